Source: an optimization exercise on an open RTL-to-GDS flow (aim: small area). Production flows keep margins and buffers that such runs may drop.
Where RTL was checked, it was by simulation tests only, not by an equivalence proof against the original.
Order is by start time. A run may have started before the one above it ended, and the first run may already hold edits.
Some runs may be left out. An edit can pass the tests and still lose a function that they never use.
No functional check of the RTL was part of runs 14 and 15.
No activity file was given, so power comes from the tool's default toggle rates.

### config.mk
export PLATFORM = sky130hd
export DESIGN_NAME = top_mem_ctrl
export DESIGN_NICKNAME = top_mem_ctrl
export VERILOG_FILES = /design/flow/design.v
export SDC_FILE = /design/flow/constraint.sdc
export NUM_CORES = 4
export LEC_CHECK = 0
export CAP_MARGIN = 20
export CORE_MARGIN = 2
export CORE_UTILIZATION = 40
export SLEW_MARGIN = 20
### constraint.sdc
create_clock -name core_clock -period 10.0 [get_ports {HCLK}]
set_input_delay 2.0000 -clock core_clock [delete_from_list [all_inputs] [get_ports {HCLK}]]
set_output_delay 2.0000 -clock core_clock [all_outputs]
set_load 0.01 [all_outputs]
### design.v
module ahb (
  input wire HCLK,            
  input wire HRESETn,          
  input wire HREADYIN,         
  input wire HSEL,             
  input wire [31:0] HADDR,     
  input wire BUSYn,            
  input wire [31:0] HRDATA_R,  
  input wire [31:0] HWDATA,    
  input wire HWRITE,           
  output wire ENABLE,          
  output wire [1:0] MEM_BA,          
  output wire [11:0] MEM_ADDR, 
  output wire HREADYOUT,       
  output wire HRESP,           
  output wire [31:0] HRDATA,   
  output wire [31:0] MEM_WDATA, 
  output wire W_EN,            
  output wire R_EN             
);
wire i_enable;
assign ENABLE = i_enable;
assign i_enable = HREADYIN & HSEL;
assign MEM_BA = HADDR[13:12];
assign MEM_ADDR[11:0] = HADDR[11:0];
assign HREADYOUT = BUSYn;
assign HRESP = 1'b0;
assign W_EN = HWRITE & i_enable;
assign R_EN = (~HWRITE) & i_enable;
assign HRDATA = HRDATA_R;
assign MEM_WDATA = HWDATA;
endmodule
module cache(
  input wire clk,
  input wire n_rst,
  input wire addr_enable,
  input wire [11:0]addr_in,
  input wire [31:0]data_in,
  input wire write_enable,
  input wire [2:0]write_pointer,
  input wire read_enable,
  input wire [2:0]read_pointer,
  output wire [11:0]addr_out,
  output wire [31:0]data_out
  );
  reg [11:0]address;  
  wire [11:0]nextaddr;  
  reg [31:0]cache0;   
  reg [31:0]cache1;   
  reg [31:0]cache2;   
  reg [31:0]cache3;   
  reg [31:0]cache4;   
  reg [31:0]cache5;   
  reg [31:0]cache6;   
  reg [31:0]cache7;   
  wire [31:0]nextcache0;   
  wire [31:0]nextcache1;   
  wire [31:0]nextcache2;   
  wire [31:0]nextcache3;   
  wire [31:0]nextcache4;   
  wire [31:0]nextcache5;   
  wire [31:0]nextcache6;   
  wire [31:0]nextcache7;   
  always_ff @ (posedge clk,negedge n_rst)
  begin
    if(n_rst == 0)
    begin
      address <= 0;
    end
    else
    begin
      address <= nextaddr;    
    end
  end
  assign nextaddr = (addr_enable == 1'b1) ? addr_in : address;
  assign addr_out = address;    
  always_ff @ (posedge clk,negedge n_rst)
  begin
    if(n_rst == 0)
    begin
      cache0 <= 0;
      cache1 <= 0;
      cache2 <= 0;
      cache3 <= 0;
      cache4 <= 0;
      cache5 <= 0;
      cache6 <= 0;
      cache7 <= 0;
    end
    else
    begin
      cache0 <= nextcache0;
      cache1 <= nextcache1;
      cache2 <= nextcache2;
      cache3 <= nextcache3;
      cache4 <= nextcache4;
      cache5 <= nextcache5;
      cache6 <= nextcache6;
      cache7 <= nextcache7;    
    end
  end
  assign nextcache0 = (write_enable == 1'b0) ? cache0 : (write_pointer == 3'b000) ? data_in : cache0;
  assign nextcache1 = (write_enable == 1'b0) ? cache1 : (write_pointer == 3'b001) ? data_in : cache1;
  assign nextcache2 = (write_enable == 1'b0) ? cache2 : (write_pointer == 3'b010) ? data_in : cache2;
  assign nextcache3 = (write_enable == 1'b0) ? cache3 : (write_pointer == 3'b011) ? data_in : cache3;
  assign nextcache4 = (write_enable == 1'b0) ? cache4 : (write_pointer == 3'b100) ? data_in : cache4;
  assign nextcache5 = (write_enable == 1'b0) ? cache5 : (write_pointer == 3'b101) ? data_in : cache5;
  assign nextcache6 = (write_enable == 1'b0) ? cache6 : (write_pointer == 3'b110) ? data_in : cache6;
  assign nextcache7 = (write_enable == 1'b0) ? cache7 : (write_pointer == 3'b111) ? data_in : cache7;
  assign data_out = (read_enable == 1'b0)? 0 : 
                    (read_pointer == 3'b000) ? cache0 : 
                    (read_pointer == 3'b001) ? cache1 : 
                    (read_pointer == 3'b010) ? cache2 : 
                    (read_pointer == 3'b011) ? cache3 :
                    (read_pointer == 3'b100) ? cache4 :
                    (read_pointer == 3'b101) ? cache5 :
                    (read_pointer == 3'b110) ? cache6 :
                    (read_pointer == 3'b111) ? cache7 : 0;
endmodule
module flex_counter
#( parameter NUM_CNT_BITS = 12
)
(
  input wire clk, n_rst, clear, count_enable,
  input wire [NUM_CNT_BITS-1:0] rollover_val,
  output reg [NUM_CNT_BITS-1:0] count_out,
  output reg rollover_flag
);
  reg [NUM_CNT_BITS-1:0] next_count;
  reg next_flag;
  always_ff @ (posedge clk, negedge n_rst) begin
    if (n_rst == 1'b0) begin
      count_out <= '0;
      rollover_flag <= 1'b0;
    end
    else if (clear == 1'b1) begin
      count_out <= '0;
      rollover_flag <= 1'b0;
    end
    else if (count_enable == 1'b1) begin
      count_out <= next_count;
      rollover_flag <= next_flag;
    end
    else begin
      count_out <= count_out;
    end
  end  
  always_comb begin
    next_count =((count_out == rollover_val) ? 1'b1 : (count_out + 1));
    next_flag = (((count_out + 1) == rollover_val) ? 1'b1 : 1'b0);
  end  
endmodule
module memcontrol
(
  input wire hclk,                     
  input wire nrst,                     
  input wire [1:0] target_ba,          
  input wire [11:0] target_addr,       
  input wire enable,                   
  input wire w_en,                     
  input wire r_en,                     
  input wire [11:0] c_addr_o,          
  input wire rollover_flag,            
  output reg c_addr_en,                
  output reg [11:0] c_addr_i,          
  output reg c_w_en,                   
  output reg [2:0] c_w_addr,           
  output reg c_r_en,                   
  output reg [2:0] c_r_addr,           
  output reg BUSYn,                    
  output reg [1:0] mem_ba,              
  output reg [11:0] mem_addr,          
  output reg mem_cke,                  
  output reg mem_CSn,                  
  output reg mem_RASn,                 
  output reg mem_CASn,                 
  output reg mem_WEn,                  
  output reg [3:0] mem_DQM,                  
  output reg tim_clear,                
  output reg tim_EN,                   
  output reg [11:0] tim_ro_value       
);
  typedef enum logic [5:0] {
    INIT_WAIT0,          
    INIT_WAIT1,          
    INIT_PRE_C,          
    INIT_WAIT2,          
    INIT_AUTO_R1,        
    INIT_WAIT3,          
    INIT_AUTO_R2,        
    INIT_WAIT4,          
    INIT_SET_MODE,       
    INIT_WAIT5,          
    INIT_WAIT6,          
    INIT_WAIT7,          
    ACTIVE_IDLE,         
    RF_PRE_C,            
    RF_AUTO_R,           
    RF_WAIT1,            
    RF_WAIT2,            
    RF_WAIT3,            
    R_CHECK_HIT,         
    R_RELAY_DATA,        
    R_SET_PREP,          
    R_SET_CMD,           
    R_WAIT1,             
    R_WAIT2,             
    R_WAIT3,             
    R_WAIT4,             
    R_WAIT5,             
    R_WAIT6,             
    R_WAIT7,             
    R_WAIT8,             
    R_PRE_C,             
    W_SET_PREP,          
    W_SET_CMD,           
    W_WAIT,              
    W_PRE_C              
  } state_type;
  state_type state;
  state_type nextState;
  reg [2:0] offset;
  reg [2:0] offset_q;             
  reg next_BUSYn;
  always_ff @ (posedge hclk, negedge nrst) begin
    if (nrst == 1'b0) begin
      state <= INIT_WAIT0;
      BUSYn <= 1'b0;
    end
    else begin
    state <= nextState;
    BUSYn <= next_BUSYn;
    end
  end
  always_ff @ (posedge hclk, negedge nrst) begin
    if (nrst == 1'b0)
      offset_q <= 3'b000;
    else if (state == R_CHECK_HIT)
      offset_q <= offset;
  end
  always_comb begin
    nextState = state;
    case (state)
      INIT_WAIT0:
      begin
        nextState = ((rollover_flag == 1'b1)? INIT_WAIT1 : INIT_WAIT0);
      end
      INIT_WAIT1:
      begin
        nextState = INIT_WAIT2;
      end
      INIT_WAIT2:
      begin
        nextState = ((rollover_flag == 1'b1)? INIT_PRE_C: INIT_WAIT2);
      end
      INIT_PRE_C:
      begin
        nextState = INIT_WAIT3;
      end
      INIT_WAIT3:
      begin
        nextState = INIT_AUTO_R1;
      end
      INIT_AUTO_R1:
      begin
        nextState = INIT_WAIT4;
      end
      INIT_WAIT4:
      begin
        nextState = ((rollover_flag == 1'b1)? INIT_AUTO_R2: INIT_WAIT4); 
      end
      INIT_AUTO_R2:
      begin
        nextState = INIT_WAIT5;
      end
      INIT_WAIT5:
      begin
        nextState = ((rollover_flag == 1'b1)? INIT_SET_MODE: INIT_WAIT5);
      end
      INIT_SET_MODE:
      begin
        nextState = INIT_WAIT6;
      end
      INIT_WAIT6:
      begin
        nextState = INIT_WAIT7;
      end
      INIT_WAIT7:
      begin
        nextState = ACTIVE_IDLE;
      end
      ACTIVE_IDLE:
      begin
        if (rollover_flag == 1'b1)
          nextState = RF_PRE_C;
        else if ((w_en == 1'b1) & (r_en == 1'b0) & (enable == 1'b1))
          nextState = W_SET_PREP;
        else if ((w_en == 1'b0) & (r_en == 1'b1) & (enable == 1'b1))
          nextState = R_CHECK_HIT;
        else
          nextState = ACTIVE_IDLE;
      end
      RF_PRE_C:
      begin
        nextState = RF_AUTO_R;
      end
      RF_AUTO_R:
      begin
        nextState = RF_WAIT1;
      end
      RF_WAIT1:
      begin
        nextState = RF_WAIT2;
      end
      RF_WAIT2:
      begin
        nextState = RF_WAIT3;
      end
      RF_WAIT3:
      begin
        nextState = ACTIVE_IDLE;
      end
      R_CHECK_HIT:
      begin
        if (target_addr == c_addr_o)
          nextState = R_RELAY_DATA;
        else if (target_addr == (c_addr_o + 1))
          nextState = R_RELAY_DATA;
        else if (target_addr == (c_addr_o + 2))
          nextState = R_RELAY_DATA;
        else if (target_addr == (c_addr_o + 3))
          nextState = R_RELAY_DATA;
        else if (target_addr == (c_addr_o + 4))
          nextState = R_RELAY_DATA;
        else if (target_addr == (c_addr_o + 5))
          nextState = R_RELAY_DATA;
        else if (target_addr == (c_addr_o + 6))
          nextState = R_RELAY_DATA;
        else if (target_addr == (c_addr_o + 7))
          nextState = R_RELAY_DATA;
        else
          nextState = R_SET_PREP;
      end
      R_RELAY_DATA:
      begin
        nextState = ACTIVE_IDLE;
      end
      R_SET_PREP:
      begin
        nextState = R_SET_CMD;
      end
      R_SET_CMD:
      begin
        nextState = R_WAIT1;
      end
      R_WAIT1:
      begin
        nextState = R_WAIT2;
      end
      R_WAIT2:
      begin
        nextState = R_WAIT3;
      end
      R_WAIT3:
      begin
        nextState = R_WAIT4;
      end
      R_WAIT4:
      begin
        nextState = R_WAIT5;
      end
      R_WAIT5:
      begin
        nextState = R_WAIT6;
      end
      R_WAIT6:
      begin
        nextState = R_WAIT7;
      end
      R_WAIT7:
      begin
        nextState = R_WAIT8;
      end
      R_WAIT8:
      begin
        nextState = R_PRE_C;
      end
      R_PRE_C:
      begin
        nextState = R_RELAY_DATA;
      end
      W_SET_PREP:
      begin
        nextState = W_SET_CMD;
      end
      W_SET_CMD:
      begin
        nextState = W_WAIT;
      end
      W_WAIT:
      begin
        nextState = W_PRE_C;
      end
      W_PRE_C:
      begin
        nextState = ACTIVE_IDLE;
      end
      default:
      begin
        nextState = state;
      end
    endcase 
  end  
  always_comb begin
    mem_ba = target_ba;            
    mem_cke = 1'b1;                
    next_BUSYn = 1'b0;
    c_addr_en = 1'b0;              
    c_addr_i = 12'b000000000000;   
    c_w_en = 1'b0;                
    c_w_addr = 3'b000;
    c_r_en = 1'b0;
    c_r_addr = 3'b000;
    mem_addr = 12'b000000000000;
    mem_CSn = 1'b0;                
    mem_RASn = 1'b1;
    mem_CASn = 1'b1;
    mem_WEn = 1'b1;
    mem_DQM = 4'b1111;
    offset = 0;
    tim_EN = 1'b0;
    tim_clear = 1'b1;
    tim_ro_value = '0;
    case (state)
      INIT_WAIT0:
      begin
        mem_addr = 12'b000000000000;
        mem_cke = 1'b0;
        mem_CSn = 1'b0;
        mem_RASn = 1'b1;
        mem_CASn = 1'b1;
        mem_WEn = 1'b1;
        tim_clear = 1'b0;
        tim_EN = 1'b1;
        tim_ro_value = 2500;
      end
      INIT_WAIT1:
      begin
        mem_addr = 12'b000000000000;
        mem_cke = 1'b1;
        mem_CSn = 1'b0;
        mem_RASn = 1'b1;
        mem_CASn = 1'b1;
        mem_WEn = 1'b1;
        tim_clear = 1'b1;
        tim_EN = 1'b0;
        tim_ro_value = 2500;  
      end
      INIT_WAIT2:
      begin
        mem_addr = 12'b000000000000;
        mem_CSn = 1'b0;
        mem_RASn = 1'b1;
        mem_CASn = 1'b1;
        mem_WEn = 1'b1;
        tim_EN = 1'b1;
        tim_clear = 1'b0;
        tim_ro_value = 2500;    
      end
      INIT_PRE_C:
      begin
        mem_CSn = 1'b0;
        mem_RASn = 1'b0;
        mem_CASn = 1'b1;
        mem_WEn = 1'b0;
        tim_EN = 1'b0;
        tim_clear = 1'b1;    
      end
      INIT_WAIT3:
      begin
        mem_CSn = 1'b0;
        mem_RASn = 1'b1;
        mem_CASn = 1'b1;
        mem_WEn = 1'b1;
      end
      INIT_AUTO_R1:
      begin
        mem_CSn = 1'b0;
        mem_RASn = 1'b0;
        mem_CASn = 1'b0;
        mem_WEn = 1'b1;
        tim_clear = 1'b1;
        tim_EN = 1'b0;
      end
      INIT_WAIT4:
      begin
        mem_CSn = 1'b0;
        mem_RASn = 1'b1;
        mem_CASn = 1'b1;
        mem_WEn = 1'b1;
        tim_clear = 1'b0;
        tim_EN = 1'b1;
        tim_ro_value = 3;
      end
      INIT_AUTO_R2:
      begin
        mem_CSn = 1'b0;
        mem_RASn = 1'b0;
        mem_CASn = 1'b0;
        mem_WEn = 1'b1;
        tim_clear = 1'b1;
        tim_EN = 1'b0;
      end
      INIT_WAIT5:
      begin
        mem_CSn = 1'b0;
        mem_RASn = 1'b1;
        mem_CASn = 1'b1;
        mem_WEn = 1'b1;
        tim_clear = 1'b0;
        tim_EN = 1'b1;
        tim_ro_value = 3;
      end
      INIT_SET_MODE:
      begin
        mem_addr = 12'b001000010011;  
        mem_CSn = 1'b0;
        mem_RASn = 1'b0;
        mem_CASn = 1'b0;
        mem_WEn = 1'b0;
        tim_clear = 1'b1;
        tim_EN = 1'b0;
      end
      INIT_WAIT6:
      begin
        mem_CSn = 1'b0;
        mem_RASn = 1'b1;
        mem_CASn = 1'b1;
        mem_WEn = 1'b1;
        tim_clear = 1'b1;
        tim_EN = 1'b0;
      end
      INIT_WAIT7:
      begin
        mem_CSn = 1'b0;
        mem_RASn = 1'b1;
        mem_CASn = 1'b1;
        mem_WEn = 1'b1;
        tim_clear = 1'b1;
        tim_EN = 1'b0;
        tim_ro_value = 750;
      end
      ACTIVE_IDLE:
      begin
        next_BUSYn = 1'b1;
        tim_clear = 1'b0;
        tim_EN = 1'b1;
        tim_ro_value = 750;
        if (rollover_flag == 1'b1) begin
          next_BUSYn = 1'b0;
          mem_CSn = 1'b0;
          mem_RASn = 1'b0;
          mem_CASn = 1'b0;
          mem_WEn = 1'b1;
          end
        else if (((w_en == 1'b1) | (r_en == 1'b1)) & (enable == 1'b1)) begin
          next_BUSYn = 1'b0;
          mem_CSn = 1'b0;
          mem_RASn = 1'b1;
          mem_CASn = 1'b1;
          mem_WEn = 1'b1;
        end
        else begin
          next_BUSYn = 1'b1;
          mem_CSn = 1'b0;
          mem_RASn = 1'b1;
          mem_CASn = 1'b1;
          mem_WEn = 1'b1;
          end
      end
      RF_PRE_C:
      begin
        mem_CSn = 1'b0;
        mem_RASn = 1'b0;
        mem_CASn = 1'b1;
        mem_WEn = 1'b0;
        tim_clear = 1'b1;
        tim_EN = 1'b0;
      end
      RF_AUTO_R:
      begin
        mem_CSn = 1'b0;
        mem_RASn = 1'b0;
        mem_CASn = 1'b0;
        mem_WEn = 1'b1;
        tim_clear = 1'b1;
        tim_EN = 1'b0;
      end
      RF_WAIT1:
      begin
        mem_CSn = 1'b0;
        mem_RASn = 1'b1;
        mem_CASn = 1'b1;
        mem_WEn = 1'b1;
        tim_clear = 1'b1;
        tim_EN = 1'b0;
      end
      RF_WAIT2:
      begin
        mem_CSn = 1'b0;
        mem_RASn = 1'b1;
        mem_CASn = 1'b1;
        mem_WEn = 1'b1;
        tim_clear = 1'b1;
        tim_EN = 1'b0;
      end
      RF_WAIT3:
      begin
        mem_CSn = 1'b0;
        mem_RASn = 1'b1;
        mem_CASn = 1'b1;
        mem_WEn = 1'b1;
        tim_clear = 1'b1;
        tim_EN = 1'b0;
        tim_ro_value = 750;
      end
      R_CHECK_HIT:
      begin
        offset = 0;
        mem_addr = 12'b000000000000;
        mem_CSn = 1'b0;
        mem_RASn = 1'b1;
        mem_CASn = 1'b1;
        mem_WEn = 1'b1;
        if (target_addr == c_addr_o) begin
          offset = 0;
        end else if (target_addr == (c_addr_o + 1)) begin
          offset = 1;
        end else if (target_addr == (c_addr_o + 2)) begin
          offset = 2;
        end else if (target_addr == (c_addr_o + 3)) begin
          offset = 3;
        end else if (target_addr == (c_addr_o + 4)) begin
          offset = 4;
        end else if (target_addr == (c_addr_o + 5)) begin
          offset = 5;
        end else if (target_addr == (c_addr_o + 6)) begin
          offset = 6;
        end else if (target_addr == (c_addr_o + 7)) begin
          offset = 7;
        end
        if(nextState == R_RELAY_DATA) begin
          next_BUSYn = 1'b1;
        end
      end
      R_RELAY_DATA:
      begin
        next_BUSYn = 1'b1;
        c_r_en = 1'b1;
        c_r_addr = offset_q;
      end
      R_SET_PREP:
      begin
        mem_addr = target_addr;
        mem_CSn = 1'b0;
        mem_RASn = 1'b0;
        mem_CASn = 1'b1;
        mem_WEn = 1'b1;
      end
      R_SET_CMD:
      begin
        mem_addr = target_addr;
        mem_CSn = 1'b0;
        mem_RASn = 1'b1;
        mem_CASn = 1'b0;
        mem_WEn = 1'b1;
      end
      R_WAIT1:
      begin
        mem_addr = target_addr;
        c_w_en = 1'b1;
        c_w_addr = 3'b000;
        c_addr_i = target_addr;
        c_addr_en = 1'b1;
        mem_CSn = 1'b0;
        mem_RASn = 1'b1;
        mem_CASn = 1'b1;
        mem_WEn = 1'b1;
      end
      R_WAIT2:
      begin
        c_w_en = 1'b1;
        c_w_addr = 3'b001;
        c_addr_i = 12'b000000000000;
        c_addr_en = 1'b0;
        mem_CSn = 1'b0;
        mem_RASn = 1'b1;
        mem_CASn = 1'b1;
        mem_WEn = 1'b1;
      end
      R_WAIT3:
      begin
        c_w_en = 1'b1;
        c_w_addr = 3'b010;
        mem_CSn = 1'b0;
        mem_RASn = 1'b1;
        mem_CASn = 1'b1;
        mem_WEn = 1'b1;
      end
      R_WAIT4:
      begin
        c_w_en = 1'b1;
        c_w_addr = 3'b011;
        mem_CSn = 1'b0;
        mem_RASn = 1'b1;
        mem_CASn = 1'b1;
        mem_WEn = 1'b1;
      end
      R_WAIT5:
      begin
        c_w_en = 1'b1;
        c_w_addr = 3'b100;
        mem_CSn = 1'b0;
        mem_RASn = 1'b1;
        mem_CASn = 1'b1;
        mem_WEn = 1'b1;
      end
      R_WAIT6:
      begin
        c_w_en = 1'b1;
        c_w_addr = 3'b101;
        mem_CSn = 1'b0;
        mem_RASn = 1'b1;
        mem_CASn = 1'b1;
        mem_WEn = 1'b1;
      end
      R_WAIT7:
      begin
        c_w_en = 1'b1;
        c_w_addr = 3'b110;
        mem_CSn = 1'b0;
        mem_RASn = 1'b1;
        mem_CASn = 1'b1;
        mem_WEn = 1'b1;
      end
      R_WAIT8:
      begin
        c_w_en = 1'b1;
        c_w_addr = 3'b111;
        mem_CSn = 1'b0;
        mem_RASn = 1'b1;
        mem_CASn = 1'b1;
        mem_WEn = 1'b0;
      end
      R_PRE_C:
      begin
        next_BUSYn = 1'b1;
        mem_CSn = 1'b0;
        mem_RASn = 1'b0;
        mem_CASn = 1'b1;
        mem_WEn = 1'b0;
      end
      W_SET_PREP:
      begin
        mem_addr = target_addr;
        mem_CSn = 1'b0;
        mem_RASn = 1'b0;
        mem_CASn = 1'b1;
        mem_WEn = 1'b1;
      end
      W_SET_CMD:
      begin
        mem_addr = target_addr;
        mem_CSn = 1'b0;
        mem_RASn = 1'b1;
        mem_CASn = 1'b0;
        mem_WEn = 1'b0;
      end
      W_WAIT:
      begin
        next_BUSYn = 1'b1;
        mem_CSn = 1'b0;
        mem_RASn = 1'b1;
        mem_CASn = 1'b1;
        mem_WEn = 1'b0;
      end
      W_PRE_C:
      begin
        next_BUSYn = 1'b1;
        mem_CSn = 1'b0;
        mem_RASn = 1'b0;
        mem_CASn = 1'b1;
        mem_WEn = 1'b0;
      end
    endcase
  end  
endmodule     
module top_mem_ctrl
  (
    input wire HCLK,
    input wire HRESETn,
    input wire [31:0] HADDR,
    input wire [2:0] HBURST,
    input wire [3:0] HPROT,
    input wire [2:0] HSIZE,
    input wire [1:0] HTRANS,
    input wire [31:0] HWDATA,
    input wire HWRITE,
    input wire HREADYIN,
    input wire HSEL,
    output wire [31:0] HRDATA,
    output wire HRESP,
    output wire HREADYOUT,
    input wire [31:0] MEM_RDATA,
    output wire [31:0] MEM_WDATA,
    output wire [11:0] MEM_ADDR,
    output wire [1:0] MEM_BA,
    output wire MEM_CKE,
    output wire MEM_CSn,
    output wire MEM_RASn,
    output wire MEM_CASn,
    output wire MEM_WEn,
    output wire[3:0] MEM_DQM
  );
  wire MEM_CTRL_ENABLE;
  wire MEM_CTRL_W_EN;
  wire MEM_CTRL_R_EN;
  wire MEM_CTRL_BUSYn;
  wire [11:0] MEM_CTRL_ADDR;
  wire MEM_CTRL_REFRESH;
  wire [1:0] MEM_CTRL_BA;
  wire c_addr_en;
  wire [11:0] c_addr_in;
  wire [31:0] c_data_in;
  wire c_w_en;
  wire [2:0] c_w_ptr;
  wire c_r_en;
  wire [2:0] c_r_ptr;
  wire [11:0] c_addr_out;
  wire [31:0] c_data_out;
  wire tim_clear;
  wire tim_EN;
  wire [11:0] tim_ro_value;
  wire [11:0] tim_out;
  wire rollover_flag;
  ahb AHB_SLAVE
  (
    .HCLK(HCLK),
    .HRESETn(HRESETn),
    .HREADYIN(HREADYIN),
    .HSEL(HSEL),
    .HADDR(HADDR),
    .BUSYn(MEM_CTRL_BUSYn),
    .HRDATA_R(c_data_out),
    .HWDATA(HWDATA),
    .HWRITE(HWRITE),
    .ENABLE(MEM_CTRL_ENABLE),
    .MEM_BA(MEM_CTRL_BA),
    .MEM_ADDR(MEM_CTRL_ADDR),
    .HREADYOUT(HREADYOUT),
    .HRESP(HRESP),
    .HRDATA(HRDATA),
    .MEM_WDATA(MEM_WDATA),
    .W_EN(MEM_CTRL_W_EN),
    .R_EN(MEM_CTRL_R_EN)
  );
  cache CACHE
  (
    .clk(HCLK),
    .n_rst(HRESETn),
    .addr_enable(c_addr_en),
    .addr_in(c_addr_in),
    .data_in(MEM_RDATA),
    .write_enable(c_w_en),
    .write_pointer(c_w_ptr),
    .read_enable(c_r_en),
    .read_pointer(c_r_ptr),
    .addr_out(c_addr_out),
    .data_out(c_data_out) 
  );
  flex_counter #(12) INIT_REFRESH_TIMER
  (
    .clk(HCLK),
    .n_rst(HRESETn),
    .clear(tim_clear),
    .count_enable(tim_EN),
    .rollover_val(tim_ro_value),
    .count_out(tim_out),
    .rollover_flag(rollover_flag)
  ); 
  memcontrol MEM_CONTROLLER
  (
    .hclk(HCLK),
    .nrst(HRESETn),
    .target_ba(MEM_CTRL_BA),
    .target_addr(MEM_CTRL_ADDR),
    .enable(MEM_CTRL_ENABLE),
    .w_en(MEM_CTRL_W_EN),
    .r_en(MEM_CTRL_R_EN),
    .c_addr_o(c_addr_out),
    .rollover_flag(rollover_flag),
    .c_addr_en(c_addr_en),
    .c_addr_i(c_addr_in),
    .c_w_en(c_w_en),
    .c_w_addr(c_w_ptr),
    .c_r_en(c_r_en),
    .c_r_addr(c_r_ptr),
    .BUSYn(MEM_CTRL_BUSYn),
    .mem_ba(MEM_BA),
    .mem_addr(MEM_ADDR),
    .mem_cke(MEM_CKE),
    .mem_CSn(MEM_CSn),
    .mem_RASn(MEM_RASn),
    .mem_CASn(MEM_CASn),
    .mem_WEn(MEM_WEn),
    .mem_DQM(MEM_DQM),
    .tim_clear(tim_clear),
    .tim_EN(tim_EN),
    .tim_ro_value(tim_ro_value)
  );
endmodule
### run.sh
#!/bin/bash
# synth_recipe.tcl (not shown) runs the flow's synth.tcl, then flattens the netlist and writes it again
# the make line also repeats each setting of config.mk as NAME=value (left out here)
make -C /OpenROAD-flow-scripts/flow DESIGN_CONFIG=/design/flow/config.mk WORK_HOME=/design/flow/orfs CLKGATE_MAP_FILE= SYNTH_SCRIPT=/design/flow/synth_recipe.tcl finish
==> results of run 1 <==
## synthesized netlist by cell type (6+ instances only)
master,number,share of area (%)
dfrtp_1,291,47
nor3b_1,8,0.38
o21ai_0,33,1.1
buf_4,41,2.0
clkbuf_1,70,1.7
buf_2,16,0.51
nor3_1,55,1.8
nand2_1,65,1.6
nand2b_1,13,0.52
or3_1,6,0.24
xnor2_1,31,1.7
a21oi_1,45,1.4
a22o_1,56,3.1
a22oi_1,57,2.7
xor2_1,27,1.5
and3_1,10,0.40
mux2i_1,7,0.45
inv_1,12,0.29
buf_1,18,0.43
nor4_1,14,0.56
and2_1,13,0.52
nor2b_1,12,0.48
ha_1,9,0.72
mux2_2,271,19
nor2_1,50,1.2
nand4_1,7,0.28
nand3_1,29,0.93
a31oi_1,38,1.5
a222oi_1,6,0.38
o211ai_1,8,0.38
o22ai_1,8,0.32
mux4_2,8,1.2
## path summary, 6_finish.rpt
| check | end | slack, ns | cells past startpoint |
|---|---|---|---|
| max in group asynchronous | CACHE.cache5[18] | 7.02 | 2 |
| max | HRDATA[24] | 3.08 | 10 |
| max reg2reg | MEM_CONTROLLER.BUSYn | 6.35 | 9 |
| min | CACHE.cache6[26] | 0.50 | 1 |
| min in group asynchronous | CACHE.address[0] | 1.51 | 1 |
| min reg2reg | CACHE.cache6[26] | 0.50 | 1 |
## layout make-up
cell class	instances	area (µm²)
diodes	1	2.50
clock buffers	50	972
clock inverters	10	100
fillers	3563	20800
inverters	14	52.6
multi-input cells	957	7650
flip-flops and latches	291	7280
well taps	518	648
repair buffers	118	1150
## flip-flops by register name, indices dropped and copies added (netlist names)
signal / flops
CACHE.address: 12
CACHE.cache0: 32
CACHE.cache1: 32
CACHE.cache2: 32
CACHE.cache3: 32
CACHE.cache4: 32
CACHE.cache5: 32
CACHE.cache6: 32
CACHE.cache7: 32
INIT_REFRESH_TIMER.count_out: 12
INIT_REFRESH_TIMER.rollover_flag: 1
MEM_CONTROLLER.BUSYn: 1
MEM_CONTROLLER.offset_q: 3
MEM_CONTROLLER.state: 6
## worst register-to-register path, stage by stage, from the launching register on
cell and delay (ns):
dfrtp_1 0.75, ha_1 0.72, nand3_1 0.34, xnor2_1 0.22
o221ai_1 0.20, nor3_1 0.07, and4b_1 0.24, or4_1 0.50
o21ai_1 0.30, o211ai_1 0.15
## layer usage
metal / share of wire, % / routed length (µm) / up-vias
met3: 5.5 / 2240 / 64
met2: 46 / 18800 / 292
li1: - / - / 5197
met4: 2.2 / 908 / 2
met1: 47 / 19100 / 5854
met5: 0.027 / 11 / -
## where the power goes
part	leakage, nW	switching, mW	internal, mW
clock	0.526	0.495	0.706
combinational	3.18	0.928	0.933
sequential	3.53	0.381	1.73
## logic make-up (layout without fill, tap and decap cells)
logic type,after synthesis,in the layout,synth area share [%]
and+or+nand+nor,308,308,10.3
muxes,286,286,21.1
buffers and inverters,159,192,4.92
AOI/OAI and AO/OA,289,289,13.0
other,2,7,0.0480
xor gates and xnor gates,59,59,3.35
DFF,291,291,46.5
adders and majority gates,9,9,0.719
## metrics by stage
stage / total power, mW / hold slack (ns) / std cells
floorplan: 3.39 / 0.474 / 1407
global placement: 3.90 / 0.483 / 1898
detailed placement: 3.97 / 0.491 / 1898
CTS: 5.20 / 0.504 / 1958
global route: 5.50 / 0.510 / 1958
finish: 5.17 / 0.503 / 1959
==> flow_summary.yaml, run 1 <==
status:
  status: "complete, no violations"
synthesis:
  yosysSeqAreaShare_pct: 46.5
  syn_inst: 1403
  ys.flop_type: "dfrtp_1"
  ys_seq_elements: 291
  ys_async_sr_fraction_pct: 100
  syn_avg_cell_area_um2: 11.2
  yosys_warnings: 3
  syn-cell-area_um2: 15700
  ys_types: 69
  synth_edf_count: 0
worst_setup_path:
  cpLargestDelayFamily: "simple AND/OR/NAND/NOR gates"
  critPathKind: "flip-flop to output pin"
  r2r-start: "CACHE.address[3]"
  cp-end-kind: "output pin"
  path_cells: "buf_4, nor2b_1, nand2_1, nor2_1, and3_2, buf_4, nor2b_1, a222oi_1, a21oi_1, clkdlybuf4s50_1"
  cp_num_buf_inv: 3
  worst_path_max_delay_cell: "buf_4"
  critPathArrivalTime_ns: 4.92
  worstPathMaxFanout: 57
  startpoint_type: "flip-flop"
  cp-startpoint: "MEM_CONTROLLER.state[4]"
  cp_slowest_stage_delay_ns: 0.67
  critPathRequiredTime_ns: 8.00
cts:
  cts_tree: "done"
  cts_resized: 0
  postCtsHoldBufs: 0
  post_cts_buffers: 0
  clock_path_buffers: 3
  clkTransAtPathRegs_ns: 0.06
  cts_sinks: 291
  cts_made_buffers: 34
  cts_root_buf: "clkbuf_16"
  clk_latency_ns: 0.52
  cts_max_level: 2
global_route:
  overflow: 0
  grt_antenna_before_repair: 2
  grt_pass1_vias: 11450
  grt_usage_pct: 20.0
  grt_max_degree: 174
  busiest_layer: "met2"
  grt_pass1_wl_um: 65300
  grt_util_met2_pct: 31.1
  grt_use_met3_pct: 4.06
  grt.met1_usage_pct: 28.4
cells_and_area:
  fin_util_pct: 46.2
  drive_gt1_share_pct: 25.5
  layout_common_cells: "dfrtp_1 (290), mux2_2 (271), clkdlybuf4s50_1 (96)"
  layout_commonest_cell: "dfrtp_1"
  area_growth_pct: 14.1
  nets: 1538
  fin_area_um2: 17900
floorplanning:
  coreArea_um2: 38600
  pin_count: 202
  rows: 72
  fp.dieW_um: 202
  die_h_um: 202
  design.die.area_um2: 40700
  initial_core_util_pct: 40.5
sta:
  slew_headroom_pct: 24.7
  finalSetupViolCount: 0
  final_hold_viol_count: 0
  fin_crit_sh_pct: 69.2
  rsz0062_at_grt: "false"
  clock_skew_ns: 0.0183
  fin_crit_ns: 6.92
  setup-tns-final_ns: 0
  fmax_ghz: 0.145
  slew_viol_final: 0
  tightest_slew_ns: 1.13
  setup_ws_ns: 3.08
route:
  routed_wl_um: 41100
  avgRoutedWirePerCell_um: 21.0
  drtAntennaViolNets: 0
  via_count: 11409
  drt_first_iter_violations: 664
  drc: 0
  first_pass_iters: 5
  vias_per_cell: 5.82
run:
  max_cap_violations: 0
placed_design:
  dpl_cell_area_um2: 16800
  pre_cts_slack_ns: 3.73
  gp_congestion: 0.903
  port_buffers: 97
  dpl.hpwl_um: 24200
pwr:
  power.leakage_nw: 7.23
  peakVddDrop_v: 0.000178
  cellPowerDensity_nw_per_um2: 290
hold_path:
  hold_path_class: "flip-flop to flip-flop"
  hold_path_startpoint: "CACHE.cache6[26]"
==> run 2, diff against run 1 <==
==> design.v (replaced) <==
module top_mem_ctrl
  (
    input wire HCLK,
    input wire HRESETn,
    input wire [31:0] HADDR,
    input wire [2:0] HBURST,
    input wire [3:0] HPROT,
    input wire [2:0] HSIZE,
    input wire [1:0] HTRANS,
    input wire [31:0] HWDATA,
    input wire HWRITE,
    input wire HREADYIN,
    input wire HSEL,
    output wire [31:0] HRDATA,
    output wire HRESP,
    output wire HREADYOUT,
    input wire [31:0] MEM_RDATA,
    output wire [31:0] MEM_WDATA,
    output wire [11:0] MEM_ADDR,
    output wire [1:0] MEM_BA,
    output wire MEM_CKE,
    output wire MEM_CSn,
    output wire MEM_RASn,
    output wire MEM_CASn,
    output wire MEM_WEn,
    output wire [3:0] MEM_DQM
  );
  localparam [5:0]
    INIT_WAIT0    = 6'd0,
    INIT_WAIT1    = 6'd1,
    INIT_PRE_C    = 6'd2,
    INIT_WAIT2    = 6'd3,
    INIT_AUTO_R1  = 6'd4,
    INIT_WAIT3    = 6'd5,
    INIT_AUTO_R2  = 6'd6,
    INIT_WAIT4    = 6'd7,
    INIT_SET_MODE = 6'd8,
    INIT_WAIT5    = 6'd9,
    INIT_WAIT6    = 6'd10,
    INIT_WAIT7    = 6'd11,
    ACTIVE_IDLE   = 6'd12,
    RF_PRE_C      = 6'd13,
    RF_AUTO_R     = 6'd14,
    RF_WAIT1      = 6'd15,
    RF_WAIT2      = 6'd16,
    RF_WAIT3      = 6'd17,
    R_CHECK_HIT   = 6'd18,
    R_RELAY_DATA  = 6'd19,
    R_SET_PREP    = 6'd20,
    R_SET_CMD     = 6'd21,
    R_WAIT1       = 6'd22,
    R_WAIT2       = 6'd23,
    R_WAIT3       = 6'd24,
    R_WAIT4       = 6'd25,
    R_WAIT5       = 6'd26,
    R_WAIT6       = 6'd27,
    R_WAIT7       = 6'd28,
    R_WAIT8       = 6'd29,
    R_PRE_C       = 6'd30,
    W_SET_PREP    = 6'd31,
    W_SET_CMD     = 6'd32,
    W_WAIT        = 6'd33,
    W_PRE_C       = 6'd34;
  reg [5:0]   state;
  reg [5:0]   next_state;
  reg [11:0]  cnt;           
  reg         busyn;         
  reg         next_busyn;
  reg         valid;         
  reg [11:0]  line_a;        
  reg [255:0] line_d;        
  reg [2:0]   offset_q;      
  wire enable = HSEL & HREADYIN;
  wire [12:0] diff = {1'b0, HADDR[11:0]} - {1'b0, line_a};
  wire hit = (diff[12:3] == 10'd0);
  wire ro_init = cnt[11] & cnt[8] & cnt[7] & cnt[6] & cnt[2];            
  wire ro_3    = cnt[1] & cnt[0];                                        
  wire ro_750  = cnt[9] & cnt[7] & cnt[6] & cnt[5] & cnt[3] & cnt[2] & cnt[1];  
  reg counting;
  reg rollover;
  reg ras, cas, we, cke, addr_sel, mode;
  always @* begin
    next_state = state;
    next_busyn = 1'b0;
    counting = 1'b0;
    rollover = 1'b0;
    ras = 1'b1; cas = 1'b1; we = 1'b1; cke = 1'b1;
    addr_sel = 1'b0; mode = 1'b0;
    case (state)
      INIT_WAIT0:    begin cke = 1'b0; counting = 1'b1; rollover = ro_init;
                           if (ro_init) next_state = INIT_WAIT1; end
      INIT_WAIT1:    next_state = INIT_WAIT2;
      INIT_WAIT2:    begin counting = 1'b1; rollover = ro_init;
                           if (ro_init) next_state = INIT_PRE_C; end
      INIT_PRE_C:    begin ras = 1'b0; we = 1'b0; next_state = INIT_WAIT3; end
      INIT_WAIT3:    next_state = INIT_AUTO_R1;
      INIT_AUTO_R1:  begin ras = 1'b0; cas = 1'b0; next_state = INIT_WAIT4; end
      INIT_WAIT4:    begin counting = 1'b1;
                           if (ro_3) next_state = INIT_AUTO_R2; end
      INIT_AUTO_R2:  begin ras = 1'b0; cas = 1'b0; next_state = INIT_WAIT5; end
      INIT_WAIT5:    begin counting = 1'b1;
                           if (ro_3) next_state = INIT_SET_MODE; end
      INIT_SET_MODE: begin ras = 1'b0; cas = 1'b0; we = 1'b0; mode = 1'b1;
                           next_state = INIT_WAIT6; end
      INIT_WAIT6:    next_state = INIT_WAIT7;
      INIT_WAIT7:    next_state = ACTIVE_IDLE;
      ACTIVE_IDLE: begin
        counting = 1'b1;
        if (ro_750) begin
          ras = 1'b0; cas = 1'b0;
          next_state = RF_PRE_C;
        end else if (enable) begin
          next_state = HWRITE ? W_SET_PREP : R_CHECK_HIT;
        end else
          next_busyn = 1'b1;
      end
      RF_PRE_C:      begin ras = 1'b0; we = 1'b0; next_state = RF_AUTO_R; end
      RF_AUTO_R:     begin ras = 1'b0; cas = 1'b0; next_state = RF_WAIT1; end
      RF_WAIT1:      next_state = RF_WAIT2;
      RF_WAIT2:      next_state = RF_WAIT3;
      RF_WAIT3:      next_state = ACTIVE_IDLE;
      R_CHECK_HIT:   begin next_busyn = hit;
                           next_state = hit ? R_RELAY_DATA : R_SET_PREP; end
      R_RELAY_DATA:  begin next_busyn = 1'b1; next_state = ACTIVE_IDLE; end
      R_SET_PREP:    begin ras = 1'b0; addr_sel = 1'b1; next_state = R_SET_CMD; end
      R_SET_CMD:     begin cas = 1'b0; addr_sel = 1'b1; next_state = R_WAIT1; end
      R_WAIT1:       begin addr_sel = 1'b1; next_state = R_WAIT2; end
      R_WAIT2:       next_state = R_WAIT3;
      R_WAIT3:       next_state = R_WAIT4;
      R_WAIT4:       next_state = R_WAIT5;
      R_WAIT5:       next_state = R_WAIT6;
      R_WAIT6:       next_state = R_WAIT7;
      R_WAIT7:       next_state = R_WAIT8;
      R_WAIT8:       begin we = 1'b0; next_state = R_PRE_C; end
      R_PRE_C:       begin ras = 1'b0; we = 1'b0; next_busyn = 1'b1;
                           next_state = R_RELAY_DATA; end
      W_SET_PREP:    begin ras = 1'b0; addr_sel = 1'b1; next_state = W_SET_CMD; end
      W_SET_CMD:     begin cas = 1'b0; we = 1'b0; addr_sel = 1'b1; next_state = W_WAIT; end
      W_WAIT:        begin we = 1'b0; next_busyn = 1'b1; next_state = W_PRE_C; end
      W_PRE_C:       begin ras = 1'b0; we = 1'b0; next_busyn = 1'b1;
                           next_state = ACTIVE_IDLE; end
      default:       ;
    endcase
  end
  always @(posedge HCLK or negedge HRESETn) begin
    if (!HRESETn) begin
      state <= INIT_WAIT0;
      busyn <= 1'b0;
      cnt   <= 12'd0;
      valid <= 1'b0;
      line_a <= 12'd0;
    end else begin
      state <= next_state;
      busyn <= next_busyn;
      cnt   <= counting ? cnt + 12'd1 : 12'd0;
      if (state == R_WAIT1) begin
        valid  <= 1'b1;
        line_a <= HADDR[11:0];
      end
    end
  end
  always @(posedge HCLK) begin
    if (state == R_WAIT1) line_d[ 31:  0] <= MEM_RDATA;
    if (state == R_WAIT2) line_d[ 63: 32] <= MEM_RDATA;
    if (state == R_WAIT3) line_d[ 95: 64] <= MEM_RDATA;
    if (state == R_WAIT4) line_d[127: 96] <= MEM_RDATA;
    if (state == R_WAIT5) line_d[159:128] <= MEM_RDATA;
    if (state == R_WAIT6) line_d[191:160] <= MEM_RDATA;
    if (state == R_WAIT7) line_d[223:192] <= MEM_RDATA;
    if (state == R_WAIT8) line_d[255:224] <= MEM_RDATA;
    offset_q <= (state == R_CHECK_HIT) ? diff[2:0] : 3'd0;
  end
  wire relay = (state == R_RELAY_DATA) & valid;
  assign HRDATA    = relay ? line_d[offset_q*32 +: 32] : 32'd0;
  assign HRESP     = 1'b0;
  assign HREADYOUT = busyn;
  assign MEM_WDATA = HWDATA;
  assign MEM_BA    = HADDR[13:12];
  assign MEM_ADDR  = mode ? 12'h213 : (addr_sel ? HADDR[11:0] : 12'd0);
  assign MEM_CKE   = cke;
  assign MEM_CSn   = 1'b0;
  assign MEM_RASn  = ras;
  assign MEM_CASn  = cas;
  assign MEM_WEn   = we;
  assign MEM_DQM   = 4'b1111;
endmodule
==> run 2 against run 1 <==
  * Still clean
  * Via count is 38% lower
  * Power decreased by 38%
  * Critical endpoint is now HRDATA[0]
  * Critical path type unchanged
  * Routed wire length down 35%
==> flow_summary.yaml, run 2 <==
status:
  status: "complete, no violations"
worst_setup_path:
  crit_top_cell: "nor2_1"
  cp-end-kind: "output pin"
  rr_endpoint: "line_d[95]"
  worstPathMaxFanout: 23
  worst_path_max_delay_cell: "dfrtp_1"
  critPathKind: "flip-flop to output pin"
  critPathArrivalTime_ns: 4.28
  r2r_slack_ns: 7.05
  path_cells: "inv_1, nor2_1, nand4_1, buf_4, nor2_1, clkdlybuf4s50_1"
  r2r-start: "state[4]"
  rr_worst_depth: 5
  cp_slowest_stage_delay_ns: 0.81
  startpoint_type: "flip-flop"
  critPathRequiredTime_ns: 8.00
synthesis:
  syn-cell-area_um2: 12800
  synth_area_leader_cell: "edfxtp_1"
  synthAdderAreaFrac_pct: 1.42
  syn_inst: 837
  synth-simple-area-share_pct: 7.31
  synth_edf_count: 256
  yosys_warnings: 1
  synthMuxAreaShare_pct: 13.9
  ys.flop_type: "edfxtp_1"
  synth_xor_area_share_pct: 1.02
  synth_top_family_by_area: "multiplexers"
  yosysSeqAreaShare_pct: 66.5
  yosysTopAreaCellShare_pct: 59.8
  synthTopCellsByCount: "edfxtp_1 (256), nor2_1 (80), mux4_2 (64), nand2_1 (53), buf_4 (40)"
  synth_compound_area_share_pct: 5.33
  ys_types: 60
  ys_seq_elements: 291
  ys_async_sr_fraction_pct: 11.0
  syn_avg_cell_area_um2: 15.4
  synth_area_leaders: "edfxtp_1 (60%), mux4_2 (11%), dfrtp_1 (6.2%)"
  yosysMostFrequentCell: "edfxtp_1"
cts:
  clk_latency_ns: 0.56
  cts_max_level: 1
  postCtsHoldBufs: 0
  cts_made_buffers: 31
  post_cts_buffers: 0
  cts_tree: "done"
  cts_root_buf: "clkbuf_16"
  cts_resized: 0
  clock_path_buffers: 3
  clkTransAtPathRegs_ns: 0.06
  cts_sinks: 291
floorplanning:
  design.die.area_um2: 33600
  rows: 65
  coreArea_um2: 31600
  fp.dieW_um: 183
  initial_core_util_pct: 40.7
  pin_count: 202
  die_h_um: 183
route:
  drt_first_iter_violations: 541
  via_count: 7102
  vias_per_cell: 5.34
  first_pass_iters: 4
  avgRoutedWirePerCell_um: 19.9
  drtAntennaViolNets: 0
  drc: 0
  routed_wl_um: 26500
global_route:
  grt_pass1_wl_um: 41500
  grt_max_degree: 65
  grt_antenna_before_repair: 2
  overflow: 0
  grt_usage_pct: 16.1
  grt_pass1_vias: 7219
hold_path:
  hold_path_startpoint: "valid"
  min_to: "valid"
  min_path_cells: 1
  hold_path_class: "flip-flop to flip-flop"
placed_design:
  pre_cts_slack_ns: 4.27
  gp_congestion: 0.873
  dpl_cell_area_um2: 14000
  port_buffers: 97
  dpl.hpwl_um: 15000
sta:
  tightest_slew_ns: 1.03
  clock_skew_ns: 0.0137
  setup_ws_ns: 3.72
  slew_headroom_pct: 31.3
  final_hold_viol_count: 0
  fin_crit_ns: 6.28
  fin_crit_sh_pct: 62.8
  slew_viol_final: 0
  finalSetupViolCount: 0
  setup-tns-final_ns: 0
  fmax_ghz: 0.159
  rsz0062_at_grt: "false"
pwr:
  peakVddDrop_v: 0.000160
  power.leakage_nw: 4.85
  cellPowerDensity_nw_per_um2: 213
cells_and_area:
  regMostFlops: "line_d"
  layout_common_cells: "edfxtp_1 (256), clkdlybuf4s50_1 (97), nor2_1 (76)"
  fin_area_um2: 14900
  fin_util_pct: 47.4
  drive_gt1_share_pct: 15.6
  area_growth_pct: 16.3
  largest_reg_flops: 256
  layout_commonest_cell: "edfxtp_1"
  reg.largest.list: "line_d: 256 flops, cnt: 12 flops, line_a: 12 flops"
  nets: 1029
run:
  max_cap_violations: 0
==> run 2: changes by cell type after synthesis, moves of 45 or more <==
cell	before	now
clkbuf_1	70	23
edfxtp_1	0	256
mux4_2	8	64
nor3_1	55	10
mux2_2	271	0
dfrtp_1	291	32
a22o_1	56	0
a22oi_1	57	3
==> run 2: how the worst max path moves through the flow <==
| stage | start | to | slack (ns) | depth (start not counted) |
|---|---|---|---|---|
| final | state[4] | HRDATA[0] | 3.72 | 6 |
| after global routing | state[4] | HRDATA[0] | 3.37 | 6 |
| after CTS | state[4] | HRDATA[0] | 3.68 | 6 |
| after detailed placement | state[4] | HRDATA[0] | 4.27 | 6 |
| after global placement | state[4] | HRDATA[0] | 4.27 | 6 |
| after floorplan | HADDR[10] | MEM_ADDR[10] | 5.85 | 1 |
==> run 2: area by class of cell <==
class	count	area (µm²)
sequential	291	8550
fill	2765	16600
tap	402	503
clock buffer	36	795
timing repair buffer	111	1080
multi-input combinational	444	3790
clock inverter	22	135
inverter	23	86.3
antenna	2	5.00
==> run 2: worst max-delay path: cells and delay by family, from the launching register on <==
kind | cells | cell delay [ns]
simple gates | 3 | 1.50
buf+inv | 3 | 1.40
flops | 1 | 0.81
==> run 2: kinds of logic (layout without fill, tap and decap cells) <==
| kind of cell | count (synthesis) | count (layout) |
|---|---|---|
| xor+xnor | 15 | 15 |
| compound gates | 105 | 105 |
| simple gates | 205 | 205 |
| other cells | 2 | 8 |
| flops | 291 | 291 |
| fa+ha+maj | 14 | 14 |
| mux | 99 | 99 |
| buf+inv | 106 | 192 |
==> run 2: routing by layer <==
layer	vias to the layer above	GRT usage [%]	share of wire, %
met5	-	0	0
met4	0	4.13	1.9
met3	43	2.78	5.0
met2	197	26.2	48
met1	3550	22.5	45
li1	3312	-	-
==> run 2: power breakdown <==
part           switching (mW)  internal [mW]  total, mW
sequential             0.0624           1.38       1.44
clock                   0.463          0.572       1.04
combinational           0.431          0.281      0.712
total                   0.957           2.23       3.19
==> run 2: stage by stage <==
step	total power [mW]	hold slack, ns	instances
6_report	3.19	0.479	1331
5_1_grt	3.35	0.494	1330
4_1_cts	3.21	0.480	1329
3_5_place_dp	2.17	0.460	1271
3_3_place_gp	2.17	0.454	1271
2_1_floorplan	1.98	0.434	841
==> run 3, diff against run 2 <==
--- a/design.v
+++ b/design.v
@@ -69,7 +69,6 @@
   reg         valid;         
   reg [11:0]  line_a;        
   reg [255:0] line_d;        
-  reg [2:0]   offset_q;      
   wire enable = HSEL & HREADYIN;
   wire [12:0] diff = {1'b0, HADDR[11:0]} - {1'b0, line_a};
   wire hit = (diff[12:3] == 10'd0);
@@ -159,19 +158,35 @@
       end
     end
   end
+  reg shift_q, hold_q;
+  wire shift_next = (next_state >= R_WAIT1) && (next_state <= R_WAIT8);
   always @(posedge HCLK) begin
-    if (state == R_WAIT1) line_d[ 31:  0] <= MEM_RDATA;
-    if (state == R_WAIT2) line_d[ 63: 32] <= MEM_RDATA;
-    if (state == R_WAIT3) line_d[ 95: 64] <= MEM_RDATA;
-    if (state == R_WAIT4) line_d[127: 96] <= MEM_RDATA;
-    if (state == R_WAIT5) line_d[159:128] <= MEM_RDATA;
-    if (state == R_WAIT6) line_d[191:160] <= MEM_RDATA;
-    if (state == R_WAIT7) line_d[223:192] <= MEM_RDATA;
-    if (state == R_WAIT8) line_d[255:224] <= MEM_RDATA;
-    offset_q <= (state == R_CHECK_HIT) ? diff[2:0] : 3'd0;
-  end
-  wire relay = (state == R_RELAY_DATA) & valid;
-  assign HRDATA    = relay ? line_d[offset_q*32 +: 32] : 32'd0;
+    shift_q <= shift_next;
+    hold_q  <= ~shift_next;
+  end
+  wire [255:0] line_in = {MEM_RDATA, line_d[255:32]};
+  always @(posedge HCLK)
+    line_d <= ({256{shift_q}} & line_in) | ({256{hold_q}} & line_d);
+  reg [7:0] sel_q;
+  wire [7:0] hit_sel = (8'd1 << diff[2:0]);
+  always @(posedge HCLK or negedge HRESETn) begin
+    if (!HRESETn)
+      sel_q <= 8'd0;
+    else if (state == R_CHECK_HIT)
+      sel_q <= (hit & valid) ? hit_sel : 8'd0;
+    else if (state == R_PRE_C)
+      sel_q <= 8'd1;
+    else
+      sel_q <= 8'd0;
+  end
+  reg [31:0] rdata;
+  integer k;
+  always @* begin
+    rdata = 32'd0;
+    for (k = 0; k < 8; k = k + 1)
+      rdata = rdata | ({32{sel_q[k]}} & line_d[k*32 +: 32]);
+  end
+  assign HRDATA    = rdata;
   assign HRESP     = 1'b0;
   assign HREADYOUT = busyn;
   assign MEM_WDATA = HWDATA;
==> run 3 against run 2 <==
  * Still clean on timing, DRC and antenna
  * Maximum frequency rose by 14%
  * Clock-buffer cell count grew 16
  * Utilization fell by 0.096 points
  * Sequential power rose by about 50%
  * Clock skew up 0.0052 ns
  * Non-clock buffer count is 1 higher
  * Combinational power is 110% higher
  * First-iteration DRC count increased by 17%
  * Synthesized cell count is 43% higher
  * Via count increased by 36%
  * Cell count rose by 22%
==> flow_summary.yaml, run 3 <==
route:
  routed_wl_um: 30200
  vias_per_cell: 5.91
  drt_first_iter_violations: 631
  via_count: 9626
  drc: 0
  first_pass_iters: 5
  avgRoutedWirePerCell_um: 18.5
  drtAntennaViolNets: 0
synthesis:
  ys_seq_elements: 298
  ys.flop_type: "dfxtp_1"
  syn_avg_cell_area_um2: 10.4
  synth_area_leaders: "dfxtp_1 (41%), a22o_1 (18%), dfrtp_1 (8.0%)"
  ys_types: 73
  yosys_warnings: 1
  yosysTopAreaCellShare_pct: 41.4
  synth_edf_count: 0
  yosysMostFrequentCell: "dfxtp_1"
  syn_inst: 1201
  yosysSeqAreaShare_pct: 49.4
  ys_async_sr_fraction_pct: 13.4
  synthTopCellsByCount: "dfxtp_1 (258), a22o_1 (256), a22oi_1 (130), clkbuf_1 (87)"
  syn-cell-area_um2: 12500
  synth_area_leader_cell: "dfxtp_1"
cells_and_area:
  drive_gt1_share_pct: 8.19
  regMostFlops: "line_d"
  nets: 1335
  largest_reg_flops: 256
  fill_cells: 2884
  reg.largest.list: "line_d: 256 flops, cnt: 12 flops, line_a: 12 flops"
  area_growth_pct: 16.3
  layout_common_cells: "a22o_1 (256), dfxtp_1 (256), a22oi_1 (130)"
worst_setup_path:
  critPathRequiredTime_ns: 8.00
  path_cells: "and2_1, nand3_1, o22ai_1, and2_1, clkdlybuf4s50_1"
  cp-end-kind: "output pin"
  startpoint_type: "flip-flop"
  r2r-start: "state[1]"
  critPathArrivalTime_ns: 3.50
  worstPathMaxFanout: 30
  crit_top_cell: "and2_1"
  worst_path_max_delay_cell: "dfrtp_1"
  critPathKind: "flip-flop to output pin"
  cp-startpoint: "state[1]"
  cp_slowest_stage_delay_ns: 0.93
global_route:
  overflow: 0
  grt_pass1_vias: 9020
  grt_max_degree: 113
  grt_usage_pct: 17.7
  grt_pass1_wl_um: 48300
  grt_antenna_before_repair: 2
cts:
  cts_resized: 0
  clkTransAtPathRegs_ns: 0.06
  cts_root_buf: "clkbuf_16"
  cts_sinks: 298
  postCtsHoldBufs: 0
  cts_tree: "done"
  post_cts_buffers: 0
  clock_path_buffers: 3
  cts_made_buffers: 34
  clk_latency_ns: 0.52
  cts_max_level: 2
sta:
  fmax_ghz: 0.182
  tightest_slew_ns: 1.06
  slew_headroom_pct: 29.3
  clock_skew_ns: 0.0189
  rsz0062_at_grt: "false"
  final_hold_viol_count: 0
  fin_crit_ns: 5.50
  setup-tns-final_ns: 0
  fin_crit_sh_pct: 55.0
  finalSetupViolCount: 0
  slew_viol_final: 0
placed_design:
  port_buffers: 97
  gp_congestion: 0.853
  dpl.hpwl_um: 16500
floorplanning:
  rows: 64
  initial_core_util_pct: 40.7
  coreArea_um2: 30700
  pin_count: 202
  design.die.area_um2: 32600
  die_h_um: 181
  fp.dieW_um: 181
pwr:
  power.leakage_nw: 5.79
  finalPower_mw: 4.90
  cellPowerDensity_nw_per_um2: 338
  peakVddDrop_v: 0.000159
run:
  max_cap_violations: 0
hold_path:
  hold_path_startpoint: "line_d[3]"
  hold_path_class: "flip-flop to flip-flop"
status:
  status: "complete, no violations"
-- run 3: cell count changes after synthesis, moves of 20 or more --
cell,previous run,this run
clkbuf_1,23,87
mux4_2,64,0
nor2_1,80,38
nand2_1,53,33
a22oi_1,3,130
mux2i_1,35,2
edfxtp_1,256,0
a22o_1,0,256
nand4_1,4,36
dfxtp_1,3,258
-- run 3: cell families after synthesis --
group	count (synthesis)	synth area share, %
fa+ha+maj	14	1.46
other cells	2	0.0602
simple gates	189	8.25
buf+inv	175	6.78
compound gates	494	31.7
xor+xnor	16	1.12
flops	298	49.4
mux	13	1.15
-- run 3: cell type report --
| cell class | instances | area (µm²) | area share [%] |
|---|---|---|---|
| Sequential cell | 298 | 6170 | 42.6 |
| Multi-Input combinational cell | 732 | 5480 | 37.8 |
| Timing Repair Buffer | 112 | 1080 | 7.46 |
| Clock buffer | 52 | 1040 | 7.18 |
| Tap cell | 396 | 495 | 3.42 |
| Clock inverter | 9 | 116 | 0.803 |
| Inverter | 30 | 113 | 0.777 |
| Antenna cell | 1 | 2.50 | 0.0173 |
-- run 3: critical path: cells and delay by family (launching register included) --
| kind | cells | cell delay (ns) |
|---|---|---|
| compound gates | 1 | 0.73 |
| buf+inv | 1 | 0.54 |
| flops | 1 | 0.93 |
| simple gates | 3 | 0.78 |
-- run 3: power by group --
group,switching (mW),internal (mW)
registers,0.457,1.70
logic,0.713,0.761
clock network,0.489,0.774
-- run 3: final timing paths --
check / end / slack [ns] / cells past startpoint
min reg2reg: line_d[3] / 0.48 / 1
min: line_d[3] / 0.48 / 1
min in group asynchronous: line_a[9] / 1.62 / 1
max: MEM_ADDR[10] / 4.50 / 5
max reg2reg: sel_q[1] / 7.03 / 5
max in group asynchronous: cnt[10] / 7.80 / 1
-- run 3: per-stage QoR --
step | cells | instance area, µm² | util [%] | hold WS (ns) | setup WS (ns)
2_1_floorplan | 1205 | 12500 | - | 0.440 | 5.85
3_3_place_gp | 1568 | 13300 | 43.5 | 0.458 | 4.78
3_5_place_dp | 1568 | 13300 | 43.5 | 0.457 | 4.78
4_1_cts | 1629 | 14500 | 47.3 | 0.477 | 4.47
5_1_grt | 1629 | 14500 | 47.3 | 0.489 | 4.16
6_report | 1630 | 14500 | 47.3 | 0.476 | 4.50
-- run 3: routing by layer --
metal,track usage (%),wire length (µm),vias up
li1,-,-,4619
met1,25.9,14700,4723
met2,26.2,13300,228
met3,3.70,1630,54
met4,4.74,543,2
met5,0,16,-
==> run 4, diff against run 3 <==
--- a/config.mk
+++ b/config.mk
@@ -7,5 +7,6 @@
 export LEC_CHECK = 0
 export CAP_MARGIN = 20
 export CORE_MARGIN = 2
-export CORE_UTILIZATION = 40
+export CORE_UTILIZATION = 60
+export CTS_BUF_LIST = sky130_fd_sc_hd__clkbuf_4 sky130_fd_sc_hd__clkbuf_8
 export SLEW_MARGIN = 20
==> run 4 against run 3 <==
  * Sequential cell count unchanged
  * Critical path depth unchanged
  * Synthesized cell count is the same
  * Cell count fell by 7.1%
  * Utilization rose by 22 points
  * Combinational power about the same
  * Sequential share of layout area rose by 1.3 points
  * Register-to-register slack got worse by 0.09 ns
  * Area after synthesis stayed put
  * Clock-buffer cell count rose by 18
  * Critical path type unchanged
  * Highest routed layer is now met4
==> flow_summary.yaml, run 4 <==
sta:
  slew_headroom_pct: 28.2
  setup-tns-final_ns: 0
  tightest_slew_ns: 1.08
  fin_crit_sh_pct: 54.6
  rsz0062_at_grt: "false"
  fin_crit_ns: 5.46
  slew_viol_final: 0
  finalSetupViolCount: 0
  fmax_ghz: 0.183
  clock_skew_ns: 0.0235
  final_hold_viol_count: 0
worst_setup_path:
  critPathArrivalTime_ns: 3.46
  critPathKind: "flip-flop to output pin"
  worstPathMaxFanout: 25
  cpLargestDelayFamily: "flip-flops"
  r2r_slack_ns: 6.94
  crit_top_cell: "and2_1"
  cp-end-kind: "output pin"
  worst_path_max_delay_cell: "dfrtp_1"
  cp_slowest_stage_delay_ns: 0.85
  cp_num_buf_inv: 1
  critPathRequiredTime_ns: 8.00
  path_cells: "and2_1, nand3_1, o22ai_1, and2_1, clkdlybuf4s50_1"
  startpoint_type: "flip-flop"
floorplanning:
  fp.dieW_um: 148
  pin_count: 202
  die_h_um: 148
  initial_core_util_pct: 61.4
  rows: 52
  coreArea_um2: 20300
  design.die.area_um2: 22000
route:
  vias_per_cell: 6.43
  routed_wl_um: 28400
  first_pass_iters: 5
  drc: 0
  drtAntennaViolNets: 0
  avgRoutedWirePerCell_um: 18.8
  drt_first_iter_violations: 863
  via_count: 9731
global_route:
  grt_usage_pct: 25.1
  grt_max_degree: 114
  grt_antenna_before_repair: 0
  grt_pass1_wl_um: 46100
  grt_pass1_vias: 9135
  overflow: 0
run:
  max_cap_violations: 0
cells_and_area:
  fill_cells: 1619
  area_growth_pct: 13.0
  regMostFlops: "line_d"
  drive_gt1_share_pct: 10.3
  diodes: 0
  reg.largest.list: "line_d: 256 flops, cnt: 12 flops, line_a: 12 flops"
  largest_reg_flops: 256
  layout_common_cells: "a22o_1 (256), dfxtp_1 (256), a22oi_1 (130)"
  nets: 1342
synthesis:
  ys_seq_elements: 298
  syn_avg_cell_area_um2: 10.4
  syn-cell-area_um2: 12500
  yosysMostFrequentCell: "dfxtp_1"
  yosysTopAreaCellShare_pct: 41.4
  yosysSeqAreaShare_pct: 49.4
  ys.flop_type: "dfxtp_1"
  synth_area_leaders: "dfxtp_1 (41%), a22o_1 (18%), dfrtp_1 (8.0%)"
  yosys_warnings: 1
  ys_types: 73
  ys_async_sr_fraction_pct: 13.4
  synthTopCellsByCount: "dfxtp_1 (258), a22o_1 (256), a22oi_1 (130), clkbuf_1 (87)"
  synth_edf_count: 0
  syn_inst: 1201
  synth_area_leader_cell: "dfxtp_1"
cts:
  cts_max_level: 2
  cts_sinks: 298
  cts_made_buffers: 47
  clk_latency_ns: 0.56
  clkTransAtPathRegs_ns: 0.06
  cts_resized: 0
  post_cts_buffers: 0
  clock_path_buffers: 3
  cts_root_buf: "clkbuf_8"
  postCtsHoldBufs: 0
  cts_tree: "done"
status:
  status: "complete, no violations"
placed_design:
  port_buffers: 97
  dpl.hpwl_um: 15400
  gp_congestion: 0.889
pwr:
  power_frac_clock_pct: 22.0
  swShare_pct: 34.9
  power.internal_mw: 3.03
  finalPower_mw: 4.65
  seqPwrFrac_pct: 46.3
  power.leakage_nw: 5.68
  peakVddDrop_v: 0.000215
  p_switching_mw: 1.62
  combPwrFrac_pct: 31.6
  cellPowerDensity_nw_per_um2: 330
hold_path:
  hold_path_class: "flip-flop to flip-flop"
## run 4: cell counts after synthesis
Identical to the previous run, type by type.
## run 4: layer usage
layer	share of wire (%)	track usage [%]
met1	45	35.6
met2	46	38.9
met3	6.9	5.67
met4	1.4	7.10
met5	0	0
## run 4: path summary, 6_finish.rpt
path                       startpoint           end  cells after the start
setup / recovery             state[0]  MEM_ADDR[11]                      5
hold / removal             line_d[11]    line_d[11]                      1
setup reg to reg            line_a[0]      state[1]                      9
hold reg to reg            line_d[11]    line_d[11]                      1
max in group asynchronous     HRESETn      sel_q[3]                      2
min in group asynchronous     HRESETn      state[5]                      2
## run 4: kinds of logic after synthesis
kind of cell | count (synthesis) | share of synthesized area [%]
fa+ha+maj | 14 | 1.46
buf+inv | 175 | 6.78
simple gates | 189 | 8.25
compound gates | 494 | 31.7
flops | 298 | 49.4
mux | 13 | 1.15
xor+xnor | 16 | 1.12
other cells | 2 | 0.0602
## run 4: cell type report
cell class	count	area, µm²	area share [%]
clock buffers	70	876	6.22
clock inverters	8	56.3	0.400
inverters	30	113	0.799
multi-input cells	732	5480	38.9
flip-flops and latches	298	6180	43.9
well taps	270	338	2.40
repair buffers	106	1050	7.43
## run 4: power by group through the flow
stage / Sequential (mW) / Combinational [mW] / Clock [mW]
2_1_floorplan: 1.98 / 1.29 / 0
3_3_place_gp: 2.16 / 1.42 / 0
3_5_place_dp: 2.15 / 1.46 / 0
4_1_cts: 2.14 / 1.46 / 1.05
5_1_grt: 2.22 / 1.63 / 1.10
6_report: 2.15 / 1.47 / 1.02
## run 4: stage by stage
stage	std cells	hold WS, ns	utilization, %	area (µm²)	setup slack, ns
after detailed placement	1435	0.456	64.7	13100	4.77
after CTS	1513	0.477	69.3	14100	4.45
after global routing	1514	0.490	69.4	14100	4.15
final	1514	0.476	69.4	14100	4.54
after global placement	1435	0.457	64.7	13100	4.79
after floorplan	1205	0.440	-	12500	5.85
==> run 5, diff against run 4 <==
--- a/config.mk
+++ b/config.mk
@@ -8,5 +8,7 @@
 export CAP_MARGIN = 20
 export CORE_MARGIN = 2
 export CORE_UTILIZATION = 60
-export CTS_BUF_LIST = sky130_fd_sc_hd__clkbuf_4 sky130_fd_sc_hd__clkbuf_8
+export CTS_BUF_LIST = sky130_fd_sc_hd__clkbuf_16
+export CTS_CLUSTER_DIAMETER = 80
+export CTS_CLUSTER_SIZE = 35
 export SLEW_MARGIN = 20
==> run 5 against run 4 <==
  * Sequential power barely moved
  * Area after synthesis did not move
  * First-iteration DRC count fell by 9.7%
  * Critical path type unchanged
==> flow_summary.yaml, run 5 <==
synthesis:
  yosysSeqAreaShare_pct: 49.4
  ys_types: 73
  ys.flop_type: "dfxtp_1"
  synthTopCellsByCount: "dfxtp_1 (258), a22o_1 (256), a22oi_1 (130), clkbuf_1 (87)"
  syn_avg_cell_area_um2: 10.4
  synth_edf_count: 0
  syn-cell-area_um2: 12500
  yosysTopAreaCellShare_pct: 41.4
  synth_area_leader_cell: "dfxtp_1"
  ys_async_sr_fraction_pct: 13.4
  yosysMostFrequentCell: "dfxtp_1"
  synth_area_leaders: "dfxtp_1 (41%), a22o_1 (18%), dfrtp_1 (8.0%)"
  syn_inst: 1201
  yosys_warnings: 1
  ys_seq_elements: 298
route:
  avgRoutedWirePerCell_um: 18.8
  routed_wl_um: 27400
  drc: 0
  drtAntennaViolNets: 0
  via_count: 9545
  first_pass_iters: 5
  drt_first_iter_violations: 779
  vias_per_cell: 6.54
cts:
  cts_max_level: 1
  cts_resized: 0
  clk_latency_ns: 0.50
  cts_sinks: 298
  postCtsHoldBufs: 0
  cts_root_buf: "clkbuf_16"
  cts_made_buffers: 14
  clkTransAtPathRegs_ns: 0.12
  cts_tree: "done"
  post_cts_buffers: 0
  clock_path_buffers: 3
sta:
  fmax_ghz: 0.186
  fin_crit_sh_pct: 53.9
  clock_skew_ns: 0.0231
  slew_viol_final: 0
  tightest_slew_ns: 1.08
  rsz0062_at_grt: "false"
  final_hold_viol_count: 0
  timing.hold.ws_ns: 0.489
  finalSetupViolCount: 0
  slew_headroom_pct: 28.2
  setup-tns-final_ns: 0
  fin_crit_ns: 5.39
cells_and_area:
  regMostFlops: "line_d"
  diodes: 0
  reg.largest.list: "line_d: 256 flops, cnt: 12 flops, line_a: 12 flops"
  fin_util_pct: 67.2
  largest_reg_flops: 256
  nets: 1309
  area_growth_pct: 9.37
  final-instance-count-excl-fill: 1459
  layout_common_cells: "a22o_1 (256), dfxtp_1 (256), a22oi_1 (130)"
  drive_gt1_share_pct: 6.14
  fill_cells: 1640
floorplanning:
  fp.dieW_um: 148
  die_h_um: 148
  initial_core_util_pct: 61.4
  rows: 52
  coreArea_um2: 20300
  design.die.area_um2: 22000
  pin_count: 202
hold_path:
  min_path_cells: 1
  hold_path_class: "flip-flop to flip-flop"
pwr:
  peakVddDrop_v: 0.000194
  power_frac_clock_pct: 16.2
  combPwrFrac_pct: 34.0
  cellPowerDensity_nw_per_um2: 316
  finalPower_mw: 4.31
  seqPwrFrac_pct: 49.7
  p_switching_mw: 1.55
  swShare_pct: 36.0
  power.internal_mw: 2.76
  power.leakage_nw: 5.41
global_route:
  grt_antenna_before_repair: 0
  grt_max_degree: 114
  grt_pass1_vias: 8775
  grt_pass1_wl_um: 44900
  grt_usage_pct: 24.3
  overflow: 0
placed_design:
  dpl.hpwl_um: 15400
  gp_congestion: 0.889
  dp_cells: 1435
  port_buffers: 97
worst_setup_path:
  worstPathMaxFanout: 25
  cpLargestDelayFamily: "flip-flops"
  critPathKind: "flip-flop to output pin"
  critPathArrivalTime_ns: 3.39
  path_cells: "and2_1, nand3_1, o22ai_1, and2_1, clkdlybuf4s50_1"
  crit_top_cell: "and2_1"
  critPathRequiredTime_ns: 8.00
  cp_num_buf_inv: 1
  path_depth: 5
  worst_path_max_delay_cell: "dfrtp_1"
  cp_slowest_stage_delay_ns: 0.86
  rr_worst_depth: 9
  cp-end-kind: "output pin"
  startpoint_type: "flip-flop"
run:
  max_cap_violations: 0
status:
  status: "complete, no violations"
## run 5: cell count changes in the layout (fill, tap and decap cells not counted), sizes merged
cell	before	now
clkinv	6	5
clkbuf	70	15
clkinvlp	1	2
## run 5: path summary, 6_finish.rpt
| check | startpoint | endpoint | slack (ns) |
|---|---|---|---|
| worst max-delay path | state[0] | MEM_ADDR[11] | 4.61 |
| worst min-delay path | line_d[28] | line_d[28] | 0.49 |
| worst max register to register | line_a[0] | sel_q[1] | 7.00 |
| worst min register to register | line_d[28] | line_d[28] | 0.49 |
| max in group asynchronous | HRESETn | sel_q[7] | 8.06 |
| min in group asynchronous | HRESETn | line_a[6] | 1.55 |
## run 5: metrics by stage
stage               worst slack [ns]  instance area [µm²]
finish                          4.61                13600
global placement                4.79                13100
global route                    4.22                13600
CTS                             4.53                13600
floorplan                       5.85                12500
detailed placement              4.77                13100
## run 5: cell type report
| class | instances | area [µm²] | area share [%] |
|---|---|---|---|
| clock buffer | 15 | 375 | 2.75 |
| clock inverter | 8 | 110 | 0.807 |
| inverter | 30 | 113 | 0.826 |
| multi-input combinational | 732 | 5480 | 40.1 |
| sequential | 298 | 6180 | 45.3 |
| tap | 270 | 338 | 2.48 |
| timing repair buffer | 106 | 1050 | 7.67 |
## run 5: power groups by stage
stage | combinational (mW) | clock, mW | sequential [mW]
6_report | 1.47 | 0.700 | 2.14
5_1_grt | 1.63 | 0.760 | 2.21
4_1_cts | 1.46 | 0.719 | 2.14
3_5_place_dp | 1.46 | 0 | 2.15
3_3_place_gp | 1.42 | 0 | 2.16
2_1_floorplan | 1.29 | 0 | 1.98
## run 5: routing by layer
| layer | GRT usage (%) | vias up | wire [µm] |
|---|---|---|---|
| li1 | - | 4552 | - |
| met1 | 35.7 | 4643 | 12600 |
| met2 | 38.0 | 307 | 12700 |
| met3 | 4.02 | 43 | 1650 |
| met4 | 5.05 | 0 | 519 |
| met5 | 0 | - | 0 |
## run 5: cells by family (layout without fill, tap and decap cells)
group / count (synthesis) / count (layout) / synth area share, %
xor gates and xnor gates: 16 / 16 / 1.12
DFF: 298 / 298 / 49.4
buffers and inverters: 175 / 159 / 6.78
adders and majority gates: 14 / 14 / 1.46
other: 2 / 6 / 0.0602
and+or+nand+nor: 189 / 189 / 8.25
AOI/OAI and AO/OA: 494 / 494 / 31.7
muxes: 13 / 13 / 1.15
==> run 6, diff against run 5 <==
--- a/config.mk
+++ b/config.mk
@@ -8,7 +8,7 @@
 export CAP_MARGIN = 20
 export CORE_MARGIN = 2
 export CORE_UTILIZATION = 60
-export CTS_BUF_LIST = sky130_fd_sc_hd__clkbuf_16
-export CTS_CLUSTER_DIAMETER = 80
-export CTS_CLUSTER_SIZE = 35
+export CTS_BUF_LIST = sky130_fd_sc_hd__clkbuf_8
+export CTS_CLUSTER_DIAMETER = 60
+export CTS_CLUSTER_SIZE = 20
 export SLEW_MARGIN = 20
==> run 6 against run 5 <==
  * Still clean on timing, DRC and antenna
  * Global-route usage increased by 0.27 points
  * Critical path depth unchanged
  * Worst hold slack barely moved
  * Sequential power about the same
  * Combinational power about the same
  * Clock-buffer cell count is 9 higher
  * Sequential cell count unchanged
  * Cell count up 0.82%
  * Critical endpoint unchanged
  * Largest power group unchanged
==> flow_summary.yaml, run 6 <==
status:
  status: "complete, no violations"
cells_and_area:
  drive_gt1_share_pct: 6.91
  area_growth_pct: 9.22
  fin_util_pct: 67.1
  largest_reg_flops: 256
  regMostFlops: "line_d"
  layout_common_cells: "a22o_1 (256), dfxtp_1 (256), a22oi_1 (130)"
  diodes: 0
  nets: 1317
  final-instance-count-excl-fill: 1471
  reg.largest.list: "line_d: 256 flops, cnt: 12 flops, line_a: 12 flops"
  fin_area_um2: 13600
synthesis:
  syn-cell-area_um2: 12500
  ys_async_sr_fraction_pct: 13.4
  synth_edf_count: 0
  yosysTopAreaCellShare_pct: 41.4
  ys_types: 73
  synth_top_family_by_area: "compound AO/OA/AOI/OAI gates"
  syn_inst: 1201
  synthAdderAreaFrac_pct: 1.46
  yosys_warnings: 1
  synth_area_leaders: "dfxtp_1 (41%), a22o_1 (18%), dfrtp_1 (8.0%)"
  synthTopCellsByCount: "dfxtp_1 (258), a22o_1 (256), a22oi_1 (130), clkbuf_1 (87)"
  syn_avg_cell_area_um2: 10.4
  synth_compound_area_share_pct: 31.7
  synthMuxAreaShare_pct: 1.15
  synth-simple-area-share_pct: 8.25
  synth_area_leader_cell: "dfxtp_1"
  synth_xor_area_share_pct: 1.12
  yosysMostFrequentCell: "dfxtp_1"
  ys.flop_type: "dfxtp_1"
  ys_seq_elements: 298
  yosysSeqAreaShare_pct: 49.4
sta:
  clock_skew_ns: 0.0255
  slew_viol_final: 0
  rsz0062_at_grt: "false"
  tightest_slew_ns: 1.09
  fin_crit_ns: 5.49
  setup-tns-final_ns: 0
  fmax_ghz: 0.182
  final_hold_viol_count: 0
  slew_headroom_pct: 27.6
  fin_crit_sh_pct: 54.9
  finalSetupViolCount: 0
worst_setup_path:
  cp-end-kind: "output pin"
  worstPathMaxFanout: 25
  path_cells: "and2_1, nand3_1, o22ai_1, and2_1, clkdlybuf4s50_1"
  cpLargestDelayFamily: "flip-flops"
  critPathRequiredTime_ns: 8.00
  r2r_slack_ns: 7.01
  worst_path_max_delay_cell: "dfrtp_1"
  startpoint_type: "flip-flop"
  crit_top_cell: "and2_1"
  critPathArrivalTime_ns: 3.49
  critPathKind: "flip-flop to output pin"
  cp_num_buf_inv: 1
  cp_slowest_stage_delay_ns: 0.88
placed_design:
  port_buffers: 97
  dpl_cell_area_um2: 13100
  gp_congestion: 0.889
  dp_cells: 1435
  dpl.hpwl_um: 15400
cts:
  cts_made_buffers: 22
  clkTransAtPathRegs_ns: 0.11
  cts_max_level: 1
  cts_root_buf: "clkbuf_8"
  clock_path_buffers: 3
  postCtsHoldBufs: 0
  cts_tree: "done"
  post_cts_buffers: 0
  clk_latency_ns: 0.57
  cts_resized: 0
  cts_sinks: 298
global_route:
  grt_antenna_before_repair: 0
  grt_pass1_wl_um: 45200
  overflow: 0
  grt_max_degree: 114
  grt_usage_pct: 24.5
  grt_pass1_vias: 8851
route:
  drc: 0
  routed_wl_um: 27700
  drtAntennaViolNets: 0
  drt_first_iter_violations: 751
  vias_per_cell: 6.51
  avgRoutedWirePerCell_um: 18.8
  first_pass_iters: 5
  via_count: 9572
pwr:
  peakVddDrop_v: 0.000207
  seqPwrFrac_pct: 50.0
  power.internal_mw: 2.73
  p_switching_mw: 1.56
  power.leakage_nw: 5.42
  swShare_pct: 36.4
  combPwrFrac_pct: 34.2
  power_frac_clock_pct: 15.8
  cellPowerDensity_nw_per_um2: 315
floorplanning:
  coreArea_um2: 20300
  design.die.area_um2: 22000
  pin_count: 202
  fp.dieW_um: 148
  rows: 52
  initial_core_util_pct: 61.4
  die_h_um: 148
run:
  max_cap_violations: 0
hold_path:
  hold_path_class: "flip-flop to flip-flop"
==> run 6: cell counts after synthesis <==
Identical to the previous run, type by type.
==> run 6: area by class of cell <==
cell class / count / area, µm²
fillers: 1668 / 6680
flip-flops and latches: 298 / 6180
multi-input cells: 732 / 5480
repair buffers: 106 / 1050
well taps: 270 / 338
clock buffers: 24 / 330
clock inverters: 11 / 136
inverters: 30 / 113
==> run 6: routing by layer <==
| metal | vias up | global-route usage (%) | routed length [µm] |
|---|---|---|---|
| li1 | 4569 | - | - |
| met1 | 4644 | 35.6 | 12700 |
| met2 | 313 | 38.4 | 12800 |
| met3 | 46 | 4.63 | 1750 |
| met4 | 0 | 5.24 | 480 |
| met5 | - | 0 | 0 |
==> run 6: cells by family (layout without fill, tap and decap cells) <==
family	Yosys count	after routing
adders and majority gates	14	14
and+or+nand+nor	189	189
AOI/OAI and AO/OA	494	494
other	2	6
muxes	13	13
buffers and inverters	175	171
xor gates and xnor gates	16	16
DFF	298	298
==> run 6: power groups by stage <==
stage	Clock, mW	Sequential, mW	Combinational [mW]
2_1_floorplan	0	1.98	1.29
3_3_place_gp	0	2.16	1.42
3_5_place_dp	0	2.15	1.46
4_1_cts	0.699	2.14	1.46
5_1_grt	0.742	2.22	1.63
6_report	0.676	2.15	1.47
==> run 6: stage by stage <==
step | total power [mW] | worst slack (ns) | hold WS [ns]
after floorplan | 3.27 | 5.85 | 0.440
after global placement | 3.58 | 4.79 | 0.457
after detailed placement | 3.61 | 4.77 | 0.456
after CTS | 4.30 | 4.42 | 0.490
after global routing | 4.59 | 4.12 | 0.506
final | 4.29 | 4.51 | 0.490
==> run 6: path summary, 6_finish.rpt <==
| check | from | end | depth (start not counted) |
|---|---|---|---|
| setup / recovery | state[0] | MEM_ADDR[11] | 5 |
| hold / removal | line_d[16] | line_d[16] | 1 |
| setup reg to reg | line_a[0] | sel_q[1] | 9 |
| hold reg to reg | line_d[16] | line_d[16] | 1 |
| max in group asynchronous | HRESETn | cnt[4] | 2 |
| min in group asynchronous | HRESETn | valid | 2 |
==> run 7, diff against run 6 <==
--- a/design.v
+++ b/design.v
@@ -158,24 +158,27 @@
       end
     end
   end
-  reg shift_q, hold_q;
-  wire shift_next = (next_state >= R_WAIT1) && (next_state <= R_WAIT8);
+  reg fill_q, keep_q;
+  wire fill_next = (next_state >= R_WAIT1) && (next_state <= R_WAIT8);
   always @(posedge HCLK) begin
-    shift_q <= shift_next;
-    hold_q  <= ~shift_next;
-  end
-  wire [255:0] line_in = {MEM_RDATA, line_d[255:32]};
+    fill_q <= fill_next;
+    keep_q <= ~fill_next;
+  end
+  wire [31:0] word7_in = ({32{fill_q}} & MEM_RDATA) | ({32{keep_q}} & line_d[31:0]);
   always @(posedge HCLK)
-    line_d <= ({256{shift_q}} & line_in) | ({256{hold_q}} & line_d);
+    line_d <= {word7_in, line_d[255:32]};
+  reg [2:0] ptr;
+  always @(posedge HCLK)
+    ptr <= (state == R_WAIT8) ? 3'd0 : ptr - 3'd1;
   reg [7:0] sel_q;
-  wire [7:0] hit_sel = (8'd1 << diff[2:0]);
+  wire [2:0] rel_off = (state == R_CHECK_HIT) ? diff[2:0] : 3'd0;
+  wire [2:0] rel_pos = ptr - 3'd1 + rel_off;
+  wire [7:0] rel_sel = (8'd1 << rel_pos);
   always @(posedge HCLK or negedge HRESETn) begin
     if (!HRESETn)
       sel_q <= 8'd0;
-    else if (state == R_CHECK_HIT)
-      sel_q <= (hit & valid) ? hit_sel : 8'd0;
-    else if (state == R_PRE_C)
-      sel_q <= 8'd1;
+    else if (((state == R_CHECK_HIT) && hit && valid) || (state == R_PRE_C))
+      sel_q <= rel_sel;
     else
       sel_q <= 8'd0;
   end
--- a/config.mk
+++ b/config.mk
@@ -7,8 +7,5 @@
 export LEC_CHECK = 0
 export CAP_MARGIN = 20
 export CORE_MARGIN = 2
-export CORE_UTILIZATION = 60
-export CTS_BUF_LIST = sky130_fd_sc_hd__clkbuf_8
-export CTS_CLUSTER_DIAMETER = 60
-export CTS_CLUSTER_SIZE = 20
+export CORE_UTILIZATION = 40
 export SLEW_MARGIN = 20
==> run 7 against run 6 <==
  * Still clean on timing, DRC and antenna
  * Synthesized cell count shrank 23%
  * Utilization shrank 19 points
  * Global-route usage shrank 7.5 points
  * Clock-buffer cell count grew 16
==> flow_summary.yaml, run 7 <==
route:
  routed_wl_um: 22800
  vias_per_cell: 5.33
  drt_first_iter_violations: 541
  first_pass_iters: 5
  avgRoutedWirePerCell_um: 17.3
  drc: 0
  drtAntennaViolNets: 0
  via_count: 7015
global_route:
  grt_pass1_vias: 6895
  grt_usage_pct: 17.1
  overflow: 0
  grt_max_degree: 41
  grt_pass1_wl_um: 36900
  grt_antenna_before_repair: 0
cells_and_area:
  drive_gt1_share_pct: 7.11
  layout_commonest_cell: "dfxtp_1"
  layout_common_cells: "dfxtp_1 (261), a22oi_1 (129), clkdlybuf4s50_1 (96)"
  fin_area_um2: 12000
  fill_cells: 2356
  reg.largest.list: "line_d: 256 flops, cnt: 12 flops, line_a: 12 flops"
  nets: 1100
  largest_reg_flops: 256
  final-instance-count-excl-fill: 1315
  multi_input_area_um2: 3430
  diodes: 0
  area_growth_pct: 17.6
  seq_area_um2: 6230
  fin_util_pct: 47.9
  regMostFlops: "line_d"
sta:
  fin_crit_ns: 5.25
  rsz0062_at_grt: "false"
  setup-tns-final_ns: 0
  slew_headroom_pct: 39.8
  fmax_ghz: 0.190
  fin_crit_sh_pct: 52.5
  clock_skew_ns: 0.0255
  tightest_slew_ns: 0.902
  final_hold_viol_count: 0
  setup_ws_ns: 4.75
  timing.hold.ws_ns: 0.329
  slew_viol_final: 0
  finalSetupViolCount: 0
hold_path:
  min_to: "line_d[6]"
  min_path_cells: 0
  hold_path_startpoint: "line_d[38]"
  hold_path_class: "flip-flop to flip-flop"
synthesis:
  synthMuxAreaShare_pct: 1.52
  synthAdderAreaFrac_pct: 2.23
  synth_area_leaders: "dfxtp_1 (51%), dfrtp_1 (9.8%), a22oi_1 (9.5%)"
  yosysMostFrequentCell: "dfxtp_1"
  yosysTopAreaCellShare_pct: 51.1
  synth_compound_area_share_pct: 17.4
  synth-simple-area-share_pct: 10.6
  ys_async_sr_fraction_pct: 13.3
  yosys_warnings: 1
  synthTopCellsByCount: "dfxtp_1 (261), a22oi_1 (129), nand2_1 (55), clkbuf_1 (47), nor2_1 (47)"
  ys_seq_elements: 301
  syn-cell-area_um2: 10200
  syn_avg_cell_area_um2: 11.1
  synth_top_family_by_area: "compound AO/OA/AOI/OAI gates"
  ys_types: 58
  synth_xor_area_share_pct: 1.63
  syn_inst: 924
  synth_area_leader_cell: "dfxtp_1"
  yosysSeqAreaShare_pct: 60.9
  synth_edf_count: 0
  ys.flop_type: "dfxtp_1"
worst_setup_path:
  cp-end-kind: "output pin"
  critPathKind: "primary input to output pin"
  worst_path_max_delay_cell: "clkdlybuf4s50_1"
  critPathArrivalTime_ns: 3.25
  cp_slowest_stage_delay_ns: 0.56
  rr_endpoint: "sel_q[3]"
  rr_worst_depth: 10
  r2r_slack_ns: 6.54
  startpoint_type: "primary input"
  path_cells: "clkdlybuf4s50_1, nand2_1, nand2_1, clkdlybuf4s50_1"
  worstPathMaxFanout: 3
  r2r-start: "state[4]"
  critPathRequiredTime_ns: 8.00
placed_design:
  pre_cts_slack_ns: 4.68
  dpl_cell_area_um2: 11200
  port_buffers: 97
  dp_cells: 1270
  dpl.hpwl_um: 13600
  gp_congestion: 0.837
cts:
  cts_root_buf: "clkbuf_16"
  clkTransAtPathRegs_ns: 0.06
  clk_latency_ns: 0.55
  clock_path_buffers: 3
  cts_tree: "done"
  cts_made_buffers: 28
  postCtsHoldBufs: 0
  post_cts_buffers: 0
  cts_sinks: 301
  cts_resized: 0
  cts_max_level: 1
floorplanning:
  coreArea_um2: 25100
  design.die.area_um2: 26800
  initial_core_util_pct: 40.7
  fp.dieW_um: 164
  die_h_um: 164
  pin_count: 202
  rows: 58
run:
  max_cap_violations: 0
pwr:
  peakVddDrop_v: 0.000131
  power.leakage_nw: 4.69
  cellPowerDensity_nw_per_um2: 290
  finalPower_mw: 3.49
status:
  status: "complete, no violations"
run 7: cell count changes after synthesis, moves of 12 or more:
cell	previous run	this run
nand2_1	33	55
nand3_1	21	9
a22o_1	256	34
clkbuf_1	87	47
run 7: layer usage:
layer / global-route usage (%) / wire [µm] / vias up
li1: - / - / 3400
met1: 24.7 / 11000 / 3352
met2: 26.7 / 10100 / 223
met3: 2.95 / 1360 / 40
met4: 3.91 / 378 / 0
met5: 0 / 0 / -
run 7: worst max-delay path, delay by kind of cell:
kind | cells | cell delay (ns)
buf+inv | 2 | 1.09
simple gates | 2 | 0.16
run 7: where the power goes:
| group | leakage [nW] | internal [mW] | switching (mW) |
|---|---|---|---|
| clock network | 0.416 | 0.563 | 0.430 |
| registers | 2.68 | 1.65 | 0.267 |
| logic | 1.59 | 0.273 | 0.310 |
run 7: cell type report:
| class | instances | area share (%) |
|---|---|---|
| clock buffers | 40 | 6.45 |
| clock inverters | 5 | 0.645 |
| inverters | 25 | 0.781 |
| multi-input cells | 513 | 28.5 |
| flip-flops and latches | 301 | 51.9 |
| well taps | 330 | 3.44 |
| repair buffers | 101 | 8.29 |
run 7: how the worst max path moves through the flow:
stage,endpoint,cells after the start,from,slack (ns)
4_1_cts,MEM_ADDR[6],7,state[0],4.47
2_1_floorplan,fill_q,12,HADDR[0],5.47
5_1_grt,MEM_ADDR[0],8,state[0],4.40
6_report,MEM_ADDR[1],4,HADDR[1],4.75
3_5_place_dp,fill_q,13,HADDR[0],4.68
3_3_place_gp,fill_q,13,HADDR[0],4.67
run 7: logic make-up after synthesis:
family                   after synthesis
buffers and inverters                114
AO/OA/AOI/OAI                        241
other                                  2
flip-flops                           301
XOR/XNOR                              19
AND/OR/NAND/NOR                      216
adder cells (fa/ha/maj)               17
multiplexers                          14
==> run 8, diff against run 7 <==
--- a/config.mk
+++ b/config.mk
@@ -7,5 +7,8 @@
 export LEC_CHECK = 0
 export CAP_MARGIN = 20
 export CORE_MARGIN = 2
-export CORE_UTILIZATION = 40
+export CORE_UTILIZATION = 65
+export CTS_BUF_LIST = sky130_fd_sc_hd__clkbuf_16
+export CTS_CLUSTER_DIAMETER = 80
+export CTS_CLUSTER_SIZE = 35
 export SLEW_MARGIN = 20
==> run 8 against run 7 <==
  * Still clean on timing, DRC and antenna
  * Global-route usage up 10 points
  * Area after synthesis unchanged
  * Clock power down 37%
  * Clock skew shrank 0.0098 ns
  * Utilization rose by 27 points
  * Power decreased by 9.8%
  * Non-clock buffer count increased by 6
  * Register-to-register slack improved by 0.16 ns
  * Final area is 4.8% lower
  * First-iteration DRC count shrank 12%
  * Critical endpoint is now MEM_ADDR[6]
  * Largest power group unchanged
==> flow_summary.yaml, run 8 <==
status:
  status: "complete, no violations"
synthesis:
  synthTopCellsByCount: "dfxtp_1 (261), a22oi_1 (129), nand2_1 (55), clkbuf_1 (47), nor2_1 (47)"
  yosysMostFrequentCell: "dfxtp_1"
  ys_async_sr_fraction_pct: 13.3
  synth_area_leader_cell: "dfxtp_1"
  syn-cell-area_um2: 10200
  syn_inst: 924
  synth_edf_count: 0
  synth_area_leaders: "dfxtp_1 (51%), dfrtp_1 (9.8%), a22oi_1 (9.5%)"
  ys_types: 58
  yosysTopAreaCellShare_pct: 51.1
  yosys_warnings: 1
  syn_avg_cell_area_um2: 11.1
  ys_seq_elements: 301
  ys.flop_type: "dfxtp_1"
  yosysSeqAreaShare_pct: 60.9
cells_and_area:
  largest_reg_flops: 256
  diodes: 0
  reg.largest.list: "line_d: 256 flops, cnt: 12 flops, line_a: 12 flops"
  area_growth_pct: 12.0
  nets: 1091
  layout_commonest_cell: "dfxtp_1"
  layout_common_cells: "dfxtp_1 (260), a22oi_1 (129), clkdlybuf4s50_1 (96)"
  regMostFlops: "line_d"
  fin_util_pct: 75.0
  drive_gt1_share_pct: 5.19
sta:
  fin_crit_ns: 5.23
  slew_viol_final: 0
  fmax_ghz: 0.191
  fin_crit_sh_pct: 52.3
  slew_headroom_pct: 39.7
  rsz0062_at_grt: "false"
  final_hold_viol_count: 0
  setup-tns-final_ns: 0
  tightest_slew_ns: 0.905
  clock_skew_ns: 0.0157
  finalSetupViolCount: 0
worst_setup_path:
  cp_slowest_stage_delay_ns: 0.65
  critPathKind: "flip-flop to output pin"
  critPathRequiredTime_ns: 8.00
  worst_path_max_delay_cell: "dfrtp_1"
  cp-end-kind: "output pin"
  cpLargestDelayFamily: "simple AND/OR/NAND/NOR gates"
  critPathArrivalTime_ns: 3.23
  startpoint_type: "flip-flop"
  path_depth: 7
  cp_num_buf_inv: 1
  rr_worst_depth: 11
  path_cells: "nor2_1, nand2_1, nor3_1, a31oi_1, o21ai_1, and2_1, clkdlybuf4s50_1"
  worstPathMaxFanout: 21
cts:
  cts_sinks: 301
  post_cts_buffers: 0
  cts_max_level: 1
  cts_made_buffers: 13
  postCtsHoldBufs: 0
  cts_resized: 0
  cts_tree: "done"
  clock_path_buffers: 3
  clk_latency_ns: 0.49
  clkTransAtPathRegs_ns: 0.12
  cts_root_buf: "clkbuf_16"
global_route:
  grt_util_met2_pct: 48.0
  overflow: 0
  grt_pass1_vias: 7266
  grt_use_met3_pct: 4.25
  grt_pass1_wl_um: 36400
  busiest_layer: "met2"
  grt.met1_usage_pct: 34.7
  grt_usage_pct: 27.1
  grt_max_degree: 41
  grt_antenna_before_repair: 0
pwr:
  peakVddDrop_v: 0.000141
  finalPower_mw: 3.15
  power.leakage_nw: 4.51
  cellPowerDensity_nw_per_um2: 275
floorplanning:
  initial_core_util_pct: 67.0
  coreArea_um2: 15300
  pin_count: 202
  fp.dieW_um: 129
  design.die.area_um2: 16700
  die_h_um: 129
  rows: 45
route:
  via_count: 7139
  drc: 0
  routed_wl_um: 23000
  avgRoutedWirePerCell_um: 19.5
  vias_per_cell: 6.08
  drtAntennaViolNets: 0
  drt_first_iter_violations: 475
  first_pass_iters: 5
placed_design:
  gp_congestion: 0.865
  dpl.hpwl_um: 14600
  port_buffers: 97
hold_path:
  hold_path_class: "flip-flop to flip-flop"
  min_path_cells: 0
run:
  max_cap_violations: 0
[run 8: cell counts after synthesis]
Identical to the previous run, type by type.
[run 8: cell type report]
| type | count | area, µm² |
|---|---|---|
| Clock buffer | 13 | 325 |
| Clock inverter | 5 | 63.8 |
| Fill cell | 1047 | 3810 |
| Inverter | 25 | 93.8 |
| Multi-Input combinational cell | 513 | 3430 |
| Sequential cell | 301 | 6230 |
| Tap cell | 211 | 264 |
| Timing Repair Buffer | 107 | 1040 |
[run 8: final timing paths]
path	start	endpoint	slack (ns)
setup / recovery	state[0]	MEM_ADDR[6]	4.77
hold / removal	line_d[223]	line_d[191]	0.35
setup reg to reg	state[0]	sel_q[3]	6.70
hold reg to reg	line_d[223]	line_d[191]	0.35
max in group asynchronous	HRESETn	cnt[2]	7.79
min in group asynchronous	HRESETn	sel_q[7]	1.64
[run 8: cells by family (layout without fill, tap and decap cells)]
group	count (synthesis)	in the layout	synth area share [%]
AO/OA/AOI/OAI	241	241	17.4
XOR/XNOR	19	19	1.63
adder cells (fa/ha/maj)	17	17	2.23
buffers and inverters	114	150	5.66
flip-flops	301	301	60.9
multiplexers	14	14	1.52
other	2	6	0.0735
AND/OR/NAND/NOR	216	216	10.6
[run 8: routing by layer]
metal,vias up,routed length [µm]
met1,3465,9580
li1,3367,-
met3,47,1500
met5,-,0
met2,260,11400
met4,0,445
[run 8: metrics by stage]
stage	setup slack, ns	cell area, µm²	std cells	hold WS (ns)
2_1_floorplan	5.47	10200	928	0.331
3_3_place_gp	4.74	11100	1157	0.333
3_5_place_dp	4.71	11100	1157	0.337
4_1_cts	4.38	11400	1175	0.351
5_1_grt	4.47	11400	1175	0.354
6_report	4.77	11400	1175	0.345
[run 8: power by group]
group	leakage [nW]	internal (mW)	switching [mW]	total [mW]
clock	0.198	0.254	0.372	0.627
sequential	2.69	1.64	0.283	1.93
combinational	1.63	0.274	0.320	0.594
total	4.51	2.17	0.976	3.15
==> run 9, diff against run 8 <==
==> flow/run.sh (new file) <==
#!/bin/bash
# Standard ORFS layout, with two changes to the steps' arguments:
#  - ports are buffered with the smallest buffer (buf_1) instead of the
#    one buffer_ports picks by itself; every port still gets its buffer
#  - clock tree synthesis inserts no dummy loads
# Each tool's output stays in orfs/logs; make's own output goes to
# standard_flow.log in the work folder.
set -euo pipefail
export BUFFER_PORTS_ARGS="-buffer_cell sky130_fd_sc_hd__buf_1"
export CTS_ARGS="-sink_clustering_enable -repair_clock_nets -dont_use_dummy_load -sink_clustering_size ${CTS_CLUSTER_SIZE:-35} -sink_clustering_max_diameter ${CTS_CLUSTER_DIAMETER:-80} -buf_list sky130_fd_sc_hd__clkbuf_16"
bash standard.sh finish > standard_flow.log 2>&1
==> standard.sh (new file) <==
#!/bin/bash
# synth_recipe.tcl (not shown) runs the flow's synth.tcl, then flattens the netlist and writes it again
# the make line also repeats each setting of config.mk as NAME=value (left out here)
make -C /OpenROAD-flow-scripts/flow DESIGN_CONFIG=/design/flow/config.mk WORK_HOME=/design/flow/orfs CLKGATE_MAP_FILE= SYNTH_SCRIPT=/design/flow/synth_recipe.tcl "${@:-finish}"
removed: run.sh
==> run 9 against run 8 <==
  * Register-to-register slack worse by 0.05 ns
  * Highest routed layer unchanged
  * Maximum frequency up 8.1%
  * Via count up 0.36%
  * Synthesized cell count unchanged
  * Still clean
  * First-iteration DRC count up 14%
  * Routed wire length down 1.6%
  * Critical path depth unchanged
==> flow_summary.yaml, run 9 <==
cells_and_area:
  regMostFlops: "line_d"
  layout_commonest_cell: "dfxtp_1"
  largest_reg_flops: 256
  fin_util_pct: 70.7
  reg.largest.list: "line_d: 256 flops, cnt: 12 flops, line_a: 12 flops"
  nets: 1092
  final-instance-count-excl-fill: 1171
  layout_common_cells: "dfxtp_1 (261), a22oi_1 (129), buf_1 (96)"
  area_growth_pct: 5.56
  drive_gt1_share_pct: 4.90
  diodes: 0
sta:
  slew_headroom_pct: 40.8
  slew_viol_final: 0
  final_hold_viol_count: 0
  rsz0062_at_grt: "false"
  setup-tns-final_ns: 0
  timing.hold.ws_ns: 0.327
  tightest_slew_ns: 0.888
  fin_crit_sh_pct: 48.4
  fmax_ghz: 0.207
  clock_skew_ns: 0.0490
  fin_crit_ns: 4.84
  finalSetupViolCount: 0
hold_path:
  hold_path_class: "flip-flop to flip-flop"
  min_path_cells: 0
  min_to: "line_d[96]"
  hold_path_startpoint: "line_d[128]"
cts:
  cts_tree: "done"
  cts_made_buffers: 13
  postCtsHoldBufs: 0
  cts_sinks: 301
  clkTransAtPathRegs_ns: 0.12
  cts_max_level: 1
  cts_resized: 0
  cts_root_buf: "clkbuf_16"
  clk_latency_ns: 0.51
  post_cts_buffers: 0
  clock_path_buffers: 3
route:
  wl_met1_um: 9490
  drc: 0
  wl_met3_um: 1580
  first_pass_iters: 5
  via_count: 7165
  drt_first_iter_violations: 543
  avgRoutedWirePerCell_um: 19.3
  vias_per_cell: 6.12
  drtAntennaViolNets: 0
  top_layer: "met4"
  wl_met2_um: 11000
  routed_wl_um: 22600
worst_setup_path:
  r2r_slack_ns: 6.65
  path_cells: "nor2_1, nand2_1, nor3_1, a31oi_1, o21ai_1, and2_1, buf_1"
  critPathRequiredTime_ns: 8.00
  cpLargestDelayFamily: "simple AND/OR/NAND/NOR gates"
  cp_num_buf_inv: 1
  cp-end-kind: "output pin"
  worstPathMaxFanout: 21
  cp_slowest_stage_delay_ns: 0.65
  critPathArrivalTime_ns: 2.84
  worst_path_max_delay_cell: "o21ai_1"
  r2r-start: "state[0]"
  rr_endpoint: "sel_q[1]"
  critPathKind: "flip-flop to output pin"
  startpoint_type: "flip-flop"
  rr_worst_depth: 12
global_route:
  grt_antenna_before_repair: 0
  grt_usage_pct: 26.5
  overflow: 0
  grt_pass1_vias: 7000
  grt_max_degree: 41
  grt_pass1_wl_um: 35500
synthesis:
  synth_top_family_by_area: "compound AO/OA/AOI/OAI gates"
  synth_edf_count: 0
  synth_area_leader_cell: "dfxtp_1"
  syn-cell-area_um2: 10200
  synth_area_leaders: "dfxtp_1 (51%), dfrtp_1 (9.8%), a22oi_1 (9.5%)"
  yosysTopAreaCellShare_pct: 51.1
  ys_async_sr_fraction_pct: 13.3
  syn_avg_cell_area_um2: 11.1
  ys.flop_type: "dfxtp_1"
  yosys_warnings: 1
  synthAdderAreaFrac_pct: 2.23
  yosysMostFrequentCell: "dfxtp_1"
  ys_types: 58
  syn_inst: 924
  yosysSeqAreaShare_pct: 60.9
  synthMuxAreaShare_pct: 1.52
  synth-simple-area-share_pct: 10.6
  ys_seq_elements: 301
  synth_compound_area_share_pct: 17.4
  synthTopCellsByCount: "dfxtp_1 (261), a22oi_1 (129), nand2_1 (55), clkbuf_1 (47), nor2_1 (47)"
  synth_xor_area_share_pct: 1.63
floorplanning:
  initial_core_util_pct: 67.0
  fp.dieW_um: 129
  die_h_um: 129
  coreArea_um2: 15300
  rows: 45
  design.die.area_um2: 16700
  pin_count: 202
placed_design:
  gp_congestion: 0.879
  dpl.hpwl_um: 13900
  port_buffers: 97
  dp_cells: 1158
pwr:
  finalPower_mw: 3.08
  power.leakage_nw: 4.24
  peakVddDrop_v: 0.000123
  cellPowerDensity_nw_per_um2: 286
run:
  max_cap_violations: 0
status:
  status: "complete, no violations"
[run 9: how the worst max path moves through the flow]
stage / to / slack [ns] / start / depth (start not counted)
2_1_floorplan: fill_q / 5.47 / HADDR[0] / 12
3_3_place_gp: fill_q / 5.11 / HADDR[0] / 13
3_5_place_dp: fill_q / 5.07 / HADDR[0] / 13
4_1_cts: MEM_ADDR[6] / 4.83 / state[0] / 7
5_1_grt: MEM_ADDR[1] / 4.77 / state[0] / 8
6_report: MEM_ADDR[6] / 5.16 / state[0] / 7
[run 9: cell type report]
type                            count  area [µm²]
Clock buffer                       13         325
Fill cell                        1097        4470
Inverter                           25        93.8
Multi-Input combinational cell    513        3430
Sequential cell                   301        6230
Tap cell                          211         264
Timing Repair Buffer              108         448
[run 9: cell families after synthesis]
family,Yosys count
fa+ha+maj,17
simple gates,216
flops,301
other cells,2
buf+inv,114
xor+xnor,19
compound gates,241
mux,14
[run 9: report_power, final]
| group | internal (mW) | total [mW] | switching [mW] |
|---|---|---|---|
| logic | 0.257 | 0.578 | 0.321 |
| registers | 1.64 | 1.92 | 0.278 |
| clock network | 0.236 | 0.579 | 0.343 |
[run 9: worst reg2reg max path: cells and delay by family (launching register included)]
family	cells	cell delay, ns
flip-flops	1	0.64
AND/OR/NAND/NOR	6	1.10
XOR/XNOR	2	0.58
buffers and inverters	2	0.39
adder cells (fa/ha/maj)	2	0.59
[run 9: metrics by stage]
step                setup WS (ns)  cell area (µm²)
global route                 4.77            10800
finish                       5.16            10800
CTS                          4.83            10800
floorplan                    5.47            10200
global placement             5.11            10500
detailed placement           5.07            10500
[run 9: per-layer routing]
metal  track usage, %  vias up
li1                 -     3374
met1             35.8     3450
met2             44.1      292
met3             3.84       49
met4             9.27        0
met5                0        -
==> run 10, diff against run 9 <==
--- a/design.v
+++ b/design.v
@@ -70,8 +70,13 @@
   reg [11:0]  line_a;        
   reg [255:0] line_d;        
   wire enable = HSEL & HREADYIN;
-  wire [12:0] diff = {1'b0, HADDR[11:0]} - {1'b0, line_a};
-  wire hit = (diff[12:3] == 10'd0);
+  wire [3:0] diff_b = {1'b0, HADDR[2:0]} - {1'b0, line_a[2:0]};
+  wire [2:0] diff = diff_b[2:0];
+  wire       b = diff_b[3];
+  wire [8:0] hx = HADDR[11:3];
+  wire [8:0] hy = ~line_a[11:3];
+  wire [9:0] hc = {hx | hy, ~b};
+  wire hit = (&((hx ^ hy) ~^ hc[8:0])) & hc[9];
   wire ro_init = cnt[11] & cnt[8] & cnt[7] & cnt[6] & cnt[2];            
   wire ro_3    = cnt[1] & cnt[0];                                        
   wire ro_750  = cnt[9] & cnt[7] & cnt[6] & cnt[5] & cnt[3] & cnt[2] & cnt[1];  
@@ -170,18 +175,18 @@
   reg [2:0] ptr;
   always @(posedge HCLK)
     ptr <= (state == R_WAIT8) ? 3'd0 : ptr - 3'd1;
-  reg [7:0] sel_q;
+  reg [2:0] pos_q;
+  reg       relay_q;
   wire [2:0] rel_off = (state == R_CHECK_HIT) ? diff[2:0] : 3'd0;
-  wire [2:0] rel_pos = ptr - 3'd1 + rel_off;
-  wire [7:0] rel_sel = (8'd1 << rel_pos);
+  always @(posedge HCLK)
+    pos_q <= ptr - 3'd1 + rel_off;
   always @(posedge HCLK or negedge HRESETn) begin
     if (!HRESETn)
-      sel_q <= 8'd0;
-    else if (((state == R_CHECK_HIT) && hit && valid) || (state == R_PRE_C))
-      sel_q <= rel_sel;
+      relay_q <= 1'b0;
     else
-      sel_q <= 8'd0;
-  end
+      relay_q <= ((state == R_CHECK_HIT) && hit && valid) || (state == R_PRE_C);
+  end
+  wire [7:0] sel_q = {8{relay_q}} & (8'd1 << pos_q);
   reg [31:0] rdata;
   integer k;
   always @* begin
==> flow/run.sh (replaced) <==
#!/bin/bash
# Standard ORFS layout (standard.sh) with three changes:
#  - synthesis maps logic with an area-oriented ABC script (flow/abc_area.script)
#    instead of ORFS's speed script; everything else in synthesis, including
#    flip-flop mapping, is the standard synthesis script, run unchanged
#  - ports are buffered with the smallest buffer (buf_1); every port still
#    gets its buffer
#  - clock tree synthesis inserts no dummy loads
# Each tool's log stays in orfs/logs; make's own output goes to
# standard_flow.log in the work folder.
set -euo pipefail
W=$(pwd)
orig=$(grep -o 'SYNTH_SCRIPT=[^ ]*' standard.sh | head -1 | cut -d= -f2)
cat > "$W/my_synth.tcl" <<EOT
proc abc {args} {
  set i [lsearch -exact \$args -script]
  if {\$i >= 0} { set args [lreplace \$args \$i [expr {\$i+1}] -script $W/flow/abc_area.script] }
  yosys abc {*}\$args
}
source $orig
EOT
sed "s#SYNTH_SCRIPT=[^ ]*#SYNTH_SCRIPT=$W/my_synth.tcl#" standard.sh > my_standard.sh
export BUFFER_PORTS_ARGS="-buffer_cell sky130_fd_sc_hd__buf_1"
export CTS_ARGS="-sink_clustering_enable -repair_clock_nets -dont_use_dummy_load -sink_clustering_size ${CTS_CLUSTER_SIZE:-35} -sink_clustering_max_diameter ${CTS_CLUSTER_DIAMETER:-80} -buf_list ${CTS_BUF_LIST:-sky130_fd_sc_hd__clkbuf_16}"
bash my_standard.sh finish > standard_flow.log 2>&1
==> flow/abc_area.script (new file) <==
strash
dch -f
amap
&get -n
&st
&dch -f
&nf -R 1000
&put
&get -n
&st
&dch -f
&nf -R 1000
&put
topo
stime -c
==> run 10 against run 9 <==
  * Routed wire length shrank 7.8%
  * Global-route usage grew 0.26 points
  * Combinational power shrank 8.0%
  * Die area shrank 8.8%
  * Largest power group unchanged
  * Register-to-register slack gained 0.43 ns
  * Synthesized cell count shrank 16%
  * Sequential power grew 7%
  * Cell count shrank 12%
  * Clock power shrank 3%
  * Critical path depth shrank 1
  * Sequential share of layout area grew 3.3 points
==> flow_summary.yaml, run 10 <==
cells_and_area:
  fill_cells: 992
  regMostFlops: "line_d"
  layout_common_cells: "dfxtp_1 (264), buf_1 (97), a222oi_1 (62)"
  reg.largest.list: "line_d: 256 flops, cnt: 12 flops, line_a: 12 flops"
  diodes: 0
  area_growth_pct: 7.83
  largest_reg_flops: 256
  layout_commonest_cell: "dfxtp_1"
  drive_gt1_share_pct: 3.17
  nets: 984
synthesis:
  yosysTopAreaCellShare_pct: 56.9
  syn-cell-area_um2: 9290
  ys_types: 42
  syn_avg_cell_area_um2: 12.0
  synth_area_leader_cell: "dfxtp_1"
  yosysSeqAreaShare_pct: 65.8
  ys_seq_elements: 297
  synth_area_leaders: "dfxtp_1 (57%), dfrtp_1 (8.9%), a222oi_1 (6.7%)"
  synth_edf_count: 0
  syn_inst: 773
  ys_async_sr_fraction_pct: 11.1
  ys.flop_type: "dfxtp_1"
  yosysMostFrequentCell: "dfxtp_1"
  yosys_warnings: 1
  synthTopCellsByCount: "dfxtp_1 (264), a222oi_1 (62), nand2_1 (45), nor2_1 (44), buf_4 (40)"
cts:
  cts_max_level: 1
  postCtsHoldBufs: 0
  cts_root_buf: "clkbuf_16"
  cts_resized: 0
  cts_sinks: 297
  post_cts_buffers: 0
  cts_made_buffers: 13
  clock_path_buffers: 3
  clkTransAtPathRegs_ns: 0.12
  cts_tree: "done"
  clk_latency_ns: 0.49
worst_setup_path:
  cp-end-kind: "output pin"
  startpoint_type: "flip-flop"
  critPathArrivalTime_ns: 2.92
  critPathRequiredTime_ns: 8.00
  cp_slowest_stage_delay_ns: 0.73
  cpLargestDelayFamily: "compound AO/OA/AOI/OAI gates"
  worstPathMaxFanout: 14
  worst_path_max_delay_cell: "a21oi_1"
  cp_num_buf_inv: 1
  critPathKind: "flip-flop to output pin"
  path_cells: "nor2_1, and3_1, o21bai_1, a21oi_1, o21ai_0, buf_1"
sta:
  finalSetupViolCount: 0
  slew_headroom_pct: 31.4
  clock_skew_ns: 0.0907
  rsz0062_at_grt: "false"
  slew_viol_final: 0
  fin_crit_ns: 4.92
  fin_crit_sh_pct: 49.2
  setup_ws_ns: 5.08
  final_hold_viol_count: 0
  fmax_ghz: 0.203
  tightest_slew_ns: 1.03
  setup-tns-final_ns: 0
pwr:
  peakVddDrop_v: 0.000158
  cellPowerDensity_nw_per_um2: 314
  swShare_pct: 30.2
  seqPwrFrac_pct: 65.3
  power_frac_clock_pct: 17.8
  p_switching_mw: 0.948
  power.leakage_nw: 3.96
  power.internal_mw: 2.20
  combPwrFrac_pct: 16.9
route:
  drc: 0
  via_count: 6600
  drtAntennaViolNets: 0
  avgRoutedWirePerCell_um: 20.2
  first_pass_iters: 6
  drt_first_iter_violations: 675
  routed_wl_um: 20800
  vias_per_cell: 6.40
placed_design:
  gp_congestion: 0.904
  dpl.hpwl_um: 12900
  port_buffers: 97
  pre_cts_slack_ns: 5.33
floorplanning:
  coreArea_um2: 13900
  die_h_um: 124
  pin_count: 202
  rows: 43
  fp.dieW_um: 124
  initial_core_util_pct: 66.6
  design.die.area_um2: 15300
global_route:
  grt_antenna_before_repair: 0
  grt_max_degree: 36
  grt_pass1_vias: 6567
  grt_usage_pct: 26.8
  overflow: 0
  grt_pass1_wl_um: 32600
run:
  max_cap_violations: 0
hold_path:
  hold_path_class: "flip-flop to flip-flop"
status:
  status: "complete, no violations"
## run 10: cell count changes after synthesis, sizes merged, moves of 12 or more
cell    change
clkinv     +21
a222oi     +62
nand4      -31
inv        -24
nand3      +28
clkbuf     -47
mux2       -12
a22oi      -96
## run 10: power groups by stage
stage          combinational (mW)  clock [mW]  sequential (mW)
2_1_floorplan               0.386           0             1.97
3_3_place_gp                0.513           0             2.02
3_5_place_dp                0.518           0             2.06
4_1_cts                     0.524       0.571             2.05
5_1_grt                     0.594       0.608             2.11
6_report                    0.532       0.559             2.05
## run 10: routing by layer
layer	vias up	track usage, %	part of all wire, %
li1	3024	-	-
met1	3192	34.1	40
met2	330	46.7	49
met3	54	4.84	8.0
met4	0	7.88	2.5
met5	-	0	0
## run 10: area by class of cell
type,instances,area [µm²],share of cell area [%]
clock buffers,13,325,3.25
multi-input cells,418,2870,28.6
well taps,180,225,2.25
inverters,22,82.6,0.825
flip-flops and latches,297,6110,61.0
repair buffers,102,402,4.01
## run 10: path summary, 6_finish.rpt
| path | start | end | slack [ns] | depth (start not counted) |
|---|---|---|---|---|
| worst min-delay path | line_d[168] | line_d[136] | 0.25 | 0 |
| worst max-delay path | state[0] | MEM_ADDR[1] | 5.08 | 6 |
| worst min register to register | line_d[168] | line_d[136] | 0.25 | 0 |
| max in group asynchronous | HRESETn | state[4] | 8.13 | 2 |
| min in group asynchronous | HRESETn | cnt[1] | 1.53 | 2 |
| worst max register to register | line_a[2] | fill_q | 7.08 | 14 |
## run 10: worst register-to-register path: stages, from the launching register on
cell       delay, ns
dfrtp_1         0.34
clkinv_1        0.07
ha_1            0.33
nand2_1         0.06
o21ai_0         0.23
xnor2_1         0.15
o2111ai_1       0.14
a211o_1         0.29
nor4_1          0.41
nand3_1         0.27
nand3_1         0.20
nand2_1         0.08
xnor2_1         0.12
nand2_1         0.09
clkinv_1        0.06
## run 10: kinds of logic (layout without fill, tap and decap cells)
kind of cell / after synthesis / in the layout / share of synthesized area [%]
and+or+nand+nor: 190 / 190 / 9.73
other: 2 / 6 / 0.0809
DFF: 297 / 297 / 65.8
buffers and inverters: 62 / 137 / 4.12
AOI/OAI and AO/OA: 193 / 193 / 16.7
adders and majority gates: 17 / 17 / 2.45
xor gates and xnor gates: 12 / 12 / 1.13
## run 10: through the flow
step | cells | power (mW) | hold slack, ns | instance area (µm²) | util [%]
after floorplan | 777 | 2.36 | 0.330 | 9300 | -
after global placement | 1019 | 2.54 | 0.332 | 9680 | 69.5
after detailed placement | 1019 | 2.58 | 0.337 | 9680 | 69.5
after CTS | 1032 | 3.14 | 0.239 | 10000 | 71.8
after global routing | 1032 | 3.31 | 0.247 | 10000 | 71.9
final | 1032 | 3.14 | 0.247 | 10000 | 71.9
==> run 11, diff against run 10 <==
--- a/flow/run.sh
+++ b/flow/run.sh
@@ -21,5 +21,5 @@
 EOT
 sed "s#SYNTH_SCRIPT=[^ ]*#SYNTH_SCRIPT=$W/my_synth.tcl#" standard.sh > my_standard.sh
 export BUFFER_PORTS_ARGS="-buffer_cell sky130_fd_sc_hd__buf_1"
-export CTS_ARGS="-sink_clustering_enable -repair_clock_nets -dont_use_dummy_load -sink_clustering_size ${CTS_CLUSTER_SIZE:-35} -sink_clustering_max_diameter ${CTS_CLUSTER_DIAMETER:-80} -buf_list ${CTS_BUF_LIST:-sky130_fd_sc_hd__clkbuf_16}"
+export CTS_ARGS="-sink_clustering_enable -repair_clock_nets -dont_use_dummy_load -sink_clustering_size ${CTS_CLUSTER_SIZE:-20} -sink_clustering_max_diameter ${CTS_CLUSTER_DIAMETER:-100} -buf_list ${CTS_BUF_LIST:-sky130_fd_sc_hd__clkbuf_8}"
 bash my_standard.sh finish > standard_flow.log 2>&1
--- a/config.mk
+++ b/config.mk
@@ -8,7 +8,7 @@
 export CAP_MARGIN = 20
 export CORE_MARGIN = 2
 export CORE_UTILIZATION = 65
-export CTS_BUF_LIST = sky130_fd_sc_hd__clkbuf_16
-export CTS_CLUSTER_DIAMETER = 80
-export CTS_CLUSTER_SIZE = 35
+export CTS_BUF_LIST = sky130_fd_sc_hd__clkbuf_8
+export CTS_CLUSTER_DIAMETER = 100
+export CTS_CLUSTER_SIZE = 20
 export SLEW_MARGIN = 20
==> run 11 against run 10 <==
  * Maximum frequency is 0.38% lower
  * Power is 2.3% lower
  * Combinational power hardly changed
  * Global-route usage is 0.19 points higher
  * Sequential share of layout area is 0.48 points higher
  * Cell count is 0.48% higher
  * Utilization is 0.56 points lower
  * Largest power group unchanged
==> flow_summary.yaml, run 11 <==
placed_design:
  dp_cells: 1019
  dpl_cell_area_um2: 9680
  port_buffers: 97
  gp_congestion: 0.904
  dpl.hpwl_um: 12900
cells_and_area:
  largest_reg_flops: 256
  layout_common_cells: "dfxtp_1 (264), buf_1 (97), a222oi_1 (62)"
  layout_commonest_cell: "dfxtp_1"
  fill_cells: 1010
  drive_gt1_share_pct: 3.73
  area_growth_pct: 6.99
  nets: 989
  diodes: 0
  regMostFlops: "line_d"
  reg.largest.list: "line_d: 256 flops, cnt: 12 flops, line_a: 12 flops"
  fin_area_um2: 9930
  final-instance-count-excl-fill: 1037
floorplanning:
  pin_count: 202
  design.die.area_um2: 15300
  initial_core_util_pct: 66.6
  die_h_um: 124
  rows: 43
  fp.dieW_um: 124
  coreArea_um2: 13900
worst_setup_path:
  rr_endpoint: "fill_q"
  worst_path_max_delay_cell: "a21oi_1"
  worstPathMaxFanout: 14
  critPathRequiredTime_ns: 8.00
  cp-end-kind: "output pin"
  cp_slowest_stage_delay_ns: 0.74
  critPathKind: "flip-flop to output pin"
  critPathArrivalTime_ns: 2.94
  path_cells: "nor2_1, and3_1, o21bai_1, a21oi_1, o21ai_0, buf_1"
  r2r-start: "line_a[1]"
  startpoint_type: "flip-flop"
  r2r_slack_ns: 7.02
  rr_worst_depth: 14
synthesis:
  yosysMostFrequentCell: "dfxtp_1"
  synth_area_leader_cell: "dfxtp_1"
  yosysSeqAreaShare_pct: 65.8
  ys.flop_type: "dfxtp_1"
  syn_inst: 773
  ys_types: 42
  syn-cell-area_um2: 9290
  synthTopCellsByCount: "dfxtp_1 (264), a222oi_1 (62), nand2_1 (45), nor2_1 (44), buf_4 (40)"
  syn_avg_cell_area_um2: 12.0
  ys_seq_elements: 297
  synth_area_leaders: "dfxtp_1 (57%), dfrtp_1 (8.9%), a222oi_1 (6.7%)"
  yosysTopAreaCellShare_pct: 56.9
  yosys_warnings: 1
  ys_async_sr_fraction_pct: 11.1
  synth_edf_count: 0
cts:
  cts_resized: 0
  cts_made_buffers: 18
  clkTransAtPathRegs_ns: 0.11
  clk_latency_ns: 0.52
  cts_sinks: 297
  clock_path_buffers: 3
  cts_root_buf: "clkbuf_8"
  post_cts_buffers: 0
  postCtsHoldBufs: 0
  cts_max_level: 1
  cts_tree: "done"
route:
  avgRoutedWirePerCell_um: 20.1
  routed_wl_um: 20900
  first_pass_iters: 6
  drt_first_iter_violations: 660
  via_count: 6603
  drtAntennaViolNets: 0
  vias_per_cell: 6.37
  drc: 0
sta:
  fin_crit_sh_pct: 49.4
  finalSetupViolCount: 0
  fmax_ghz: 0.202
  final_hold_viol_count: 0
  fin_crit_ns: 4.94
  slew_headroom_pct: 31.5
  clock_skew_ns: 0.0415
  tightest_slew_ns: 1.02
  slew_viol_final: 0
  rsz0062_at_grt: "false"
  setup-tns-final_ns: 0
pwr:
  power.leakage_nw: 3.93
  cellPowerDensity_nw_per_um2: 309
  peakVddDrop_v: 0.000130
hold_path:
  min_path_cells: 0
  min_to: "line_d[66]"
  hold_path_startpoint: "line_d[98]"
  hold_path_class: "flip-flop to flip-flop"
run:
  max_cap_violations: 0
global_route:
  overflow: 0
  grt_antenna_before_repair: 0
  grt_max_degree: 34
  grt_pass1_wl_um: 32700
  grt_pass1_vias: 6564
  grt_usage_pct: 27.0
status:
  status: "complete, no violations"
==> run 11: cell counts after synthesis <==
No cell type changed its count.
==> run 11: power breakdown <==
group          switching [mW]  internal [mW]  leakage [nW]  total (mW)
clock                   0.326          0.164         0.129       0.490
sequential              0.315           1.74          2.61        2.05
combinational           0.308          0.224          1.20       0.532
==> run 11: per-stage QoR <==
| stage | hold slack, ns | utilization, % | power [mW] | setup WS [ns] |
|---|---|---|---|---|
| 6_report | 0.316 | 71.3 | 3.07 | 5.06 |
| 2_1_floorplan | 0.330 | - | 2.36 | 5.36 |
| 3_3_place_gp | 0.332 | 69.5 | 2.54 | 5.32 |
| 5_1_grt | 0.331 | 71.3 | 3.24 | 4.92 |
| 4_1_cts | 0.322 | 71.3 | 3.07 | 5.10 |
| 3_5_place_dp | 0.337 | 69.5 | 2.58 | 5.33 |
==> run 11: cell families (layout without fill, tap and decap cells) <==
| group | count (synthesis) | count (layout) | synth area share [%] |
|---|---|---|---|
| and+or+nand+nor | 190 | 190 | 9.73 |
| buffers and inverters | 62 | 142 | 4.12 |
| other | 2 | 6 | 0.0809 |
| DFF | 297 | 297 | 65.8 |
| xor gates and xnor gates | 12 | 12 | 1.13 |
| AOI/OAI and AO/OA | 193 | 193 | 16.7 |
| adders and majority gates | 17 | 17 | 2.45 |
==> run 11: metal layers <==
layer	up-vias	track usage, %	share of wire [%]
met5	-	0	0
met4	0	8.03	2.6
met3	60	5.03	8.2
met2	317	46.3	48
met1	3197	34.9	41
li1	3029	-	-
==> run 11: area by class of cell <==
cell class / count / area, µm² / area share [%]
Sequential cell: 297 / 6110 / 61.5
Multi-Input combinational cell: 418 / 2870 / 28.9
Timing Repair Buffer: 102 / 402 / 4.04
Clock buffer: 18 / 248 / 2.49
Tap cell: 180 / 225 / 2.27
Inverter: 22 / 82.6 / 0.831
==> run 11: worst max-delay path: cells and delay by family, from the launching register on <==
kind	cells	cell delay, ns
buffers and inverters	1	0.18
AND/OR/NAND/NOR	2	0.47
AO/OA/AOI/OAI	3	1.16
flip-flops	1	0.63
==> run 11: worst max-delay path by stage <==
| stage | from | to | slack, ns | cells past startpoint |
|---|---|---|---|---|
| final | state[0] | MEM_ADDR[1] | 5.06 | 6 |
| after global routing | state[0] | MEM_ADDR[1] | 4.92 | 6 |
| after CTS | state[0] | MEM_ADDR[1] | 5.10 | 6 |
| after detailed placement | HADDR[1] | MEM_ADDR[1] | 5.33 | 4 |
| after global placement | HADDR[1] | MEM_ADDR[1] | 5.32 | 4 |
| after floorplan | pos_q[2] | HRDATA[12] | 5.36 | 4 |
==> run 12, diff against run 11 <==
--- a/design.v
+++ b/design.v
@@ -25,50 +25,44 @@
     output wire MEM_WEn,
     output wire [3:0] MEM_DQM
   );
-  localparam [5:0]
-    INIT_WAIT0    = 6'd0,
-    INIT_WAIT1    = 6'd1,
-    INIT_PRE_C    = 6'd2,
-    INIT_WAIT2    = 6'd3,
-    INIT_AUTO_R1  = 6'd4,
-    INIT_WAIT3    = 6'd5,
-    INIT_AUTO_R2  = 6'd6,
-    INIT_WAIT4    = 6'd7,
-    INIT_SET_MODE = 6'd8,
-    INIT_WAIT5    = 6'd9,
-    INIT_WAIT6    = 6'd10,
-    INIT_WAIT7    = 6'd11,
-    ACTIVE_IDLE   = 6'd12,
-    RF_PRE_C      = 6'd13,
-    RF_AUTO_R     = 6'd14,
-    RF_WAIT1      = 6'd15,
-    RF_WAIT2      = 6'd16,
-    RF_WAIT3      = 6'd17,
-    R_CHECK_HIT   = 6'd18,
-    R_RELAY_DATA  = 6'd19,
-    R_SET_PREP    = 6'd20,
-    R_SET_CMD     = 6'd21,
-    R_WAIT1       = 6'd22,
-    R_WAIT2       = 6'd23,
-    R_WAIT3       = 6'd24,
-    R_WAIT4       = 6'd25,
-    R_WAIT5       = 6'd26,
-    R_WAIT6       = 6'd27,
-    R_WAIT7       = 6'd28,
-    R_WAIT8       = 6'd29,
-    R_PRE_C       = 6'd30,
-    W_SET_PREP    = 6'd31,
-    W_SET_CMD     = 6'd32,
-    W_WAIT        = 6'd33,
-    W_PRE_C       = 6'd34;
-  reg [5:0]   state;
-  reg [5:0]   next_state;
+  localparam [4:0]
+    INIT_WAIT0    = 5'd0,
+    INIT_WAIT1    = 5'd1,
+    INIT_PRE_C    = 5'd2,
+    INIT_WAIT2    = 5'd3,
+    INIT_AUTO_R1  = 5'd4,
+    INIT_WAIT3    = 5'd5,
+    INIT_AUTO_R2  = 5'd6,
+    INIT_WAIT4    = 5'd7,
+    INIT_SET_MODE = 5'd8,
+    INIT_WAIT5    = 5'd9,
+    INIT_WAIT6    = 5'd10,
+    INIT_WAIT7    = 5'd11,
+    ACTIVE_IDLE   = 5'd12,
+    RF_PRE_C      = 5'd13,
+    RF_AUTO_R     = 5'd14,
+    RF_WAIT1      = 5'd15,
+    RF_WAIT2      = 5'd16,
+    RF_WAIT3      = 5'd17,
+    R_CHECK_HIT   = 5'd18,
+    R_RELAY_DATA  = 5'd19,
+    R_SET_PREP    = 5'd20,
+    R_SET_CMD     = 5'd21,
+    R_BURST       = 5'd22,
+    R_PRE_C       = 5'd23,
+    W_SET_PREP    = 5'd24,
+    W_SET_CMD     = 5'd25,
+    W_WAIT        = 5'd26,
+    W_PRE_C       = 5'd27;
+  reg [4:0]   state;
+  reg [4:0]   next_state;
   reg [11:0]  cnt;           
   reg         busyn;         
   reg         next_busyn;
   reg         valid;         
   reg [11:0]  line_a;        
-  reg [255:0] line_d;        
+  reg [255:0] line_d;
+  reg [2:0]   ptr;           
   wire enable = HSEL & HREADYIN;
   wire [3:0] diff_b = {1'b0, HADDR[2:0]} - {1'b0, line_a[2:0]};
   wire [2:0] diff = diff_b[2:0];
@@ -77,9 +71,12 @@
   wire [8:0] hy = ~line_a[11:3];
   wire [9:0] hc = {hx | hy, ~b};
   wire hit = (&((hx ^ hy) ~^ hc[8:0])) & hc[9];
-  wire ro_init = cnt[11] & cnt[8] & cnt[7] & cnt[6] & cnt[2];            
-  wire ro_3    = cnt[1] & cnt[0];                                        
-  wire ro_750  = cnt[9] & cnt[7] & cnt[6] & cnt[5] & cnt[3] & cnt[2] & cnt[1];  
+  wire lfsr_fb = ~(cnt[11] ^ cnt[10] ^ cnt[7] ^ cnt[5]);
+  wire ro_3    = cnt[2];                                                    
+  wire ro_750  = cnt[0] & ~cnt[1] & ~cnt[3] & cnt[5] & ~cnt[8] & cnt[9] & ~cnt[10];   
+  wire ro_init = ~cnt[0] & ~cnt[2] & ~cnt[4] & ~cnt[5] & cnt[6] & ~cnt[7] & ~cnt[8]
+               & cnt[9] & cnt[10];                                        
+  wire first_beat = (state == R_BURST) && (ptr == 3'd0);    
   reg counting;
   reg rollover;
   reg ras, cas, we, cke, addr_sel, mode;
@@ -127,15 +124,9 @@
                            next_state = hit ? R_RELAY_DATA : R_SET_PREP; end
       R_RELAY_DATA:  begin next_busyn = 1'b1; next_state = ACTIVE_IDLE; end
       R_SET_PREP:    begin ras = 1'b0; addr_sel = 1'b1; next_state = R_SET_CMD; end
-      R_SET_CMD:     begin cas = 1'b0; addr_sel = 1'b1; next_state = R_WAIT1; end
-      R_WAIT1:       begin addr_sel = 1'b1; next_state = R_WAIT2; end
-      R_WAIT2:       next_state = R_WAIT3;
-      R_WAIT3:       next_state = R_WAIT4;
-      R_WAIT4:       next_state = R_WAIT5;
-      R_WAIT5:       next_state = R_WAIT6;
-      R_WAIT6:       next_state = R_WAIT7;
-      R_WAIT7:       next_state = R_WAIT8;
-      R_WAIT8:       begin we = 1'b0; next_state = R_PRE_C; end
+      R_SET_CMD:     begin cas = 1'b0; addr_sel = 1'b1; next_state = R_BURST; end
+      R_BURST:       begin addr_sel = (ptr == 3'd0); we = (ptr != 3'd1);
+                           if (ptr == 3'd1) next_state = R_PRE_C; end
       R_PRE_C:       begin ras = 1'b0; we = 1'b0; next_busyn = 1'b1;
                            next_state = R_RELAY_DATA; end
       W_SET_PREP:    begin ras = 1'b0; addr_sel = 1'b1; next_state = W_SET_CMD; end
@@ -156,15 +147,15 @@
     end else begin
       state <= next_state;
       busyn <= next_busyn;
-      cnt   <= counting ? cnt + 12'd1 : 12'd0;
-      if (state == R_WAIT1) begin
+      cnt   <= counting ? {cnt[10:0], lfsr_fb} : 12'd0;
+      if (first_beat) begin
         valid  <= 1'b1;
         line_a <= HADDR[11:0];
       end
     end
   end
   reg fill_q, keep_q;
-  wire fill_next = (next_state >= R_WAIT1) && (next_state <= R_WAIT8);
+  wire fill_next = (next_state == R_BURST);
   always @(posedge HCLK) begin
     fill_q <= fill_next;
     keep_q <= ~fill_next;
@@ -172,9 +163,8 @@
   wire [31:0] word7_in = ({32{fill_q}} & MEM_RDATA) | ({32{keep_q}} & line_d[31:0]);
   always @(posedge HCLK)
     line_d <= {word7_in, line_d[255:32]};
-  reg [2:0] ptr;
   always @(posedge HCLK)
-    ptr <= (state == R_WAIT8) ? 3'd0 : ptr - 3'd1;
+    ptr <= (state == R_SET_CMD) ? 3'd0 : ptr - 3'd1;
   reg [2:0] pos_q;
   reg       relay_q;
   wire [2:0] rel_off = (state == R_CHECK_HIT) ? diff[2:0] : 3'd0;
==> run 12 against run 11 <==
  * Still clean on timing, DRC and antenna
  * Clock-buffer cell count did not move
  * Clock skew decreased by 0.016 ns
  * First-iteration DRC count up 0.45%
  * Critical path type unchanged
  * Largest cell class unchanged
  * Highest routed layer unchanged
==> flow_summary.yaml, run 12 <==
status:
  status: "complete, no violations"
global_route:
  grt_pass1_vias: 6382
  grt_antenna_before_repair: 0
  grt_usage_pct: 27.3
  grt_pass1_wl_um: 32500
  overflow: 0
  grt_max_degree: 33
cells_and_area:
  reg.largest.list: "line_d: 256 flops, cnt: 12 flops, line_a: 12 flops"
  largest_reg_flops: 256
  nets: 965
  fill_cells: 1011
  drive_gt1_share_pct: 3.73
  seq_area_um2: 6090
  diodes: 0
  area_growth_pct: 7.06
  layout_common_cells: "dfxtp_1 (263), buf_1 (97), a222oi_1 (57)"
  multi_input_area_um2: 2740
  layout_commonest_cell: "dfxtp_1"
  regMostFlops: "line_d"
sta:
  fin_crit_ns: 5.36
  finalSetupViolCount: 0
  tightest_slew_ns: 1.02
  slew_headroom_pct: 31.8
  slew_viol_final: 0
  fin_crit_sh_pct: 53.6
  setup-tns-final_ns: 0
  rsz0062_at_grt: "false"
  final_hold_viol_count: 0
  clock_skew_ns: 0.0252
  fmax_ghz: 0.186
hold_path:
  min_to: "line_d[147]"
  hold_path_startpoint: "line_d[179]"
  min_path_cells: 0
  hold_path_class: "flip-flop to flip-flop"
cts:
  clk_latency_ns: 0.52
  post_cts_buffers: 0
  postCtsHoldBufs: 0
  cts_root_buf: "clkbuf_8"
  cts_sinks: 296
  cts_resized: 0
  clock_path_buffers: 3
  cts_max_level: 1
  cts_tree: "done"
  cts_made_buffers: 18
  clkTransAtPathRegs_ns: 0.12
floorplanning:
  pin_count: 202
  fp.dieW_um: 123
  die_h_um: 123
  initial_core_util_pct: 66.3
  coreArea_um2: 13800
  design.die.area_um2: 15000
  rows: 43
worst_setup_path:
  cp-end-kind: "output pin"
  worstPathMaxFanout: 27
  path_cells: "nor2b_1, nand2_1, nor3_1, nand2_1, o21a_1, o21ai_0, buf_1"
  rr_endpoint: "keep_q"
  cp-startpoint: "state[2]"
  critPathKind: "flip-flop to output pin"
  cp_slowest_stage_delay_ns: 0.55
  cp_num_buf_inv: 1
  rr_worst_depth: 13
  cpLargestDelayFamily: "simple AND/OR/NAND/NOR gates"
  crit_top_cell: "nand2_1"
  critPathRequiredTime_ns: 8.00
  r2r-start: "state[1]"
  r2r_slack_ns: 7.40
  startpoint_type: "flip-flop"
  critPathArrivalTime_ns: 3.36
  worst_path_max_delay_cell: "dfrtp_1"
placed_design:
  gp_congestion: 0.882
  dpl.hpwl_um: 12300
  port_buffers: 97
synthesis:
  yosys_warnings: 1
  yosysMostFrequentCell: "dfxtp_1"
  syn-cell-area_um2: 9130
  synth_area_leaders: "dfxtp_1 (58%), dfrtp_1 (8.8%), a222oi_1 (6.3%)"
  ys.flop_type: "dfxtp_1"
  syn_inst: 749
  synth_area_leader_cell: "dfxtp_1"
  synth_edf_count: 0
  ys_seq_elements: 296
  yosysSeqAreaShare_pct: 66.7
  synthTopCellsByCount: "dfxtp_1 (264), a222oi_1 (57), nand2_1 (50), nand3_1 (41), buf_4 (40)"
  yosysTopAreaCellShare_pct: 57.9
  syn_avg_cell_area_um2: 12.2
  ys_async_sr_fraction_pct: 10.8
  ys_types: 39
route:
  via_count: 6327
  routed_wl_um: 20500
  drc: 0
  vias_per_cell: 6.25
  drt_first_iter_violations: 663
  avgRoutedWirePerCell_um: 20.3
  drtAntennaViolNets: 0
  first_pass_iters: 12
run:
  max_cap_violations: 0
## run 12: changes by cell type after synthesis, moves of 5 or more
cell      before  now
nor2_1        44   36
a221oi_1       1    7
nand2_1       45   50
nor3_1        16   11
nor2b_1        8   15
nor4_1         7    2
a222oi_1      62   57
and3_1         8    1
o21ai_0       23   28
a21oi_1       19   11
## run 12: kinds of logic after synthesis
group                      share of synthesized area, %
AOI/OAI and AO/OA                                  16.0
xor gates and xnor gates                           1.06
adders and majority gates                          2.63
buffers and inverters                              4.11
DFF                                                66.7
other                                            0.0823
and+or+nand+nor                                    9.46
## run 12: layer usage
metal / GRT usage [%] / vias to the layer above / share of wire (%)
met5: 0 / - / 0
li1: - / 2924 / -
met2: 44.9 / 300 / 48
met1: 36.5 / 3064 / 41
met3: 5.25 / 39 / 8.6
met4: 8.91 / 0 / 2.0
## run 12: final cells by class
class / instances / area share, %
inverters: 20 / 0.768
multi-input cells: 397 / 28.1
clock buffers: 18 / 2.54
well taps: 180 / 2.30
flip-flops and latches: 296 / 62.3
repair buffers: 101 / 4.03
## run 12: per-stage QoR
step | setup WS, ns | util, % | hold slack (ns) | cells | cell area (µm²)
3_5_place_dp | 5.24 | 69.1 | 0.336 | 994 | 9520
2_1_floorplan | 5.32 | - | 0.330 | 753 | 9140
4_1_cts | 4.67 | 70.9 | 0.344 | 1012 | 9770
6_report | 4.64 | 70.9 | 0.335 | 1012 | 9770
3_3_place_gp | 5.21 | 69.1 | 0.332 | 994 | 9520
5_1_grt | 4.32 | 70.9 | 0.344 | 1012 | 9770
## run 12: worst max path at each step
stage / slack [ns] / endpoint / cells after the start
2_1_floorplan: 5.32 / HRDATA[25] / 4
3_3_place_gp: 5.21 / MEM_ADDR[9] / 7
3_5_place_dp: 5.24 / MEM_ADDR[0] / 7
4_1_cts: 4.67 / MEM_ADDR[0] / 7
5_1_grt: 4.32 / MEM_ADDR[0] / 7
6_report: 4.64 / MEM_ADDR[0] / 7
## run 12: worst register-to-register path, stage by stage, from the launching register on
cell,delay [ns]
dfrtp_1,0.56
nand2_1,0.26
nor2_1,0.13
a21oi_1,0.17
o21ai_0,0.14
nand2b_1,0.19
nor4b_1,0.29
nand4_1,0.20
clkinv_1,0.11
a21oi_1,0.07
nand3_1,0.12
nand2_1,0.06
nor2_1,0.12
clkinv_1,0.07
Power of run 12 is not shown: the default activity estimate is doubtful for this run.
==> run 13, diff against run 12 <==
--- a/flow/run.sh
+++ b/flow/run.sh
@@ -21,5 +21,5 @@
 EOT
 sed "s#SYNTH_SCRIPT=[^ ]*#SYNTH_SCRIPT=$W/my_synth.tcl#" standard.sh > my_standard.sh
 export BUFFER_PORTS_ARGS="-buffer_cell sky130_fd_sc_hd__buf_1"
-export CTS_ARGS="-sink_clustering_enable -repair_clock_nets -dont_use_dummy_load -sink_clustering_size ${CTS_CLUSTER_SIZE:-20} -sink_clustering_max_diameter ${CTS_CLUSTER_DIAMETER:-100} -buf_list ${CTS_BUF_LIST:-sky130_fd_sc_hd__clkbuf_8}"
+export CTS_ARGS="-sink_clustering_enable -repair_clock_nets -dont_use_dummy_load -sink_clustering_size ${CTS_CLUSTER_SIZE:-16} -sink_clustering_max_diameter ${CTS_CLUSTER_DIAMETER:-60} -buf_list ${CTS_BUF_LIST:-sky130_fd_sc_hd__clkbuf_8}"
 bash my_standard.sh finish > standard_flow.log 2>&1
--- a/config.mk
+++ b/config.mk
@@ -9,6 +9,6 @@
 export CORE_MARGIN = 2
 export CORE_UTILIZATION = 65
 export CTS_BUF_LIST = sky130_fd_sc_hd__clkbuf_8
-export CTS_CLUSTER_DIAMETER = 100
-export CTS_CLUSTER_SIZE = 20
+export CTS_CLUSTER_DIAMETER = 60
+export CTS_CLUSTER_SIZE = 16
 export SLEW_MARGIN = 20
==> run 13 against run 12 <==
  * Setup slack improved by 0.0067 ns
  * First-iteration DRC count grew 4.7%
  * Non-clock buffer count did not move
  * Area after synthesis unchanged
==> flow_summary.yaml, run 13 <==
sta:
  finalSetupViolCount: 0
  fin_crit_sh_pct: 53.6
  clock_skew_ns: 0.0457
  slew_viol_final: 0
  fin_crit_ns: 5.36
  tightest_slew_ns: 1.02
  setup-tns-final_ns: 0
  fmax_ghz: 0.187
  rsz0062_at_grt: "false"
  timing.hold.ws_ns: 0.315
  slew_headroom_pct: 32.2
  final_hold_viol_count: 0
route:
  first_pass_iters: 9
  drc: 0
  avgRoutedWirePerCell_um: 20.0
  vias_per_cell: 6.26
  via_count: 6363
  drtAntennaViolNets: 0
  drt_first_iter_violations: 694
  routed_wl_um: 20300
cts:
  cts_tree: "done"
  clock_path_buffers: 3
  post_cts_buffers: 0
  cts_sinks: 296
  cts_made_buffers: 22
  clkTransAtPathRegs_ns: 0.10
  cts_resized: 0
  postCtsHoldBufs: 0
  cts_root_buf: "clkbuf_8"
  cts_max_level: 1
  clk_latency_ns: 0.54
synthesis:
  yosysMostFrequentCell: "dfxtp_1"
  syn-cell-area_um2: 9130
  syn_avg_cell_area_um2: 12.2
  yosysTopAreaCellShare_pct: 57.9
  synthTopCellsByCount: "dfxtp_1 (264), a222oi_1 (57), nand2_1 (50), nand3_1 (41), buf_4 (40)"
  ys_seq_elements: 296
  yosys_warnings: 1
  ys.flop_type: "dfxtp_1"
  yosysSeqAreaShare_pct: 66.7
  syn_inst: 749
  ys_async_sr_fraction_pct: 10.8
  synth_area_leaders: "dfxtp_1 (58%), dfrtp_1 (8.8%), a222oi_1 (6.3%)"
  synth_edf_count: 0
  ys_types: 39
  synth_area_leader_cell: "dfxtp_1"
floorplanning:
  initial_core_util_pct: 66.3
  die_h_um: 123
  rows: 43
  pin_count: 202
  coreArea_um2: 13800
  fp.dieW_um: 123
  design.die.area_um2: 15000
hold_path:
  hold_path_class: "flip-flop to flip-flop"
  hold_path_startpoint: "line_d[115]"
worst_setup_path:
  crit_top_cell: "nand2_1"
  critPathArrivalTime_ns: 3.36
  worst_path_max_delay_cell: "dfrtp_1"
  cp-end-kind: "output pin"
  path_cells: "nor2b_1, nand2_1, nor3_1, nand2_1, o21a_1, o21ai_0, buf_1"
  cp_slowest_stage_delay_ns: 0.54
  startpoint_type: "flip-flop"
  cp_num_buf_inv: 1
  cpLargestDelayFamily: "simple AND/OR/NAND/NOR gates"
  worstPathMaxFanout: 27
  r2r-start: "state[1]"
  critPathKind: "flip-flop to output pin"
  critPathRequiredTime_ns: 8.00
  cp-startpoint: "state[2]"
cells_and_area:
  nets: 969
  largest_reg_flops: 256
  drive_gt1_share_pct: 4.19
  fill_cells: 1012
  layout_commonest_cell: "dfxtp_1"
  area_growth_pct: 7.66
  reg.largest.list: "line_d: 256 flops, cnt: 12 flops, line_a: 12 flops"
  regMostFlops: "line_d"
  layout_common_cells: "dfxtp_1 (263), buf_1 (97), a222oi_1 (57)"
  final-instance-count-excl-fill: 1016
  diodes: 0
global_route:
  grt_pass1_wl_um: 32400
  grt_pass1_vias: 6359
  grt_usage_pct: 27.1
  overflow: 0
  grt_max_degree: 33
  grt_antenna_before_repair: 0
placed_design:
  gp_congestion: 0.882
  port_buffers: 97
  dp_cells: 994
  dpl.hpwl_um: 12300
status:
  status: "complete, no violations"
run:
  max_cap_violations: 0
==> run 13: changes by cell type in the layout (fill, tap and decap cells not counted) <==
cell      change
clkbuf_8      +4
==> run 13: area by class of cell <==
class                   instances  area, µm²  area share, %
clock buffers                  22        303           3.08
inverters                      20       75.1          0.764
repair buffers                101        394           4.01
well taps                     180        225           2.29
multi-input cells             397       2740           27.9
flip-flops and latches        296       6090           61.9
==> run 13: per-layer routing <==
| metal | GRT usage (%) | routed length, µm | up-vias |
|---|---|---|---|
| met5 | 0 | 0 | - |
| met4 | 8.41 | 413 | 0 |
| met3 | 5.67 | 1710 | 44 |
| met2 | 44.3 | 9650 | 307 |
| li1 | - | - | 2921 |
| met1 | 36.6 | 8510 | 3091 |
==> run 13: stage by stage <==
stage                     instance area [µm²]  setup slack [ns]  util, %
final                                    9830              4.64     71.3
after floorplan                          9140              5.32        -
after global routing                     9830              4.32     71.3
after CTS                                9830              4.66     71.3
after global placement                   9520              5.21     69.1
after detailed placement                 9520              5.24     69.1
==> run 13: cell families (layout without fill, tap and decap cells) <==
logic type / after synthesis / after routing / share of synthesized area [%]
flops: 296 / 296 / 66.7
compound gates: 181 / 181 / 16.0
simple gates: 181 / 181 / 9.46
buf+inv: 60 / 143 / 4.11
fa+ha+maj: 18 / 18 / 2.63
xor+xnor: 11 / 11 / 1.06
other cells: 2 / 6 / 0.0823
==> run 13: path summary, 6_finish.rpt <==
check / slack, ns / depth (start not counted) / end
min reg2reg: 0.31 / 0 / line_d[83]
min: 0.31 / 0 / line_d[83]
max in group asynchronous: 8.19 / 2 / line_a[5]
max: 4.64 / 7 / MEM_ADDR[0]
max reg2reg: 7.38 / 13 / keep_q
min in group asynchronous: 1.50 / 2 / state[1]
Power of run 13 is not shown: the default activity estimate is doubtful for this run.
==> run 14, diff against run 13 <==
==> design.v (replaced) <==
module top_mem_ctrl
  (
    input wire HCLK,
    input wire HRESETn,
    input wire [31:0] HADDR,
    input wire [2:0] HBURST,
    input wire [3:0] HPROT,
    input wire [2:0] HSIZE,
    input wire [1:0] HTRANS,
    input wire [31:0] HWDATA,
    input wire HWRITE,
    input wire HREADYIN,
    input wire HSEL,
    output wire [31:0] HRDATA,
    output wire HRESP,
    output wire HREADYOUT,
    input wire [31:0] MEM_RDATA,
    output wire [31:0] MEM_WDATA,
    output wire [11:0] MEM_ADDR,
    output wire [1:0] MEM_BA,
    output wire MEM_CKE,
    output wire MEM_CSn,
    output wire MEM_RASn,
    output wire MEM_CASn,
    output wire MEM_WEn,
    output wire [3:0] MEM_DQM
  );
  localparam [3:0]
    S_IW0   = 4'd0,    
    S_IW1   = 4'd1,    
    S_IW2   = 4'd2,    
    S_PCR   = 4'd3,    
    S_IW4   = 4'd4,    
    S_IAR2  = 4'd5,    
    S_IW5   = 4'd6,    
    S_MODE  = 4'd7,    
    S_IDLE  = 4'd8,    
    S_RF    = 4'd9,    
    S_CHECK = 4'd10,   
    S_RELAY = 4'd11,   
    S_PREP  = 4'd12,   
    S_BURST = 4'd13,   
    S_RPRE  = 4'd14,   
    S_W     = 4'd15;   
  reg [3:0]   state;
  reg [3:0]   next_state;
  reg [11:0]  cnt;           
  reg         busyn;         
  reg         next_busyn;
  reg         valid;         
  reg [11:0]  line_a;        
  reg [255:0] line_d;        
  reg [2:0]   ptr;           
  wire enable = HSEL & HREADYIN;
  wire [3:0] diff_b = {1'b0, HADDR[2:0]} - {1'b0, line_a[2:0]};
  wire [2:0] diff = diff_b[2:0];
  wire       b = diff_b[3];
  wire [8:0] hx = HADDR[11:3];
  wire [8:0] hy = ~line_a[11:3];
  wire [9:0] hc = {hx | hy, ~b};
  wire hit = (&((hx ^ hy) ~^ hc[8:0])) & hc[9];
  wire lfsr_fb = ~(cnt[11] ^ cnt[10] ^ cnt[7] ^ cnt[5]);
  wire ro_3    = cnt[2];                                                    
  wire ro_750  = cnt[0] & ~cnt[1] & ~cnt[3] & cnt[5] & ~cnt[8] & cnt[9] & ~cnt[10];   
  wire ro_init = ~cnt[0] & ~cnt[2] & ~cnt[4] & ~cnt[5] & cnt[6] & ~cnt[7] & ~cnt[8]
               & cnt[9] & cnt[10];                                        
  wire step0   = ~cnt[0];                  
  wire step1   = cnt[0] & ~cnt[1];         
  wire first_beat = (state == S_BURST) && (ptr == 3'd0);    
  reg step;
  reg ras, cas, we, cke, addr_sel, mode;
  always @* begin
    next_state = state;
    next_busyn = 1'b0;
    step = 1'b0;
    ras = 1'b1; cas = 1'b1; we = 1'b1; cke = 1'b1;
    addr_sel = 1'b0; mode = 1'b0;
    case (state)
      S_IW0:   begin cke = 1'b0; step = 1'b1;
                     if (ro_init) next_state = S_IW1; end
      S_IW1:   next_state = S_IW2;
      S_IW2:   begin step = ~ro_init;
                     if (ro_init) next_state = S_PCR; end
      S_PCR:   begin
                 step = ~cnt[1];
                 if (step0) begin ras = 1'b0; we = 1'b0; end             
                 if (cnt[1]) begin ras = 1'b0; cas = 1'b0;               
                                   next_state = S_IW4; end
               end
      S_IW4:   begin step = 1'b1;
                     if (ro_3) next_state = S_IAR2; end
      S_IAR2:  begin ras = 1'b0; cas = 1'b0; next_state = S_IW5; end
      S_IW5:   begin step = ~ro_3;
                     if (ro_3) next_state = S_MODE; end
      S_MODE:  begin
                 step = ~cnt[1];
                 if (step0) begin ras = 1'b0; cas = 1'b0; we = 1'b0;     
                                  mode = 1'b1; end
                 if (cnt[1]) next_state = S_IDLE;                        
               end
      S_IDLE: begin
        if (ro_750) begin
          ras = 1'b0; cas = 1'b0;
          next_state = S_RF;
        end else if (enable) begin
          next_state = HWRITE ? S_W : S_CHECK;
        end else begin
          next_busyn = 1'b1;
          step = 1'b1;
        end
      end
      S_RF:    begin
                 step = ~cnt[3];
                 if (step0) begin ras = 1'b0; we = 1'b0; end             
                 if (step1) begin ras = 1'b0; cas = 1'b0; end            
                 if (cnt[3]) next_state = S_IDLE;                        
               end
      S_CHECK: begin next_busyn = hit;
                     next_state = hit ? S_RELAY : S_PREP; end
      S_RELAY: begin next_busyn = 1'b1; next_state = S_IDLE; end
      S_PREP:  begin
                 step = step0; addr_sel = 1'b1;
                 if (step0) ras = 1'b0;                                  
                 else begin cas = 1'b0; next_state = S_BURST; end       
               end
      S_BURST: begin addr_sel = (ptr == 3'd0); we = (ptr != 3'd1);
                     if (ptr == 3'd1) next_state = S_RPRE; end
      S_RPRE:  begin ras = 1'b0; we = 1'b0; next_busyn = 1'b1;
                     next_state = S_RELAY; end
      S_W:     begin
                 step = ~cnt[2];
                 addr_sel = ~cnt[1];                                     
                 we = step0;                                             
                 cas = ~step1;                                           
                 ras = ~(step0 | cnt[2]);                                
                 next_busyn = cnt[1];                                    
                 if (cnt[2]) next_state = S_IDLE;                        
               end
      default: ;
    endcase
  end
  always @(posedge HCLK or negedge HRESETn) begin
    if (!HRESETn) begin
      state <= S_IW0;
      busyn <= 1'b0;
      cnt   <= 12'd0;
      valid <= 1'b0;
      line_a <= 12'd0;
    end else begin
      state <= next_state;
      busyn <= next_busyn;
      cnt   <= step ? {cnt[10:0], lfsr_fb} : 12'd0;
      if (first_beat) begin
        valid  <= 1'b1;
        line_a <= HADDR[11:0];
      end
    end
  end
  reg fill_q, keep_q;
  wire fill_next = (next_state == S_BURST);
  always @(posedge HCLK) begin
    fill_q <= fill_next;
    keep_q <= ~fill_next;
  end
  wire [31:0] word7_in = ({32{fill_q}} & MEM_RDATA) | ({32{keep_q}} & line_d[31:0]);
  always @(posedge HCLK)
    line_d <= {word7_in, line_d[255:32]};
  always @(posedge HCLK)
    ptr <= (state == S_PREP && !step0) ? 3'd0 : ptr - 3'd1;
  reg [2:0] pos_q;
  wire [2:0] rel_off = (state == S_CHECK) ? diff[2:0] : 3'd0;
  always @(posedge HCLK)
    pos_q <= ptr - 3'd1 + rel_off;
  wire relay_q = (state == S_RELAY) & valid;
  wire [7:0] sel_q = {8{relay_q}} & (8'd1 << pos_q);
  reg [31:0] rdata;
  integer k;
  always @* begin
    rdata = 32'd0;
    for (k = 0; k < 8; k = k + 1)
      rdata = rdata | ({32{sel_q[k]}} & line_d[k*32 +: 32]);
  end
  assign HRDATA    = rdata;
  assign HRESP     = 1'b0;
  assign HREADYOUT = busyn;
  assign MEM_WDATA = HWDATA;
  assign MEM_BA    = HADDR[13:12];
  assign MEM_ADDR  = mode ? 12'h213 : (addr_sel ? HADDR[11:0] : 12'd0);
  assign MEM_CKE   = cke;
  assign MEM_CSn   = 1'b0;
  assign MEM_RASn  = ras;
  assign MEM_CASn  = cas;
  assign MEM_WEn   = we;
  assign MEM_DQM   = 4'b1111;
endmodule
==> flow/run.sh (replaced) <==
#!/bin/bash
# Standard ORFS layout (standard.sh) with these changes:
#  - synthesis maps logic with an area-oriented ABC script (flow/abc_area.script)
#    instead of ORFS's speed script, and leaves adders to ABC instead of
#    mapping them to half/full adder cells first (ADDER_MAP_FILE empty);
#    everything else in synthesis, including flip-flop mapping, is the
#    standard synthesis script, run unchanged
#  - ports are buffered with the smallest buffer (buf_1); every port still
#    gets its buffer
#  - clock tree synthesis uses clkbuf_8 and inserts no dummy loads
# Each tool's log stays in orfs/logs; make's own output goes to
# standard_flow.log in the work folder.
set -euo pipefail
W=$(pwd)
orig=$(grep -o 'SYNTH_SCRIPT=[^ ]*' standard.sh | head -1 | cut -d= -f2)
cat > "$W/my_synth.tcl" <<EOT
proc abc {args} {
  set i [lsearch -exact \$args -script]
  if {\$i >= 0} { set args [lreplace \$args \$i [expr {\$i+1}] -script $W/flow/abc_area.script] }
  yosys abc {*}\$args
}
source $orig
EOT
sed "s#SYNTH_SCRIPT=[^ ]*#SYNTH_SCRIPT=$W/my_synth.tcl ADDER_MAP_FILE=#" standard.sh > my_standard.sh
export BUFFER_PORTS_ARGS="-buffer_cell sky130_fd_sc_hd__buf_1"
export CTS_ARGS="-sink_clustering_enable -repair_clock_nets -dont_use_dummy_load -sink_clustering_size 20 -sink_clustering_max_diameter 60 -buf_list sky130_fd_sc_hd__clkbuf_8"
bash my_standard.sh finish > standard_flow.log 2>&1
--- a/config.mk
+++ b/config.mk
@@ -10,5 +10,5 @@
 export CORE_UTILIZATION = 65
 export CTS_BUF_LIST = sky130_fd_sc_hd__clkbuf_8
 export CTS_CLUSTER_DIAMETER = 60
-export CTS_CLUSTER_SIZE = 16
+export CTS_CLUSTER_SIZE = 20
 export SLEW_MARGIN = 20
==> run 14 against run 13 <==
  * Clock-buffer cell count decreased by 3
  * Worst hold slack improved by 0.0017 ns
  * Final area decreased by 2.2%
  * Cell count down 2.6%
  * Synthesized cell count fell by 2.8%
  * Area after synthesis decreased by 1.8%
  * Critical path depth rose by 1
  * Register-to-register slack lost 0.16 ns
  * Critical endpoint is now HRDATA[2]
  * Sequential cell count fell by 2
  * Highest routed layer unchanged
  * Global-route usage shrank 0.73 points
  * Largest cell class unchanged
  * Non-clock buffer count grew 1
==> flow_summary.yaml, run 14 <==
synthesis:
  synth_edf_count: 0
  synth_compound_area_share_pct: 15.4
  synth_top_family_by_area: "compound AO/OA/AOI/OAI gates"
  synth_xor_area_share_pct: 1.76
  ys.flop_type: "dfxtp_1"
  synth_area_leader_cell: "dfxtp_1"
  synth-simple-area-share_pct: 10.5
  yosysTopAreaCellShare_pct: 59.0
  syn_inst: 728
  yosys_warnings: 1
  syn-cell-area_um2: 8960
  ys_types: 43
  yosysSeqAreaShare_pct: 67.4
  synth_area_leaders: "dfxtp_1 (59%), dfrtp_1 (8.4%), a222oi_1 (6.0%)"
  synthAdderAreaFrac_pct: 0.223
  ys_async_sr_fraction_pct: 10.2
  synthTopCellsByCount: "dfxtp_1 (264), a222oi_1 (54), nand2_1 (45), buf_4 (40), nor2_1 (34)"
  syn_avg_cell_area_um2: 12.3
  synthMuxAreaShare_pct: 1.01
  ys_seq_elements: 294
  yosysMostFrequentCell: "dfxtp_1"
cts:
  cts_max_level: 1
  cts_sinks: 294
  clk_latency_ns: 0.52
  post_cts_buffers: 0
  clkTransAtPathRegs_ns: 0.11
  cts_made_buffers: 19
  cts_resized: 0
  postCtsHoldBufs: 0
  cts_tree: "done"
  cts_root_buf: "clkbuf_8"
  clock_path_buffers: 3
sta:
  setup_ws_ns: 4.53
  slew_viol_final: 0
  rsz0062_at_grt: "false"
  setup-tns-final_ns: 0
  fin_crit_sh_pct: 54.7
  finalSetupViolCount: 0
  slew_headroom_pct: 32.4
  fin_crit_ns: 5.47
  tightest_slew_ns: 1.01
  clock_skew_ns: 0.0439
  timing.hold.ws_ns: 0.316
  final_hold_viol_count: 0
  fmax_ghz: 0.183
route:
  via_count: 6187
  avgRoutedWirePerCell_um: 20.0
  first_pass_iters: 5
  routed_wl_um: 19800
  drt_first_iter_violations: 619
  drc: 0
  vias_per_cell: 6.25
  drtAntennaViolNets: 0
hold_path:
  min_to: "line_d[151]"
  hold_path_startpoint: "line_d[183]"
  min_path_cells: 0
  hold_path_class: "flip-flop to flip-flop"
pwr:
  finalPower_mw: 3.05
  power.leakage_nw: 3.73
  cellPowerDensity_nw_per_um2: 317
  peakVddDrop_v: 0.000146
global_route:
  grt_use_met3_pct: 5.73
  busiest_layer: "met2"
  grt_pass1_wl_um: 31000
  grt.met1_usage_pct: 33.7
  overflow: 0
  grt_pass1_vias: 6210
  grt_usage_pct: 26.4
  grt_max_degree: 33
  grt_util_met2_pct: 45.3
  grt_antenna_before_repair: 1
worst_setup_path:
  critPathKind: "flip-flop to output pin"
  startpoint_type: "flip-flop"
  worstPathMaxFanout: 32
  cp-end-kind: "output pin"
  critPathRequiredTime_ns: 8.00
  r2r_slack_ns: 7.22
  r2r-start: "state[3]"
  rr_endpoint: "cnt[0]"
  critPathArrivalTime_ns: 3.47
  rr_worst_depth: 8
run:
  max_cap_violations: 0
cells_and_area:
  fin_util_pct: 72.0
  fin_area_um2: 9620
  drive_gt1_share_pct: 3.94
  fill_cells: 995
  layout_commonest_cell: "dfxtp_1"
  largest_reg_flops: 256
  nets: 928
  final-instance-count-excl-fill: 990
  regMostFlops: "line_d"
  layout_common_cells: "dfxtp_1 (264), buf_1 (97), a222oi_1 (54)"
  reg.largest.list: "line_d: 256 flops, cnt: 12 flops, line_a: 12 flops"
  area_growth_pct: 7.32
floorplanning:
  coreArea_um2: 13300
  rows: 42
  pin_count: 202
  fp.dieW_um: 121
  initial_core_util_pct: 67.1
  design.die.area_um2: 14700
  die_h_um: 121
placed_design:
  pre_cts_slack_ns: 5.08
  gp_congestion: 0.840
  dp_cells: 970
  dpl.hpwl_um: 12100
  dpl_cell_area_um2: 9350
  port_buffers: 97
status:
  status: "complete, no violations"
## run 14: logic make-up after synthesis
logic type,after synthesis
AND/OR/NAND/NOR,189
other,2
AO/OA/AOI/OAI,168
adder cells (fa/ha/maj),2
buffers and inverters,47
XOR/XNOR,18
flip-flops,294
multiplexers,8
## run 14: layer usage
layer	vias up	part of all wire [%]
li1	2855	-
met2	289	49
met4	0	2.0
met5	-	0
met3	41	8.0
met1	3002	41
## run 14: report_power, final
group | internal [mW] | switching (mW) | total, mW
Sequential | 1.71 | 0.328 | 2.04
Combinational | 0.222 | 0.280 | 0.503
Clock | 0.173 | 0.330 | 0.503
## run 14: worst max path at each step
stage | start | to | slack, ns | cells after the start
finish | state[2] | HRDATA[2] | 4.53 | 8
global route | state[2] | HRDATA[2] | 4.33 | 8
CTS | state[2] | HRDATA[2] | 4.49 | 8
detailed placement | state[3] | HRDATA[2] | 5.08 | 8
global placement | state[3] | HRDATA[2] | 5.12 | 8
floorplan | state[2] | HRDATA[30] | 4.79 | 6
## run 14: cell type report
class / count / area (µm²) / area share (%)
flip-flops and latches: 294 / 6040 / 62.8
diodes: 1 / 2.50 / 0.0260
well taps: 176 / 220 / 2.29
multi-input cells: 391 / 2670 / 27.7
repair buffers: 102 / 402 / 4.18
inverters: 7 / 26.3 / 0.273
clock buffers: 19 / 262 / 2.72
## run 14: worst max-delay path, cell delays in order (launching register included)
cell      delay, ns
dfrtp_1        0.54
nand2b_1       0.24
nor2_1         0.26
nand3b_1       0.33
nor2_4         0.86
a22o_1         0.27
a221oi_1       0.06
nand3_1        0.18
buf_1          0.19
==> run 15, diff against run 14 <==
--- a/flow/run.sh
+++ b/flow/run.sh
@@ -23,5 +23,5 @@
 EOT
 sed "s#SYNTH_SCRIPT=[^ ]*#SYNTH_SCRIPT=$W/my_synth.tcl ADDER_MAP_FILE=#" standard.sh > my_standard.sh
 export BUFFER_PORTS_ARGS="-buffer_cell sky130_fd_sc_hd__buf_1"
-export CTS_ARGS="-sink_clustering_enable -repair_clock_nets -dont_use_dummy_load -sink_clustering_size 20 -sink_clustering_max_diameter 60 -buf_list sky130_fd_sc_hd__clkbuf_8"
+export CTS_ARGS="-sink_clustering_enable -repair_clock_nets -dont_use_dummy_load -sink_clustering_size 18 -sink_clustering_max_diameter 80 -buf_list sky130_fd_sc_hd__clkbuf_8"
 bash my_standard.sh finish > standard_flow.log 2>&1
--- a/config.mk
+++ b/config.mk
@@ -9,6 +9,6 @@
 export CORE_MARGIN = 2
 export CORE_UTILIZATION = 65
 export CTS_BUF_LIST = sky130_fd_sc_hd__clkbuf_8
-export CTS_CLUSTER_DIAMETER = 60
-export CTS_CLUSTER_SIZE = 20
+export CTS_CLUSTER_DIAMETER = 80
+export CTS_CLUSTER_SIZE = 18
 export SLEW_MARGIN = 20
==> run 15 against run 14 <==
  * Global-route usage is 0.11 points higher
  * Clock skew fell by 0.0011 ns
  * Worst hold slack better by 0.0035 ns
  * Area after synthesis stayed put
  * Clock-buffer cell count rose by 1
  * Sequential share of layout area fell by 0.090 points
  * Setup slack worse by 0.014 ns
  * Register-to-register slack lost 0.03 ns
  * Maximum frequency decreased by 0.25%
  * Via count grew 0.23%
  * Critical path type unchanged
  * Critical endpoint unchanged
  * Largest cell class unchanged
  * Largest power group unchanged
==> flow_summary.yaml, run 15 <==
status:
  status: "complete, no violations"
cells_and_area:
  fin_util_pct: 72.1
  layout_commonest_cell: "dfxtp_1"
  multi_input_area_um2: 2670
  regMostFlops: "line_d"
  nets: 929
  largest_reg_flops: 256
  layout_common_cells: "dfxtp_1 (264), buf_1 (97), a222oi_1 (54)"
  fin_area_um2: 9630
  area_growth_pct: 7.47
  fill_cells: 969
  reg.largest.list: "line_d: 256 flops, cnt: 12 flops, line_a: 12 flops"
  drive_gt1_share_pct: 4.05
  seq_area_um2: 6040
  final-instance-count-excl-fill: 991
floorplanning:
  fp.dieW_um: 121
  coreArea_um2: 13300
  design.die.area_um2: 14700
  pin_count: 202
  rows: 42
  die_h_um: 121
  initial_core_util_pct: 67.1
synthesis:
  ys_async_sr_fraction_pct: 10.2
  ys_types: 43
  ys_seq_elements: 294
  synth_area_leader_cell: "dfxtp_1"
  syn_avg_cell_area_um2: 12.3
  yosys_warnings: 1
  ys.flop_type: "dfxtp_1"
  synth_area_leaders: "dfxtp_1 (59%), dfrtp_1 (8.4%), a222oi_1 (6.0%)"
  synth_edf_count: 0
  yosysSeqAreaShare_pct: 67.4
  yosysMostFrequentCell: "dfxtp_1"
  syn_inst: 728
  yosysTopAreaCellShare_pct: 59.0
  synthTopCellsByCount: "dfxtp_1 (264), a222oi_1 (54), nand2_1 (45), buf_4 (40), nor2_1 (34)"
  syn-cell-area_um2: 8960
route:
  top_layer: "met4"
  vias_per_cell: 6.26
  routed_wl_um: 19800
  drt_first_iter_violations: 639
  drtAntennaViolNets: 0
  avgRoutedWirePerCell_um: 20.0
  wl_met2_um: 9860
  wl_met3_um: 1730
  wl_met1_um: 7970
  via_count: 6201
  drc: 0
  first_pass_iters: 8
cts:
  post_cts_buffers: 0
  clk_latency_ns: 0.51
  cts_resized: 0
  postCtsHoldBufs: 0
  cts_root_buf: "clkbuf_8"
  cts_tree: "done"
  cts_made_buffers: 20
  clkTransAtPathRegs_ns: 0.11
  cts_sinks: 294
  clock_path_buffers: 3
  cts_max_level: 1
sta:
  final_hold_viol_count: 0
  fmax_ghz: 0.182
  slew_headroom_pct: 31.8
  tightest_slew_ns: 1.02
  fin_crit_sh_pct: 54.8
  rsz0062_at_grt: "false"
  slew_viol_final: 0
  finalSetupViolCount: 0
  setup-tns-final_ns: 0
  fin_crit_ns: 5.48
  clock_skew_ns: 0.0428
placed_design:
  port_buffers: 97
  gp_congestion: 0.840
  dpl.hpwl_um: 12100
  dp_cells: 970
  dpl_cell_area_um2: 9350
worst_setup_path:
  critPathRequiredTime_ns: 8.00
  rr_worst_depth: 8
  path_depth: 8
  critPathKind: "flip-flop to output pin"
  worstPathMaxFanout: 32
  cp_slowest_stage_delay_ns: 0.88
  cp_num_buf_inv: 1
  worst_path_max_delay_cell: "nor2_4"
  cp-end-kind: "output pin"
  path_cells: "nand2b_1, nor2_1, nand3b_1, nor2_4, a22o_1, a221oi_1, nand3_1, buf_1"
  startpoint_type: "flip-flop"
  cpLargestDelayFamily: "simple AND/OR/NAND/NOR gates"
  critPathArrivalTime_ns: 3.48
global_route:
  grt_usage_pct: 26.5
  grt_pass1_wl_um: 31200
  overflow: 0
  grt_antenna_before_repair: 1
  grt_pass1_vias: 6258
  grt_max_degree: 33
pwr:
  peakVddDrop_v: 0.000151
  power.leakage_nw: 3.73
  cellPowerDensity_nw_per_um2: 317
run:
  max_cap_violations: 0
hold_path:
  hold_path_class: "flip-flop to flip-flop"
  min_path_cells: 0
## run 15: changes by cell type in the layout (fill, tap and decap cells not counted), sizes merged
cell | previous run | this run
clkbuf | 19 | 20
## run 15: path summary, 6_finish.rpt
path	startpoint	endpoint	slack [ns]
worst max-delay path	state[3]	HRDATA[2]	4.52
worst min-delay path	line_d[149]	line_d[117]	0.32
worst max register to register	state[3]	cnt[0]	7.19
worst min register to register	line_d[149]	line_d[117]	0.32
max in group asynchronous	HRESETn	cnt[4]	8.18
min in group asynchronous	HRESETn	line_a[9]	1.48
## run 15: area by class of cell
class,count,area share [%]
flip-flops and latches,294,62.7
multi-input cells,391,27.7
repair buffers,102,4.17
clock buffers,20,2.86
well taps,176,2.29
inverters,7,0.273
diodes,1,0.0260
## run 15: cell families after synthesis
logic type	after synthesis	synth area share (%)
AO/OA/AOI/OAI	168	15.4
multiplexers	8	1.01
AND/OR/NAND/NOR	189	10.5
buffers and inverters	47	3.64
XOR/XNOR	18	1.76
adder cells (fa/ha/maj)	2	0.223
flip-flops	294	67.4
other	2	0.0838
## run 15: routing by layer
layer | track usage, % | vias up
met5 | 0 | -
met4 | 6.54 | 0
met3 | 5.83 | 28
met2 | 45.5 | 290
met1 | 34.3 | 3027
li1 | - | 2856
## run 15: worst reg2reg max path: cells and delay by family (launching register included)
kind	cells	cell delay (ns)
simple gates	3	0.69
flops	1	0.65
compound gates	5	1.39
## run 15: power breakdown
part / switching (mW) / total, mW / internal [mW]
sequential: 0.328 / 2.04 / 1.71
combinational: 0.281 / 0.503 / 0.223
clock: 0.329 / 0.511 / 0.181
## run 15: metrics by stage
step	power, mW	hold slack (ns)	setup slack (ns)
after CTS	3.06	0.322	4.55
after global placement	2.50	0.332	5.12
final	3.05	0.320	4.52
after floorplan	2.32	0.330	4.79
after detailed placement	2.55	0.335	5.08
after global routing	3.22	0.329	4.33
==> run 16, diff against run 15 <==
--- a/design.v
+++ b/design.v
@@ -27,20 +27,20 @@
   );
   localparam [3:0]
     S_IW0   = 4'd0,    
-    S_IW1   = 4'd1,    
-    S_IW2   = 4'd2,    
+    S_IW1   = 4'd2,    
+    S_IW2   = 4'd1,    
     S_PCR   = 4'd3,    
     S_IW4   = 4'd4,    
     S_IAR2  = 4'd5,    
     S_IW5   = 4'd6,    
     S_MODE  = 4'd7,    
-    S_IDLE  = 4'd8,    
+    S_IDLE  = 4'd14,   
     S_RF    = 4'd9,    
     S_CHECK = 4'd10,   
-    S_RELAY = 4'd11,   
+    S_RELAY = 4'd8,    
     S_PREP  = 4'd12,   
     S_BURST = 4'd13,   
-    S_RPRE  = 4'd14,   
+    S_RPRE  = 4'd11,   
     S_W     = 4'd15;   
   reg [3:0]   state;
   reg [3:0]   next_state;
--- a/flow/run.sh
+++ b/flow/run.sh
@@ -23,5 +23,5 @@
 EOT
 sed "s#SYNTH_SCRIPT=[^ ]*#SYNTH_SCRIPT=$W/my_synth.tcl ADDER_MAP_FILE=#" standard.sh > my_standard.sh
 export BUFFER_PORTS_ARGS="-buffer_cell sky130_fd_sc_hd__buf_1"
-export CTS_ARGS="-sink_clustering_enable -repair_clock_nets -dont_use_dummy_load -sink_clustering_size 18 -sink_clustering_max_diameter 80 -buf_list sky130_fd_sc_hd__clkbuf_8"
+export CTS_ARGS="-sink_clustering_enable -repair_clock_nets -dont_use_dummy_load -sink_clustering_size 20 -sink_clustering_max_diameter 60 -buf_list sky130_fd_sc_hd__clkbuf_8"
 bash my_standard.sh finish > standard_flow.log 2>&1
--- a/config.mk
+++ b/config.mk
@@ -9,6 +9,6 @@
 export CORE_MARGIN = 2
 export CORE_UTILIZATION = 65
 export CTS_BUF_LIST = sky130_fd_sc_hd__clkbuf_8
-export CTS_CLUSTER_DIAMETER = 80
-export CTS_CLUSTER_SIZE = 18
+export CTS_CLUSTER_DIAMETER = 60
+export CTS_CLUSTER_SIZE = 20
 export SLEW_MARGIN = 20
==> run 16 against run 15 <==
  * Critical endpoint is now HRDATA[31]
  * Routed wire length is 2.1% lower
  * Power is 7.3% lower
  * Setup slack worse by 0.28 ns
  * Sequential power is 8% lower
  * Utilization is 0.27 points lower
  * Non-clock buffer count is 5 higher
  * Synthesized cell count is 2.1% lower
  * Clock power is 3% lower
  * Sequential cell count stayed put
  * Still clean
  * Via count is 1.8% lower
  * Largest cell class unchanged
==> flow_summary.yaml, run 16 <==
status:
  status: "complete, no violations"
sta:
  fin_crit_sh_pct: 57.6
  rsz0062_at_grt: "false"
  fin_crit_ns: 5.76
  setup-tns-final_ns: 0
  slew_headroom_pct: 27.9
  tightest_slew_ns: 1.08
  fmax_ghz: 0.174
  slew_viol_final: 0
  timing.hold.ws_ns: 0.330
  final_hold_viol_count: 0
  finalSetupViolCount: 0
  clock_skew_ns: 0.0503
run:
  max_cap_violations: 0
cells_and_area:
  reg.largest.list: "line_d: 256 flops, cnt: 12 flops, line_a: 12 flops"
  layout_common_cells: "dfxtp_1 (264), buf_1 (97), a222oi_1 (62)"
  nets: 918
  regMostFlops: "line_d"
  drive_gt1_share_pct: 4.61
  diodes: 0
  largest_reg_flops: 256
  area_growth_pct: 7.46
  layout_commonest_cell: "dfxtp_1"
synthesis:
  syn_avg_cell_area_um2: 12.5
  ys.flop_type: "dfxtp_1"
  synthTopCellsByCount: "dfxtp_1 (264), a222oi_1 (62), buf_4 (40), nand3_1 (35), nor2_1 (35)"
  yosysMostFrequentCell: "dfxtp_1"
  yosys_warnings: 1
  yosysTopAreaCellShare_pct: 59.2
  ys_async_sr_fraction_pct: 10.2
  synth_area_leader_cell: "dfxtp_1"
  synth_area_leaders: "dfxtp_1 (59%), dfrtp_1 (8.4%), a222oi_1 (7.0%)"
  synth_edf_count: 0
  ys_types: 40
  syn-cell-area_um2: 8930
  syn_inst: 713
  ys_seq_elements: 294
  yosysSeqAreaShare_pct: 67.6
cts:
  post_cts_buffers: 0
  clock_path_buffers: 3
  cts_sinks: 294
  clkTransAtPathRegs_ns: 0.11
  cts_tree: "done"
  cts_made_buffers: 19
  cts_resized: 0
  cts_max_level: 1
  postCtsHoldBufs: 0
  cts_root_buf: "clkbuf_8"
  clk_latency_ns: 0.51
worst_setup_path:
  worst_path_max_delay_cell: "nor2_2"
  critPathRequiredTime_ns: 8.00
  endpoint: "HRDATA[31]"
  path_depth: 8
  startpoint_type: "flip-flop"
  path_cells: "nand2b_1, nor3_1, nand3b_1, nor2_2, buf_4, a222oi_1, nand3_1, buf_1"
  cp-startpoint: "state[3]"
  r2r-start: "cnt[1]"
  cp-end-kind: "output pin"
  critPathKind: "flip-flop to output pin"
  rr_endpoint: "cnt[0]"
  worstPathMaxFanout: 19
  critPathArrivalTime_ns: 3.76
  rr_worst_depth: 9
  cp_slowest_stage_delay_ns: 0.69
  cpLargestDelayFamily: "simple AND/OR/NAND/NOR gates"
  cp_num_buf_inv: 2
  r2r_slack_ns: 7.58
pwr:
  p_switching_mw: 0.856
  power.internal_mw: 1.97
  cellPowerDensity_nw_per_um2: 295
  finalPower_mw: 2.83
  power.leakage_nw: 3.68
  peakVddDrop_v: 0.000165
  power_frac_clock_pct: 17.5
  seqPwrFrac_pct: 66.4
  combPwrFrac_pct: 16.1
  swShare_pct: 30.2
route:
  vias_per_cell: 6.22
  avgRoutedWirePerCell_um: 19.8
  drc: 0
  drtAntennaViolNets: 0
  via_count: 6092
  first_pass_iters: 6
  routed_wl_um: 19400
  drt_first_iter_violations: 698
placed_design:
  gp_congestion: 0.937
  dpl.hpwl_um: 12100
  port_buffers: 97
hold_path:
  hold_path_class: "flip-flop to flip-flop"
global_route:
  grt_max_degree: 33
  grt_antenna_before_repair: 0
  grt_pass1_vias: 6079
  grt_pass1_wl_um: 30800
  overflow: 0
  grt_usage_pct: 26.1
floorplanning:
  coreArea_um2: 13300
  pin_count: 202
  die_h_um: 121
  initial_core_util_pct: 66.9
  rows: 42
  fp.dieW_um: 121
  design.die.area_um2: 14700
==> run 16: how the worst min path moves through the flow <==
stage / start / to / slack, ns / depth (start not counted)
floorplan: line_d[133] / line_d[101] / 0.33 / 0
global placement: line_d[193] / line_d[161] / 0.33 / 0
detailed placement: line_d[122] / line_d[90] / 0.33 / 0
CTS: line_d[155] / line_d[123] / 0.33 / 0
global route: line_d[155] / line_d[123] / 0.33 / 0
finish: line_d[155] / line_d[123] / 0.33 / 0
==> run 16: worst register-to-register path: stages, from the launching register on <==
cell and delay (ns):
dfrtp_1 0.56, clkinv_1 0.15, nand4_1 0.11, nor4_1 0.07, nor3_1 0.41, and2_0 0.22, nor2_1 0.08, nor2_1 0.43
o21ai_0 0.18, a21oi_1 0.15
==> run 16: per-stage QoR <==
step                      cell area, µm²  setup slack [ns]  instances  utilization [%]
final                               9590              4.24        979             71.9
after detailed placement            9330              4.81        960             69.9
after floorplan                     8940              4.65        717                -
after CTS                           9590              4.24        979             71.9
after global routing                9590              4.05        979             71.9
after global placement              9330              4.85        960             69.9
==> run 16: power groups by stage <==
stage	sequential, mW	clock, mW	combinational [mW]
floorplan	1.82	0	0.337
global placement	1.87	0	0.442
CTS	1.87	0.505	0.456
finish	1.88	0.495	0.455
detailed placement	1.89	0	0.453
global route	1.93	0.544	0.508
==> run 16: cell families after synthesis <==
family                   synth area share [%]
flip-flops                               67.6
AO/OA/AOI/OAI                            15.9
AND/OR/NAND/NOR                          9.40
buffers and inverters                    3.74
XOR/XNOR                                 1.86
multiplexers                             1.14
adder cells (fa/ha/maj)                 0.224
other                                  0.0841
==> run 16: per-layer routing <==
| layer | share of wire, % | global-route usage (%) | vias to the layer above |
|---|---|---|---|
| met5 | 0 | 0 | - |
| li1 | - | - | 2836 |
| met2 | 47 | 43.5 | 273 |
| met1 | 42 | 35.2 | 2921 |
| met4 | 2.9 | 8.62 | 0 |
| met3 | 7.8 | 3.90 | 62 |
==> run 16: layout make-up <==
| class | count | area [µm²] |
|---|---|---|
| clock buffers | 19 | 262 |
| fillers | 967 | 3750 |
| inverters | 9 | 33.8 |
| multi-input cells | 374 | 2600 |
| flip-flops and latches | 294 | 6040 |
| well taps | 176 | 220 |
| repair buffers | 107 | 439 |
==> run 17, diff against run 16 <==
--- a/config.mk
+++ b/config.mk
@@ -7,7 +7,7 @@
 export LEC_CHECK = 0
 export CAP_MARGIN = 20
 export CORE_MARGIN = 2
-export CORE_UTILIZATION = 65
+export CORE_UTILIZATION = 75
 export CTS_BUF_LIST = sky130_fd_sc_hd__clkbuf_8
 export CTS_CLUSTER_DIAMETER = 60
 export CTS_CLUSTER_SIZE = 20
==> run 17 against run 16 <==
  * Maximum frequency is 4.7% lower
  * Critical path depth stayed put
  * Clock skew is 0.0018 ns higher
  * Register-to-register slack worse by 0.03 ns
  * Routed wire length is 8.4% higher
  * Utilization is 11 points higher
  * Critical path type unchanged
  * Largest power group unchanged
  * Highest routed layer unchanged
==> flow_summary.yaml, run 17 <==
run:
  max_cap_violations: 0
global_route:
  grt_antenna_before_repair: 0
  grt_usage_pct: 32.5
  overflow: 0
  grt_max_degree: 33
  grt_pass1_vias: 6534
  grt_pass1_wl_um: 33400
cts:
  cts_max_level: 1
  cts_tree: "done"
  clock_path_buffers: 3
  clkTransAtPathRegs_ns: 0.11
  cts_root_buf: "clkbuf_8"
  cts_made_buffers: 19
  cts_resized: 0
  postCtsHoldBufs: 0
  post_cts_buffers: 0
  clk_latency_ns: 0.54
  cts_sinks: 294
sta:
  slew_viol_final: 0
  finalSetupViolCount: 0
  slew_headroom_pct: 35.1
  fmax_ghz: 0.166
  clock_skew_ns: 0.0521
  tightest_slew_ns: 0.968
  rsz0062_at_grt: "false"
  setup-tns-final_ns: 0
  timing.hold.ws_ns: 0.315
  final_hold_viol_count: 0
  fin_crit_ns: 6.04
  fin_crit_sh_pct: 60.4
status:
  status: "complete, no violations"
cells_and_area:
  reg.largest.list: "line_d: 256 flops, cnt: 12 flops, line_a: 12 flops"
  layout_common_cells: "dfxtp_1 (264), buf_1 (97), a222oi_1 (62)"
  area_growth_pct: 6.85
  layout_commonest_cell: "dfxtp_1"
  regMostFlops: "line_d"
  nets: 913
  drive_gt1_share_pct: 4.01
  diodes: 0
  largest_reg_flops: 256
  fin_util_pct: 82.8
route:
  first_pass_iters: 26
  vias_per_cell: 6.74
  avgRoutedWirePerCell_um: 22.3
  drtAntennaViolNets: 0
  via_count: 6344
  routed_wl_um: 21000
  drt_first_iter_violations: 942
  drc: 0
synthesis:
  synthTopCellsByCount: "dfxtp_1 (264), a222oi_1 (62), buf_4 (40), nand3_1 (35), nor2_1 (35)"
  yosysSeqAreaShare_pct: 67.6
  ys_types: 40
  synth_area_leader_cell: "dfxtp_1"
  yosys_warnings: 1
  syn_avg_cell_area_um2: 12.5
  yosysMostFrequentCell: "dfxtp_1"
  ys_seq_elements: 294
  ys.flop_type: "dfxtp_1"
  yosysTopAreaCellShare_pct: 59.2
  ys_async_sr_fraction_pct: 10.2
  synth_edf_count: 0
  syn-cell-area_um2: 8930
  syn_inst: 713
  synth_area_leaders: "dfxtp_1 (59%), dfrtp_1 (8.4%), a222oi_1 (7.0%)"
pwr:
  power.internal_mw: 1.98
  cellPowerDensity_nw_per_um2: 301
  p_switching_mw: 0.898
  swShare_pct: 31.3
  peakVddDrop_v: 0.000172
  power_frac_clock_pct: 17.5
  power.leakage_nw: 3.65
  combPwrFrac_pct: 15.7
  seqPwrFrac_pct: 66.8
hold_path:
  hold_path_class: "flip-flop to flip-flop"
  min_path_cells: 0
floorplanning:
  coreArea_um2: 11500
  die_h_um: 113
  initial_core_util_pct: 77.5
  pin_count: 202
  fp.dieW_um: 113
  rows: 39
  design.die.area_um2: 12800
worst_setup_path:
  path_cells: "nand2b_1, nor3_1, nand3_1, nor3_2, buf_4, a222oi_1, nand3_1, buf_1"
  path_depth: 8
  startpoint_type: "flip-flop"
  cp-end-kind: "output pin"
  crit_top_cell: "nand3_1"
  worst_path_max_delay_cell: "nor3_2"
  critPathKind: "flip-flop to output pin"
  critPathArrivalTime_ns: 4.04
  worstPathMaxFanout: 21
  cp_slowest_stage_delay_ns: 0.84
  critPathRequiredTime_ns: 8.00
  cpLargestDelayFamily: "simple AND/OR/NAND/NOR gates"
  cp_num_buf_inv: 2
  rr_worst_depth: 7
placed_design:
  port_buffers: 97
  dpl.hpwl_um: 12800
  gp_congestion: 0.887
run 17: changes by cell type in the layout (fill, tap and decap cells not counted), sizes merged:
cell / before / now
buf: 107 / 102
run 17: path summary, 6_finish.rpt:
path | startpoint | end | slack, ns
worst max register to register | state[3] | cnt[0] | 7.55
worst min-delay path | line_d[196] | line_d[164] | 0.32
max in group asynchronous | HRESETn | valid | 8.17
worst max-delay path | state[3] | HRDATA[10] | 3.96
worst min register to register | line_d[196] | line_d[164] | 0.32
min in group asynchronous | HRESETn | cnt[5] | 1.49
run 17: stage by stage:
stage	cell area, µm²	worst slack (ns)	power, mW	instances
final	9540	3.96	2.87	941
after CTS	9540	3.95	2.86	941
after global routing	9540	3.73	3.00	941
after global placement	9280	4.60	2.31	922
after floorplan	8940	4.65	2.15	717
after detailed placement	9280	4.54	2.36	922
run 17: area by class of cell:
class / instances / area, µm²
Clock buffer: 19 / 262
Fill cell: 653 / 1980
Inverter: 9 / 33.8
Multi-Input combinational cell: 374 / 2630
Sequential cell: 294 / 6040
Tap cell: 143 / 179
Timing Repair Buffer: 102 / 402
run 17: routing by layer:
| metal | share of wire (%) | wire length (µm) | GRT usage (%) | vias to the layer above |
|---|---|---|---|---|
| li1 | - | - | - | 2827 |
| met1 | 38 | 8080 | 41.8 | 3007 |
| met2 | 48 | 10200 | 55.0 | 405 |
| met3 | 8.9 | 1870 | 5.95 | 105 |
| met4 | 4.3 | 914 | 12.9 | 0 |
| met5 | 0 | 0 | 0 | - |
run 17: cells by family (layout without fill, tap and decap cells):
logic type / Yosys count / count (layout) / synth area share [%]
multiplexers: 9 / 9 / 1.14
adder cells (fa/ha/maj): 2 / 2 / 0.224
AO/OA/AOI/OAI: 172 / 172 / 15.9
buffers and inverters: 49 / 130 / 3.74
flip-flops: 294 / 294 / 67.6
AND/OR/NAND/NOR: 166 / 166 / 9.40
XOR/XNOR: 19 / 19 / 1.86
other: 2 / 6 / 0.0841
run 17: worst register-to-register path: stages, from the launching register on:
cell and delay, ns:
dfrtp_1 0.67, nand2_1 0.24, nor3_1 0.43, and2_0 0.24, nor2_1 0.08, nor2_1 0.41, o21ai_0 0.17, a21oi_1 0.16
run 17: power groups by stage:
stage          registers, mW  clock network [mW]  logic, mW
6_report                1.92               0.502      0.452
2_1_floorplan           1.82                   0      0.337
4_1_cts                 1.91               0.501      0.452
5_1_grt                 1.95               0.539      0.507
3_3_place_gp            1.87                   0      0.436
3_5_place_dp            1.92                   0      0.447
==> run 18, diff against run 17 <==
--- a/flow/run.sh
+++ b/flow/run.sh
@@ -8,6 +8,8 @@
 #  - ports are buffered with the smallest buffer (buf_1); every port still
 #    gets its buffer
 #  - clock tree synthesis uses clkbuf_8 and inserts no dummy loads
+#  - the constant outputs keep synthesis's two tie cells (one tie-high and
+#    one tie-low) instead of getting one tie cell each
 # Each tool's log stays in orfs/logs; make's own output goes to
 # standard_flow.log in the work folder.
 set -euo pipefail
@@ -22,6 +24,7 @@
 source $orig
 EOT
 sed "s#SYNTH_SCRIPT=[^ ]*#SYNTH_SCRIPT=$W/my_synth.tcl ADDER_MAP_FILE=#" standard.sh > my_standard.sh
+export SKIP_REPAIR_TIE_FANOUT=1
 export BUFFER_PORTS_ARGS="-buffer_cell sky130_fd_sc_hd__buf_1"
 export CTS_ARGS="-sink_clustering_enable -repair_clock_nets -dont_use_dummy_load -sink_clustering_size 20 -sink_clustering_max_diameter 60 -buf_list sky130_fd_sc_hd__clkbuf_8"
 bash my_standard.sh finish > standard_flow.log 2>&1
--- a/config.mk
+++ b/config.mk
@@ -7,7 +7,7 @@
 export LEC_CHECK = 0
 export CAP_MARGIN = 20
 export CORE_MARGIN = 2
-export CORE_UTILIZATION = 75
+export CORE_UTILIZATION = 65
 export CTS_BUF_LIST = sky130_fd_sc_hd__clkbuf_8
 export CTS_CLUSTER_DIAMETER = 60
 export CTS_CLUSTER_SIZE = 20
==> run 18 against run 17 <==
  * Setup slack better by 0.23 ns
  * Clock power hardly changed
  * Utilization down 11 points
  * Worst hold slack worse by 0.0048 ns
  * Combinational power hardly changed
  * Non-clock buffer count is the same
  * Cell count up 3.1%
  * Critical path depth shrank 1
  * Area after synthesis unchanged
  * Critical path type unchanged
  * Critical endpoint unchanged
  * Largest cell class unchanged
  * Highest routed layer unchanged
==> flow_summary.yaml, run 18 <==
cts:
  cts_resized: 0
  cts_made_buffers: 19
  cts_root_buf: "clkbuf_8"
  clock_path_buffers: 3
  cts_sinks: 294
  cts_max_level: 1
  cts_tree: "done"
  clkTransAtPathRegs_ns: 0.11
  postCtsHoldBufs: 0
  post_cts_buffers: 0
  clk_latency_ns: 0.52
cells_and_area:
  fin_area_um2: 9570
  largest_reg_flops: 256
  layout_common_cells: "dfxtp_1 (264), buf_1 (97), a222oi_1 (62)"
  diodes: 0
  multi_input_area_um2: 2610
  layout_commonest_cell: "dfxtp_1"
  drive_gt1_share_pct: 4.03
  fill_cells: 973
  seq_area_um2: 6040
  fin_util_pct: 71.7
  reg.largest.list: "line_d: 256 flops, cnt: 12 flops, line_a: 12 flops"
  area_growth_pct: 7.15
  regMostFlops: "line_d"
  nets: 909
synthesis:
  synth_top_family_by_area: "compound AO/OA/AOI/OAI gates"
  synthAdderAreaFrac_pct: 0.224
  synthTopCellsByCount: "dfxtp_1 (264), a222oi_1 (62), buf_4 (40), nand3_1 (35), nor2_1 (35)"
  syn_inst: 713
  ys.flop_type: "dfxtp_1"
  synth_xor_area_share_pct: 1.86
  yosysTopAreaCellShare_pct: 59.2
  syn_avg_cell_area_um2: 12.5
  synthMuxAreaShare_pct: 1.14
  yosysMostFrequentCell: "dfxtp_1"
  ys_async_sr_fraction_pct: 10.2
  synth_area_leader_cell: "dfxtp_1"
  yosys_warnings: 1
  synth_compound_area_share_pct: 15.9
  synth_edf_count: 0
  yosysSeqAreaShare_pct: 67.6
  synth-simple-area-share_pct: 9.40
  synth_area_leaders: "dfxtp_1 (59%), dfrtp_1 (8.4%), a222oi_1 (7.0%)"
  ys_seq_elements: 294
  ys_types: 40
  syn-cell-area_um2: 8930
pwr:
  cellPowerDensity_nw_per_um2: 297
  power.leakage_nw: 3.64
  finalPower_mw: 2.84
  peakVddDrop_v: 0.000154
sta:
  finalSetupViolCount: 0
  final_hold_viol_count: 0
  fmax_ghz: 0.172
  fin_crit_ns: 5.81
  tightest_slew_ns: 1.03
  timing.hold.ws_ns: 0.310
  clock_skew_ns: 0.0466
  rsz0062_at_grt: "false"
  setup-tns-final_ns: 0
  fin_crit_sh_pct: 58.1
  slew_headroom_pct: 30.8
  slew_viol_final: 0
hold_path:
  hold_path_startpoint: "line_d[251]"
  min_path_cells: 0
  hold_path_class: "flip-flop to flip-flop"
  min_to: "line_d[219]"
route:
  via_count: 6145
  first_pass_iters: 8
  drtAntennaViolNets: 0
  avgRoutedWirePerCell_um: 20.3
  vias_per_cell: 6.34
  drt_first_iter_violations: 697
  drc: 0
  routed_wl_um: 19700
floorplanning:
  coreArea_um2: 13300
  pin_count: 202
  initial_core_util_pct: 66.9
  die_h_um: 121
  rows: 42
  design.die.area_um2: 14700
  fp.dieW_um: 121
worst_setup_path:
  critPathArrivalTime_ns: 3.81
  worstPathMaxFanout: 32
  startpoint_type: "flip-flop"
  critPathRequiredTime_ns: 8.00
  cp-end-kind: "output pin"
  rr_endpoint: "cnt[0]"
  r2r-start: "cnt[1]"
  r2r_slack_ns: 7.57
  critPathKind: "flip-flop to output pin"
  rr_worst_depth: 9
run:
  max_cap_violations: 0
global_route:
  grt_antenna_before_repair: 0
  grt_max_degree: 33
  grt_pass1_wl_um: 30800
  overflow: 0
  grt_usage_pct: 26.0
  grt_pass1_vias: 6144
placed_design:
  dpl.hpwl_um: 12000
  gp_congestion: 0.883
  dpl_cell_area_um2: 9300
  port_buffers: 97
status:
  status: "complete, no violations"
[run 18: layout make-up]
class | count | area share, %
inverters | 9 | 0.353
well taps | 176 | 2.30
clock buffers | 19 | 2.73
flip-flops and latches | 294 | 63.1
repair buffers | 102 | 4.20
multi-input cells | 370 | 27.3
[run 18: layer usage]
metal  part of all wire [%]  vias to the layer above  global-route usage (%)
met4                    2.4                        0                    6.54
met2                     48                      284                    45.0
met5                      0                        -                       0
met1                     41                     2996                    33.8
met3                    7.9                       49                    4.89
li1                       -                     2816                       -
[run 18: through the flow]
step                      worst slack (ns)  instances
after floorplan                       4.65        713
after global placement                4.81        951
after detailed placement              4.74        951
after CTS                             4.17        970
after global routing                  3.90        970
final                                 4.19        970
[run 18: where the power goes]
group	switching [mW]	internal, mW
Clock	0.328	0.172
Sequential	0.290	1.60
Combinational	0.250	0.201
[run 18: logic make-up (layout without fill, tap and decap cells)]
family / Yosys count / after routing
buffers and inverters: 49 / 130
AOI/OAI and AO/OA: 172 / 172
xor gates and xnor gates: 19 / 19
adders and majority gates: 2 / 2
and+or+nand+nor: 166 / 166
DFF: 294 / 294
muxes: 9 / 9
other: 2 / 2
[run 18: worst max path at each step]
stage                       to  slack (ns)  cells after the start     start
global route        HRDATA[29]        3.90                      7  state[3]
detailed placement  HRDATA[10]        4.74                      7  state[3]
floorplan           HRDATA[30]        4.65                      6  state[2]
finish              HRDATA[10]        4.19                      7  state[3]
CTS                 HRDATA[10]        4.17                      7  state[3]
global placement    HRDATA[16]        4.81                      7  state[3]
[run 18: critical path, stage by stage (launching register included)]
cell and delay [ns]:
dfrtp_1 0.67, nand2b_1 0.17, nor3_1 0.49, nand3_1 0.41
nor2_4 0.88, a222oi_1 0.30, nand3_1 0.18, buf_1 0.19
==> run 19, diff against run 18 <==
--- a/config.mk
+++ b/config.mk
@@ -5,10 +5,10 @@
 export SDC_FILE = /design/flow/constraint.sdc
 export NUM_CORES = 4
 export LEC_CHECK = 0
-export CAP_MARGIN = 20
+export CAP_MARGIN = 0
 export CORE_MARGIN = 2
 export CORE_UTILIZATION = 65
 export CTS_BUF_LIST = sky130_fd_sc_hd__clkbuf_8
 export CTS_CLUSTER_DIAMETER = 60
 export CTS_CLUSTER_SIZE = 20
-export SLEW_MARGIN = 20
+export SLEW_MARGIN = 0
==> run 19 against run 18 <==
  * Still clean
  * Clock skew unchanged
  * Via count unchanged
  * Utilization unchanged
  * Die area unchanged
  * Combinational power about the same
  * Worst hold slack unchanged
  * Global-route usage unchanged
  * Non-clock buffer count unchanged
  * Sequential cell count unchanged
  * Critical path depth unchanged
  * Largest cell class unchanged
==> flow_summary.yaml, run 19 <==
route:
  via_count: 6145
  drc: 0
  first_pass_iters: 8
  routed_wl_um: 19700
  avgRoutedWirePerCell_um: 20.3
  drtAntennaViolNets: 0
  drt_first_iter_violations: 697
  vias_per_cell: 6.34
cells_and_area:
  drive_gt1_share_pct: 4.03
  nets: 909
  layout_commonest_cell: "dfxtp_1"
  layout_common_cells: "dfxtp_1 (264), buf_1 (97), a222oi_1 (62)"
  fin_area_um2: 9570
  seq_area_um2: 6040
  regMostFlops: "line_d"
  multi_input_area_um2: 2610
  largest_reg_flops: 256
  fill_cells: 973
  area_growth_pct: 7.15
  diodes: 0
  fin_util_pct: 71.7
  reg.largest.list: "line_d: 256 flops, cnt: 12 flops, line_a: 12 flops"
worst_setup_path:
  cp-startpoint: "state[3]"
  r2r-start: "cnt[1]"
  startpoint_type: "flip-flop"
  rr_endpoint: "cnt[0]"
  rr_worst_depth: 9
  critPathArrivalTime_ns: 3.81
  critPathKind: "flip-flop to output pin"
  worstPathMaxFanout: 32
  r2r_slack_ns: 7.57
  cp-end-kind: "output pin"
  critPathRequiredTime_ns: 8.00
  endpoint: "HRDATA[10]"
placed_design:
  dpl_cell_area_um2: 9300
  dpl.hpwl_um: 12000
  port_buffers: 97
  gp_congestion: 0.883
run:
  max_cap_violations: 0
global_route:
  grt_use_met3_pct: 4.89
  grt_antenna_before_repair: 0
  grt.met1_usage_pct: 33.8
  grt_util_met2_pct: 45.0
  overflow: 0
  busiest_layer: "met2"
  grt_max_degree: 33
  grt_pass1_vias: 6144
  grt_usage_pct: 26.0
  grt_pass1_wl_um: 30800
synthesis:
  ys_types: 40
  synth_area_leaders: "dfxtp_1 (59%), dfrtp_1 (8.4%), a222oi_1 (7.0%)"
  syn_inst: 713
  syn-cell-area_um2: 8930
  yosysSeqAreaShare_pct: 67.6
  yosys_warnings: 1
  synthTopCellsByCount: "dfxtp_1 (264), a222oi_1 (62), buf_4 (40), nand3_1 (35), nor2_1 (35)"
  ys_async_sr_fraction_pct: 10.2
  syn_avg_cell_area_um2: 12.5
  yosysTopAreaCellShare_pct: 59.2
  yosysMostFrequentCell: "dfxtp_1"
  synth_area_leader_cell: "dfxtp_1"
  ys.flop_type: "dfxtp_1"
  ys_seq_elements: 294
  synth_edf_count: 0
cts:
  cts_made_buffers: 19
  postCtsHoldBufs: 0
  clkTransAtPathRegs_ns: 0.11
  cts_root_buf: "clkbuf_8"
  cts_max_level: 1
  clock_path_buffers: 3
  cts_tree: "done"
  clk_latency_ns: 0.52
  post_cts_buffers: 0
  cts_resized: 0
  cts_sinks: 294
pwr:
  seqPwrFrac_pct: 66.5
  cellPowerDensity_nw_per_um2: 297
  combPwrFrac_pct: 15.9
  finalPower_mw: 2.84
  swShare_pct: 30.5
  p_switching_mw: 0.868
  power_frac_clock_pct: 17.6
  peakVddDrop_v: 0.000154
  power.internal_mw: 1.97
  power.leakage_nw: 3.64
sta:
  rsz0062_at_grt: "false"
  slew_headroom_pct: 30.8
  fin_crit_ns: 5.81
  fmax_ghz: 0.172
  clock_skew_ns: 0.0466
  fin_crit_sh_pct: 58.1
  tightest_slew_ns: 1.03
  setup-tns-final_ns: 0
  slew_viol_final: 0
  final_hold_viol_count: 0
  timing.hold.ws_ns: 0.310
  finalSetupViolCount: 0
status:
  status: "complete, no violations"
hold_path:
  hold_path_class: "flip-flop to flip-flop"
  min_path_cells: 0
  hold_path_startpoint: "line_d[251]"
floorplanning:
  fp.dieW_um: 121
  rows: 42
  die_h_um: 121
  initial_core_util_pct: 66.9
  design.die.area_um2: 14700
  pin_count: 202
  coreArea_um2: 13300
## run 19: cell counts after synthesis
Identical to the previous run, type by type.
## run 19: how the worst min path moves through the flow
stage,slack [ns],endpoint
floorplan,0.33,line_d[101]
global placement,0.33,line_d[112]
detailed placement,0.34,line_d[168]
CTS,0.32,line_d[157]
global route,0.31,line_d[219]
finish,0.31,line_d[219]
## run 19: per-layer routing
metal  part of all wire, %  wire [µm]
met1                    41       8180
met2                    48       9510
met3                   7.9       1560
met4                   2.4        470
met5                     0          0
## run 19: final cells by class
cell class | instances | share of cell area (%)
clock buffer | 19 | 2.73
timing repair buffer | 102 | 4.20
inverter | 9 | 0.353
sequential | 294 | 63.1
tap | 176 | 2.30
multi-input combinational | 370 | 27.3
## run 19: cells by family (layout without fill, tap and decap cells)
family | count (synthesis) | count (layout) | synth area share, %
AND/OR/NAND/NOR | 166 | 166 | 9.40
other | 2 | 2 | 0.0841
multiplexers | 9 | 9 | 1.14
buffers and inverters | 49 | 130 | 3.74
adder cells (fa/ha/maj) | 2 | 2 | 0.224
flip-flops | 294 | 294 | 67.6
XOR/XNOR | 19 | 19 | 1.86
AO/OA/AOI/OAI | 172 | 172 | 15.9
## run 19: power by group through the flow
stage / logic [mW] / clock network, mW / registers, mW
4_1_cts: 0.452 / 0.510 / 1.88
6_report: 0.451 / 0.500 / 1.89
2_1_floorplan: 0.337 / 0 / 1.82
3_3_place_gp: 0.440 / 0 / 1.87
5_1_grt: 0.501 / 0.554 / 1.94
3_5_place_dp: 0.450 / 0 / 1.90
## run 19: stage by stage
stage	setup WS [ns]	std cells
after global placement	4.81	951
final	4.19	970
after floorplan	4.65	713
after detailed placement	4.74	951
after CTS	4.17	970
after global routing	3.90	970
## run 19: critical path: stages, from the launching register on
cell	delay, ns
dfrtp_1	0.67
nand2b_1	0.17
nor3_1	0.49
nand3_1	0.41
nor2_4	0.88
a222oi_1	0.30
nand3_1	0.18
buf_1	0.19
==> run 20, diff against run 19 <==
--- a/design.v
+++ b/design.v
@@ -66,7 +66,6 @@
                & cnt[9] & cnt[10];                                        
   wire step0   = ~cnt[0];                  
   wire step1   = cnt[0] & ~cnt[1];         
-  wire first_beat = (state == S_BURST) && (ptr == 3'd0);    
   reg step;
   reg ras, cas, we, cke, addr_sel, mode;
   always @* begin
@@ -123,7 +122,7 @@
                  if (step0) ras = 1'b0;                                  
                  else begin cas = 1'b0; next_state = S_BURST; end       
                end
-      S_BURST: begin addr_sel = (ptr == 3'd0); we = (ptr != 3'd1);
+      S_BURST: begin addr_sel = la_load; we = (ptr != 3'd1);
                      if (ptr == 3'd1) next_state = S_RPRE; end
       S_RPRE:  begin ras = 1'b0; we = 1'b0; next_busyn = 1'b1;
                      next_state = S_RELAY; end
@@ -144,17 +143,21 @@
       state <= S_IW0;
       busyn <= 1'b0;
       cnt   <= 12'd0;
-      valid <= 1'b0;
-      line_a <= 12'd0;
     end else begin
       state <= next_state;
       busyn <= next_busyn;
       cnt   <= step ? {cnt[10:0], lfsr_fb} : 12'd0;
-      if (first_beat) begin
-        valid  <= 1'b1;
-        line_a <= HADDR[11:0];
-      end
     end
+  end
+  reg la_load, la_keep;
+  wire la_load_next = (state == S_PREP) && !step0;
+  always @(posedge HCLK) begin
+    la_load <= la_load_next;
+    la_keep <= !la_load_next && (next_state != S_IW0);
+  end
+  always @(posedge HCLK) begin
+    valid  <= la_load | (la_keep & valid);
+    line_a <= ({12{la_load}} & HADDR[11:0]) | ({12{la_keep}} & line_a);
   end
   reg fill_q, keep_q;
   wire fill_next = (next_state == S_BURST);
--- a/config.mk
+++ b/config.mk
@@ -5,10 +5,10 @@
 export SDC_FILE = /design/flow/constraint.sdc
 export NUM_CORES = 4
 export LEC_CHECK = 0
-export CAP_MARGIN = 0
+export CAP_MARGIN = 20
 export CORE_MARGIN = 2
 export CORE_UTILIZATION = 65
 export CTS_BUF_LIST = sky130_fd_sc_hd__clkbuf_8
 export CTS_CLUSTER_DIAMETER = 60
 export CTS_CLUSTER_SIZE = 20
-export SLEW_MARGIN = 0
+export SLEW_MARGIN = 20
==> run 20 against run 19 <==
  * Area after synthesis shrank 0.53%
  * Clock skew increased by 0.017 ns
  * Combinational power up 22%
  * Clock power decreased by 1%
  * Power grew 9.7%
  * Routed wire length shrank 1.9%
  * Largest cell class unchanged
==> flow_summary.yaml, run 20 <==
status:
  status: "complete, no violations"
pwr:
  cellPowerDensity_nw_per_um2: 328
  peakVddDrop_v: 0.000156
  power.leakage_nw: 3.69
placed_design:
  gp_congestion: 0.880
  dpl.hpwl_um: 11800
  port_buffers: 97
  pre_cts_slack_ns: 4.77
route:
  drc: 0
  avgRoutedWirePerCell_um: 19.9
  first_pass_iters: 8
  vias_per_cell: 6.26
  drt_first_iter_violations: 706
  routed_wl_um: 19300
  drtAntennaViolNets: 0
  via_count: 6089
synthesis:
  yosysTopAreaCellShare_pct: 62.9
  ys_async_sr_fraction_pct: 5.74
  ys_seq_elements: 296
  synthTopCellsByCount: "dfxtp_1 (279), a222oi_1 (57), a22o_1 (47), buf_4 (40), nand3_1 (35)"
  synth_area_leader_cell: "dfxtp_1"
  ys.flop_type: "dfxtp_1"
  yosysMostFrequentCell: "dfxtp_1"
  synth_area_leaders: "dfxtp_1 (63%), a222oi_1 (6.4%), dfrtp_1 (4.8%)"
  syn_inst: 716
  yosysSeqAreaShare_pct: 67.7
  syn_avg_cell_area_um2: 12.4
  ys_types: 37
  yosys_warnings: 1
  syn-cell-area_um2: 8880
  synth_edf_count: 0
worst_setup_path:
  critPathKind: "flip-flop to output pin"
  critPathRequiredTime_ns: 8.00
  critPathArrivalTime_ns: 3.85
  cp-end-kind: "output pin"
  worstPathMaxFanout: 23
  startpoint_type: "flip-flop"
sta:
  setup_ws_ns: 4.15
  fin_crit_sh_pct: 58.5
  rsz0062_at_grt: "false"
  final_hold_viol_count: 0
  fin_crit_ns: 5.85
  fmax_ghz: 0.171
  slew_viol_final: 0
  setup-tns-final_ns: 0
  slew_headroom_pct: 32.4
  clock_skew_ns: 0.0633
  tightest_slew_ns: 1.01
  finalSetupViolCount: 0
floorplanning:
  pin_count: 202
  rows: 42
  fp.dieW_um: 121
  coreArea_um2: 13300
  initial_core_util_pct: 66.8
  die_h_um: 121
  design.die.area_um2: 14600
cells_and_area:
  fill_cells: 991
  reg.largest.list: "line_d: 256 flops, cnt: 12 flops, line_a: 12 flops"
  largest_reg_flops: 256
  drive_gt1_share_pct: 3.89
  layout_common_cells: "dfxtp_1 (279), buf_1 (97), a222oi_1 (57)"
  area_growth_pct: 7.10
  regMostFlops: "line_d"
  layout_commonest_cell: "dfxtp_1"
  diodes: 0
  nets: 911
cts:
  cts_root_buf: "clkbuf_8"
  clock_path_buffers: 3
  cts_tree: "done"
  cts_sinks: 296
  post_cts_buffers: 0
  clkTransAtPathRegs_ns: 0.11
  clk_latency_ns: 0.52
  cts_resized: 0
  cts_max_level: 1
  cts_made_buffers: 19
  postCtsHoldBufs: 0
global_route:
  grt_pass1_vias: 5931
  grt_pass1_wl_um: 30400
  overflow: 0
  grt_max_degree: 33
  grt_usage_pct: 25.9
  grt_antenna_before_repair: 0
run:
  max_cap_violations: 0
hold_path:
  hold_path_class: "flip-flop to flip-flop"
==> run 20: changes by cell type after synthesis, moves of 5 or more <==
cell,change
a21oi_1,-5
a222oi_1,-5
a22o_1,+15
dfrtp_1,-13
dfxtp_1,+15
mux2_1,-9
nand2_1,+9
==> run 20: worst max-delay path: stages (launching register included) <==
cell and delay [ns]:
dfrtp_1 0.51, nor2_1 0.30, nand2_1 0.14, nor2_1 0.29, nand3_1 0.35, nor3_2 0.74, buf_4 0.45, a222oi_1 0.18
nand3_1 0.16, buf_1 0.22
==> run 20: stage by stage <==
stage               util, %  cells  cell area [µm²]  power (mW)  hold WS, ns
finish                 71.5    972             9510        3.12        0.289
global route           71.5    972             9510        3.30        0.292
CTS                    71.5    972             9510        3.13        0.291
detailed placement     69.6    953             9250        2.63        0.335
global placement       69.6    953             9250        2.58        0.332
floorplan                 -    716             8880        2.38        0.330
==> run 20: area by class of cell <==
type / count / area, µm² / area share, %
flip-flops and latches: 296 / 6010 / 63.2
well taps: 176 / 220 / 2.32
multi-input cells: 374 / 2600 / 27.4
inverters: 6 / 22.5 / 0.237
repair buffers: 101 / 394 / 4.14
clock buffers: 19 / 262 / 2.75
==> run 20: final timing paths <==
kind / start / end / slack (ns) / depth (start not counted)
setup / recovery: state[1] / HRDATA[0] / 4.15 / 9
max in group asynchronous: HRESETn / cnt[4] / 7.77 / 1
setup reg to reg: state[3] / cnt[0] / 7.38 / 7
hold reg to reg: line_d[41] / line_d[9] / 0.29 / 0
min in group asynchronous: HRESETn / state[1] / 1.61 / 1
hold / removal: line_d[41] / line_d[9] / 0.29 / 0
==> run 20: cells by family (layout without fill, tap and decap cells) <==
family / after synthesis / after routing / synth area share (%)
adders and majority gates: 1 / 1 / 0.113
and+or+nand+nor: 167 / 167 / 9.36
AOI/OAI and AO/OA: 185 / 185 / 17.2
buffers and inverters: 46 / 126 / 3.64
DFF: 296 / 296 / 67.7
xor gates and xnor gates: 19 / 19 / 1.87
other: 2 / 2 / 0.0846
==> run 20: metal layers <==
metal	vias up	share of wire [%]	GRT usage (%)	wire length [µm]
met3	50	8.2	4.70	1590
li1	2822	-	-	-
met1	2941	42	34.9	8050
met2	276	48	43.5	9260
met5	-	0	0	0
met4	0	2.3	6.25	436
==> run 20: where the power goes <==
| group | internal [mW] | switching, mW |
|---|---|---|
| Combinational | 0.237 | 0.312 |
| Sequential | 1.74 | 0.335 |
| Clock | 0.173 | 0.322 |
==> run 21, diff against run 20 <==
--- a/flow/run.sh
+++ b/flow/run.sh
@@ -26,5 +26,5 @@
 sed "s#SYNTH_SCRIPT=[^ ]*#SYNTH_SCRIPT=$W/my_synth.tcl ADDER_MAP_FILE=#" standard.sh > my_standard.sh
 export SKIP_REPAIR_TIE_FANOUT=1
 export BUFFER_PORTS_ARGS="-buffer_cell sky130_fd_sc_hd__buf_1"
-export CTS_ARGS="-sink_clustering_enable -repair_clock_nets -dont_use_dummy_load -sink_clustering_size 20 -sink_clustering_max_diameter 60 -buf_list sky130_fd_sc_hd__clkbuf_8"
+export CTS_ARGS="-sink_clustering_enable -repair_clock_nets -dont_use_dummy_load -sink_clustering_size 20 -sink_clustering_max_diameter 60 -buf_list \"sky130_fd_sc_hd__clkbuf_4 sky130_fd_sc_hd__clkbuf_8\""
 bash my_standard.sh finish > standard_flow.log 2>&1
--- a/config.mk
+++ b/config.mk
@@ -8,7 +8,7 @@
 export CAP_MARGIN = 20
 export CORE_MARGIN = 2
 export CORE_UTILIZATION = 65
-export CTS_BUF_LIST = sky130_fd_sc_hd__clkbuf_8
+export CTS_BUF_LIST = sky130_fd_sc_hd__clkbuf_4 sky130_fd_sc_hd__clkbuf_8
 export CTS_CLUSTER_DIAMETER = 60
 export CTS_CLUSTER_SIZE = 20
 export SLEW_MARGIN = 20
==> run 21 against run 20 <==
  * Critical path depth did not move
  * First-iteration DRC count stayed put
  * Die area unchanged
  * Cell count unchanged
  * Worst hold slack unchanged
  * Synthesized cell count unchanged
  * Sequential share of layout area did not move
  * Power did not move
  * Final area did not move
  * Largest cell class unchanged
==> flow_summary.yaml, run 21 <==
placed_design:
  port_buffers: 97
  dpl.hpwl_um: 11800
  gp_congestion: 0.880
cts:
  post_cts_buffers: 0
  cts_max_level: 1
  clock_path_buffers: 3
  clk_latency_ns: 0.52
  cts_sinks: 296
  postCtsHoldBufs: 0
  cts_root_buf: "clkbuf_8"
  cts_made_buffers: 19
  cts_resized: 0
  cts_tree: "done"
  clkTransAtPathRegs_ns: 0.11
sta:
  slew_viol_final: 0
  finalSetupViolCount: 0
  tightest_slew_ns: 1.01
  fmax_ghz: 0.171
  timing.hold.ws_ns: 0.289
  fin_crit_sh_pct: 58.5
  rsz0062_at_grt: "false"
  fin_crit_ns: 5.85
  slew_headroom_pct: 32.4
  clock_skew_ns: 0.0633
  final_hold_viol_count: 0
  setup-tns-final_ns: 0
run:
  max_cap_violations: 0
hold_path:
  hold_path_class: "flip-flop to flip-flop"
  hold_path_startpoint: "line_d[41]"
floorplanning:
  pin_count: 202
  coreArea_um2: 13300
  die_h_um: 121
  design.die.area_um2: 14600
  fp.dieW_um: 121
  rows: 42
  initial_core_util_pct: 66.8
cells_and_area:
  nets: 911
  reg.largest.list: "line_d: 256 flops, cnt: 12 flops, line_a: 12 flops"
  regMostFlops: "line_d"
  drive_gt1_share_pct: 3.89
  multi_input_area_um2: 2600
  fill_cells: 991
  seq_area_um2: 6010
  layout_commonest_cell: "dfxtp_1"
  area_growth_pct: 7.10
  largest_reg_flops: 256
  diodes: 0
  layout_common_cells: "dfxtp_1 (279), buf_1 (97), a222oi_1 (57)"
global_route:
  grt.met1_usage_pct: 34.9
  grt_util_met2_pct: 43.5
  overflow: 0
  grt_use_met3_pct: 4.70
  grt_max_degree: 33
  grt_pass1_wl_um: 30400
  grt_usage_pct: 25.9
  busiest_layer: "met2"
  grt_antenna_before_repair: 0
  grt_pass1_vias: 5931
route:
  via_count: 6089
  avgRoutedWirePerCell_um: 19.9
  routed_wl_um: 19300
  first_pass_iters: 8
  drtAntennaViolNets: 0
  drt_first_iter_violations: 706
  drc: 0
  vias_per_cell: 6.26
pwr:
  power.internal_mw: 2.15
  swShare_pct: 31.1
  peakVddDrop_v: 0.000156
  seqPwrFrac_pct: 66.5
  power_frac_clock_pct: 15.9
  combPwrFrac_pct: 17.6
  cellPowerDensity_nw_per_um2: 328
  p_switching_mw: 0.970
  power.leakage_nw: 3.69
worst_setup_path:
  critPathArrivalTime_ns: 3.85
  critPathKind: "flip-flop to output pin"
  cp-end-kind: "output pin"
  r2r-start: "state[3]"
  startpoint_type: "flip-flop"
  critPathRequiredTime_ns: 8.00
  cp-startpoint: "state[1]"
  worstPathMaxFanout: 23
synthesis:
  yosysTopAreaCellShare_pct: 62.9
  yosysSeqAreaShare_pct: 67.7
  syn_avg_cell_area_um2: 12.4
  synth_area_leader_cell: "dfxtp_1"
  synth_edf_count: 0
  synthTopCellsByCount: "dfxtp_1 (279), a222oi_1 (57), a22o_1 (47), buf_4 (40), nand3_1 (35)"
  ys_seq_elements: 296
  syn_inst: 716
  yosys_warnings: 1
  ys_types: 37
  ys.flop_type: "dfxtp_1"
  synth_area_leaders: "dfxtp_1 (63%), a222oi_1 (6.4%), dfrtp_1 (4.8%)"
  syn-cell-area_um2: 8880
  ys_async_sr_fraction_pct: 5.74
  yosysMostFrequentCell: "dfxtp_1"
status:
  status: "complete, no violations"
## run 21: cell counts after synthesis
No cell type changed its count.
## run 21: metal layers
| metal | wire, µm | vias to the layer above |
|---|---|---|
| met5 | 0 | - |
| met4 | 436 | 0 |
| met3 | 1590 | 50 |
| met2 | 9260 | 276 |
| met1 | 8050 | 2941 |
| li1 | - | 2822 |
## run 21: final cells by class
class,instances,share of cell area [%]
inverter,6,0.237
multi-input combinational,374,27.4
sequential,296,63.2
tap,176,2.32
timing repair buffer,101,4.14
clock buffer,19,2.75
## run 21: power groups by stage
stage	clock network, mW	logic (mW)	registers, mW
after detailed placement	0	0.543	2.09
after floorplan	0	0.396	1.99
final	0.495	0.549	2.08
after global placement	0	0.534	2.05
after global routing	0.556	0.606	2.13
after CTS	0.510	0.546	2.07
## run 21: through the flow
stage | util, % | instance area, µm² | instances | setup slack [ns] | power (mW)
after CTS | 71.5 | 9510 | 972 | 4.23 | 3.13
after global routing | 71.5 | 9510 | 972 | 3.90 | 3.30
after detailed placement | 69.6 | 9250 | 953 | 4.77 | 2.63
final | 71.5 | 9510 | 972 | 4.15 | 3.12
after floorplan | - | 8880 | 716 | 4.68 | 2.38
after global placement | 69.6 | 9250 | 953 | 4.82 | 2.58
## run 21: worst paths after layout
check | cells after the start | to | slack, ns
worst max-delay path | 9 | HRDATA[0] | 4.15
worst min-delay path | 0 | line_d[9] | 0.29
worst max register to register | 7 | cnt[0] | 7.38
min in group asynchronous | 1 | state[1] | 1.61
worst min register to register | 0 | line_d[9] | 0.29
max in group asynchronous | 1 | cnt[4] | 7.77
## run 21: cells by family (layout without fill, tap and decap cells)
group	Yosys count	in the layout	synth area share, %
flip-flops	296	296	67.7
AO/OA/AOI/OAI	185	185	17.2
AND/OR/NAND/NOR	167	167	9.36
buffers and inverters	46	126	3.64
XOR/XNOR	19	19	1.87
other	2	2	0.0846
adder cells (fa/ha/maj)	1	1	0.113
## run 21: critical path, cell delays in order (launching register included)
cell	delay, ns
dfrtp_1	0.51
nor2_1	0.30
nand2_1	0.14
nor2_1	0.29
nand3_1	0.35
nor3_2	0.74
buf_4	0.45
a222oi_1	0.18
nand3_1	0.16
buf_1	0.22
==> run 22, diff against run 21 <==
--- a/flow/run.sh
+++ b/flow/run.sh
@@ -26,5 +26,5 @@
 sed "s#SYNTH_SCRIPT=[^ ]*#SYNTH_SCRIPT=$W/my_synth.tcl ADDER_MAP_FILE=#" standard.sh > my_standard.sh
 export SKIP_REPAIR_TIE_FANOUT=1
 export BUFFER_PORTS_ARGS="-buffer_cell sky130_fd_sc_hd__buf_1"
-export CTS_ARGS="-sink_clustering_enable -repair_clock_nets -dont_use_dummy_load -sink_clustering_size 20 -sink_clustering_max_diameter 60 -buf_list \"sky130_fd_sc_hd__clkbuf_4 sky130_fd_sc_hd__clkbuf_8\""
+export CTS_ARGS="-sink_clustering_enable -repair_clock_nets -dont_use_dummy_load -sink_clustering_size 20 -sink_clustering_max_diameter 60 -buf_list sky130_fd_sc_hd__clkbuf_8 -root_buf sky130_fd_sc_hd__clkbuf_4"
 bash my_standard.sh finish > standard_flow.log 2>&1
--- a/config.mk
+++ b/config.mk
@@ -8,7 +8,7 @@
 export CAP_MARGIN = 20
 export CORE_MARGIN = 2
 export CORE_UTILIZATION = 65
-export CTS_BUF_LIST = sky130_fd_sc_hd__clkbuf_4 sky130_fd_sc_hd__clkbuf_8
+export CTS_BUF_LIST = sky130_fd_sc_hd__clkbuf_8
 export CTS_CLUSTER_DIAMETER = 60
 export CTS_CLUSTER_SIZE = 20
 export SLEW_MARGIN = 20
==> run 22 against run 21 <==
  * Still clean on timing, DRC and antenna
  * Via count increased by 0.36%
  * Synthesized cell count unchanged
  * Global-route usage about the same
  * Sequential cell count unchanged
  * Worst hold slack got worse by 0.020 ns
  * Setup slack got worse by 0.13 ns
  * Sequential share of layout area increased by 0.11 points
  * Critical path depth unchanged
  * Critical path type unchanged
==> flow_summary.yaml, run 22 <==
global_route:
  overflow: 0
  grt_antenna_before_repair: 1
  grt_max_degree: 33
  grt_usage_pct: 25.9
  grt_pass1_vias: 5957
  grt_pass1_wl_um: 30400
sta:
  slew_headroom_pct: 32.6
  slew_viol_final: 0
  setup_ws_ns: 4.02
  setup-tns-final_ns: 0
  tightest_slew_ns: 1.01
  fmax_ghz: 0.167
  fin_crit_ns: 5.98
  finalSetupViolCount: 0
  clock_skew_ns: 0.0846
  rsz0062_at_grt: "false"
  fin_crit_sh_pct: 59.8
  final_hold_viol_count: 0
worst_setup_path:
  worst_path_max_delay_cell: "nor3_2"
  path_cells: "nor2_1, nand2_1, nor2_1, nand3_1, nor3_2, buf_4, a222oi_1, nand3_1, buf_1"
  critPathArrivalTime_ns: 3.98
  cp_slowest_stage_delay_ns: 0.76
  startpoint_type: "flip-flop"
  r2r_slack_ns: 7.42
  critPathKind: "flip-flop to output pin"
  rr_worst_depth: 8
  r2r-start: "state[3]"
  rr_endpoint: "keep_q"
  critPathRequiredTime_ns: 8.00
  cp-end-kind: "output pin"
  worstPathMaxFanout: 23
placed_design:
  dpl.hpwl_um: 11800
  pre_cts_slack_ns: 4.77
  port_buffers: 97
  gp_congestion: 0.880
route:
  wl_met1_um: 8080
  routed_wl_um: 19300
  wl_met2_um: 9280
  first_pass_iters: 6
  drtAntennaViolNets: 0
  drc: 0
  vias_per_cell: 6.28
  avgRoutedWirePerCell_um: 19.8
  drt_first_iter_violations: 675
  top_layer: "met4"
  via_count: 6111
  wl_met3_um: 1440
pwr:
  peakVddDrop_v: 0.000156
  power.leakage_nw: 3.69
  cellPowerDensity_nw_per_um2: 327
synthesis:
  synth_area_leader_cell: "dfxtp_1"
  syn_avg_cell_area_um2: 12.4
  synth_edf_count: 0
  yosysTopAreaCellShare_pct: 62.9
  yosysMostFrequentCell: "dfxtp_1"
  ys_async_sr_fraction_pct: 5.74
  ys_seq_elements: 296
  ys.flop_type: "dfxtp_1"
  syn_inst: 716
  yosysSeqAreaShare_pct: 67.7
  ys_types: 37
  synth_area_leaders: "dfxtp_1 (63%), a222oi_1 (6.4%), dfrtp_1 (4.8%)"
  synthTopCellsByCount: "dfxtp_1 (279), a222oi_1 (57), a22o_1 (47), buf_4 (40), nand3_1 (35)"
  syn-cell-area_um2: 8880
  yosys_warnings: 1
cells_and_area:
  reg.largest.list: "line_d: 256 flops, cnt: 12 flops, line_a: 12 flops"
  layout_commonest_cell: "dfxtp_1"
  drive_gt1_share_pct: 3.89
  layout_common_cells: "dfxtp_1 (279), buf_1 (97), a222oi_1 (57)"
  fill_cells: 996
  area_growth_pct: 6.92
  nets: 911
  seq_area_um2: 6010
  multi_input_area_um2: 2600
  regMostFlops: "line_d"
  largest_reg_flops: 256
hold_path:
  hold_path_startpoint: "line_d[41]"
  min_to: "line_d[9]"
  min_path_cells: 0
  hold_path_class: "flip-flop to flip-flop"
status:
  status: "complete, no violations"
cts:
  post_cts_buffers: 0
  clkTransAtPathRegs_ns: 0.11
  cts_resized: 0
  cts_sinks: 296
  clk_latency_ns: 0.64
  cts_made_buffers: 19
  postCtsHoldBufs: 0
  cts_root_buf: "clkbuf_4"
  cts_max_level: 1
  clock_path_buffers: 3
  cts_tree: "done"
floorplanning:
  rows: 42
  fp.dieW_um: 121
  die_h_um: 121
  initial_core_util_pct: 66.8
  coreArea_um2: 13300
  pin_count: 202
  design.die.area_um2: 14600
run:
  max_cap_violations: 0
[run 22: cell counts after synthesis]
No cell type changed its count.
[run 22: per-stage QoR]
step	std cells	instance area, µm²	total power, mW	hold WS, ns	utilization (%)
global placement	953	9250	2.58	0.332	69.6
global route	973	9490	3.28	0.274	71.4
CTS	972	9490	3.11	0.268	71.4
finish	973	9490	3.10	0.268	71.4
floorplan	716	8880	2.38	0.330	-
detailed placement	953	9250	2.63	0.335	69.6
[run 22: where the power goes]
group / switching, mW / internal [mW] / total (mW)
logic: 0.310 / 0.237 / 0.547
clock network: 0.322 / 0.158 / 0.479
registers: 0.335 / 1.74 / 2.08
[run 22: kinds of logic (layout without fill, tap and decap cells)]
group	Yosys count	in the layout	synth area share, %
other cells	2	3	0.0846
flops	296	296	67.7
simple gates	167	167	9.36
compound gates	185	185	17.2
xor+xnor	19	19	1.87
fa+ha+maj	1	1	0.113
buf+inv	46	126	3.64
[run 22: how the worst max path moves through the flow]
stage                       to      from  slack (ns)  depth (start not counted)
finish               HRDATA[0]  state[1]        4.02                          9
global route         HRDATA[0]  state[1]        3.79                          9
CTS                  HRDATA[0]  state[1]        4.12                          9
detailed placement   HRDATA[0]  state[0]        4.77                          9
global placement     HRDATA[0]  state[0]        4.82                          9
floorplan           HRDATA[26]  state[0]        4.68                          7
[run 22: critical path: cells and delay by family, from the launching register on]
family                 cells  cell delay, ns
and+or+nand+nor            6            2.02
buffers and inverters      2            0.68
DFF                        1            0.51
AOI/OAI and AO/OA          1            0.18
[run 22: area by class of cell]
class	count	area share [%]
repair buffers	101	4.15
well taps	176	2.32
multi-input cells	374	27.4
diodes	1	0.0264
flip-flops and latches	296	63.3
inverters	6	0.237
clock buffers	19	2.56
[run 22: layer usage]
metal / vias up / global-route usage, %
met5: - / 0
met4: 0 / 6.76
met3: 51 / 4.89
met2: 269 / 43.3
met1: 2961 / 34.8
li1: 2830 / -
==> run 23, diff against run 22 <==
--- a/flow/run.sh
+++ b/flow/run.sh
@@ -7,7 +7,8 @@
 #    standard synthesis script, run unchanged
 #  - ports are buffered with the smallest buffer (buf_1); every port still
 #    gets its buffer
-#  - clock tree synthesis uses clkbuf_8 and inserts no dummy loads
+#  - clock tree synthesis uses clkbuf_8 (clkbuf_4 at the root) and inserts
+#    no dummy loads
 #  - the constant outputs keep synthesis's two tie cells (one tie-high and
 #    one tie-low) instead of getting one tie cell each
 # Each tool's log stays in orfs/logs; make's own output goes to
==> run 23 against run 22 <==
  * Sequential share of layout area unchanged
  * Power did not move
  * Highest routed layer unchanged
  * Non-clock buffer count stayed put
  * Critical endpoint unchanged
  * Die area unchanged
  * Global-route usage did not move
  * Critical path depth unchanged
  * Final area unchanged
  * Area after synthesis unchanged
==> flow_summary.yaml, run 23 <==
cells_and_area:
  fin_area_um2: 9490
  final-instance-count-excl-fill: 973
  largest_reg_flops: 256
  drive_gt1_share_pct: 3.89
  reg.largest.list: "line_d: 256 flops, cnt: 12 flops, line_a: 12 flops"
  area_growth_pct: 6.92
  regMostFlops: "line_d"
  layout_common_cells: "dfxtp_1 (279), buf_1 (97), a222oi_1 (57)"
  nets: 911
  layout_commonest_cell: "dfxtp_1"
synthesis:
  yosysMostFrequentCell: "dfxtp_1"
  syn_avg_cell_area_um2: 12.4
  yosysTopAreaCellShare_pct: 62.9
  ys_async_sr_fraction_pct: 5.74
  ys_types: 37
  yosys_warnings: 1
  yosysSeqAreaShare_pct: 67.7
  syn_inst: 716
  ys.flop_type: "dfxtp_1"
  synth_edf_count: 0
  synthTopCellsByCount: "dfxtp_1 (279), a222oi_1 (57), a22o_1 (47), buf_4 (40), nand3_1 (35)"
  synth_area_leaders: "dfxtp_1 (63%), a222oi_1 (6.4%), dfrtp_1 (4.8%)"
  ys_seq_elements: 296
  synth_area_leader_cell: "dfxtp_1"
  syn-cell-area_um2: 8880
cts:
  clock_path_buffers: 3
  clkTransAtPathRegs_ns: 0.11
  cts_root_buf: "clkbuf_4"
  clk_latency_ns: 0.64
  cts_made_buffers: 19
  postCtsHoldBufs: 0
  post_cts_buffers: 0
  cts_resized: 0
  cts_max_level: 1
  cts_sinks: 296
  cts_tree: "done"
worst_setup_path:
  worst_path_max_delay_cell: "nor3_2"
  critPathArrivalTime_ns: 3.98
  cp-end-kind: "output pin"
  critPathRequiredTime_ns: 8.00
  startpoint_type: "flip-flop"
  critPathKind: "flip-flop to output pin"
  path_cells: "nor2_1, nand2_1, nor2_1, nand3_1, nor3_2, buf_4, a222oi_1, nand3_1, buf_1"
  worstPathMaxFanout: 23
  cp_slowest_stage_delay_ns: 0.76
route:
  routed_wl_um: 19300
  drt_first_iter_violations: 675
  drtAntennaViolNets: 0
  vias_per_cell: 6.28
  avgRoutedWirePerCell_um: 19.8
  first_pass_iters: 6
  drc: 0
  via_count: 6111
placed_design:
  gp_congestion: 0.880
  dpl_cell_area_um2: 9250
  pre_cts_slack_ns: 4.77
  dp_cells: 953
  dpl.hpwl_um: 11800
  port_buffers: 97
status:
  status: "complete, no violations"
floorplanning:
  design.die.area_um2: 14600
  coreArea_um2: 13300
  die_h_um: 121
  fp.dieW_um: 121
  pin_count: 202
  rows: 42
  initial_core_util_pct: 66.8
run:
  max_cap_violations: 0
sta:
  clock_skew_ns: 0.0846
  final_hold_viol_count: 0
  setup_ws_ns: 4.02
  fin_crit_ns: 5.98
  fin_crit_sh_pct: 59.8
  rsz0062_at_grt: "false"
  setup-tns-final_ns: 0
  finalSetupViolCount: 0
  slew_viol_final: 0
  slew_headroom_pct: 32.6
  fmax_ghz: 0.167
  tightest_slew_ns: 1.01
global_route:
  grt_max_degree: 33
  grt_pass1_vias: 5957
  overflow: 0
  grt_antenna_before_repair: 1
  grt_usage_pct: 25.9
  grt_pass1_wl_um: 30400
pwr:
  cellPowerDensity_nw_per_um2: 327
  peakVddDrop_v: 0.000156
  power.leakage_nw: 3.69
hold_path:
  hold_path_class: "flip-flop to flip-flop"
-- run 23: routing by layer --
| layer | vias up | GRT usage [%] | routed length [µm] |
|---|---|---|---|
| met3 | 51 | 4.89 | 1440 |
| li1 | 2830 | - | - |
| met5 | - | 0 | 0 |
| met1 | 2961 | 34.8 | 8080 |
| met2 | 269 | 43.3 | 9280 |
| met4 | 0 | 6.76 | 451 |
-- run 23: layout make-up --
cell class | instances | area [µm²]
inverter | 6 | 22.5
antenna | 1 | 2.50
timing repair buffer | 101 | 394
multi-input combinational | 374 | 2600
sequential | 296 | 6010
clock buffer | 19 | 243
fill | 996 | 3800
tap | 176 | 220
-- run 23: worst max-delay path: cells and delay by family, from the launching register on --
| kind | cells | cell delay [ns] |
|---|---|---|
| AOI/OAI and AO/OA | 1 | 0.18 |
| DFF | 1 | 0.51 |
| and+or+nand+nor | 6 | 2.02 |
| buffers and inverters | 2 | 0.68 |
-- run 23: worst paths after layout --
check	start	to	cells after the start	slack [ns]
setup / recovery	state[1]	HRDATA[0]	9	4.02
hold / removal	line_d[41]	line_d[9]	0	0.27
setup reg to reg	state[3]	keep_q	8	7.42
hold reg to reg	line_d[41]	line_d[9]	0	0.27
max in group asynchronous	HRESETn	cnt[4]	1	7.88
min in group asynchronous	HRESETn	state[1]	1	1.51
-- run 23: power breakdown --
part / switching [mW] / leakage, nW / internal, mW
clock: 0.322 / 0.129 / 0.158
combinational: 0.310 / 1.01 / 0.237
sequential: 0.335 / 2.55 / 1.74
-- run 23: metrics by stage --
step                      util, %  power (mW)  hold slack, ns
after global routing         71.4        3.28           0.274
after floorplan                 -        2.38           0.330
final                        71.4        3.10           0.268
after CTS                    71.4        3.11           0.268
after global placement       69.6        2.58           0.332
after detailed placement     69.6        2.63           0.335
-- run 23: cells by family after synthesis --
| family | Yosys count | synth area share [%] |
|---|---|---|
| flip-flops | 296 | 67.7 |
| AND/OR/NAND/NOR | 167 | 9.36 |
| buffers and inverters | 46 | 3.64 |
| adder cells (fa/ha/maj) | 1 | 0.113 |
| other | 2 | 0.0846 |
| AO/OA/AOI/OAI | 185 | 17.2 |
| XOR/XNOR | 19 | 1.87 |
==> run 24, diff against run 23 <==
--- a/config.mk
+++ b/config.mk
@@ -7,7 +7,7 @@
 export LEC_CHECK = 0
 export CAP_MARGIN = 20
 export CORE_MARGIN = 2
-export CORE_UTILIZATION = 65
+export CORE_UTILIZATION = 70
 export CTS_BUF_LIST = sky130_fd_sc_hd__clkbuf_8
 export CTS_CLUSTER_DIAMETER = 60
 export CTS_CLUSTER_SIZE = 20
==> run 24 against run 23 <==
  * Still clean on timing, DRC and antenna
  * Non-clock buffer count is the same
  * Clock-buffer cell count shrank 1
  * Setup slack gained 0.11 ns
  * Final area shrank 0.22%
  * Power grew 0.27%
  * First-iteration DRC count grew 7.3%
  * Critical path type unchanged
  * Largest cell class unchanged
==> flow_summary.yaml, run 24 <==
cts:
  clock_path_buffers: 3
  clkTransAtPathRegs_ns: 0.11
  cts_made_buffers: 18
  postCtsHoldBufs: 0
  cts_max_level: 1
  cts_resized: 0
  cts_root_buf: "clkbuf_4"
  clk_latency_ns: 0.59
  cts_sinks: 296
  post_cts_buffers: 0
  cts_tree: "done"
sta:
  fin_crit_ns: 5.87
  slew_viol_final: 0
  fin_crit_sh_pct: 58.7
  setup-tns-final_ns: 0
  final_hold_viol_count: 0
  clock_skew_ns: 0.0353
  tightest_slew_ns: 1.01
  fmax_ghz: 0.170
  finalSetupViolCount: 0
  rsz0062_at_grt: "false"
  slew_headroom_pct: 32.3
worst_setup_path:
  critPathArrivalTime_ns: 3.87
  worstPathMaxFanout: 23
  startpoint_type: "flip-flop"
  rr_endpoint: "cnt[0]"
  critPathRequiredTime_ns: 8.00
  endpoint: "HRDATA[15]"
  cp-end-kind: "output pin"
  r2r_slack_ns: 7.40
  path_depth: 9
  critPathKind: "flip-flop to output pin"
  cpLargestDelayFamily: "simple AND/OR/NAND/NOR gates"
  cp-startpoint: "state[0]"
  path_cells: "nor2_1, nand2_1, nor2_1, nand3b_1, nor3_2, buf_4, a222oi_1, nand3_1, buf_1"
  worst_path_max_delay_cell: "nor3_2"
  rr_worst_depth: 7
  r2r-start: "state[3]"
  cp_slowest_stage_delay_ns: 0.70
  cp_num_buf_inv: 2
  crit_top_cell: "nor2_1"
pwr:
  power.internal_mw: 2.13
  cellPowerDensity_nw_per_um2: 328
  power.leakage_nw: 3.68
  peakVddDrop_v: 0.000161
  power_frac_clock_pct: 15.2
  seqPwrFrac_pct: 67.2
  swShare_pct: 31.6
  combPwrFrac_pct: 17.6
  p_switching_mw: 0.983
route:
  drc: 0
  routed_wl_um: 19800
  avgRoutedWirePerCell_um: 20.4
  via_count: 6088
  drt_first_iter_violations: 724
  drtAntennaViolNets: 0
  first_pass_iters: 5
  vias_per_cell: 6.30
global_route:
  grt_pass1_vias: 5978
  overflow: 0
  grt_antenna_before_repair: 0
  grt_pass1_wl_um: 30500
  grt_usage_pct: 28.3
  grt_max_degree: 33
floorplanning:
  die_h_um: 117
  fp.dieW_um: 117
  coreArea_um2: 12500
  rows: 41
  pin_count: 202
  design.die.area_um2: 13600
  initial_core_util_pct: 70.9
hold_path:
  hold_path_class: "flip-flop to flip-flop"
cells_and_area:
  area_growth_pct: 6.68
  fin_util_pct: 75.7
  reg.largest.list: "line_d: 256 flops, cnt: 12 flops, line_a: 12 flops"
  layout_commonest_cell: "dfxtp_1"
  layout_common_cells: "dfxtp_1 (279), buf_1 (97), a222oi_1 (57)"
  largest_reg_flops: 256
  drive_gt1_share_pct: 3.77
  regMostFlops: "line_d"
  nets: 910
  diodes: 0
synthesis:
  synth_area_leaders: "dfxtp_1 (63%), a222oi_1 (6.4%), dfrtp_1 (4.8%)"
  ys_async_sr_fraction_pct: 5.74
  synth_area_leader_cell: "dfxtp_1"
  synthTopCellsByCount: "dfxtp_1 (279), a222oi_1 (57), a22o_1 (47), buf_4 (40), nand3_1 (35)"
  ys.flop_type: "dfxtp_1"
  yosysSeqAreaShare_pct: 67.7
  syn-cell-area_um2: 8880
  ys_seq_elements: 296
  ys_types: 37
  yosys_warnings: 1
  synth_edf_count: 0
  syn_inst: 716
  yosysMostFrequentCell: "dfxtp_1"
  yosysTopAreaCellShare_pct: 62.9
  syn_avg_cell_area_um2: 12.4
run:
  max_cap_violations: 0
placed_design:
  port_buffers: 97
  gp_congestion: 0.878
  dpl.hpwl_um: 12300
status:
  status: "complete, no violations"
==> run 24: cell counts after synthesis <==
No cell type changed its count.
==> run 24: metal layers <==
layer	global-route usage (%)	up-vias	routed length, µm
li1	-	2822	-
met1	37.9	2989	8370
met2	48.0	243	9720
met3	5.29	34	1350
met4	7.37	0	308
met5	0	-	0
==> run 24: layout make-up <==
cell class / count / area [µm²]
Multi-Input combinational cell: 374 / 2600
Tap cell: 172 / 215
Sequential cell: 296 / 6010
Inverter: 6 / 22.5
Fill cell: 848 / 3040
Timing Repair Buffer: 101 / 394
Clock buffer: 18 / 229
==> run 24: worst min path at each step <==
stage,start,endpoint,slack (ns),cells past startpoint
5_1_grt,line_d[66],line_d[34],0.34,0
6_report,line_d[66],line_d[34],0.34,0
4_1_cts,line_d[73],line_d[41],0.34,0
3_5_place_dp,line_d[133],line_d[101],0.34,0
2_1_floorplan,line_d[132],line_d[100],0.33,0
3_3_place_gp,line_d[144],line_d[112],0.33,0
==> run 24: kinds of logic after synthesis <==
family                     Yosys count  synth area share (%)
and+or+nand+nor                    167                  9.36
buffers and inverters               46                  3.64
AOI/OAI and AO/OA                  185                  17.2
other                                2                0.0846
adders and majority gates            1                 0.113
xor gates and xnor gates            19                  1.87
DFF                                296                  67.7
==> run 24: stage by stage <==
step / power (mW) / hold WS, ns / setup slack (ns) / instances / area, µm²
floorplan: 2.38 / 0.330 / 4.68 / 716 / 8880
global placement: 2.58 / 0.333 / 4.87 / 949 / 9240
detailed placement: 2.64 / 0.337 / 4.84 / 949 / 9240
CTS: 3.10 / 0.337 / 4.17 / 967 / 9470
global route: 3.28 / 0.336 / 3.87 / 967 / 9470
finish: 3.11 / 0.344 / 4.13 / 967 / 9470
==> run 24: power by group through the flow <==
stage	combinational (mW)	clock (mW)	sequential [mW]
after floorplan	0.396	0	1.99
after global placement	0.531	0	2.05
after detailed placement	0.540	0	2.10
after CTS	0.545	0.478	2.08
after global routing	0.605	0.525	2.15
final	0.546	0.474	2.09
==> run 24: worst reg2reg max path, cell delays in order, from the launching register on <==
cell and delay (ns):
dfrtp_1 0.63, and2_0 0.34, nand3_1 0.29, nand2_1 0.13, o211ai_1 0.11, a32oi_1 0.65
o21ai_0 0.21, a21oi_1 0.16
==> run 25, diff against run 24 <==
--- a/design.v
+++ b/design.v
@@ -122,8 +122,8 @@
                  if (step0) ras = 1'b0;                                  
                  else begin cas = 1'b0; next_state = S_BURST; end       
                end
-      S_BURST: begin addr_sel = la_load; we = (ptr != 3'd1);
-                     if (ptr == 3'd1) next_state = S_RPRE; end
+      S_BURST: begin addr_sel = la_load; we = (ptr != 3'd0);
+                     if (ptr == 3'd0) next_state = S_RPRE; end
       S_RPRE:  begin ras = 1'b0; we = 1'b0; next_busyn = 1'b1;
                      next_state = S_RELAY; end
       S_W:     begin
@@ -169,11 +169,11 @@
   always @(posedge HCLK)
     line_d <= {word7_in, line_d[255:32]};
   always @(posedge HCLK)
-    ptr <= (state == S_PREP && !step0) ? 3'd0 : ptr - 3'd1;
+    ptr <= (state == S_PREP && !step0) ? 3'd7 : ptr - 3'd1;
   reg [2:0] pos_q;
   wire [2:0] rel_off = (state == S_CHECK) ? diff[2:0] : 3'd0;
   always @(posedge HCLK)
-    pos_q <= ptr - 3'd1 + rel_off;
+    pos_q <= ptr + rel_off;
   wire relay_q = (state == S_RELAY) & valid;
   wire [7:0] sel_q = {8{relay_q}} & (8'd1 << pos_q);
   reg [31:0] rdata;
==> run 25 against run 24 <==
  * Non-clock buffer count is the same
  * Cell count decreased by 0.93%
  * Power decreased by 11%
  * Largest cell class unchanged
  * Largest power group unchanged
==> flow_summary.yaml, run 25 <==
status:
  status: "complete, no violations"
pwr:
  power.internal_mw: 1.93
  power_frac_clock_pct: 17.4
  seqPwrFrac_pct: 67.4
  combPwrFrac_pct: 15.2
  power.leakage_nw: 3.62
  cellPowerDensity_nw_per_um2: 293
  peakVddDrop_v: 0.000176
  p_switching_mw: 0.844
  swShare_pct: 30.4
cts:
  cts_max_level: 1
  postCtsHoldBufs: 0
  cts_root_buf: "clkbuf_4"
  cts_sinks: 296
  clkTransAtPathRegs_ns: 0.11
  cts_tree: "done"
  clk_latency_ns: 0.65
  cts_resized: 0
  post_cts_buffers: 0
  clock_path_buffers: 3
  cts_made_buffers: 19
cells_and_area:
  regMostFlops: "line_d"
  final-instance-count-excl-fill: 958
  largest_reg_flops: 256
  nets: 900
  layout_commonest_cell: "dfxtp_1"
  area_growth_pct: 6.88
  reg.largest.list: "line_d: 256 flops, cnt: 12 flops, line_a: 12 flops"
  fin_area_um2: 9470
  drive_gt1_share_pct: 3.95
  layout_common_cells: "dfxtp_1 (279), buf_1 (97), a222oi_1 (59)"
global_route:
  overflow: 0
  grt_max_degree: 33
  grt_usage_pct: 27.9
  grt_antenna_before_repair: 1
  grt_pass1_vias: 5990
  grt_pass1_wl_um: 30000
sta:
  tightest_slew_ns: 1.01
  rsz0062_at_grt: "false"
  clock_skew_ns: 0.0602
  finalSetupViolCount: 0
  slew_headroom_pct: 32.7
  fmax_ghz: 0.169
  final_hold_viol_count: 0
  fin_crit_sh_pct: 59.3
  setup-tns-final_ns: 0
  slew_viol_final: 0
  fin_crit_ns: 5.93
worst_setup_path:
  path_cells: "nand2b_1, nor3_1, nand3_1, nor3_2, buf_4, a222oi_1, nand3_1, buf_1"
  r2r_slack_ns: 7.17
  startpoint_type: "flip-flop"
  cp_slowest_stage_delay_ns: 0.57
  rr_endpoint: "la_keep"
  worstPathMaxFanout: 26
  critPathArrivalTime_ns: 3.93
  worst_path_max_delay_cell: "nor3_1"
  cp-end-kind: "output pin"
  critPathRequiredTime_ns: 8.00
  rr_worst_depth: 9
  critPathKind: "flip-flop to output pin"
  crit_top_cell: "nand3_1"
  r2r-start: "line_a[6]"
route:
  first_pass_iters: 9
  drt_first_iter_violations: 662
  via_count: 6170
  routed_wl_um: 19500
  drtAntennaViolNets: 0
  drc: 0
  vias_per_cell: 6.44
  avgRoutedWirePerCell_um: 20.3
synthesis:
  synth_edf_count: 0
  syn_avg_cell_area_um2: 12.6
  syn-cell-area_um2: 8860
  yosys_warnings: 1
  ys_types: 46
  yosysMostFrequentCell: "dfxtp_1"
  synth_area_leaders: "dfxtp_1 (63%), a222oi_1 (6.7%), dfrtp_1 (4.8%)"
  synthTopCellsByCount: "dfxtp_1 (279), a222oi_1 (59), a22o_1 (45), buf_4 (40), nand3_1 (36)"
  yosysTopAreaCellShare_pct: 63.0
  syn_inst: 705
  yosysSeqAreaShare_pct: 67.8
  ys_async_sr_fraction_pct: 5.74
  synth_area_leader_cell: "dfxtp_1"
  ys.flop_type: "dfxtp_1"
  ys_seq_elements: 296
floorplanning:
  pin_count: 202
  rows: 41
  fp.dieW_um: 117
  die_h_um: 117
  initial_core_util_pct: 71.1
  design.die.area_um2: 13600
  coreArea_um2: 12500
hold_path:
  hold_path_startpoint: "line_d[48]"
  min_to: "line_d[16]"
  hold_path_class: "flip-flop to flip-flop"
  min_path_cells: 0
placed_design:
  dpl.hpwl_um: 12100
  gp_congestion: 0.888
  port_buffers: 97
  dpl_cell_area_um2: 9230
  dp_cells: 938
run:
  max_cap_violations: 0
## run 25: changes by cell type after synthesis, moves of 5 or more
cell | before | now
o21ai_0 | 15 | 10
a21oi_1 | 10 | 17
nand2_1 | 34 | 25
nor2_1 | 31 | 23
clkinv_1 | 6 | 11
## run 25: logic make-up (layout without fill, tap and decap cells)
kind of cell | count (synthesis) | count (layout) | share of synthesized area [%]
other | 2 | 3 | 0.0847
buffers and inverters | 51 | 131 | 3.85
AND/OR/NAND/NOR | 146 | 146 | 8.43
AO/OA/AOI/OAI | 192 | 192 | 18.0
XOR/XNOR | 17 | 17 | 1.68
flip-flops | 296 | 296 | 67.8
adder cells (fa/ha/maj) | 1 | 1 | 0.113
## run 25: per-layer routing
metal  share of wire, %  routed length (µm)  vias up  global-route usage, %
li1                   -                   -     2813                      -
met1                 41                8030     3029                   37.3
met2                 49                9570      283                   46.6
met3                7.8                1510       45                   6.07
met4                1.9                 370        0                   7.30
met5                  0                   0        -                      0
## run 25: how the worst max path moves through the flow
stage | startpoint | endpoint | slack [ns] | cells past startpoint
2_1_floorplan | state[2] | HRDATA[30] | 4.63 | 6
3_3_place_gp | state[3] | HRDATA[31] | 4.84 | 8
3_5_place_dp | state[2] | HRDATA[30] | 4.81 | 8
4_1_cts | state[2] | HRDATA[30] | 4.14 | 8
5_1_grt | state[3] | HRDATA[31] | 3.94 | 8
6_report | state[3] | HRDATA[6] | 4.07 | 8
## run 25: critical path, delay by kind of cell, from the launching register on
family | cells | cell delay (ns)
and+or+nand+nor | 5 | 1.90
buffers and inverters | 2 | 0.69
DFF | 1 | 0.56
AOI/OAI and AO/OA | 1 | 0.15
## run 25: cell type report
class	count	area [µm²]
sequential	296	6010
fill	853	2990
multi-input combinational	358	2560
timing repair buffer	101	394
clock buffer	19	243
tap	172	215
inverter	11	41.3
antenna	1	2.50
## run 25: stage by stage
stage	util (%)	hold slack [ns]	setup slack [ns]	power, mW
after CTS	76.0	0.296	4.14	2.77
after global routing	76.0	0.311	3.94	2.91
after floorplan	-	0.330	4.63	2.10
after global placement	74.0	0.332	4.84	2.26
final	76.0	0.298	4.07	2.77
after detailed placement	74.0	0.337	4.81	2.30
## run 25: power groups by stage
stage | sequential, mW | clock, mW | combinational, mW
3_5_place_dp | 1.88 | 0 | 0.416
3_3_place_gp | 1.85 | 0 | 0.404
2_1_floorplan | 1.81 | 0 | 0.292
4_1_cts | 1.86 | 0.492 | 0.417
5_1_grt | 1.91 | 0.537 | 0.460
6_report | 1.87 | 0.483 | 0.420

what the ideal ports hide:
Ports are ideal in the flow. The routed layouts listed here were re-timed in OpenROAD.
Step 1, drivers: a clkbuf_16 drives HCLK and a buf_2 each remaining input, both assumed.
Step 2 times the ports against the registers' clock, not the clock port: input delays grow and output delays shrink by t, the midpoint of the rising clock arrivals with the driver on.
a / b / c = ideal ports / drivers / drivers and shift; a / b = the first two.
| run | shift t [ns] | slack for setup (ns) | pins driven straight from the clock port |
|---|---|---|---|
| run 1 | 0.570 | 3.085 / 3.028 / 3.598 | 1 |
| run 2 | 0.604 | 3.722 / 3.671 / 4.275 | 1 |
| run 3 | 0.555 | 4.500 / 4.451 / 4.756 | 1 |
| run 4 | 0.591 | 4.536 / 4.495 / 4.742 | 1 |
| run 5 | 0.534 | 4.614 / 4.568 / 4.765 | 1 |
| run 6 | 0.591 | 4.514 / 4.474 / 4.765 | 1 |
| run 7 | 0.585 | 4.748 / 4.722 / 4.671 | 1 |
| run 8 | 0.526 | 4.768 / 4.724 / 4.719 | 1 |
| run 9 | 0.530 | 5.158 / 5.112 / 5.058 | 1 |
| run 10 | 0.482 | 5.079 / 5.042 / 5.279 | 1 |
| run 11 | 0.538 | 5.060 / 5.025 / 5.288 | 1 |
| run 12 | 0.542 | 4.635 / 4.602 / 5.144 | 1 |
| run 13 | 0.547 | 4.642 / 4.610 / 5.157 | 1 |
| run 14 | 0.534 | 4.532 / 4.496 / 5.031 | 1 |
| run 15 | 0.526 | 4.518 / 4.483 / 5.008 | 1 |
| run 16 | 0.522 | 4.241 / 4.207 / 4.730 | 1 |
| run 17 | 0.536 | 3.960 / 3.927 / 4.463 | 1 |
| run 18 | 0.528 | 4.189 / 4.158 / 4.686 | 1 |
| run 19 | 0.528 | 4.189 / 4.158 / 4.686 | 1 |
| run 20 | 0.514 | 4.148 / 4.121 / 4.635 | 1 |
| run 21 | 0.514 | 4.148 / 4.121 / 4.635 | 1 |
| run 22 | 0.616 | 4.023 / 3.997 / 4.613 | 1 |
| run 23 | 0.616 | 4.023 / 3.997 / 4.613 | 1 |
| run 24 | 0.603 | 4.134 / 4.104 / 4.707 | 1 |
| run 25 | 0.629 | 4.073 / 4.047 / 4.676 | 1 |
After both steps every run listed still meets setup and hold. For run 9, which loses most, drivers alone change the setup slack by -0.046 ns; drivers and shift together by -0.100 ns.
